This is an optimization exercise on Yosys and OpenROAD, whose aim is small area, not a production implementation.
Where RTL was checked, it was by simulation tests only, not by an equivalence proof against the original.
Runs are listed by start time; runs that overlapped did not see each other's results, and the first one shown may already differ from the original design.
Some runs may be left out. An edit can pass the tests and still lose a function that they never use.
The RTL of runs 10 to 15, 21 to 24 and 32 was laid out without a check of its function.
Power figures rest on the tool's default switching activity, not on a simulated workload.

File: design.v
module cfg_count_stat  #(
    parameter DATA_WIDTH = 1 
)(
    input                     clk,
    input                     rstn,
    input                     rd_count_mode,      
    input                     sample_mode,        
    input                     rd,
    input    [DATA_WIDTH-1:0] data_in,
    input                     data_in_vld,
    input                     wr,                 
    input    [31:0]           wr_data,
    output  reg [31:0]        data_out 
);
reg [31:0] data_tmp;
reg  data_in_r;
always @ (posedge clk)
begin
    if (!rstn)
        data_in_r <= 0;
    else
        data_in_r <= data_in;
end
always @ (posedge clk)
begin
    if (!rstn)
        data_out <= 0;
    else if(rd)begin
        if (sample_mode)
            if (data_in_vld)
                data_out <= data_tmp + data_in;
            else
                data_out <= data_tmp;
        else
            data_out <= data_tmp ;
    end
end
always @ (posedge clk)
begin
    if (!rstn)
        data_tmp <= 0;
    else if (wr)
        data_tmp <= wr_data;
    else if(data_in_vld)begin
        case ({rd,rd_count_mode,sample_mode})
        3'b000: data_tmp <= data_tmp + (data_in && !data_in_r);
        3'b001: data_tmp <= data_tmp + data_in;
        3'b010: data_tmp <= data_tmp + (data_in && !data_in_r);
        3'b011: data_tmp <= data_tmp + data_in;
        3'b100: data_tmp <= 0; 
        3'b101: data_tmp <= 0;
        3'b110: data_tmp <= data_tmp + (data_in && !data_in_r);
        3'b111: data_tmp <= data_tmp + data_in;
        endcase
    end
    else if (rd && !rd_count_mode) begin
        data_tmp <= 0;
    end
end
endmodule
module cfg#(
    parameter ADDR_WIDTH = 32,
    parameter DATA_WIDTH = 32
)(
    input                             clk          ,
    input                             rstn         ,
    input        [ADDR_WIDTH - 1 : 0] addr         ,
    input        [DATA_WIDTH - 1 : 0] wdata        ,
    output  reg  [DATA_WIDTH - 1 : 0] rdata        ,
    output  reg                       rdata_vld    ,
    input                             wr           ,
    input                             rd           ,
    output  reg  [DATA_WIDTH - 1 : 0] addr_0_2     ,
    output  reg  [DATA_WIDTH - 1 : 0] addr_0_3     ,
    output  reg  [DATA_WIDTH - 1 : 0] addr_0_4     ,
    output  reg  [DATA_WIDTH - 1 : 0] addr_1_0     ,
    output  reg  [DATA_WIDTH - 1 : 0] addr_1_1     ,
    output  reg  [DATA_WIDTH - 1 : 0] addr_1_2     ,
    output  reg  [DATA_WIDTH - 1 : 0] addr_1_3     ,
    output  reg  [DATA_WIDTH - 1 : 0] addr_1_4     ,
    input        [DATA_WIDTH - 1 : 0] addr_2_0     ,
    input        [DATA_WIDTH - 1 : 0] addr_2_1     ,
    input        [DATA_WIDTH - 1 : 0] addr_2_2     ,
    input        [DATA_WIDTH - 1 : 0] addr_2_3      
);
localparam  RD_COUNT_MODE_0   = 6'h0  ;   
localparam  SAMPLE_MODE_0   = 6'h1  ;   
localparam  ADDR_0_2   = 6'h2  ;   
localparam  ADDR_0_3   = 6'h3  ;   
localparam  ADDR_0_4   = 6'h4  ;   
localparam  ADDR_1_0   = 6'h10  ;   
localparam  ADDR_1_1   = 6'h11  ;   
localparam  ADDR_1_2   = 6'h12  ;   
localparam  ADDR_1_3   = 6'h13  ;   
localparam  ADDR_1_4   = 6'h14  ;   
localparam  ADDR_2_0   = 6'h20  ;   
localparam  ADDR_2_1   = 6'h21  ;   
localparam  ADDR_2_2   = 6'h22  ;   
localparam  ADDR_2_3   = 6'h23  ;   
reg rd_count_mode;
reg sample_mode;
reg rdata_vld_r ;
reg rd_r;
reg [31:0]  addr_r;
reg [DATA_WIDTH - 1 : 0] addr_2_3_cnt;      
always @ (posedge clk)
begin
    rd_r <= rd ;
    addr_r   <= addr ;
end
always @ (posedge clk)
begin
    rdata_vld_r <= rd ;
    rdata_vld   <= rdata_vld_r ;
end
always @ (posedge clk)
begin
    if (!rstn)begin
        rd_count_mode  <= 1'h0 ;
        sample_mode  <= 1'h0 ;
        addr_0_2  <= 32'h0 ;
        addr_0_3  <= 32'h0 ;
        addr_0_4  <= 32'h0 ;
        addr_1_0  <= 32'h0 ;
        addr_1_1  <= 32'h0 ;
        addr_1_2  <= 32'h0 ;
        addr_1_3  <= 32'h0 ;
        addr_1_4  <= 32'h0 ;
    end
    else if (wr) begin
        case (addr[5:0])
            RD_COUNT_MODE_0 :
                rd_count_mode <= wdata[0] ;
            SAMPLE_MODE_0 :
                sample_mode <= wdata[0] ;
            ADDR_0_2 :
                addr_0_2 <= wdata ;
            ADDR_0_3 :
                addr_0_3 <= wdata ;
            ADDR_0_4 :
                addr_0_4 <= wdata ;
            ADDR_1_0 :
                addr_1_0 <= wdata ;
            ADDR_1_1 :
                addr_1_1 <= wdata ;
            ADDR_1_2 :
                addr_1_2 <= wdata ;
            ADDR_1_3 :
                addr_1_3 <= wdata ;
            ADDR_1_4 :
                addr_1_4 <= wdata ;
        endcase
    end
end
always @ (posedge clk)
begin
    if (!rstn) begin
        rdata <= 32'b0;
    end
    else if (rd_r) begin
        case (addr_r[5:0])
            RD_COUNT_MODE_0:
                rdata <= {31'b0,rd_count_mode};
            SAMPLE_MODE_0:
                rdata <= {31'b0,sample_mode};
            ADDR_0_2:
                rdata <= addr_0_2;
            ADDR_0_3:
                rdata <= addr_0_3;
            ADDR_0_4:
                rdata <= addr_0_4;
            ADDR_1_0:
                rdata <= addr_1_0;
            ADDR_1_1:
                rdata <= addr_1_1;
            ADDR_1_2:
                rdata <= addr_1_2;
            ADDR_1_3:
                rdata <= addr_1_3;
            ADDR_1_4:
                rdata <= addr_1_4;
            ADDR_2_0:
                rdata <= addr_2_0;
            ADDR_2_1:
                rdata <= addr_2_1;
            ADDR_2_2:
                rdata <= addr_2_2;
            ADDR_2_3:
                rdata <= addr_2_3_cnt;
            default :
                rdata <= 32'hf0f0f0f0;
        endcase
    end
end
wire addr_2_3_rd;
assign addr_2_3_rd = (addr[5:0] == ADDR_2_3 ) ? rd : 1'b0;
cfg_count_stat  addr_2_3_stat(
    .clk(clk),
    .rstn(rstn),
    .rd_count_mode(rd_count_mode),
    .sample_mode(sample_mode),
    .rd(addr_2_3_rd),
    .data_in(addr_2_3[0]),
    .data_in_vld(1'b1),
    .wr(wr && (addr[5:0] == ADDR_2_3)),
    .wr_data(wdata),
    .data_out(addr_2_3_cnt) 
);
endmodule
module cfg_test#(
    parameter DATA_WIDTH = 32
)(
    input clk,
    input rstn,
    input        [DATA_WIDTH - 1 : 0] in_0_2     ,
    input        [DATA_WIDTH - 1 : 0] in_0_3     ,
    input        [DATA_WIDTH - 1 : 0] in_0_4     ,
    input        [DATA_WIDTH - 1 : 0] in_1_0     ,
    input        [DATA_WIDTH - 1 : 0] in_1_1     ,
    input        [DATA_WIDTH - 1 : 0] in_1_2     ,
    input        [DATA_WIDTH - 1 : 0] in_1_3     ,
    input        [DATA_WIDTH - 1 : 0] in_1_4     ,
    output       [DATA_WIDTH - 1 : 0] out_2_0     ,
    output       [DATA_WIDTH - 1 : 0] out_2_1     ,
    output       [DATA_WIDTH - 1 : 0] out_2_2     ,
    output       [DATA_WIDTH - 1 : 0] out_2_3      
);
reg [18:0] cnt;
reg [31:0] reg_0_2;
reg [31:0] reg_2_0;
assign out_2_1 = 1'b1;
assign out_2_2 = 1'b0;
assign out_2_0 = reg_2_0;
always @ (posedge clk)
begin
    if (!rstn)
        reg_0_2 <= 0;
    else
        reg_0_2 <= in_0_2;
end
always @ (posedge clk)
begin
    if (!rstn)
        reg_2_0 <= 0;
    else
        reg_2_0 <= reg_0_2 + 1;
end
always @ (posedge clk)
begin
    if (!rstn)
        cnt <= 0;
    else 
        cnt <= cnt +1;
end
assign out_2_3 = (cnt <100) ? 1'b0 :1'b1;
endmodule
module cfg_test_top(
    input clk ,
    input rstn ,
    input        [32 - 1 : 0] addr         ,
    input        [32 - 1 : 0] wdata        ,
    output       [32 - 1 : 0] rdata        ,
    output                    rdata_vld    ,
    input                     wr           ,
    input                     rd            
);
wire [31:0] in_0_2   ;
wire [31:0] in_0_3   ;
wire [31:0] in_0_4   ;
wire [31:0] in_1_0   ;
wire [31:0] in_1_1   ;
wire [31:0] in_1_2   ;
wire [31:0] in_1_3   ;
wire [31:0] in_1_4   ;
wire [31:0] out_2_0  ;
wire [31:0] out_2_1  ;
wire [31:0] out_2_2  ;
wire [31:0] out_2_3  ;
cfg_test cfg_test_u0(
    .clk        ( clk       ),
    .rstn       ( rstn      ),
    .in_0_2     ( in_0_2    ),
    .in_0_3     ( in_0_3    ),
    .in_0_4     ( in_0_4    ),
    .in_1_0     ( in_1_0    ),
    .in_1_1     ( in_1_1    ),
    .in_1_2     ( in_1_2    ),
    .in_1_3     ( in_1_3    ),
    .in_1_4     ( in_1_4    ),
    .out_2_0    ( out_2_0   ),
    .out_2_1    ( out_2_1   ),
    .out_2_2    ( out_2_2   ),
    .out_2_3    ( out_2_3   )  
);
cfg cfg_u0(
    .clk          (clk         ),
    .rstn         (rstn        ),
    .addr         (addr        ),
    .wdata        (wdata       ),
    .rdata        (rdata       ),
    .rdata_vld    (rdata_vld   ),
    .wr           (wr          ),
    .rd           (rd          ),
    .addr_0_2     (in_0_2     ),
    .addr_0_3     (in_0_3     ),
    .addr_0_4     (in_0_4     ),
    .addr_1_0     (in_1_0     ),
    .addr_1_1     (in_1_1     ),
    .addr_1_2     (in_1_2     ),
    .addr_1_3     (in_1_3     ),
    .addr_1_4     (in_1_4     ),
    .addr_2_0     (out_2_0    ),
    .addr_2_1     (out_2_1    ),
    .addr_2_2     (out_2_2    ),
    .addr_2_3     (out_2_3    ) 
);
endmodule
File: run.sh
#!/bin/bash
# synth_recipe.tcl (not shown) runs the flow's synth.tcl, then flattens the netlist and writes it again
# the make line also repeats each setting of config.mk as NAME=value (left out here)
make -C /OpenROAD-flow-scripts/flow DESIGN_CONFIG=/design/flow/config.mk WORK_HOME=/design/flow/orfs CLKGATE_MAP_FILE= SYNTH_SCRIPT=/design/flow/synth_recipe.tcl finish
File: config.mk
export PLATFORM = sky130hd
export DESIGN_NAME = cfg_test_top
export DESIGN_NICKNAME = cfg_test_top
export VERILOG_FILES = /design/flow/design.v
export SDC_FILE = /design/flow/constraint.sdc
export NUM_CORES = 4
export LEC_CHECK = 0
export CAP_MARGIN = 20
export CORE_MARGIN = 2
export CORE_UTILIZATION = 40
export SLEW_MARGIN = 20
File: constraint.sdc
create_clock -name core_clock -period 5.0 [get_ports {clk}]
set_input_delay 1.0000 -clock core_clock [delete_from_list [all_inputs] [get_ports {clk}]]
set_output_delay 1.0000 -clock core_clock [all_outputs]
set_load 0.01 [all_outputs]
==> flow_summary.toml, run 1 <==
[clock_tree]
cts_max_path_buffers = 3
path_clk_slew_ns = 0.06
cts_hold_buf = 0
cts.sinks = 446
cts_resized = 0
cts_tree = "yes"
post-cts-setup-buffer-count = 0
cts-htree-levels = 2
clk_latency_ns = 0.58
cts_made_buffers = 47
cts-root-buf = "clkbuf_16"

[route]
top_layer = "met4"
wl_met3_um = 4510
wl_met1_um = 28100
vias = 17300
first_iter_violations = 1824
dr.pass1.iters = 5
dr_wl_met2_um = 30200
drcViolationCount = 0
drt_wl_total_um = 65200
wl_per_cell_um = 22.1
via_per_inst = 5.86
ant_nets = 0

[floorplan]
die_y_um = 222
initial_core_util = 0.406
rows = 79
die_area_mm2 = 0.0492
core_area_mm2 = 0.0468
io_pins = 101
fp.dieW_um = 222

[pwr]
pwr-share-seq = 0.479
power.internal_uw = 5860
p_leak_uw = 0.00705
switching_share = 0.223
vdd_drop_max_v = 0.000208
clock_power_share = 0.483
power_uw = 7540
p_per_area_mw_per_mm2 = 349
pwr-share-comb = 0.038
p_sw_uw = 1680

[cells_and_area]
layout-drive-gt1-share = 0.0586
final_cells = 2944
fin_nets = 2375
final_area_mm2 = 0.0216
area_growth_pct = 13.7

[sta]
hold_viol = 0
worst_slew_pin_slew_ns = 1.09
slew_headroom = 0.258
grt_setup_unrepaired = "false"
finalSetupTns_ns = 0
setup_viol = 0
fmax_ghz = 0.289
layout_setup_ws_ns = 1.54
drv_slew = 0
min_period_ns = 3.46
fin_crit_sh = 0.692
clock_skew_ns = 0.0190

[run_status]
status = "finished clean"

[synth]
synth_most_common_cell = "nand2_1"
syn_inst = 2352
synthFlopType = "dfxtp_1"
ys_seq_elements = 446
async_flop_share = 0
yosys.area.top_type_share = 0.470
synth_common_cells = "nand2_1, dfxtp_1, a21oi_1"
synth_top_cell_by_area = "dfxtp_1"
ys_seq_area_frac = 0.470
synth_edf_count = 0
avgSynthCellArea_um2 = 8.08
synth_cell_type_count = 65
yosys-top-cells-area = "dfxtp_1, nand2_1, a21oi_1, clkbuf_1, a22o_1"
syn_area_mm2 = 0.0190
yosys_warnings = 3
synth.net_count = 2426

[placement]
dp_cells = 2859
hpwl_um = 40600
io_buffer_count = 74
pre_cts_ws_ns = 1.07
dpl_cell_area_mm2 = 0.0200
gp_congestion = 0.843

[global_routing]
grt_start_max_net_pins = 178
antenna_found_initial = 1
track_usage = 0.261
grt.overflow.total = 0
first_global_vias = 16400
grt_pass1_wl_um = 99300

[worst_setup_path]
crit_fanout = 16
startpoint_type = "input pin"
r2r_cells = 9
worst-setup-path-type = "input pin to register"
critPathRequiredTime_ns = 5.49
critPathCaptureType = "register"
arrival_ns = 3.95

[min_path]
hp-class = "register to register"
hold_depth = 2

[run]
maxCapViolations = 0
sequential cells by signal, summed over array words and instances, names as in the netlist, 19 cells and up:
| register | flops |
|---|---|
| cfg_u0.addr_1_3 | 32 |
| cfg_u0.addr_2_3_stat.data_tmp | 32 |
| cfg_u0.addr_0_3 | 32 |
| cfg_test_u0.reg_0_2 | 32 |
| cfg_u0.addr_1_0 | 32 |
| cfg_u0.addr_1_2 | 32 |
| cfg_u0.addr_1_1 | 32 |
| cfg_u0.rdata | 32 |
| cfg_u0.addr_0_4 | 32 |
| cfg_u0.addr_1_4 | 32 |
| cfg_u0.addr_2_3_stat.data_out | 32 |
| cfg_test_u0.reg_2_0 | 32 |
| cfg_u0.addr_0_2 | 32 |
| cfg_test_u0.cnt | 19 |
final cells by class:
class / count / area (µm²)
clock buffer: 75 / 1450
tap: 607 / 759
sequential: 446 / 8930
inverter: 7 / 33.8
multi-input combinational: 1681 / 9190
fill: 4517 / 25100
timing repair buffer: 118 / 1080
antenna: 1 / 2.50
clock inverter: 9 / 163
stage by stage:
stage	hold slack, ns	utilization
floorplan	0.329	-
global placement	0.437	0.427
detailed placement	0.443	0.427
CTS	0.451	0.462
global route	0.466	0.462
finish	0.450	0.462
cell families after synthesis:
logic type	count (synthesis)	synth area share
xor gates and xnor gates	78	0.0360
adders and majority gates	6	0.00395
buffers and inverters	225	0.0477
AOI/OAI and AO/OA	589	0.194
and+or+nand+nor	999	0.243
DFF	446	0.470
muxes	9	0.00507
worst paths after layout:
check,endpoint,slack (ns),startpoint
worst min register to register,cfg_u0.addr_1_3[24]$_SDFFE_PN0P_,0.45,cfg_u0.addr_1_3[24]$_SDFFE_PN0P_
worst max-delay path,cfg_u0.addr_2_3_stat.data_tmp[22]$_SDFF_PN0_,1.54,addr[0]
worst min-delay path,cfg_u0.addr_1_3[24]$_SDFFE_PN0P_,0.45,cfg_u0.addr_1_3[24]$_SDFFE_PN0P_
worst max register to register,cfg_u0.addr_2_3_stat.data_out[26]$_SDFFE_PN0P_,1.89,cfg_test_u0.cnt[5]$_SDFF_PN0_
placed cells by master (no fill, tap or decap), types with 4 or more instances in the layout:
cell type	n
dfxtp_1	446
a21oi_1	284
nand2_1	587
bufinv_16	4
clkbuf_16	48
nand3_1	41
o31a_1	7
ha_1	6
a31oi_1	24
a2111oi_0	17
o21a_1	5
xnor2_1	45
or4_1	11
a22oi_1	54
mux2_2	5
o21ai_0	64
clkbuf_8	15
xor2_1	33
o211ai_1	7
clkbuf_1	12
nor4_1	25
a211oi_1	38
a222oi_1	16
nand4_1	41
inv_1	6
a221oi_1	16
mux2i_1	4
nor2b_1	4
a22o_1	48
buf_4	43
nor2_1	88
nor3_1	30
clkdlybuf4s50_1	73
nor4b_1	5
and3_1	58
and4_1	13
or3_1	15
and2_1	52
per-layer routing:
| metal | vias up | global-route usage |
|---|---|---|
| li1 | 8112 | - |
| met3 | 111 | 0.0297 |
| met4 | 0 | 0.102 |
| met2 | 649 | 0.429 |
| met1 | 8394 | 0.351 |
| met5 | - | 0 |
critical path, cell delays in order:
cell	delay (ns)
clkdlybuf4s50_1	0.55
nor4bb_2	0.31
buf_4	0.25
nand3_1	0.52
nor2_1	1.01
nand2_1	0.17
o21ai_0	0.12
power groups by stage:
stage          clock network (µW)  logic, µW  registers (µW)
2_1_floorplan                   0        143            3680
3_3_place_gp                    0        282            3690
3_5_place_dp                    0        286            3690
4_1_cts                      3700        287            3610
5_1_grt                      3840        304            3610
6_report                     3640        288            3610
==> run 2: changes to the inputs <==
==> design.v (replaced) <==
module cfg_test_top(
    input             clk ,
    input             rstn ,
    input      [31:0] addr ,
    input      [31:0] wdata ,
    output reg [31:0] rdata ,
    output            rdata_vld ,
    input             wr ,
    input             rd
);
wire [5:0] a = addr[5:0];
reg        rd_count_mode;
reg        sample_mode;
reg [31:0] r02, r03, r04, r10, r11, r12, r13, r14;
wire [31:0] wd = wdata & {32{rstn}};
wire        ld = wr | ~rstn;
always @(posedge clk) begin
    if (ld && (!rstn || a == 6'h00)) rd_count_mode <= wd[0];
    if (ld && (!rstn || a == 6'h01)) sample_mode   <= wd[0];
    if (ld && (!rstn || a == 6'h02)) r02 <= wd;
    if (ld && (!rstn || a == 6'h03)) r03 <= wd;
    if (ld && (!rstn || a == 6'h04)) r04 <= wd;
    if (ld && (!rstn || a == 6'h10)) r10 <= wd;
    if (ld && (!rstn || a == 6'h11)) r11 <= wd;
    if (ld && (!rstn || a == 6'h12)) r12 <= wd;
    if (ld && (!rstn || a == 6'h13)) r13 <= wd;
    if (ld && (!rstn || a == 6'h14)) r14 <= wd;
end
reg [31:0] p1;
reg        rst_d;
always @(posedge clk) begin
    p1    <= r02;
    rst_d <= ~rstn;
end
reg  [18:0] up;
reg         s_prev;
wire        s = |up[18:7] | (up[6:5] == 2'b11 & |up[4:2]);    
always @(posedge clk) begin
    up     <= rstn ? up + 19'd1 : 19'd0;
    s_prev <= s;
end
wire e = s & ~s_prev;
reg  [31:0] acc;
wire        is23 = (a == 6'h23);
wire [31:0] acc_inc = acc + {31'd0, sample_mode ? s : e};
always @(posedge clk) begin
    if (!rstn || (wr && is23))
        acc <= wd;
    else if (rd && is23 && !rd_count_mode)
        acc <= 32'd0;
    else
        acc <= acc_inc;
end
reg  [31:0] x;
always @(posedge clk)
    x <= (a[0] ? acc : p1) + {31'd0, a[0] ? (sample_mode & s) : 1'b1};
reg  [5:0] ar;
reg        v1, v2;
always @(posedge clk) begin
    ar <= {a[5:1], a[0] | (rst_d & a[5] & ~a[1])};
    v1 <= rd;
    v2 <= v1;
end
assign rdata_vld = v2;
always @(posedge clk) begin
    case (ar)
        6'h00: rdata <= {31'd0, rd_count_mode};
        6'h01: rdata <= {31'd0, sample_mode};
        6'h02: rdata <= r02;
        6'h03: rdata <= r03;
        6'h04: rdata <= r04;
        6'h10: rdata <= r10;
        6'h11: rdata <= r11;
        6'h12: rdata <= r12;
        6'h13: rdata <= r13;
        6'h14: rdata <= r14;
        6'h20: rdata <= x;
        6'h21: rdata <= 32'h1;
        6'h22: rdata <= 32'h0;
        6'h23: rdata <= x;
        default: rdata <= 32'hF0F0F0F0;
    endcase
end
endmodule
==> flow_summary.toml, run 2 <==
[run_status]
status = "finished clean"

[floorplan]
fp.dieW_um = 203
io_pins = 101
initial_core_util = 0.408
die_area_mm2 = 0.0413
rows = 72
die_y_um = 203
core_area_mm2 = 0.0389

[synth]
avgSynthCellArea_um2 = 13.4
synth_common_cells = "edfxtp_1, dfxtp_1, nand2_1"
synthFlopType = "edfxtp_1"
ys_seq_elements = 415
synth_edf_count = 258
yosys-top-cells-area = "edfxtp_1, dfxtp_1, mux2i_1, xor2_1, a22oi_1"
yosys.area.top_type_share = 0.488
synth.net_count = 1253
synth_top_cell_by_area = "edfxtp_1"
synth_cell_type_count = 67
syn_area_mm2 = 0.0159
syn_inst = 1180
yosys_warnings = 1
ys_seq_area_frac = 0.686
async_flop_share = 0
synth_most_common_cell = "edfxtp_1"

[clock_tree]
post-cts-setup-buffer-count = 0
cts_tree = "yes"
cts-root-buf = "clkbuf_16"
cts-htree-levels = 2
cts.sinks = 415
cts_made_buffers = 42
cts_resized = 0
path_clk_slew_ns = 0.06
cts_hold_buf = 0
clk_latency_ns = 0.54
cts_max_path_buffers = 3

[cells_and_area]
area_growth_pct = 17.5
layout-drive-gt1-share = 0.100
layout_common_cells = "edfxtp_1, dfxtp_1, nand2_1, clkdlybuf4s50_1, nor2_1"
n_antenna_cell = 0
final_area_mm2 = 0.0187
layout.cells.most_common = "edfxtp_1"
fillers = 3440
fin_nets = 1329

[worst_setup_path]
crit_fanout = 68
critPathCaptureType = "register"
worst-path-buf-inv = 2
critPathSlowestCell = "buf_4"
path_cells = "buf_2 -> buf_4 -> and3_1 -> a2bb2oi_4 -> and4_1 -> nand3_2 -> nor3b_2 -> xnor2_1"
critPathRequiredTime_ns = 5.47
cp_top_family = "simple AND/OR/NAND/NOR gates"
worst-setup-path-type = "input pin to register"
startpoint_type = "input pin"
critPathMaxStageDelay_ns = 0.69
arrival_ns = 3.65

[sta]
finalSetupTns_ns = 0
fmax_ghz = 0.314
fin_crit_sh = 0.637
hold_viol = 0
min_period_ns = 3.19
grt_setup_unrepaired = "false"
setup_viol = 0
slew_headroom = 0.338
drv_slew = 0
worst_slew_pin_slew_ns = 0.992
clock_skew_ns = 0.0130

[route]
wl_met3_um = 2100
ant_nets = 0
dr_wl_met2_um = 20000
top_layer = "met5"
dr.pass1.iters = 5
wl_per_cell_um = 22.8
wl_met1_um = 18000
via_per_inst = 5.52
vias = 9978
drcViolationCount = 0
first_iter_violations = 878
drt_wl_total_um = 41300

[placement]
dpl_cell_area_mm2 = 0.0172
io_buffer_count = 74
gp_congestion = 0.826
hpwl_um = 25500

[global_routing]
track_usage = 0.201
grt.overflow.total = 0
first_global_vias = 10000
grt_pass1_wl_um = 62300
antenna_found_initial = 1
grt_start_max_net_pins = 69

[min_path]
hp-class = "register to register"

[pwr]
p_per_area_mw_per_mm2 = 405
vdd_drop_max_v = 0.000276
p_leak_uw = 0.00656

[run]
maxCapViolations = 0
## run 2: metal layers
layer | global-route usage | vias up
li1 | - | 4601
met1 | 0.267 | 4981
met2 | 0.341 | 311
met3 | 0.0272 | 83
met4 | 0.0626 | 2
met5 | 0 | -
## run 2: final cells by class
type,instances,area (µm²),share of cell area
clock inverter,15,155,0.00832
clock buffer,63,1250,0.0672
inverter,39,146,0.00785
multi-input combinational,662,4640,0.249
sequential,415,10900,0.584
tap,518,648,0.0348
timing repair buffer,96,916,0.0491
## run 2: report_power, final
group | internal, µW | switching, µW | total [µW]
combinational | 143 | 254 | 397
sequential | 3900 | 89.0 | 3980
clock | 1890 | 1290 | 3180
total | 5930 | 1630 | 7560
## run 2: through the flow
step | setup slack (ns) | hold slack (ns) | instances | utilization | power [µW]
floorplan | 0.181 | 0.310 | 1180 | - | 4240
global route | 1.63 | 0.346 | 1808 | 0.479 | 7810
detailed placement | 1.28 | 0.314 | 1729 | 0.442 | 4460
CTS | 1.86 | 0.329 | 1807 | 0.479 | 7610
finish | 1.81 | 0.328 | 1808 | 0.479 | 7560
global placement | 1.32 | 0.312 | 1729 | 0.442 | 4440
## run 2: logic make-up (layout without fill, tap and decap cells)
group	count (synthesis)	count (layout)	synth area share
compound gates	206	206	0.0956
xor+xnor	82	82	0.0453
buf+inv	103	213	0.0290
fa+ha+maj	5	5	0.00394
mux	44	44	0.0280
simple gates	325	325	0.112
flops	415	415	0.686
## run 2: final timing paths
check              startpoint             to  slack [ns]  cells after the start
max                   addr[0]  x[28]$_DFF_P_        1.81                      8
max reg2reg  up[7]$_SDFF_PN0_  x[28]$_DFF_P_        2.09                     12
min reg2reg        v1$_DFF_P_     v2$_DFF_P_        0.33                      0
min                v1$_DFF_P_     v2$_DFF_P_        0.33                      0
==> run 3: changes to the inputs <==
--- a/config.mk
+++ b/config.mk
@@ -8,4 +8,7 @@
 export CAP_MARGIN = 20
 export CORE_MARGIN = 2
 export CORE_UTILIZATION = 40
+export CTS_BUF_LIST = sky130_fd_sc_hd__clkbuf_4
+export CTS_CLUSTER_DIAMETER = 50
+export CTS_CLUSTER_SIZE = 8
 export SLEW_MARGIN = 20
==> flow_summary.toml, run 3 <==
[clock_tree]
cts.sinks = 415
path_clk_slew_ns = 0.10
clk_latency_ns = 0.77
post-cts-setup-buffer-count = 0
cts_made_buffers = 59
cts-htree-levels = 2
cts_max_path_buffers = 3
cts_hold_buf = 0
cts_resized = 0
cts_tree = "yes"
cts-root-buf = "clkbuf_4"

[floorplan]
initial_core_util = 0.408
fp.dieW_um = 203
io_pins = 101
die_y_um = 203
rows = 72
core_area_mm2 = 0.0389
die_area_mm2 = 0.0413

[sta]
fin_crit_sh = 0.593
clock_skew_ns = 0.0391
setup_viol = 0
grt_setup_unrepaired = "false"
fmax_ghz = 0.337
finalSetupTns_ns = 0
worst_slew_pin_slew_ns = 0.987
layout_setup_ws_ns = 2.03
min_period_ns = 2.97
drv_slew = 0
slew_headroom = 0.341
hold-worst-slack_ns = 0.336
hold_viol = 0

[global_routing]
grt_start_max_net_pins = 69
track_usage = 0.201
grt_pass1_wl_um = 62500
grt.overflow.total = 0
antenna_found_initial = 2
first_global_vias = 10100

[run]
maxCapViolations = 0

[cells_and_area]
fin_nets = 1346
multiInputGateArea_mm2 = 0.00464
area_growth_pct = 13.8
final_cells = 1841
layout.cells.most_common = "edfxtp_1"
fillers = 3548
layout-drive-gt1-share = 0.133
layout_common_cells = "edfxtp_1, dfxtp_1, clkbuf_4, nand2_1, clkdlybuf4s50_1"
seq_area_mm2 = 0.0109

[route]
drcViolationCount = 0
dr.pass1.iters = 5
first_iter_violations = 921
ant_nets = 0
via_per_inst = 5.48
wl_per_cell_um = 22.4
vias = 10100
drt_wl_total_um = 41300

[synth]
syn_area_mm2 = 0.0159
yosys_warnings = 1
async_flop_share = 0
yosys-top-cells-area = "edfxtp_1, dfxtp_1, mux2i_1, xor2_1, a22oi_1"
synthFlopType = "edfxtp_1"
synth_top_cell_by_area = "edfxtp_1"
yosys.area.top_type_share = 0.488
syn_inst = 1180
synth_edf_count = 258
synth_common_cells = "edfxtp_1, dfxtp_1, nand2_1"
synth.net_count = 1253
synth_cell_type_count = 67
synth_most_common_cell = "edfxtp_1"
ys_seq_area_frac = 0.686
avgSynthCellArea_um2 = 13.4
ys_seq_elements = 415

[placement]
dp_cells = 1729
hpwl_um = 25500
pre_cts_ws_ns = 1.28
io_buffer_count = 74
gp_congestion = 0.826

[worst_setup_path]
worst-setup-path-type = "input pin to register"
critPathRequiredTime_ns = 5.68
arrival_ns = 3.65
startpoint_type = "input pin"
critPathCaptureType = "register"
crit_fanout = 68

[pwr]
p_per_area_mw_per_mm2 = 359
vdd_drop_max_v = 0.000189
p_leak_uw = 0.00637

[run_status]
status = "finished clean"

[min_path]
hp-class = "register to register"
==> run 3: report_power, final <==
part / switching (µW) / internal (µW) / total [µW]
clock: 1180 / 943 / 2120
sequential: 88.1 / 3890 / 3980
combinational: 253 / 143 / 396
total: 1520 / 4980 / 6490
==> run 3: area by class of cell <==
class / count / share of cell area
inverters: 39 / 0.00810
flip-flops and latches: 415 / 0.603
diodes: 1 / 0.000139
repair buffers: 96 / 0.0507
clock buffers: 106 / 0.0441
multi-input cells: 662 / 0.257
clock inverters: 4 / 0.00132
well taps: 518 / 0.0359
==> run 3: final timing paths <==
| check | cells past startpoint | startpoint | endpoint | slack [ns] |
|---|---|---|---|---|
| min reg2reg | 0 | v1$_DFF_P_ | v2$_DFF_P_ | 0.34 |
| min | 0 | v1$_DFF_P_ | v2$_DFF_P_ | 0.34 |
| max | 8 | addr[0] | x[28]$_DFF_P_ | 2.03 |
| max reg2reg | 11 | up[7]$_SDFF_PN0_ | x[25]$_DFF_P_ | 2.08 |
==> run 3: worst max-delay path, stage by stage <==
cell,delay [ns]
buf_2,0.23
buf_4,0.69
and3_1,0.36
a2bb2oi_4,0.26
and4_1,0.51
nand3_2,0.18
nor3b_2,0.25
xnor2_1,0.14
==> run 3: kinds of logic (layout without fill, tap and decap cells) <==
family | Yosys count | after routing | synth area share
compound gates | 206 | 206 | 0.0956
xor+xnor | 82 | 82 | 0.0453
fa+ha+maj | 5 | 5 | 0.00394
buf+inv | 103 | 245 | 0.0290
flops | 415 | 415 | 0.686
mux | 44 | 44 | 0.0280
other cells | 0 | 1 | 0
simple gates | 325 | 325 | 0.112
==> run 3: layer usage <==
layer	vias to the layer above	global-route usage	wire length, µm
met4	2	0.0691	1150
met5	-	0	16
met1	5025	0.268	18200
met2	336	0.337	19700
li1	4657	-	-
met3	76	0.0302	2220
==> run 3: through the flow <==
step	power [µW]	cell area (µm²)	utilization
2_1_floorplan	4240	15900	-
3_5_place_dp	4460	17200	0.442
5_1_grt	6750	18100	0.464
4_1_cts	6550	18000	0.463
3_3_place_gp	4440	17200	0.442
6_report	6490	18100	0.464
==> run 4: changes to the inputs <==
--- a/config.mk
+++ b/config.mk
@@ -8,7 +8,7 @@
 export CAP_MARGIN = 20
 export CORE_MARGIN = 2
 export CORE_UTILIZATION = 40
-export CTS_BUF_LIST = sky130_fd_sc_hd__clkbuf_4
-export CTS_CLUSTER_DIAMETER = 50
-export CTS_CLUSTER_SIZE = 8
+export CTS_BUF_LIST = sky130_fd_sc_hd__clkbuf_8
+export CTS_CLUSTER_DIAMETER = 60
+export CTS_CLUSTER_SIZE = 14
 export SLEW_MARGIN = 20
==> flow_summary.toml, run 4 <==
[clock_tree]
clk_latency_ns = 0.57
cts_max_path_buffers = 3
path_clk_slew_ns = 0.08
post-cts-setup-buffer-count = 0
cts.sinks = 415
cts_resized = 0
cts_tree = "yes"
cts_hold_buf = 0
cts-htree-levels = 2
cts-root-buf = "clkbuf_8"
cts_made_buffers = 37

[floorplan]
die_area_mm2 = 0.0413
fp.dieW_um = 203
die_y_um = 203
core_area_mm2 = 0.0389
rows = 72
initial_core_util = 0.408
io_pins = 101

[sta]
fin_crit_sh = 0.628
slew_headroom = 0.342
finalSetupTns_ns = 0
drv_slew = 0
grt_setup_unrepaired = "false"
min_period_ns = 3.14
clock_skew_ns = 0.0185
hold_viol = 0
worst_slew_pin_slew_ns = 0.986
fmax_ghz = 0.319
setup_viol = 0

[synth]
ys_seq_area_frac = 0.686
synth_cell_type_count = 67
yosys-top-cells-area = "edfxtp_1, dfxtp_1, mux2i_1, xor2_1, a22oi_1"
synthFlopType = "edfxtp_1"
ys_seq_elements = 415
synth_most_common_cell = "edfxtp_1"
syn_area_mm2 = 0.0159
synth_common_cells = "edfxtp_1, dfxtp_1, nand2_1"
synth_top_cell_by_area = "edfxtp_1"
async_flop_share = 0
yosys_warnings = 1
synth_edf_count = 258
yosys.area.top_type_share = 0.488
syn_inst = 1180
synth.net_count = 1253
avgSynthCellArea_um2 = 13.4

[worst_setup_path]
crit_fanout = 68
path_cells = "buf_2 -> buf_4 -> and3_1 -> a2bb2oi_4 -> and4_1 -> nand3_2 -> nor3b_2 -> xnor2_1"
r2r_slack_ns = 2.09
worst-setup-path-type = "input pin to register"
startpoint_type = "input pin"
critPathCaptureType = "register"
critPathRequiredTime_ns = 5.49
arrival_ns = 3.63
critPathSlowestCell = "buf_4"
critPathMaxStageDelay_ns = 0.69

[pwr]
pwr-share-comb = 0.063
power_uw = 6300
p_per_area_mw_per_mm2 = 351
p_leak_uw = 0.00629
p_sw_uw = 1480
vdd_drop_max_v = 0.000227
clock_power_share = 0.305
pwr-share-seq = 0.632
power.internal_uw = 4820
switching_share = 0.234

[route]
first_iter_violations = 860
wl_per_cell_um = 22.8
vias = 9838
drt_wl_total_um = 41000
via_per_inst = 5.47
dr.pass1.iters = 5
drcViolationCount = 0
ant_nets = 0

[global_routing]
antenna_found_initial = 1
first_global_vias = 9896
track_usage = 0.199
grt_start_max_net_pins = 69
grt.overflow.total = 0
grt_pass1_wl_um = 61900

[cells_and_area]
layout-drive-gt1-share = 0.0884
fin_nets = 1324
area_growth_pct = 13.0
layout.cells.most_common = "edfxtp_1"
n_antenna_cell = 0
layout_common_cells = "edfxtp_1, dfxtp_1, nand2_1, clkdlybuf4s50_1, nor2_1"

[run]
maxCapViolations = 0

[min_path]
hp-class = "register to register"

[placement]
io_buffer_count = 74
gp_congestion = 0.826
hpwl_um = 25500

[run_status]
status = "finished clean"
[run 4: power by group through the flow]
stage	registers, µW	clock network [µW]	logic [µW]
global placement	4050	0	396
floorplan	4040	0	201
finish	3980	1920	396
CTS	3980	1980	403
detailed placement	4060	0	401
global route	4000	2110	430
[run 4: final cells by class]
cell class,count,area (µm²)
sequential,415,10900
inverter,39,146
multi-input combinational,662,4640
clock inverter,28,148
timing repair buffer,96,916
tap,518,648
clock buffer,39,537
fill,3520,21000
[run 4: through the flow]
stage	setup WS (ns)	utilization	cells	hold slack [ns]	instance area, µm²
3_3_place_gp	1.32	0.442	1729	0.312	17200
2_1_floorplan	0.181	-	1180	0.310	15900
5_1_grt	1.69	0.461	1797	0.353	17900
3_5_place_dp	1.28	0.442	1729	0.314	17200
6_report	1.86	0.461	1797	0.334	17900
4_1_cts	1.90	0.460	1796	0.335	17900
[run 4: worst paths after layout]
| path | startpoint | cells after the start | endpoint |
|---|---|---|---|
| worst min-delay path | v1$_DFF_P_ | 0 | v2$_DFF_P_ |
| worst min register to register | v1$_DFF_P_ | 0 | v2$_DFF_P_ |
| worst max-delay path | addr[0] | 8 | x[28]$_DFF_P_ |
| worst max register to register | up[7]$_SDFF_PN0_ | 11 | x[25]$_DFF_P_ |
[run 4: metal layers]
| layer | share of wire | track usage |
|---|---|---|
| met1 | 0.44 | 0.269 |
| met2 | 0.48 | 0.336 |
| met3 | 0.051 | 0.0276 |
| met4 | 0.025 | 0.0566 |
| met5 | 0.00039 | 0 |
[run 4: cells by family after synthesis]
group,count (synthesis),share of synthesized area
AOI/OAI and AO/OA,206,0.0956
xor gates and xnor gates,82,0.0453
adders and majority gates,5,0.00394
buffers and inverters,103,0.0290
DFF,415,0.686
muxes,44,0.0280
and+or+nand+nor,325,0.112
[run 4: worst max-delay path: cells and delay by family]
family	cells	cell delay, ns
buffers and inverters	2	0.92
AOI/OAI and AO/OA	1	0.26
and+or+nand+nor	4	1.28
xor gates and xnor gates	1	0.14
==> run 5: changes to the inputs <==
--- a/config.mk
+++ b/config.mk
@@ -9,6 +9,6 @@
 export CORE_MARGIN = 2
 export CORE_UTILIZATION = 40
 export CTS_BUF_LIST = sky130_fd_sc_hd__clkbuf_8
-export CTS_CLUSTER_DIAMETER = 60
-export CTS_CLUSTER_SIZE = 14
+export CTS_CLUSTER_DIAMETER = 40
+export CTS_CLUSTER_SIZE = 18
 export SLEW_MARGIN = 20
==> flow_summary.toml, run 5 <==
[run_status]
status = "finished clean"

[floorplan]
rows = 72
io_pins = 101
die_area_mm2 = 0.0413
die_y_um = 203
initial_core_util = 0.408
core_area_mm2 = 0.0389
fp.dieW_um = 203

[global_routing]
grt_start_max_net_pins = 69
first_global_vias = 9975
antenna_found_initial = 1
grt_pass1_wl_um = 61700
track_usage = 0.199
grt.overflow.total = 0

[pwr]
clock_power_share = 0.370
vdd_drop_max_v = 0.000185
pwr-share-comb = 0.057
p_per_area_mw_per_mm2 = 379
p_sw_uw = 1680
power.internal_uw = 5260
p_leak_uw = 0.00645
switching_share = 0.242
pwr-share-seq = 0.573

[route]
drt_wl_total_um = 41000
via_per_inst = 5.47
ant_nets = 0
dr.pass1.iters = 5
wl_per_cell_um = 22.5
drcViolationCount = 0
first_iter_violations = 854
vias = 9949

[synth]
yosys.area.top_type_share = 0.488
synthFlopType = "edfxtp_1"
synth_xor_area_frac = 0.0453
synth_top_cell_by_area = "edfxtp_1"
yosys_warnings = 1
async_flop_share = 0
synth_fa_ha_area_frac = 0.00394
ys_seq_elements = 415
avgSynthCellArea_um2 = 13.4
syn_area_mm2 = 0.0159
synth.net_count = 1253
synth_compound_area_frac = 0.0956
synth_common_cells = "edfxtp_1, dfxtp_1, nand2_1"
synth_edf_count = 258
muxShareOfSynthArea = 0.0280
synth_most_common_cell = "edfxtp_1"
syn_inst = 1180
yosys-top-cells-area = "edfxtp_1, dfxtp_1, mux2i_1, xor2_1, a22oi_1"
ys_seq_area_frac = 0.686
synth_top_family_by_area = "simple AND/OR/NAND/NOR gates"
synth-simple-area-share = 0.112
synth_cell_type_count = 67

[clock_tree]
cts_max_path_buffers = 3
cts.sinks = 415
cts-root-buf = "clkbuf_8"
path_clk_slew_ns = 0.08
post-cts-setup-buffer-count = 0
clk_latency_ns = 0.60
cts_tree = "yes"
cts-htree-levels = 2
cts_made_buffers = 49
cts_resized = 0
cts_hold_buf = 0

[placement]
io_buffer_count = 74
gp_congestion = 0.826
pre_cts_ws_ns = 1.28
hpwl_um = 25500
dp_cells = 1729

[worst_setup_path]
worst-setup-path-type = "input pin to register"
startpoint_type = "input pin"
crit_fanout = 68
critPathRequiredTime_ns = 5.48
critPathCaptureType = "register"
arrival_ns = 3.59
r2r_slack_ns = 2.11

[cells_and_area]
area_growth_pct = 15.5
seq_area_mm2 = 0.0109
fin_util = 0.471
fillers = 3489
layout_common_cells = "edfxtp_1, dfxtp_1, nand2_1, clkdlybuf4s50_1, nor2_1"
multiInputGateArea_mm2 = 0.00464
final_cells = 1819
layout.cells.most_common = "edfxtp_1"
n_antenna_cell = 0
layout-drive-gt1-share = 0.114
fin_nets = 1336

[sta]
finalSetupTns_ns = 0
worst_slew_pin_slew_ns = 0.963
layout_setup_ws_ns = 1.89
slew_headroom = 0.358
fmax_ghz = 0.322
grt_setup_unrepaired = "false"
drv_slew = 0
fin_crit_sh = 0.622
hold_viol = 0
clock_skew_ns = 0.0265
min_period_ns = 3.11
setup_viol = 0

[min_path]
hp-class = "register to register"

[run]
maxCapViolations = 0
## run 5: kinds of logic after synthesis
group                    after synthesis
multiplexers                          44
AO/OA/AOI/OAI                        206
flip-flops                           415
buffers and inverters                103
XOR/XNOR                              82
AND/OR/NAND/NOR                      325
adder cells (fa/ha/maj)                5
## run 5: path summary, 6_finish.rpt
path,from,endpoint,cells past startpoint
max,addr[0],x[31]$_DFF_P_,7
min,v1$_DFF_P_,v2$_DFF_P_,0
max reg2reg,up[7]$_SDFF_PN0_,x[25]$_DFF_P_,11
min reg2reg,v1$_DFF_P_,v2$_DFF_P_,0
## run 5: area by class of cell
cell class	instances	share of cell area
inverter	39	0.00799
multi-input combinational	662	0.253
sequential	415	0.594
timing repair buffer	96	0.0500
clock buffer	51	0.0383
clock inverter	38	0.0209
tap	518	0.0354
## run 5: per-stage QoR
step	total power [µW]	hold WS, ns	area, µm²
2_1_floorplan	4240	0.310	15900
4_1_cts	7000	0.333	18300
3_3_place_gp	4440	0.312	17200
3_5_place_dp	4460	0.314	17200
5_1_grt	7190	0.351	18300
6_report	6940	0.332	18300
## run 5: per-layer routing
metal | track usage | up-vias | part of all wire
li1 | - | 4613 | -
met4 | 0.0631 | 2 | 0.026
met3 | 0.0286 | 75 | 0.047
met1 | 0.265 | 4987 | 0.44
met5 | 0 | - | 0.00039
met2 | 0.336 | 272 | 0.48
## run 5: worst max-delay path, cell delays in order
cell      delay [ns]
buf_2           0.23
buf_4           0.69
a41oi_1         0.48
nand4b_4        0.40
nor3_1          0.46
nand2_1         0.13
xor2_1          0.18
## run 5: power groups by stage
stage          clock network, µW  logic (µW)  registers [µW]
4_1_cts                     2620         403            3980
3_3_place_gp                   0         396            4050
2_1_floorplan                  0         201            4040
3_5_place_dp                   0         401            4060
6_report                    2560         397            3980
5_1_grt                     2750         430            4000
==> run 6: changes to the inputs <==
--- a/config.mk
+++ b/config.mk
@@ -7,7 +7,7 @@
 export LEC_CHECK = 0
 export CAP_MARGIN = 20
 export CORE_MARGIN = 2
-export CORE_UTILIZATION = 40
+export CORE_UTILIZATION = 65
 export CTS_BUF_LIST = sky130_fd_sc_hd__clkbuf_8
 export CTS_CLUSTER_DIAMETER = 40
 export CTS_CLUSTER_SIZE = 18
==> flow_summary.toml, run 6 <==
[global_routing]
grt_start_max_net_pins = 58
grtUsageMet1 = 0.406
antenna_found_initial = 1
track_usage = 0.288
grt.overflow.total = 0
grt_pass1_wl_um = 56000
grt.met2_usage = 0.464
grt.met3_usage = 0.0447
first_global_vias = 9708
busiest_layer = "met2"

[synth]
avgSynthCellArea_um2 = 13.4
ys_seq_elements = 415
synth_xor_area_frac = 0.0453
synth_edf_count = 258
syn_area_mm2 = 0.0159
yosys_warnings = 1
synth_cell_type_count = 67
synth.net_count = 1253
muxShareOfSynthArea = 0.0280
synthFlopType = "edfxtp_1"
yosys.area.top_type_share = 0.488
synth_common_cells = "edfxtp_1, dfxtp_1, nand2_1"
ys_seq_area_frac = 0.686
synth_top_cell_by_area = "edfxtp_1"
synth_top_family_by_area = "simple AND/OR/NAND/NOR gates"
syn_inst = 1180
synth_compound_area_frac = 0.0956
synth_most_common_cell = "edfxtp_1"
synth_fa_ha_area_frac = 0.00394
yosys-top-cells-area = "edfxtp_1, dfxtp_1, mux2i_1, xor2_1, a22oi_1"
async_flop_share = 0
synth-simple-area-share = 0.112

[floorplan]
io_pins = 101
rows = 57
fp.dieW_um = 160
die_y_um = 160
initial_core_util = 0.656
core_area_mm2 = 0.0242
die_area_mm2 = 0.0257

[sta]
fmax_ghz = 0.322
clock_skew_ns = 0.0295
drv_slew = 0
layout_setup_ws_ns = 1.89
worst_slew_pin_slew_ns = 1.07
grt_setup_unrepaired = "false"
finalSetupTns_ns = 0
slew_headroom = 0.286
fin_crit_sh = 0.622
hold-worst-slack_ns = 0.341
hold_viol = 0
min_period_ns = 3.11
setup_viol = 0

[cells_and_area]
seq_area_mm2 = 0.0109
layout_common_cells = "edfxtp_1, dfxtp_1, nand2_1, clkdlybuf4s50_1, nor2_1"
n_antenna_cell = 0
layout-drive-gt1-share = 0.114
area_growth_pct = 13.3
fillers = 1602
fin_util = 0.744
layout.cells.most_common = "edfxtp_1"
multiInputGateArea_mm2 = 0.00463
fin_nets = 1332

[route]
ant_nets = 0
drt_wl_total_um = 36500
dr.pass1.iters = 6
drcViolationCount = 0
vias = 9942
first_iter_violations = 959
wl_per_cell_um = 22.5
via_per_inst = 6.14

[placement]
io_buffer_count = 74
hpwl_um = 23600
pre_cts_ws_ns = 1.40
gp_congestion = 0.967

[clock_tree]
cts-root-buf = "clkbuf_8"
cts.sinks = 415
cts_resized = 0
cts_tree = "yes"
cts_made_buffers = 43
cts_max_path_buffers = 3
clk_latency_ns = 0.59
path_clk_slew_ns = 0.09
cts-htree-levels = 2
post-cts-setup-buffer-count = 0
cts_hold_buf = 0

[worst_setup_path]
worst-setup-path-type = "register to register"
startpoint_type = "register"
arrival_ns = 3.57
crit_fanout = 5
critPathCaptureType = "register"
r2r_cells = 11
critPathRequiredTime_ns = 5.46

[min_path]
hold_depth = 0
hp-class = "register to register"

[pwr]
vdd_drop_max_v = 0.000328
p_leak_uw = 0.00638
p_per_area_mw_per_mm2 = 376

[run_status]
status = "finished clean"

[run]
maxCapViolations = 0
run 6: cell counts after synthesis:
No cell type changed its count.
run 6: kinds of logic after synthesis:
kind of cell / Yosys count
muxes: 44
xor gates and xnor gates: 82
DFF: 415
buffers and inverters: 103
adders and majority gates: 5
AOI/OAI and AO/OA: 206
and+or+nand+nor: 325
run 6: area by class of cell:
class	count	area share
Sequential cell	415	0.606
Timing Repair Buffer	98	0.0506
Inverter	39	0.00814
Multi-Input combinational cell	662	0.258
Tap cell	324	0.0225
Clock inverter	35	0.0211
Clock buffer	45	0.0344
run 6: report_power, final:
part           switching [µW]  leakage [µW]  internal [µW]
combinational             242       0.00209            143
sequential               88.0       0.00379           3890
clock                    1310      0.000498           1090
run 6: stage by stage:
| stage | cell area (µm²) | total power, µW | instances |
|---|---|---|---|
| 2_1_floorplan | 15900 | 4240 | 1180 |
| 3_3_place_gp | 17000 | 4420 | 1538 |
| 3_5_place_dp | 17000 | 4440 | 1538 |
| 4_1_cts | 18000 | 6790 | 1618 |
| 5_1_grt | 18000 | 6990 | 1618 |
| 6_report | 18000 | 6760 | 1618 |
run 6: per-layer routing:
layer / part of all wire / vias up
met5: 0.00041 / -
met4: 0.032 / 2
met3: 0.067 / 86
met2: 0.47 / 411
met1: 0.43 / 4842
li1: - / 4601
run 6: critical path: stages (launching register included):
cell and delay (ns):
dfxtp_1 0.36, nor4_1 0.36, nand3_1 0.12, a21oi_1 0.29, o21ai_0 0.15, ha_1 0.28
and4b_1 0.21, a41oi_1 0.53, and4b_1 0.31, nand4_1 0.16, nor3_1 0.10, xnor2_1 0.13
run 6: worst paths after layout:
check                    startpoint             to  slack (ns)
setup / recovery  up[15]$_SDFF_PN0_  x[25]$_DFF_P_        1.89
hold / removal           v1$_DFF_P_     v2$_DFF_P_        0.34
setup reg to reg  up[15]$_SDFF_PN0_  x[25]$_DFF_P_        1.89
hold reg to reg          v1$_DFF_P_     v2$_DFF_P_        0.34
==> run 7: changes to the inputs <==
==> flow/run.sh (new file) <==
#!/bin/bash
set -euo pipefail
work=$(pwd)
rm -rf "$work/scripts"
mkdir -p "$work/scripts"
cp -r "$FLOW_HOME/scripts/." "$work/scripts/"
cp "$work/flow/abc.script" "$work/scripts/abc_speed.script"
export SCRIPTS_DIR="$work/scripts"
export BUFFER_PORTS_ARGS="-buffer_cell sky130_fd_sc_hd__buf_1"
bash standard.sh > "$work/orfs_make.log" 2>&1
==> flow/abc.script (new file) <==
&get -n
&st
&syn2
&dch
&nf -a -R 1000
&put
==> standard.sh (new file) <==
#!/bin/bash
# synth_recipe.tcl (not shown) runs the flow's synth.tcl, then flattens the netlist and writes it again
# the make line also repeats each setting of config.mk as NAME=value (left out here)
make -C /OpenROAD-flow-scripts/flow DESIGN_CONFIG=/design/flow/config.mk WORK_HOME=/design/flow/orfs CLKGATE_MAP_FILE= SYNTH_SCRIPT=/design/flow/synth_recipe.tcl "${@:-finish}"
--- a/config.mk
+++ b/config.mk
@@ -9,6 +9,7 @@
 export CORE_MARGIN = 2
 export CORE_UTILIZATION = 65
 export CTS_BUF_LIST = sky130_fd_sc_hd__clkbuf_8
-export CTS_CLUSTER_DIAMETER = 40
-export CTS_CLUSTER_SIZE = 18
+export CTS_CLUSTER_DIAMETER = 60
+export CTS_CLUSTER_SIZE = 14
+export GPL_TIMING_DRIVEN = 0
 export SLEW_MARGIN = 20
removed: run.sh
==> flow_summary.toml, run 7 <==
[worst_setup_path]
critPathRequiredTime_ns = 5.43
path_cells = "buf_2 -> buf_12 -> a32oi_1 -> nor2_1 -> and2_0 -> nor2b_1 -> nand2_1 -> or3_1 -> nor3_1 -> nor3b_2 -> nand2b_1 -> nand2b_1 -> or3b_1 -> nor2_1 -> nand4b_1 -> xor2_1"
crit_fanout = 27
critPathMaxStageDelay_ns = 0.40
arrival_ns = 5.09
critPathCaptureType = "register"
worst-setup-path-type = "input pin to register"
startpoint_type = "input pin"
critPathSlowestCell = "or3b_1"

[floorplan]
rows = 55
fp.dieW_um = 155
die_area_mm2 = 0.0239
initial_core_util = 0.656
io_pins = 101
core_area_mm2 = 0.0225
die_y_um = 155

[sta]
slew_headroom = 0.429
fmax_ghz = 0.215
fin_crit_sh = 0.932
layout_setup_ws_ns = 0.341
worst_slew_pin_slew_ns = 0.854
setup_viol = 0
grt_setup_unrepaired = "false"
hold_viol = 0
clock_skew_ns = 0.0270
drv_slew = 0
min_period_ns = 4.66

[synth]
syn_inst = 1049
syn_area_mm2 = 0.0148
synth_cell_type_count = 43
async_flop_share = 0
synthFlopType = "edfxtp_1"
avgSynthCellArea_um2 = 14.1
synth.net_count = 1122
synth_most_common_cell = "edfxtp_1"
synth_top_cell_by_area = "edfxtp_1"
ys_seq_area_frac = 0.738
ys_seq_elements = 415
synth_common_cells = "edfxtp_1, dfxtp_1, nand2_1"
yosys.area.top_type_share = 0.525
synth_edf_count = 258
yosys-top-cells-area = "edfxtp_1, dfxtp_1, a222oi_1, nand2_1, a22oi_1"
yosys_warnings = 1

[placement]
hpwl_um = 23900
dpl_cell_area_mm2 = 0.0163
gp_congestion = 0.808
pre_cts_ws_ns = -0.332
io_buffer_count = 74

[route]
ant_nets = 0
vias = 9466
drcViolationCount = 0
drt_wl_total_um = 36100
wl_met3_um = 2820
dr.pass1.iters = 6
top_layer = "met4"
first_iter_violations = 1194
via_per_inst = 6.29
wl_met1_um = 14800
dr_wl_met2_um = 17600
wl_per_cell_um = 24.0

[pwr]
vdd_drop_max_v = 0.000296
p_leak_uw = 0.00598
p_per_area_mw_per_mm2 = 368

[min_path]
hp-class = "register to register"

[clock_tree]
cts-root-buf = "clkbuf_8"
post-cts-setup-buffer-count = 0
cts_max_path_buffers = 3
cts_tree = "yes"
cts.sinks = 415
clk_latency_ns = 0.55
cts_hold_buf = 0
path_clk_slew_ns = 0.08
cts_resized = 0
cts-htree-levels = 2
cts_made_buffers = 36

[cells_and_area]
layout-drive-gt1-share = 0.0820
fin_nets = 1271
n_antenna_cell = 0
layout.cells.most_common = "edfxtp_1"
final_area_mm2 = 0.0169
area_growth_pct = 14.6
fillers = 1449
layout_common_cells = "edfxtp_1, dfxtp_1, nand2_1, buf_1, a21oi_1"

[global_routing]
track_usage = 0.308
grt_pass1_wl_um = 54700
first_global_vias = 9292
grt_start_max_net_pins = 30
grt.overflow.total = 0
antenna_found_initial = 0

[run_status]
status = "finished clean"

[run]
maxCapViolations = 0
-- run 7: cell types whose count changed after synthesis, moves of 13 or more --
cell / previous run / this run
a222oi_1: 16 / 49
a221oi_1: 30 / 1
clkbuf_1: 25 / 0
buf_2: 22 / 0
a22o_1: 13 / 0
nand4_1: 34 / 6
nor2_1: 70 / 54
inv_1: 38 / 0
o22ai_1: 32 / 19
xnor2_1: 36 / 22
a21oi_1: 29 / 61
mux2i_1: 41 / 21
nand2_1: 81 / 114
clkinv_1: 1 / 34
-- run 7: worst paths after layout --
| kind | startpoint | end | slack [ns] | cells past startpoint |
|---|---|---|---|---|
| hold / removal | v1$_DFF_P_ | v2$_DFF_P_ | 0.35 | 0 |
| hold reg to reg | v1$_DFF_P_ | v2$_DFF_P_ | 0.35 | 0 |
| setup reg to reg | p1[8]$_DFF_P_ | x[31]$_DFF_P_ | 1.01 | 15 |
| setup / recovery | addr[0] | x[31]$_DFF_P_ | 0.34 | 16 |
-- run 7: layout make-up --
type | instances | area, µm² | area share
clock buffer | 37 | 509 | 0.0301
clock inverter | 23 | 126 | 0.00747
inverter | 34 | 128 | 0.00754
multi-input combinational | 600 | 3920 | 0.232
sequential | 415 | 10900 | 0.644
tap | 285 | 357 | 0.0211
timing repair buffer | 111 | 988 | 0.0584
-- run 7: cells by family after synthesis --
group | share of synthesized area
XOR/XNOR | 0.0338
buffers and inverters | 0.00864
AO/OA/AOI/OAI | 0.104
adder cells (fa/ha/maj) | 0.00424
flip-flops | 0.738
AND/OR/NAND/NOR | 0.0918
multiplexers | 0.0203
-- run 7: metal layers --
metal,GRT usage,vias up
met5,0,-
met4,0.0979,0
met3,0.0429,76
met2,0.513,449
met1,0.429,4605
li1,-,4336
-- run 7: power breakdown --
part	internal (µW)	total, µW	switching, µW
Combinational	141	396	255
Clock	746	1810	1060
Sequential	3920	4020	104
Total	4810	6230	1420
-- run 7: critical path: cells and delay by family --
family	cells	cell delay, ns
AO/OA/AOI/OAI	1	0.17
AND/OR/NAND/NOR	12	2.99
buffers and inverters	2	0.67
XOR/XNOR	1	0.23
-- run 7: per-stage QoR --
stage	hold WS [ns]	instances	setup TNS (ns)	power (µW)	util
after floorplan	0.310	1049	0	4270	-
after global placement	0.310	1408	-1075.83	4430	0.684
after detailed placement	0.328	1445	-0.964	4490	0.723
after CTS	0.348	1505	0	6250	0.751
after global routing	0.355	1505	0	6420	0.752
final	0.351	1505	0	6230	0.752
==> run 8: changes to the inputs <==
--- a/config.mk
+++ b/config.mk
@@ -5,11 +5,11 @@
 export SDC_FILE = /design/flow/constraint.sdc
 export NUM_CORES = 4
 export LEC_CHECK = 0
-export CAP_MARGIN = 20
+export CAP_MARGIN = 5
 export CORE_MARGIN = 2
 export CORE_UTILIZATION = 65
 export CTS_BUF_LIST = sky130_fd_sc_hd__clkbuf_8
 export CTS_CLUSTER_DIAMETER = 60
 export CTS_CLUSTER_SIZE = 14
 export GPL_TIMING_DRIVEN = 0
-export SLEW_MARGIN = 20
+export SLEW_MARGIN = 5
==> flow_summary.toml, run 8 <==
[placement]
pre_cts_ws_ns = -0.183
dp_cells = 1435
io_buffer_count = 74
hpwl_um = 22700
gp_congestion = 0.808

[synth]
synth_compound_area_frac = 0.104
avgSynthCellArea_um2 = 14.1
yosys.area.top_type_share = 0.525
synth_xor_area_frac = 0.0338
synthFlopType = "edfxtp_1"
synth-simple-area-share = 0.0918
syn_inst = 1049
yosys-top-cells-area = "edfxtp_1, dfxtp_1, a222oi_1, nand2_1, a22oi_1"
muxShareOfSynthArea = 0.0203
synth_top_family_by_area = "compound AO/OA/AOI/OAI gates"
synth_most_common_cell = "edfxtp_1"
synth_fa_ha_area_frac = 0.00424
yosys_warnings = 1
async_flop_share = 0
ys_seq_area_frac = 0.738
ys_seq_elements = 415
synth_top_cell_by_area = "edfxtp_1"
syn_area_mm2 = 0.0148
synth_cell_type_count = 43
synth.net_count = 1122
synth_edf_count = 258
synth_common_cells = "edfxtp_1, dfxtp_1, nand2_1"

[sta]
worst_slew_pin_slew_ns = 1.37
setup_viol = 0
clock_skew_ns = 0.0262
slew_headroom = 0.0835
fmax_ghz = 0.215
layout_setup_ws_ns = 0.347
fin_crit_sh = 0.931
drv_slew = 0
min_period_ns = 4.65
grt_setup_unrepaired = "false"
hold_viol = 0

[cells_and_area]
final_cells = 1498
layout_common_cells = "edfxtp_1, dfxtp_1, nand2_1, buf_1, a21oi_1"
fin_util = 0.740
fin_nets = 1261
area_growth_pct = 12.8
n_antenna_cell = 0
layout.cells.most_common = "edfxtp_1"
layout-drive-gt1-share = 0.0725
fillers = 1533

[worst_setup_path]
startpoint_type = "input pin"
crit_fanout = 28
worst-setup-path-type = "input pin to register"
r2r_slack_ns = 0.98
r2r_cells = 15
rr_endpoint = "x[31]$_DFF_P_"
critPathRequiredTime_ns = 5.43
critPathCaptureType = "register"
arrival_ns = 5.08
rr_startpoint = "p1[8]$_DFF_P_"

[route]
via_per_inst = 6.28
first_iter_violations = 1199
dr.pass1.iters = 8
drcViolationCount = 0
ant_nets = 0
drt_wl_total_um = 35900
wl_per_cell_um = 24.0
vias = 9410

[min_path]
hold_depth = 0
hold_path_end = "v2$_DFF_P_"
min-delay-start = "v1$_DFF_P_"
hp-class = "register to register"

[clock_tree]
clk_latency_ns = 0.56
cts-root-buf = "clkbuf_8"
cts_max_path_buffers = 3
cts_resized = 0
cts_hold_buf = 0
post-cts-setup-buffer-count = 0
cts_made_buffers = 36
cts-htree-levels = 2
cts.sinks = 415
path_clk_slew_ns = 0.09
cts_tree = "yes"

[run]
maxCapViolations = 0

[run_status]
status = "finished clean"

[global_routing]
grt_start_max_net_pins = 30
grt.overflow.total = 0
grt_pass1_wl_um = 53700
first_global_vias = 9125
track_usage = 0.302
antenna_found_initial = 0

[floorplan]
io_pins = 101
core_area_mm2 = 0.0225
fp.dieW_um = 155
die_area_mm2 = 0.0239
initial_core_util = 0.656
die_y_um = 155
rows = 55

[pwr]
p_leak_uw = 0.00586
vdd_drop_max_v = 0.000284
p_per_area_mw_per_mm2 = 370
==> run 8: cell types whose count changed in the layout (fill, tap and decap cells not counted), sizes merged <==
cell,before,now
inv,20,24
bufinv,1,0
clkinvlp,0,1
buf,111,101
clkinv,36,35
==> run 8: worst max-delay path by stage <==
stage,end,slack (ns),start,cells past startpoint
4_1_cts,x[31]$_DFF_P_,0.37,addr[0],16
6_report,x[31]$_DFF_P_,0.35,addr[0],16
3_3_place_gp,acc[18]$_DFF_P_,-4.24,rstn,6
5_1_grt,x[31]$_DFF_P_,0.1,addr[0],16
2_1_floorplan,r02[0]$_DFFE_PP_,0.79,addr[5],2
3_5_place_dp,x[31]$_DFF_P_,-0.18,addr[0],16
==> run 8: logic make-up after synthesis <==
family          after synthesis
buf+inv                      34
fa+ha+maj                     5
simple gates                289
compound gates              220
xor+xnor                     57
mux                          29
flops                       415
==> run 8: power breakdown <==
part           internal [µW]  total [µW]  switching, µW
combinational            124         374            250
sequential              3920        4020            103
clock                    698        1770           1070
==> run 8: stage by stage <==
stage / TNS [ns] / hold slack, ns / power [µW] / instance area (µm²)
floorplan: 0 / 0.310 / 4270 / 14800
global placement: -1075.83 / 0.310 / 4430 / 15400
detailed placement: -0.239 / 0.313 / 4470 / 16000
CTS: 0 / 0.334 / 6170 / 16700
global route: 0 / 0.336 / 6350 / 16700
finish: 0 / 0.334 / 6160 / 16700
==> run 8: layout make-up <==
type / instances / area, µm² / share of cell area
flip-flops and latches: 415 / 10900 / 0.654
multi-input cells: 600 / 3910 / 0.235
repair buffers: 101 / 748 / 0.0449
clock buffers: 37 / 509 / 0.0306
well taps: 285 / 357 / 0.0214
inverters: 34 / 128 / 0.00766
clock inverters: 26 / 110 / 0.00661
==> run 8: metal layers <==
layer	track usage	wire, µm	share of wire
met1	0.424	14700	0.41
met2	0.503	17500	0.49
met3	0.0373	2860	0.080
met4	0.0948	860	0.024
met5	0	0	0
==> run 8: worst max-delay path: stages <==
cell and delay [ns]:
buf_2 0.36, buf_12 0.28, a32oi_1 0.17, nor2_1 0.16, and2_0 0.19, nor2b_1 0.18
nand2_1 0.11, or3_1 0.38, nor3_1 0.31, nor3b_2 0.32, nand2b_1 0.12, nand2b_1 0.25
or3b_1 0.40, nor2_1 0.30, nand4b_1 0.29, xor2_1 0.25
==> run 9: changes to the inputs <==
==> config.mk (replaced) <==
export PLATFORM = sky130hd
export DESIGN_NAME = cfg_test_top
export DESIGN_NICKNAME = cfg_test_top
export VERILOG_FILES = /design/flow/design.v
export SDC_FILE = /design/flow/constraint.sdc
export NUM_CORES = 4
export LEC_CHECK = 0
export CAP_MARGIN = 20
export CORE_MARGIN = 2
export CORE_UTILIZATION = 40
export CTS_BUF_LIST = sky130_fd_sc_hd__clkbuf_8
export CTS_CLUSTER_DIAMETER = 60
export CTS_CLUSTER_SIZE = 14
export SLEW_MARGIN = 20
==> flow_summary.toml, run 9 <==
[sta]
grt_setup_unrepaired = "false"
slew_headroom = 0.321
layout_setup_ws_ns = 0.925
setup_viol = 0
fmax_ghz = 0.245
clock_skew_ns = 0.0322
fin_crit_sh = 0.815
hold_viol = 0
drv_slew = 0
worst_slew_pin_slew_ns = 1.02
hold-worst-slack_ns = 0.329
finalSetupTns_ns = 0
min_period_ns = 4.08

[worst_setup_path]
critPathRequiredTime_ns = 5.47
crit_fanout = 6
critPathCaptureType = "register"
arrival_ns = 4.55
worst-setup-path-type = "input pin to register"
startpoint_type = "input pin"

[synth]
muxShareOfSynthArea = 0.0203
synth_top_family_by_area = "compound AO/OA/AOI/OAI gates"
synth_xor_area_frac = 0.0338
ys_seq_area_frac = 0.738
synth-simple-area-share = 0.0918
yosys.area.top_type_share = 0.525
ys_seq_elements = 415
yosys_warnings = 1
synth.net_count = 1122
synth_cell_type_count = 43
synth_most_common_cell = "edfxtp_1"
synth_compound_area_frac = 0.104
syn_area_mm2 = 0.0148
avgSynthCellArea_um2 = 14.1
yosys-top-cells-area = "edfxtp_1, dfxtp_1, a222oi_1, nand2_1, a22oi_1"
synth_fa_ha_area_frac = 0.00424
syn_inst = 1049
async_flop_share = 0
synth_common_cells = "edfxtp_1, dfxtp_1, nand2_1"
synth_top_cell_by_area = "edfxtp_1"
synth_edf_count = 258
synthFlopType = "edfxtp_1"

[pwr]
switching_share = 0.236
clock_power_share = 0.297
power.internal_uw = 4750
pwr-share-comb = 0.057
p_per_area_mw_per_mm2 = 374
pwr-share-seq = 0.646
vdd_drop_max_v = 0.000195
power_uw = 6220
p_sw_uw = 1470
p_leak_uw = 0.00578

[global_routing]
busiest_layer = "met2"
track_usage = 0.197
grtUsageMet1 = 0.263
first_global_vias = 9222
grt_start_max_net_pins = 45
grt.met3_usage = 0.0313
grt.met2_usage = 0.332
grt.overflow.total = 0
grt_pass1_wl_um = 56300
antenna_found_initial = 0

[floorplan]
rows = 70
fp.dieW_um = 196
die_y_um = 196
core_area_mm2 = 0.0365
initial_core_util = 0.404
die_area_mm2 = 0.0385
io_pins = 101

[clock_tree]
cts_hold_buf = 0
path_clk_slew_ns = 0.09
cts_tree = "yes"
cts.sinks = 415
cts_made_buffers = 37
cts-htree-levels = 2
cts_resized = 0
clk_latency_ns = 0.58
cts-root-buf = "clkbuf_8"
post-cts-setup-buffer-count = 0
cts_max_path_buffers = 3

[cells_and_area]
layout-drive-gt1-share = 0.0757
fillers = 3264
area_growth_pct = 12.8
n_antenna_cell = 0
layout_common_cells = "edfxtp_1, dfxtp_1, nand2_1, buf_1, a21oi_1"
layout.cells.most_common = "edfxtp_1"
fin_nets = 1262

[route]
drt_wl_total_um = 37900
ant_nets = 0
via_per_inst = 5.52
dr.pass1.iters = 6
wl_per_cell_um = 22.5
drcViolationCount = 0
vias = 9298
first_iter_violations = 937

[min_path]
hp-class = "register to register"

[placement]
hpwl_um = 22300
io_buffer_count = 74
pre_cts_ws_ns = 0.383
gp_congestion = 0.779

[run]
maxCapViolations = 0

[run_status]
status = "finished clean"
[run 9: changes by cell type in the layout (fill, tap and decap cells not counted), sizes merged]
cell | before | now
clkbuf | 37 | 40
inv | 24 | 23
clkinvlp | 1 | 2
buf | 101 | 99
clkinv | 35 | 37
[run 9: final cells by class]
type | count | area, µm² | share of cell area
Tap cell | 468 | 586 | 0.0352
Inverter | 34 | 128 | 0.00766
Clock inverter | 28 | 131 | 0.00789
Clock buffer | 38 | 523 | 0.0314
Multi-Input combinational cell | 600 | 3890 | 0.234
Timing Repair Buffer | 101 | 503 | 0.0302
Sequential cell | 415 | 10900 | 0.654
[run 9: critical path: stages]
cell      delay [ns]
clkbuf_2        0.16
nor2b_1         0.19
a32oi_1         0.10
nor2_1          0.15
and2_0          0.19
nor2b_1         0.18
nand2_1         0.11
or3_1           0.36
nor3_1          0.24
nor3b_1         0.32
nand2b_1        0.18
nand2b_1        0.25
or3b_1          0.40
nor2_1          0.35
nand4b_1        0.19
xor2_1          0.17
[run 9: kinds of logic after synthesis]
| kind of cell | Yosys count |
|---|---|
| adder cells (fa/ha/maj) | 5 |
| XOR/XNOR | 57 |
| multiplexers | 29 |
| AO/OA/AOI/OAI | 220 |
| buffers and inverters | 34 |
| AND/OR/NAND/NOR | 289 |
| flip-flops | 415 |
[run 9: worst paths after layout]
check / slack [ns] / to / startpoint / cells past startpoint
setup / recovery: 0.92 / x[31]$_DFF_P_ / addr[0] / 16
hold / removal: 0.33 / v2$_DFF_P_ / v1$_DFF_P_ / 0
setup reg to reg: 1.15 / x[31]$_DFF_P_ / p1[8]$_DFF_P_ / 15
hold reg to reg: 0.33 / v2$_DFF_P_ / v1$_DFF_P_ / 0
[run 9: metal layers]
| layer | wire length (µm) | vias up |
|---|---|---|
| met4 | 1020 | 0 |
| met2 | 18100 | 306 |
| met1 | 16400 | 4603 |
| met3 | 2420 | 66 |
| li1 | - | 4323 |
| met5 | 0 | - |
[run 9: through the flow]
step,utilization,cell area [µm²],cells
6_report,0.456,16700,1684
5_1_grt,0.456,16700,1684
3_5_place_dp,0.437,16000,1617
3_3_place_gp,0.437,16000,1617
4_1_cts,0.455,16600,1683
2_1_floorplan,-,14800,1049
[run 9: power groups by stage]
stage          registers (µW)  clock network [µW]  logic (µW)
5_1_grt                  4050                2010         394
3_3_place_gp             4090                   0         355
4_1_cts                  4020                1890         362
2_1_floorplan            4080                   0         192
3_5_place_dp             4100                   0         360
6_report                 4020                1850         357
==> run 10: changes to the inputs <==
--- a/design.v
+++ b/design.v
@@ -26,12 +26,9 @@
     if (ld && (!rstn || a == 6'h13)) r13 <= wd;
     if (ld && (!rstn || a == 6'h14)) r14 <= wd;
 end
-reg [31:0] p1;
 reg        rst_d;
-always @(posedge clk) begin
-    p1    <= r02;
+always @(posedge clk)
     rst_d <= ~rstn;
-end
 reg  [18:0] up;
 reg         s_prev;
 wire        s = |up[18:7] | (up[6:5] == 2'b11 & |up[4:2]);    
@@ -51,10 +48,11 @@
     else
         acc <= acc_inc;
 end
+reg  [5:0] ar;
 reg  [31:0] x;
+wire [31:0] p1 = (ar == 6'h02) ? x : r02;
 always @(posedge clk)
-    x <= (a[0] ? acc : p1) + {31'd0, a[0] ? (sample_mode & s) : 1'b1};
-reg  [5:0] ar;
+    x <= (a[0] ? acc : (a[5] ? p1 : r02)) + {31'd0, a[0] ? (sample_mode & s) : a[5]};
 reg        v1, v2;
 always @(posedge clk) begin
     ar <= {a[5:1], a[0] | (rst_d & a[5] & ~a[1])};
==> flow_summary.toml, run 10 <==
[pwr]
power.internal_uw = 4660
switching_share = 0.233
pwr-share-comb = 0.061
vdd_drop_max_v = 0.000205
clock_power_share = 0.322
p_per_area_mw_per_mm2 = 370
pwr-share-seq = 0.617
p_sw_uw = 1420
power_uw = 6070
p_leak_uw = 0.00572

[clock_tree]
cts_hold_buf = 0
cts_made_buffers = 35
cts.sinks = 383
cts_tree = "yes"
cts-root-buf = "clkbuf_8"
clk_latency_ns = 0.57
cts_max_path_buffers = 3
cts_resized = 0
path_clk_slew_ns = 0.09
cts-htree-levels = 2
post-cts-setup-buffer-count = 0

[worst_setup_path]
startpoint_type = "input pin"
path_cells = "buf_1 -> clkinv_1 -> nor4_4 -> buf_12 -> o21ai_0 -> o21ai_0 -> and3_1 -> nand2_1 -> nor2_1 -> and2_0 -> nand2_1 -> nor3b_1 -> nand2_1 -> nor3_1 -> and2_0 -> and4b_1 -> nand2_1 -> nor2_1 -> xnor2_1"
critPathSlowestCell = "nor4_4"
critPathRequiredTime_ns = 5.51
arrival_ns = 4.68
worst-setup-path-type = "input pin to register"
cp_top_family = "simple AND/OR/NAND/NOR gates"
cpMostUsedCell = "nand2_1"
critPathMaxStageDelay_ns = 0.36
worst-path-buf-inv = 3
crit_fanout = 32
critPathCaptureType = "register"

[global_routing]
grt_start_max_net_pins = 44
first_global_vias = 9323
grt.overflow.total = 0
track_usage = 0.198
antenna_found_initial = 1
grt_pass1_wl_um = 56900

[synth]
avgSynthCellArea_um2 = 13.3
syn_inst = 1079
async_flop_share = 0
yosys_warnings = 1
synth_cell_type_count = 34
syn_area_mm2 = 0.0144
ys_seq_area_frac = 0.713
synth_edf_count = 258
ys_seq_elements = 383
synthFlopType = "edfxtp_1"
synth_top_cell_by_area = "edfxtp_1"
yosys-top-cells-area = "edfxtp_1, dfxtp_1, a222oi_1, nand2_1, nor2_1"
yosys.area.top_type_share = 0.539
synth.net_count = 1152
synth_common_cells = "edfxtp_1, nand2_1, dfxtp_1"
synth_most_common_cell = "edfxtp_1"

[sta]
worst_slew_pin_slew_ns = 1.11
grt_setup_unrepaired = "false"
drv_slew = 0
clock_skew_ns = 0.0212
slew_headroom = 0.261
setup_viol = 0
hold_viol = 0
min_period_ns = 4.18
finalSetupTns_ns = 0
fmax_ghz = 0.240
fin_crit_sh = 0.835

[route]
drcViolationCount = 0
ant_nets = 0
wl_per_cell_um = 21.9
first_iter_violations = 1048
vias = 9520
dr.pass1.iters = 7
via_per_inst = 5.55
drt_wl_total_um = 37500

[cells_and_area]
final_area_mm2 = 0.0164
layout-drive-gt1-share = 0.0815
fin_util = 0.463
seq_area_mm2 = 0.0102
fin_nets = 1298
fillers = 3175
layout_common_cells = "edfxtp_1, nand2_1, dfxtp_1, nor2_1, buf_1"
area_growth_pct = 14.3
layout.cells.most_common = "edfxtp_1"
multiInputGateArea_mm2 = 0.00425

[placement]
io_buffer_count = 74
gp_congestion = 0.825
hpwl_um = 23000
dpl_cell_area_mm2 = 0.0157

[run]
maxCapViolations = 0

[min_path]
hp-class = "register to register"

[floorplan]
core_area_mm2 = 0.0355
die_y_um = 194
initial_core_util = 0.405
rows = 69
fp.dieW_um = 194
die_area_mm2 = 0.0375
io_pins = 101

[run_status]
status = "finished clean"
run 10: logic make-up (layout without fill, tap and decap cells):
| logic type | Yosys count | in the layout | share of synthesized area |
|---|---|---|---|
| AO/OA/AOI/OAI | 222 | 222 | 0.115 |
| buffers and inverters | 9 | 182 | 0.00235 |
| other | 0 | 1 | 0 |
| AND/OR/NAND/NOR | 398 | 398 | 0.127 |
| flip-flops | 383 | 383 | 0.713 |
| XOR/XNOR | 62 | 62 | 0.0378 |
| adder cells (fa/ha/maj) | 5 | 5 | 0.00435 |
run 10: worst paths after layout:
check / from / end / slack, ns / cells after the start
hold / removal: v1$_DFF_P_ / v2$_DFF_P_ / 0.33 / 0
hold reg to reg: v1$_DFF_P_ / v2$_DFF_P_ / 0.33 / 0
setup / recovery: addr[5] / x[31]$_DFF_P_ / 0.82 / 19
setup reg to reg: ar[2]$_DFF_P_ / x[31]$_DFF_P_ / 0.91 / 19
run 10: per-stage QoR:
step	setup slack (ns)	instances	hold WS, ns
floorplan	0.230	1079	0.310
global placement	0.408	1648	0.311
detailed placement	0.267	1648	0.313
CTS	0.846	1712	0.335
global route	0.272	1713	0.338
finish	0.825	1714	0.334
run 10: layout make-up:
type / count / share of cell area
diodes: 1 / 0.000152
clock buffers: 36 / 0.0302
clock inverters: 28 / 0.0142
inverters: 9 / 0.00206
multi-input cells: 687 / 0.259
flip-flops and latches: 383 / 0.624
well taps: 461 / 0.0351
repair buffers: 109 / 0.0358
run 10: power groups by stage:
stage / Clock (µW) / Combinational [µW] / Sequential [µW]
6_report: 1950 / 371 / 3750
3_5_place_dp: 0 / 372 / 3820
2_1_floorplan: 0 / 205 / 3800
5_1_grt: 2120 / 413 / 3770
3_3_place_gp: 0 / 366 / 3810
4_1_cts: 2000 / 374 / 3750
run 10: metal layers:
layer	global-route usage	vias to the layer above	wire [µm]
li1	-	4458	-
met1	0.284	4703	16900
met2	0.315	305	17300
met3	0.0300	54	2560
met4	0.0529	0	749
met5	0	-	0
==> run 11: changes to the inputs <==
--- a/config.mk
+++ b/config.mk
@@ -7,8 +7,8 @@
 export LEC_CHECK = 0
 export CAP_MARGIN = 20
 export CORE_MARGIN = 2
-export CORE_UTILIZATION = 40
+export CORE_UTILIZATION = 65
 export CTS_BUF_LIST = sky130_fd_sc_hd__clkbuf_8
-export CTS_CLUSTER_DIAMETER = 60
-export CTS_CLUSTER_SIZE = 14
+export CTS_CLUSTER_DIAMETER = 100
+export CTS_CLUSTER_SIZE = 17
 export SLEW_MARGIN = 20
==> flow_summary.toml, run 11 <==
[sta]
finalSetupTns_ns = 0
slew_headroom = 0.355
grt_setup_unrepaired = "false"
setup_viol = 0
drv_slew = 0
worst_slew_pin_slew_ns = 0.963
fin_crit_sh = 0.872
hold_viol = 0
clock_skew_ns = 0.0132
min_period_ns = 4.36
fmax_ghz = 0.229

[cells_and_area]
fin_nets = 1289
fin_util = 0.730
layout_common_cells = "edfxtp_1, nand2_1, dfxtp_1, nor2_1, buf_1"
area_growth_pct = 10.5
layout-drive-gt1-share = 0.0672
final_cells = 1517
layout.cells.most_common = "edfxtp_1"

[global_routing]
first_global_vias = 9151
antenna_found_initial = 0
grt.overflow.total = 0
track_usage = 0.297
grt_start_max_net_pins = 37
grt_pass1_wl_um = 53000

[min_path]
hp-class = "register to register"
min-delay-start = "v1$_DFF_P_"

[route]
ant_nets = 0
drt_wl_total_um = 35100
via_per_inst = 6.35
first_iter_violations = 1091
wl_per_cell_um = 23.1
dr.pass1.iters = 9
drcViolationCount = 0
vias = 9639

[floorplan]
die_area_mm2 = 0.0233
die_y_um = 153
rows = 54
core_area_mm2 = 0.0218
initial_core_util = 0.661
io_pins = 101
fp.dieW_um = 153

[synth]
synth_cell_type_count = 34
synth_edf_count = 258
synth_top_cell_by_area = "edfxtp_1"
synth_common_cells = "edfxtp_1, nand2_1, dfxtp_1"
ys_seq_area_frac = 0.713
yosys.area.top_type_share = 0.539
syn_inst = 1079
avgSynthCellArea_um2 = 13.3
synth_most_common_cell = "edfxtp_1"
yosys_warnings = 1
ys_seq_elements = 383
synth.net_count = 1152
synthFlopType = "edfxtp_1"
async_flop_share = 0
yosys-top-cells-area = "edfxtp_1, dfxtp_1, a222oi_1, nand2_1, nor2_1"
syn_area_mm2 = 0.0144

[clock_tree]
post-cts-setup-buffer-count = 0
cts_resized = 0
clk_latency_ns = 0.59
cts_max_path_buffers = 3
cts_made_buffers = 26
path_clk_slew_ns = 0.11
cts_tree = "yes"
cts_hold_buf = 0
cts-htree-levels = 1
cts.sinks = 383
cts-root-buf = "clkbuf_8"

[worst_setup_path]
rr_startpoint = "ar[2]$_DFF_P_"
crit_fanout = 5
startpoint_type = "input pin"
critPathRequiredTime_ns = 5.53
arrival_ns = 4.89
critPathCaptureType = "register"
crit_start = "addr[5]"
worst-setup-path-type = "input pin to register"

[placement]
io_buffer_count = 74
dp_cells = 1468
hpwl_um = 21600
gp_congestion = 0.861

[pwr]
p_leak_uw = 0.00560
vdd_drop_max_v = 0.000256
p_per_area_mw_per_mm2 = 350

[run_status]
status = "finished clean"

[run]
maxCapViolations = 0
-- run 11: cell counts after synthesis --
No cell type changed its count.
-- run 11: area by class of cell --
type                    count  area (µm²)
diodes                      1        2.50
well taps                 280         350
multi-input cells         687        4250
fillers                  1522        5870
repair buffers            109         543
clock buffers              27         372
flip-flops and latches    383       10200
inverters                   9        33.8
clock inverters            21        83.8
-- run 11: logic make-up after synthesis --
kind of cell / Yosys count / synth area share
AND/OR/NAND/NOR: 398 / 0.127
AO/OA/AOI/OAI: 222 / 0.115
flip-flops: 383 / 0.713
XOR/XNOR: 62 / 0.0378
adder cells (fa/ha/maj): 5 / 0.00435
buffers and inverters: 9 / 0.00235
-- run 11: critical path, stage by stage --
cell and delay [ns]:
buf_1 0.18, clkinv_1 0.24, nor4_4 0.53, o21ai_0 0.13, o21ai_0 0.30, and3_1 0.26
nand2_1 0.08, nor2_1 0.18, and2_0 0.24, nand2_1 0.10, nor3b_1 0.26, nand2_1 0.11
nor3_1 0.34, and2_0 0.22, and4b_1 0.31, nand2_1 0.12, nor2_1 0.15, xnor2_1 0.12
-- run 11: per-layer routing --
metal | wire length, µm | global-route usage
met2 | 15800 | 0.454
met1 | 15300 | 0.451
met4 | 780 | 0.0816
met5 | 0 | 0
met3 | 3210 | 0.0501
-- run 11: stage by stage --
stage	area (µm²)	power, µW	setup slack, ns	hold slack [ns]
global placement	15400	4170	0.309	0.318
finish	15900	5560	0.641	0.361
global route	15900	5750	0.303	0.348
CTS	15900	5570	0.708	0.367
detailed placement	15400	4190	0.111	0.339
floorplan	14400	4010	0.230	0.310
-- run 11: path summary, 6_finish.rpt --
path | endpoint | slack [ns] | depth (start not counted)
max | x[31]$_DFF_P_ | 0.64 | 18
min | v2$_DFF_P_ | 0.36 | 0
max reg2reg | x[31]$_DFF_P_ | 0.78 | 18
min reg2reg | v2$_DFF_P_ | 0.36 | 0
-- run 11: power by group --
part           internal (µW)  switching, µW
Clock                    508            938
Combinational            121            246
Sequential              3640            108
Total                   4270           1290
==> run 12: changes to the inputs <==
==> config.mk (replaced) <==
export PLATFORM = sky130hd
export DESIGN_NAME = cfg_test_top
export DESIGN_NICKNAME = cfg_test_top
export VERILOG_FILES = /design/flow/design.v
export SDC_FILE = /design/flow/constraint.sdc
export NUM_CORES = 4
export LEC_CHECK = 0
export CAP_MARGIN = 0
export CORE_MARGIN = 2
export CORE_UTILIZATION = 40
export CTS_BUF_LIST = sky130_fd_sc_hd__clkbuf_8
export CTS_CLUSTER_DIAMETER = 60
export CTS_CLUSTER_SIZE = 14
export SLEW_MARGIN = 0
==> flow_summary.toml, run 12 <==
[worst_setup_path]
critPathCaptureType = "register"
critPathSlowestCell = "nor4_4"
cpMostUsedCell = "nand2_1"
worst-setup-path-type = "input pin to register"
critPathRequiredTime_ns = 5.51
critPathMaxStageDelay_ns = 0.36
startpoint_type = "input pin"
arrival_ns = 4.69
crit_fanout = 32
cp_top_family = "simple AND/OR/NAND/NOR gates"
worst-path-buf-inv = 3
path_cells = "buf_1 -> clkinv_1 -> nor4_4 -> buf_12 -> o21ai_0 -> o21ai_0 -> and3_1 -> nand2_1 -> nor2_1 -> and2_0 -> nand2_1 -> nor3b_1 -> nand2_1 -> nor3_1 -> and2_0 -> and4b_1 -> nand2_1 -> nor2_1 -> xnor2_1"

[sta]
clock_skew_ns = 0.0228
fmax_ghz = 0.239
worst_slew_pin_slew_ns = 1.24
min_period_ns = 4.19
setup_viol = 0
slew_headroom = 0.168
hold_viol = 0
grt_setup_unrepaired = "false"
fin_crit_sh = 0.837
drv_slew = 0
finalSetupTns_ns = 0

[floorplan]
rows = 69
initial_core_util = 0.405
core_area_mm2 = 0.0355
fp.dieW_um = 194
die_y_um = 194
die_area_mm2 = 0.0375
io_pins = 101

[synth]
syn_area_mm2 = 0.0144
syn_inst = 1079
synthFlopType = "edfxtp_1"
avgSynthCellArea_um2 = 13.3
synth.net_count = 1152
async_flop_share = 0
yosys_warnings = 1
synth_most_common_cell = "edfxtp_1"
synth_top_cell_by_area = "edfxtp_1"
yosys.area.top_type_share = 0.539
yosys-top-cells-area = "edfxtp_1, dfxtp_1, a222oi_1, nand2_1, nor2_1"
synth_edf_count = 258
synth_common_cells = "edfxtp_1, nand2_1, dfxtp_1"
ys_seq_elements = 383
synth_cell_type_count = 34
ys_seq_area_frac = 0.713

[clock_tree]
post-cts-setup-buffer-count = 0
path_clk_slew_ns = 0.09
cts_made_buffers = 35
cts-root-buf = "clkbuf_8"
cts.sinks = 383
cts-htree-levels = 2
cts_resized = 0
clk_latency_ns = 0.57
cts_max_path_buffers = 3
cts_tree = "yes"
cts_hold_buf = 0

[pwr]
vdd_drop_max_v = 0.000205
p_leak_uw = 0.00571
p_per_area_mw_per_mm2 = 370
power_uw = 6070

[route]
dr.pass1.iters = 6
first_iter_violations = 1079
wl_per_cell_um = 21.9
ant_nets = 0
drt_wl_total_um = 37500
vias = 9555
drcViolationCount = 0
via_per_inst = 5.58

[min_path]
hp-class = "register to register"

[run]
maxCapViolations = 0

[global_routing]
track_usage = 0.198
antenna_found_initial = 1
grt.overflow.total = 0
grt_start_max_net_pins = 44
first_global_vias = 9323
grt_pass1_wl_um = 56900

[cells_and_area]
fin_nets = 1297
layout_common_cells = "edfxtp_1, nand2_1, dfxtp_1, nor2_1, buf_1"
layout.cells.most_common = "edfxtp_1"
layout-drive-gt1-share = 0.0807
area_growth_pct = 14.1

[placement]
io_buffer_count = 74
gp_congestion = 0.825
hpwl_um = 23000

[run_status]
status = "finished clean"
run 12: cell types whose count changed in the layout (fill, tap and decap cells not counted), sizes merged:
cell / before / now
buf: 107 / 106
bufinv: 0 / 4
clkinvlp: 0 / 4
inv: 21 / 16
clkinv: 9 / 13
clkbuf: 29 / 38
run 12: kinds of logic after synthesis:
logic type               share of synthesized area
flip-flops                                   0.713
AND/OR/NAND/NOR                              0.127
buffers and inverters                      0.00235
XOR/XNOR                                    0.0378
adder cells (fa/ha/maj)                    0.00435
AO/OA/AOI/OAI                                0.115
run 12: routing by layer:
| layer | share of wire | global-route usage | routed length [µm] |
|---|---|---|---|
| met4 | 0.019 | 0.0529 | 726 |
| met2 | 0.46 | 0.315 | 17200 |
| met5 | 0 | 0 | 0 |
| met3 | 0.065 | 0.0300 | 2440 |
| met1 | 0.46 | 0.284 | 17100 |
run 12: cell type report:
cell class | instances | area (µm²)
Antenna cell | 1 | 2.50
Clock buffer | 36 | 495
Clock inverter | 28 | 233
Fill cell | 3176 | 19100
Inverter | 9 | 33.8
Multi-Input combinational cell | 687 | 4250
Sequential cell | 383 | 10200
Tap cell | 461 | 577
Timing Repair Buffer | 108 | 561
run 12: per-stage QoR:
step	instance area, µm²	hold WS (ns)	util	setup slack (ns)	instances
floorplan	14400	0.310	-	0.230	1079
global placement	15700	0.311	0.442	0.408	1648
detailed placement	15700	0.313	0.442	0.267	1648
CTS	16400	0.335	0.462	0.846	1712
global route	16400	0.338	0.462	0.272	1712
finish	16400	0.334	0.462	0.814	1713
run 12: path summary, 6_finish.rpt:
path                      start       endpoint  slack (ns)  cells past startpoint
hold reg to reg      v1$_DFF_P_     v2$_DFF_P_        0.33                      0
setup reg to reg  ar[2]$_DFF_P_  x[31]$_DFF_P_        0.90                     19
hold / removal       v1$_DFF_P_     v2$_DFF_P_        0.33                      0
setup / recovery        addr[5]  x[31]$_DFF_P_        0.81                     19
run 12: where the power goes:
group / total [µW] / internal [µW] / leakage [µW] / switching, µW
Sequential: 3750 / 3640 / 0.00353 / 105
Clock: 1950 / 892 / 0.000415 / 1060
Combinational: 371 / 121 / 0.00177 / 250
==> run 13: changes to the inputs <==
--- a/config.mk
+++ b/config.mk
@@ -5,10 +5,10 @@
 export SDC_FILE = /design/flow/constraint.sdc
 export NUM_CORES = 4
 export LEC_CHECK = 0
-export CAP_MARGIN = 0
+export CAP_MARGIN = 5
 export CORE_MARGIN = 2
 export CORE_UTILIZATION = 40
 export CTS_BUF_LIST = sky130_fd_sc_hd__clkbuf_8
 export CTS_CLUSTER_DIAMETER = 60
 export CTS_CLUSTER_SIZE = 14
-export SLEW_MARGIN = 0
+export SLEW_MARGIN = 5
==> flow_summary.toml, run 13 <==
[run_status]
status = "finished clean"

[worst_setup_path]
worst-setup-path-type = "input pin to register"
critPathRequiredTime_ns = 5.51
critPathSlowestCell = "nor4_4"
crit_fanout = 32
arrival_ns = 4.69
critPathMaxStageDelay_ns = 0.36
path_cells = "buf_1 -> clkinv_1 -> nor4_4 -> buf_12 -> o21ai_0 -> o21ai_0 -> and3_1 -> nand2_1 -> nor2_1 -> and2_0 -> nand2_1 -> nor3b_1 -> nand2_1 -> nor3_1 -> and2_0 -> and4b_1 -> nand2_1 -> nor2_1 -> xnor2_1"
startpoint_type = "input pin"
critPathCaptureType = "register"
cpMostUsedCell = "nand2_1"
r2r_cells = 19

[placement]
io_buffer_count = 74
pre_cts_ws_ns = 0.267
hpwl_um = 23000
gp_congestion = 0.825

[route]
dr_wl_met2_um = 17200
dr.pass1.iters = 6
wl_met1_um = 17100
drcViolationCount = 0
via_per_inst = 5.58
ant_nets = 0
drt_wl_total_um = 37500
first_iter_violations = 1079
wl_met3_um = 2440
wl_per_cell_um = 21.9
vias = 9555
top_layer = "met4"

[cells_and_area]
layout-drive-gt1-share = 0.0807
fin_nets = 1297
layout_common_cells = "edfxtp_1, nand2_1, dfxtp_1, nor2_1, buf_1"
multiInputGateArea_mm2 = 0.00425
area_growth_pct = 14.1
layout.cells.most_common = "edfxtp_1"
fillers = 3176
seq_area_mm2 = 0.0102

[clock_tree]
clk_latency_ns = 0.57
cts_made_buffers = 35
cts-root-buf = "clkbuf_8"
cts_resized = 0
cts_max_path_buffers = 3
cts-htree-levels = 2
cts_hold_buf = 0
cts_tree = "yes"
post-cts-setup-buffer-count = 0
path_clk_slew_ns = 0.09
cts.sinks = 383

[sta]
clock_skew_ns = 0.0228
setup_viol = 0
worst_slew_pin_slew_ns = 1.24
finalSetupTns_ns = 0
min_period_ns = 4.19
hold_viol = 0
drv_slew = 0
fin_crit_sh = 0.837
grt_setup_unrepaired = "false"
fmax_ghz = 0.239
slew_headroom = 0.168
layout_setup_ws_ns = 0.814

[global_routing]
antenna_found_initial = 1
first_global_vias = 9323
grt_start_max_net_pins = 44
grt.overflow.total = 0
track_usage = 0.198
grt_pass1_wl_um = 56900

[synth]
synthFlopType = "edfxtp_1"
syn_inst = 1079
synth_most_common_cell = "edfxtp_1"
yosys-top-cells-area = "edfxtp_1, dfxtp_1, a222oi_1, nand2_1, nor2_1"
async_flop_share = 0
synth_top_cell_by_area = "edfxtp_1"
ys_seq_elements = 383
synth_edf_count = 258
ys_seq_area_frac = 0.713
syn_area_mm2 = 0.0144
yosys.area.top_type_share = 0.539
avgSynthCellArea_um2 = 13.3
synth.net_count = 1152
synth_common_cells = "edfxtp_1, nand2_1, dfxtp_1"
yosys_warnings = 1
synth_cell_type_count = 34

[floorplan]
io_pins = 101
initial_core_util = 0.405
core_area_mm2 = 0.0355
rows = 69
fp.dieW_um = 194
die_area_mm2 = 0.0375
die_y_um = 194

[pwr]
p_per_area_mw_per_mm2 = 370
p_leak_uw = 0.00571
vdd_drop_max_v = 0.000205
power_uw = 6070

[run]
maxCapViolations = 0

[min_path]
hp-class = "register to register"
hold_depth = 0
-- run 13: power by group --
part	internal [µW]	switching, µW
clock network	892	1060
registers	3640	105
logic	121	250
total	4660	1420
-- run 13: cells by family after synthesis --
kind of cell	share of synthesized area
AOI/OAI and AO/OA	0.115
DFF	0.713
xor gates and xnor gates	0.0378
buffers and inverters	0.00235
and+or+nand+nor	0.127
adders and majority gates	0.00435
-- run 13: worst paths after layout --
path | from | end | slack, ns
worst max-delay path | addr[5] | x[31]$_DFF_P_ | 0.81
worst min register to register | v1$_DFF_P_ | v2$_DFF_P_ | 0.33
worst min-delay path | v1$_DFF_P_ | v2$_DFF_P_ | 0.33
worst max register to register | ar[2]$_DFF_P_ | x[31]$_DFF_P_ | 0.90
-- run 13: metrics by stage --
step | hold slack, ns | instances | instance area, µm² | utilization
6_report | 0.334 | 1713 | 16400 | 0.462
3_3_place_gp | 0.311 | 1648 | 15700 | 0.442
2_1_floorplan | 0.310 | 1079 | 14400 | -
3_5_place_dp | 0.313 | 1648 | 15700 | 0.442
4_1_cts | 0.335 | 1712 | 16400 | 0.462
5_1_grt | 0.338 | 1712 | 16400 | 0.462
-- run 13: critical path, delay by kind of cell --
| family | cells | cell delay (ns) |
|---|---|---|
| AOI/OAI and AO/OA | 2 | 0.36 |
| xor gates and xnor gates | 1 | 0.12 |
| and+or+nand+nor | 13 | 2.61 |
| buffers and inverters | 3 | 0.60 |
-- run 13: area by class of cell --
| type | instances | share of cell area |
|---|---|---|
| antenna | 1 | 0.000153 |
| clock buffer | 36 | 0.0302 |
| clock inverter | 28 | 0.0142 |
| inverter | 9 | 0.00206 |
| multi-input combinational | 687 | 0.259 |
| sequential | 383 | 0.625 |
| tap | 461 | 0.0352 |
| timing repair buffer | 108 | 0.0342 |
-- run 13: metal layers --
metal	GRT usage	up-vias
li1	-	4453
met5	0	-
met3	0.0300	54
met2	0.315	300
met4	0.0529	0
met1	0.284	4748
==> run 14: changes to the inputs <==
==> config.mk (replaced) <==
export PLATFORM = sky130hd
export DESIGN_NAME = cfg_test_top
export DESIGN_NICKNAME = cfg_test_top
export VERILOG_FILES = /design/flow/design.v
export SDC_FILE = /design/flow/constraint.sdc
export NUM_CORES = 4
export LEC_CHECK = 0
export CAP_MARGIN = 0
export CORE_MARGIN = 2
export CORE_UTILIZATION = 85
export CTS_BUF_LIST = sky130_fd_sc_hd__clkbuf_8
export CTS_CLUSTER_DIAMETER = 100
export CTS_CLUSTER_SIZE = 17
export SLEW_MARGIN = 0
==> flow_summary.toml, run 14 <==
[run_status]
status = "complete, but fails checks"
failed_checks = "setup timing"

[worst_setup_path]
startpoint_type = "register"
arrival_ns = 5.66
critPathSlowestCell = "o21ai_0"
crit_fanout = 7
rr_startpoint = "ar[2]$_DFF_P_"
r2r_cells = 18
path_cells = "nor2_1 -> nand3b_1 -> nor4_4 -> buf_4 -> o21ai_0 -> o21ai_0 -> nand2_1 -> nor2_1 -> and2_0 -> nand2_1 -> nor3b_1 -> nand2_1 -> nor3_2 -> and2_0 -> and4b_1 -> nand2_1 -> nor2_1 -> xnor2_1"
worst-setup-path-type = "register to register"
critPathRequiredTime_ns = 5.54
rr_endpoint = "x[31]$_DFF_P_"
critPathCaptureType = "register"
cpMostUsedCell = "nand2_1"
r2r_slack_ns = -0.12
critPathMaxStageDelay_ns = 0.64

[synth]
syn_inst = 1079
synth_top_cell_by_area = "edfxtp_1"
avgSynthCellArea_um2 = 13.3
synth.net_count = 1152
synthFlopType = "edfxtp_1"
synth_cell_type_count = 34
yosys-top-cells-area = "edfxtp_1, dfxtp_1, a222oi_1, nand2_1, nor2_1"
yosys.area.top_type_share = 0.539
syn_area_mm2 = 0.0144
ys_seq_elements = 383
synth_edf_count = 258
yosys_warnings = 1
synth_common_cells = "edfxtp_1, nand2_1, dfxtp_1"
ys_seq_area_frac = 0.713
synth_most_common_cell = "edfxtp_1"
async_flop_share = 0

[placement]
io_buffer_count = 74
gp_congestion = 0.933
hpwl_um = 24600
pre_cts_ws_ns = 0.0646

[route]
drcViolationCount = 0
drt_wl_total_um = 48300
first_iter_violations = 3342
ant_nets = 0
via_per_inst = 8.31
dr.pass1.iters = 13
wl_per_cell_um = 33.2
vias = 12100

[sta]
fmax_ghz = 0.195
worst_slew_pin_slew_ns = 1.41
setup_viol = 2
clock_skew_ns = 0.0256
hold_viol = 0
layout_setup_ws_ns = -0.123
finalSetupTns_ns = -0.143
min_period_ns = 5.12
slew_headroom = 0.0589
fin_crit_sh = 1.02
drv_slew = 0
grt_setup_unrepaired = "false"

[clock_tree]
path_clk_slew_ns = 0.11
clk_latency_ns = 0.62
cts_max_path_buffers = 3
cts.sinks = 383
cts-root-buf = "clkbuf_8"
cts_tree = "yes"
cts_made_buffers = 26
cts-htree-levels = 1
cts_hold_buf = 0

[floorplan]
initial_core_util = 0.867
fp.dieW_um = 134
rows = 47
die_area_mm2 = 0.0180
core_area_mm2 = 0.0166
die_y_um = 134
io_pins = 101

[global_routing]
grt_pass1_wl_um = 71400
first_global_vias = 12000
antenna_found_initial = 2
grt_start_max_net_pins = 47
grt.overflow.total = 0
track_usage = 0.544

[cells_and_area]
layout.cells.most_common = "edfxtp_1"
layout_common_cells = "edfxtp_1, nand2_1, dfxtp_1, nor2_1, buf_1"
area_growth_pct = 9.75
seq_area_mm2 = 0.0102
fillers = 389
layout-drive-gt1-share = 0.0634
fin_nets = 1283
multiInputGateArea_mm2 = 0.00424

[min_path]
hold_depth = 0
hp-class = "register to register"
min-delay-start = "v1$_DFF_P_"
hold_path_end = "v2$_DFF_P_"

[run]
maxCapViolations = 0

[pwr]
p_per_area_mw_per_mm2 = 363
vdd_drop_max_v = 0.000327
p_leak_uw = 0.00557
==> run 14: stage by stage <==
step	hold WS (ns)	power (µW)	cell area [µm²]	cells	util
after floorplan	0.310	4010	14400	1079	-
after global placement	0.310	4150	15300	1401	0.922
after detailed placement	0.321	4200	15300	1401	0.922
after CTS	0.352	5620	15800	1449	0.950
after global routing	0.363	5780	15800	1450	0.951
final	0.357	5730	15800	1455	0.951
==> run 14: worst max-delay path: cells and delay by family, from the launching register on <==
family / cells / cell delay, ns
simple gates: 14 / 3.58
xor+xnor: 1 / 0.15
buf+inv: 1 / 0.21
flops: 1 / 0.36
compound gates: 2 / 0.75
==> run 14: how the worst max path moves through the flow <==
stage                              from  cells past startpoint       endpoint
final                     ar[2]$_DFF_P_                     18  x[31]$_DFF_P_
after global routing      ar[2]$_DFF_P_                     19  x[31]$_DFF_P_
after CTS                       addr[5]                     18  x[31]$_DFF_P_
after detailed placement        addr[5]                     18  x[31]$_DFF_P_
after global placement          addr[5]                     18  x[31]$_DFF_P_
after floorplan                 addr[5]                     17  x[31]$_DFF_P_
==> run 14: cell type report <==
| type | instances | share of cell area |
|---|---|---|
| antenna | 5 | 0.000793 |
| clock buffer | 27 | 0.0236 |
| clock inverter | 21 | 0.00531 |
| inverter | 9 | 0.00214 |
| multi-input combinational | 687 | 0.269 |
| sequential | 383 | 0.650 |
| tap | 220 | 0.0174 |
| timing repair buffer | 103 | 0.0324 |
==> run 14: what timing repair did <==
action / CTS / global route
resized for setup: 0 / 1
endpoints found under the setup margin: 0 / 3
setup buffers: 0 / 1
==> run 14: layer usage <==
| layer | vias to the layer above | global-route usage | share of wire |
|---|---|---|---|
| met2 | 1771 | 0.797 | 0.43 |
| met4 | 2 | 0.365 | 0.098 |
| li1 | 4429 | - | - |
| met3 | 573 | 0.223 | 0.20 |
| met1 | 5313 | 0.671 | 0.28 |
| met5 | - | 0.0111 | 0.0017 |
==> run 14: power by group <==
part / switching [µW] / internal, µW
Clock: 996 / 508
Sequential: 149 / 3650
Combinational: 309 / 119
Total: 1450 / 4270
==> run 14: logic make-up (layout without fill, tap and decap cells) <==
family,count (synthesis),after routing,share of synthesized area
AOI/OAI and AO/OA,222,222,0.115
xor gates and xnor gates,62,62,0.0378
adders and majority gates,5,5,0.00435
buffers and inverters,9,160,0.00235
DFF,383,383,0.713
other,0,5,0
and+or+nand+nor,398,398,0.127
==> run 15: changes to the inputs <==
--- a/config.mk
+++ b/config.mk
@@ -7,8 +7,8 @@
 export LEC_CHECK = 0
 export CAP_MARGIN = 0
 export CORE_MARGIN = 2
-export CORE_UTILIZATION = 85
+export CORE_UTILIZATION = 75
 export CTS_BUF_LIST = sky130_fd_sc_hd__clkbuf_8
 export CTS_CLUSTER_DIAMETER = 100
-export CTS_CLUSTER_SIZE = 17
+export CTS_CLUSTER_SIZE = 18
 export SLEW_MARGIN = 0
==> flow_summary.toml, run 15 <==
[run_status]
status = "finished clean"

[cells_and_area]
layout.cells.most_common = "edfxtp_1"
fillers = 997
fin_nets = 1288
layout_common_cells = "edfxtp_1, nand2_1, dfxtp_1, nor2_1, buf_1"
layout-drive-gt1-share = 0.0665
area_growth_pct = 9.93
fin_util = 0.842

[global_routing]
track_usage = 0.353
antenna_found_initial = 0
grt_start_max_net_pins = 33
grt.overflow.total = 0
grt_pass1_wl_um = 53800
first_global_vias = 9627

[synth]
avgSynthCellArea_um2 = 13.3
syn_inst = 1079
synth_most_common_cell = "edfxtp_1"
synth_edf_count = 258
synth_top_cell_by_area = "edfxtp_1"
yosys_warnings = 1
ys_seq_area_frac = 0.713
synth.net_count = 1152
synth_common_cells = "edfxtp_1, nand2_1, dfxtp_1"
synthFlopType = "edfxtp_1"
yosys-top-cells-area = "edfxtp_1, dfxtp_1, a222oi_1, nand2_1, nor2_1"
synth_cell_type_count = 34
ys_seq_elements = 383
syn_area_mm2 = 0.0144
async_flop_share = 0
yosys.area.top_type_share = 0.539

[pwr]
p_sw_uw = 1290
pwr-share-comb = 0.067
p_leak_uw = 0.00558
vdd_drop_max_v = 0.000275
pwr-share-seq = 0.679
switching_share = 0.233
power.internal_uw = 4240
clock_power_share = 0.254
p_per_area_mw_per_mm2 = 350

[sta]
hold_viol = 0
clock_skew_ns = 0.0319
min_period_ns = 4.42
fmax_ghz = 0.226
fin_crit_sh = 0.884
layout_setup_ws_ns = 0.579
finalSetupTns_ns = 0
setup_viol = 0
drv_slew = 0
grt_setup_unrepaired = "false"
worst_slew_pin_slew_ns = 1.25
slew_headroom = 0.164

[clock_tree]
clk_latency_ns = 0.59
path_clk_slew_ns = 0.11
cts_resized = 0
cts_tree = "yes"
cts_max_path_buffers = 3
cts.sinks = 383
cts-htree-levels = 1
cts_made_buffers = 25
post-cts-setup-buffer-count = 0
cts-root-buf = "clkbuf_8"
cts_hold_buf = 0

[route]
wl_per_cell_um = 24.0
vias = 10000
drt_wl_total_um = 35200
ant_nets = 0
drcViolationCount = 0
via_per_inst = 6.81
dr.pass1.iters = 9
first_iter_violations = 1427

[placement]
hpwl_um = 21700
pre_cts_ws_ns = 0.115
io_buffer_count = 74
gp_congestion = 0.942

[run]
maxCapViolations = 0

[worst_setup_path]
crit_fanout = 9
startpoint_type = "input pin"
critPathRequiredTime_ns = 5.51
worst-setup-path-type = "input pin to register"
arrival_ns = 4.93
critPathCaptureType = "register"

[floorplan]
core_area_mm2 = 0.0188
io_pins = 101
die_y_um = 142
fp.dieW_um = 142
initial_core_util = 0.766
rows = 50
die_area_mm2 = 0.0203

[min_path]
hp-class = "register to register"
run 15: cell counts after synthesis:
No cell type changed its count.
run 15: final timing paths:
kind,cells after the start,from,endpoint,slack [ns]
worst min register to register,0,v1$_DFF_P_,v2$_DFF_P_,0.35
worst max-delay path,19,addr[5],x[31]$_DFF_P_,0.58
worst min-delay path,0,v1$_DFF_P_,v2$_DFF_P_,0.35
worst max register to register,19,ar[2]$_DFF_P_,x[31]$_DFF_P_,0.69
run 15: worst max-delay path, cell delays in order:
cell and delay [ns]:
buf_1 0.19, clkinv_1 0.24, nor4_4 0.32, buf_4 0.22, o21ai_0 0.08, o21ai_0 0.33, and3_1 0.27, nand2_1 0.09
nor2_1 0.17, and2_0 0.24, nand2_1 0.10, nor3b_1 0.28, nand2_1 0.11, nor3_1 0.37, and2_0 0.24, and4b_1 0.29
nand2_1 0.11, nor2_1 0.14, xnor2_1 0.12
run 15: per-stage QoR:
step	std cells	cell area, µm²	power [µW]	hold WS, ns
final	1469	15800	5540	0.349
after global routing	1468	15800	5700	0.355
after CTS	1468	15800	5530	0.348
after detailed placement	1422	15400	4190	0.315
after global placement	1422	15400	4160	0.319
after floorplan	1079	14400	4010	0.310
run 15: kinds of logic after synthesis:
group                      Yosys count  share of synthesized area
buffers and inverters                9                    0.00235
xor gates and xnor gates            62                     0.0378
and+or+nand+nor                    398                      0.127
AOI/OAI and AO/OA                  222                      0.115
DFF                                383                      0.713
adders and majority gates            5                    0.00435
run 15: per-layer routing:
layer / up-vias / track usage / wire [µm]
met4: 0 / 0.127 / 1020
met2: 686 / 0.548 / 16000
met5: - / 0 / 0
met3: 81 / 0.0491 / 4260
met1: 4805 / 0.523 / 13900
li1: 4435 / - / -
run 15: power groups by stage:
stage,Combinational [µW],Clock [µW],Sequential (µW)
2_1_floorplan,205,0,3800
3_3_place_gp,350,0,3810
3_5_place_dp,365,0,3830
4_1_cts,367,1410,3750
5_1_grt,402,1520,3780
6_report,371,1410,3760
run 15: area by class of cell:
type / count / area (µm²) / share of cell area
Timing Repair Buffer: 109 / 543 / 0.0344
Sequential cell: 383 / 10200 / 0.649
Inverter: 9 / 33.8 / 0.00214
Clock buffer: 25 / 344 / 0.0218
Clock inverter: 21 / 95.1 / 0.00602
Antenna cell: 1 / 2.50 / 0.000158
Multi-Input combinational cell: 687 / 4240 / 0.268
Tap cell: 234 / 293 / 0.0185
==> run 16: changes to the inputs <==
--- a/design.v
+++ b/design.v
@@ -12,19 +12,33 @@
 reg        rd_count_mode;
 reg        sample_mode;
 reg [31:0] r02, r03, r04, r10, r11, r12, r13, r14;
-wire [31:0] wd = wdata & {32{rstn}};
-wire        ld = wr | ~rstn;
 always @(posedge clk) begin
-    if (ld && (!rstn || a == 6'h00)) rd_count_mode <= wd[0];
-    if (ld && (!rstn || a == 6'h01)) sample_mode   <= wd[0];
-    if (ld && (!rstn || a == 6'h02)) r02 <= wd;
-    if (ld && (!rstn || a == 6'h03)) r03 <= wd;
-    if (ld && (!rstn || a == 6'h04)) r04 <= wd;
-    if (ld && (!rstn || a == 6'h10)) r10 <= wd;
-    if (ld && (!rstn || a == 6'h11)) r11 <= wd;
-    if (ld && (!rstn || a == 6'h12)) r12 <= wd;
-    if (ld && (!rstn || a == 6'h13)) r13 <= wd;
-    if (ld && (!rstn || a == 6'h14)) r14 <= wd;
+    if (!rstn) begin
+        rd_count_mode <= 1'b0;
+        sample_mode   <= 1'b0;
+        r02 <= 32'd0;
+        r03 <= 32'd0;
+        r04 <= 32'd0;
+        r10 <= 32'd0;
+        r11 <= 32'd0;
+        r12 <= 32'd0;
+        r13 <= 32'd0;
+        r14 <= 32'd0;
+    end else if (wr) begin
+        case (a)
+            6'h00: rd_count_mode <= wdata[0];
+            6'h01: sample_mode   <= wdata[0];
+            6'h02: r02 <= wdata;
+            6'h03: r03 <= wdata;
+            6'h04: r04 <= wdata;
+            6'h10: r10 <= wdata;
+            6'h11: r11 <= wdata;
+            6'h12: r12 <= wdata;
+            6'h13: r13 <= wdata;
+            6'h14: r14 <= wdata;
+            default: ;
+        endcase
+    end
 end
 reg        rst_d;
 always @(posedge clk)
@@ -41,8 +55,10 @@
 wire        is23 = (a == 6'h23);
 wire [31:0] acc_inc = acc + {31'd0, sample_mode ? s : e};
 always @(posedge clk) begin
-    if (!rstn || (wr && is23))
-        acc <= wd;
+    if (!rstn)
+        acc <= 32'd0;
+    else if (wr && is23)
+        acc <= wdata;
     else if (rd && is23 && !rd_count_mode)
         acc <= 32'd0;
     else
==> flow/abc.script (replaced) <==
&get -n
&st
&syn4
&dch
&nf -a -R 1000
&put
==> config.mk (replaced) <==
export PLATFORM = sky130hd
export DESIGN_NAME = cfg_test_top
export DESIGN_NICKNAME = cfg_test_top
export VERILOG_FILES = /design/flow/design.v
export SDC_FILE = /design/flow/constraint.sdc
export NUM_CORES = 4
export LEC_CHECK = 0
export CAP_MARGIN = 20
export CORE_MARGIN = 2
export CORE_UTILIZATION = 70
export CTS_BUF_LIST = sky130_fd_sc_hd__clkbuf_8
export CTS_CLUSTER_DIAMETER = 100
export CTS_CLUSTER_SIZE = 17
export SLEW_MARGIN = 20
==> flow_summary.toml, run 16 <==
[sta]
fmax_ghz = 0.217
hold-worst-slack_ns = 0.342
min_period_ns = 4.61
clock_skew_ns = 0.0438
finalSetupTns_ns = 0
worst_slew_pin_slew_ns = 1.21
grt_setup_unrepaired = "false"
slew_headroom = 0.192
drv_slew = 0
fin_crit_sh = 0.921
setup_viol = 0
hold_viol = 0

[floorplan]
die_y_um = 144
core_area_mm2 = 0.0194
initial_core_util = 0.710
io_pins = 101
rows = 51
fp.dieW_um = 144
die_area_mm2 = 0.0208

[cells_and_area]
layout-drive-gt1-share = 0.0732
final_cells = 1686
area_growth_pct = 11.6
layout.cells.most_common = "dfxtp_1"
final_area_mm2 = 0.0154
fin_nets = 1494
layout_common_cells = "dfxtp_1, a22o_1, nand2_1, buf_1, a222oi_1"
n_antenna_cell = 0
fillers = 1336

[route]
drt_wl_total_um = 40900
ant_nets = 0
vias = 12200
wl_per_cell_um = 24.3
via_per_inst = 7.23
dr.pass1.iters = 7
first_iter_violations = 1802
drcViolationCount = 0

[synth]
avgSynthCellArea_um2 = 10.8
synth_cell_type_count = 38
ys_seq_elements = 383
async_flop_share = 0
synth_most_common_cell = "dfxtp_1"
synthFlopType = "dfxtp_1"
synth_top_cell_by_area = "dfxtp_1"
synth.net_count = 1348
yosys-top-cells-area = "dfxtp_1, a22o_1, a222oi_1, nand2_1, a21oi_1"
synth_common_cells = "dfxtp_1, a22o_1, nand2_1"
synth_edf_count = 0
yosys_warnings = 1
ys_seq_area_frac = 0.557
syn_inst = 1275
syn_area_mm2 = 0.0138
yosys.area.top_type_share = 0.557

[placement]
dpl_cell_area_mm2 = 0.0149
io_buffer_count = 74
dp_cells = 1656
hpwl_um = 25600
gp_congestion = 0.944

[min_path]
hp-class = "register to register"

[worst_setup_path]
startpoint_type = "register"
critPathRequiredTime_ns = 5.51
critPathCaptureType = "register"
worst-setup-path-type = "register to register"
arrival_ns = 5.12
crit_fanout = 4

[clock_tree]
cts-htree-levels = 1
cts-root-buf = "clkbuf_8"
path_clk_slew_ns = 0.11
cts_hold_buf = 0
cts.sinks = 383
cts_max_path_buffers = 3
cts_made_buffers = 26
cts_tree = "yes"
clk_latency_ns = 0.61

[global_routing]
first_global_vias = 11400
grt_pass1_wl_um = 63000
grt_start_max_net_pins = 33
track_usage = 0.388
antenna_found_initial = 2
grt.overflow.total = 0

[pwr]
vdd_drop_max_v = 0.000287
p_leak_uw = 0.00578
p_per_area_mw_per_mm2 = 309
power_uw = 4760

[run]
maxCapViolations = 0

[run_status]
status = "finished clean"
==> run 16: stage by stage <==
stage | utilization | worst slack, ns
2_1_floorplan | - | 0.126
3_3_place_gp | 0.766 | 0.134
3_5_place_dp | 0.769 | -0.00237
4_1_cts | 0.789 | 0.264
5_1_grt | 0.793 | 0.00293
6_report | 0.793 | 0.395
==> run 16: final cells by class <==
type / instances / area (µm²) / share of cell area
Sequential cell: 383 / 7670 / 0.499
Tap cell: 265 / 332 / 0.0216
Timing Repair Buffer: 118 / 702 / 0.0457
Clock inverter: 1 / 8.76 / 0.000570
Inverter: 9 / 33.8 / 0.00220
Multi-Input combinational cell: 883 / 6260 / 0.407
Clock buffer: 27 / 372 / 0.0242
==> run 16: repair_timing <==
| item | in CTS | in global routing |
|---|---|---|
| setup buffers | 0 | 0 |
| setup endpoints to repair | 0 | 3 |
| hold endpoints to repair | 0 | 0 |
| resized for setup | 0 | 4 |
==> run 16: path summary, 6_finish.rpt <==
check                start             to  slack [ns]  cells after the start
max          ar[3]$_DFF_P_  x[30]$_DFF_P_        0.39                     23
min             v1$_DFF_P_     v2$_DFF_P_        0.34                      0
max reg2reg  ar[3]$_DFF_P_  x[30]$_DFF_P_        0.39                     23
min reg2reg     v1$_DFF_P_     v2$_DFF_P_        0.34                      0
==> run 16: logic make-up (layout without fill, tap and decap cells) <==
kind of cell	after synthesis	after routing	share of synthesized area
DFF	383	383	0.557
and+or+nand+nor	314	314	0.103
AOI/OAI and AO/OA	521	521	0.306
adders and majority gates	5	5	0.00454
buffers and inverters	9	155	0.00245
xor gates and xnor gates	43	43	0.0273
==> run 16: routing by layer <==
metal,vias up,track usage,part of all wire
met1,5865,0.548,0.40
met2,816,0.596,0.44
met5,-,0,0.00032
met4,2,0.149,0.038
met3,125,0.0692,0.12
li1,5382,-,-
==> run 16: worst max-delay path: stages, from the launching register on <==
cell      delay, ns
dfxtp_1        0.36
nor2_2         0.20
nand3b_1       0.20
nor3_4         0.24
nand2_1        0.13
nor2_4         0.14
a22oi_1        0.08
nand2_1        0.13
nand2b_1       0.08
nand2b_1       0.19
nor3_2         0.17
nand2_1        0.15
nor2_2         0.15
nand2_1        0.09
nor3b_1        0.27
or3b_1         0.43
nor2_1         0.18
nand4_1        0.18
nor2_1         0.12
nand2_1        0.09
or3_1          0.42
nor3b_2        0.22
nor2b_1        0.18
xor2_1         0.15
==> run 16: where the power goes <==
part           leakage (µW)  total, µW  switching, µW  internal [µW]
Clock              0.000199       1430            940            488
Combinational       0.00249        237            177           59.8
Sequential          0.00309       3090           16.6           3070
==> run 17: changes to the inputs <==
--- a/flow/run.sh
+++ b/flow/run.sh
@@ -7,4 +7,5 @@
 cp "$work/flow/abc.script" "$work/scripts/abc_speed.script"
 export SCRIPTS_DIR="$work/scripts"
 export BUFFER_PORTS_ARGS="-buffer_cell sky130_fd_sc_hd__buf_1"
+export DONT_USE_CELLS="sky130_fd_sc_hd__buf_8 sky130_fd_sc_hd__buf_12 sky130_fd_sc_hd__buf_16"
 bash standard.sh > "$work/orfs_make.log" 2>&1
--- a/config.mk
+++ b/config.mk
@@ -10,5 +10,5 @@
 export CORE_UTILIZATION = 70
 export CTS_BUF_LIST = sky130_fd_sc_hd__clkbuf_8
 export CTS_CLUSTER_DIAMETER = 100
-export CTS_CLUSTER_SIZE = 17
+export CTS_CLUSTER_SIZE = 16
 export SLEW_MARGIN = 20
==> flow_summary.toml, run 17 <==
[sta]
hold_viol = 0
drv_slew = 0
fmax_ghz = 0.218
worst_slew_pin_slew_ns = 1.14
clock_skew_ns = 0.0264
fin_crit_sh = 0.917
setup_viol = 0
slew_headroom = 0.242
hold-worst-slack_ns = 0.343
min_period_ns = 4.58

[clock_tree]
cts_hold_buf = 0
cts_made_buffers = 27
path_clk_slew_ns = 0.10
cts_max_path_buffers = 3
cts-root-buf = "clkbuf_8"
post-cts-setup-buffer-count = 0
cts-htree-levels = 1
clk_latency_ns = 0.60
cts_tree = "yes"
cts_resized = 0
cts.sinks = 383

[synth]
synth_top_cell_by_area = "dfxtp_1"
ys_seq_elements = 383
synth_cell_type_count = 38
muxShareOfSynthArea = 0
yosys_warnings = 1
synth_compound_area_frac = 0.306
yosys.area.top_type_share = 0.557
synth_edf_count = 0
async_flop_share = 0
ys_seq_area_frac = 0.557
synth_common_cells = "dfxtp_1, a22o_1, nand2_1"
yosys-top-cells-area = "dfxtp_1, a22o_1, a222oi_1, nand2_1, a21oi_1"
synth_xor_area_frac = 0.0273
synth.net_count = 1348
avgSynthCellArea_um2 = 10.8
syn_area_mm2 = 0.0138
synthFlopType = "dfxtp_1"
synth_most_common_cell = "dfxtp_1"
synth_top_family_by_area = "compound AO/OA/AOI/OAI gates"
synth-simple-area-share = 0.103
synth_fa_ha_area_frac = 0.00454
syn_inst = 1275

[worst_setup_path]
crit_fanout = 7
startpoint_type = "register"
worst-setup-path-type = "register to register"
path_cells = "nor2_2 -> nand3b_1 -> nor3_4 -> buf_4 -> a21oi_2 -> a22o_1 -> a21oi_1 -> nand2b_1 -> nand2b_1 -> nor3_2 -> nand2_1 -> nor2_1 -> nand2_1 -> nor3b_1 -> or3b_1 -> nor2_1 -> nand4_1 -> nor2_1 -> nand2_1 -> or3_1 -> nor3b_2 -> nor2b_1 -> xor2_1"
arrival_ns = 5.12
critPathMaxStageDelay_ns = 0.43
cp_top_family = "simple AND/OR/NAND/NOR gates"
critPathCaptureType = "register"
critPathSlowestCell = "or3b_1"
worst-path-buf-inv = 1
critPathRequiredTime_ns = 5.53

[cells_and_area]
layout_common_cells = "dfxtp_1, a22o_1, nand2_1, buf_1, a222oi_1"
multiInputGateArea_mm2 = 0.00626
final_cells = 1687
final_area_mm2 = 0.0154
fin_nets = 1496
seq_area_mm2 = 0.00767
area_growth_pct = 11.8
n_antenna_cell = 0
layout.cells.most_common = "dfxtp_1"
layout-drive-gt1-share = 0.0724
fillers = 1327

[min_path]
hp-class = "register to register"

[floorplan]
die_y_um = 144
rows = 51
initial_core_util = 0.710
core_area_mm2 = 0.0194
fp.dieW_um = 144
die_area_mm2 = 0.0208
io_pins = 101

[pwr]
p_per_area_mw_per_mm2 = 308
vdd_drop_max_v = 0.000302
p_leak_uw = 0.00580

[global_routing]
track_usage = 0.387
antenna_found_initial = 2
first_global_vias = 11400
grt_start_max_net_pins = 33
grt.overflow.total = 0
grt_pass1_wl_um = 62800

[placement]
dpl_cell_area_mm2 = 0.0149
dp_cells = 1656
gp_congestion = 0.944
hpwl_um = 25600
io_buffer_count = 74

[route]
vias = 12100
dr.pass1.iters = 10
via_per_inst = 7.18
ant_nets = 0
drcViolationCount = 0
wl_per_cell_um = 24.3
first_iter_violations = 1773
drt_wl_total_um = 41000

[run_status]
status = "finished clean"

[run]
maxCapViolations = 0
-- run 17: cell types whose count changed in the layout (fill, tap and decap cells not counted), sizes merged --
cell  change
buf       +1
-- run 17: report_power, final --
| group | internal [µW] | switching [µW] | leakage [µW] | total (µW) |
|---|---|---|---|---|
| registers | 3070 | 16.3 | 0.00309 | 3090 |
| logic | 62.2 | 178 | 0.00250 | 240 |
| clock network | 485 | 925 | 0.000199 | 1410 |
-- run 17: metal layers --
metal,share of wire,track usage
met1,0.41,0.550
met2,0.44,0.597
met3,0.11,0.0632
met4,0.037,0.147
met5,0.00034,0
-- run 17: per-stage QoR --
| step | power [µW] | TNS, ns | utilization | worst slack (ns) |
|---|---|---|---|---|
| 2_1_floorplan | 3240 | 0 | - | 0.126 |
| 3_3_place_gp | 3370 | 0 | 0.766 | 0.134 |
| 3_5_place_dp | 3380 | -0.00241 | 0.769 | -0.00237 |
| 4_1_cts | 4720 | 0 | 0.789 | 0.282 |
| 5_1_grt | 4860 | -0.0112 | 0.794 | -0.00773 |
| 6_report | 4740 | 0 | 0.794 | 0.415 |
-- run 17: worst reg2reg max path, cell delays in order, from the launching register on --
cell	delay, ns
dfxtp_1	0.40
nor2_2	0.07
nand3b_1	0.18
nor3_4	0.07
buf_4	0.20
a21oi_2	0.21
a22o_1	0.15
a21oi_1	0.05
nand2b_1	0.15
nand2b_1	0.19
nor3_2	0.17
nand2_1	0.14
nor2_1	0.19
nand2_1	0.11
nor3b_1	0.28
or3b_1	0.43
nor2_1	0.19
nand4_1	0.18
nor2_1	0.12
nand2_1	0.09
or3_1	0.41
nor3b_2	0.22
nor2b_1	0.17
xor2_1	0.15
-- run 17: area by class of cell --
cell class,instances,area share
inverter,9,0.00219
clock inverter,1,0.000244
sequential,383,0.498
multi-input combinational,883,0.407
timing repair buffer,119,0.0474
clock buffer,27,0.0241
tap,265,0.0215
-- run 17: final timing paths --
kind	from	end	slack, ns	cells after the start
setup reg to reg	ar[2]$_DFF_P_	x[30]$_DFF_P_	0.42	23
setup / recovery	ar[2]$_DFF_P_	x[30]$_DFF_P_	0.42	23
hold reg to reg	v1$_DFF_P_	v2$_DFF_P_	0.34	0
hold / removal	v1$_DFF_P_	v2$_DFF_P_	0.34	0
-- run 17: cells by family after synthesis --
group                      after synthesis
AOI/OAI and AO/OA                      521
DFF                                    383
and+or+nand+nor                        314
xor gates and xnor gates                43
buffers and inverters                    9
adders and majority gates                5
==> run 18: changes to the inputs <==
==> flow/run.sh (replaced) <==
#!/bin/bash
set -euo pipefail
work=$(pwd)
rm -rf "$work/scripts"
mkdir -p "$work/scripts"
cp -r "$FLOW_HOME/scripts/." "$work/scripts/"
cp "$work/flow/abc.script" "$work/scripts/abc_speed.script"
export SCRIPTS_DIR="$work/scripts"
export BUFFER_PORTS_ARGS="-buffer_cell sky130_fd_sc_hd__buf_1"
bash standard.sh > "$work/orfs_make.log" 2>&1
==> flow_summary.toml, run 18 <==
[cells_and_area]
n_antenna_cell = 0
layout_common_cells = "dfxtp_1, a22o_1, nand2_1, buf_1, a222oi_1"
multiInputGateArea_mm2 = 0.00626
layout.cells.most_common = "dfxtp_1"
layout-drive-gt1-share = 0.0724
fin_nets = 1496
fillers = 1327
area_growth_pct = 11.8
seq_area_mm2 = 0.00767
fin_util = 0.794

[synth]
yosys_warnings = 1
avgSynthCellArea_um2 = 10.8
syn_area_mm2 = 0.0138
synth.net_count = 1348
ys_seq_elements = 383
synth_edf_count = 0
synth_top_cell_by_area = "dfxtp_1"
ys_seq_area_frac = 0.557
synthFlopType = "dfxtp_1"
syn_inst = 1275
synth_common_cells = "dfxtp_1, a22o_1, nand2_1"
yosys.area.top_type_share = 0.557
yosys-top-cells-area = "dfxtp_1, a22o_1, a222oi_1, nand2_1, a21oi_1"
async_flop_share = 0
synth_cell_type_count = 38
synth_most_common_cell = "dfxtp_1"

[pwr]
p_leak_uw = 0.00580
vdd_drop_max_v = 0.000302
p_per_area_mw_per_mm2 = 308
power_uw = 4740

[global_routing]
track_usage = 0.387
first_global_vias = 11400
grt_pass1_wl_um = 62800
grt_start_max_net_pins = 33
grt.overflow.total = 0
antenna_found_initial = 2

[worst_setup_path]
r2r_slack_ns = 0.42
critPathRequiredTime_ns = 5.53
crit_fanout = 7
cp_top_family = "simple AND/OR/NAND/NOR gates"
worst-setup-path-type = "register to register"
path_cells = "nor2_2 -> nand3b_1 -> nor3_4 -> buf_4 -> a21oi_2 -> a22o_1 -> a21oi_1 -> nand2b_1 -> nand2b_1 -> nor3_2 -> nand2_1 -> nor2_1 -> nand2_1 -> nor3b_1 -> or3b_1 -> nor2_1 -> nand4_1 -> nor2_1 -> nand2_1 -> or3_1 -> nor3b_2 -> nor2b_1 -> xor2_1"
worst-path-buf-inv = 1
critPathCaptureType = "register"
arrival_ns = 5.12
critPathMaxStageDelay_ns = 0.43
startpoint_type = "register"
critPathSlowestCell = "or3b_1"

[route]
dr.pass1.iters = 10
wl_per_cell_um = 24.3
vias = 12100
ant_nets = 0
drcViolationCount = 0
first_iter_violations = 1773
drt_wl_total_um = 41000
via_per_inst = 7.18

[placement]
gp_congestion = 0.944
io_buffer_count = 74
hpwl_um = 25600
pre_cts_ws_ns = -0.00237

[clock_tree]
cts-htree-levels = 1
cts_max_path_buffers = 3
cts-root-buf = "clkbuf_8"
cts_made_buffers = 27
path_clk_slew_ns = 0.10
cts_tree = "yes"
clk_latency_ns = 0.60
cts.sinks = 383

[run]
maxCapViolations = 0

[floorplan]
die_y_um = 144
initial_core_util = 0.710
fp.dieW_um = 144
rows = 51
io_pins = 101
core_area_mm2 = 0.0194
die_area_mm2 = 0.0208

[sta]
fin_crit_sh = 0.917
finalSetupTns_ns = 0
fmax_ghz = 0.218
hold_viol = 0
layout_setup_ws_ns = 0.415
drv_slew = 0
worst_slew_pin_slew_ns = 1.14
slew_headroom = 0.242
min_period_ns = 4.58
hold-worst-slack_ns = 0.343
clock_skew_ns = 0.0264
setup_viol = 0

[min_path]
hp-class = "register to register"

[run_status]
status = "finished clean"
[run 18: cell counts in the layout (fill, tap and decap cells not counted)]
Identical to the previous run, type by type.
[run 18: logic make-up after synthesis]
group           Yosys count  share of synthesized area
compound gates          521                      0.306
flops                   383                      0.557
simple gates            314                      0.103
xor+xnor                 43                     0.0273
buf+inv                   9                    0.00245
fa+ha+maj                 5                    0.00454
[run 18: path summary, 6_finish.rpt]
path	startpoint	end	depth (start not counted)
worst min-delay path	v1$_DFF_P_	v2$_DFF_P_	0
worst min register to register	v1$_DFF_P_	v2$_DFF_P_	0
worst max register to register	ar[2]$_DFF_P_	x[30]$_DFF_P_	23
worst max-delay path	ar[2]$_DFF_P_	x[30]$_DFF_P_	23
[run 18: through the flow]
step / instances / instance area (µm²)
floorplan: 1275 / 13800
global placement: 1654 / 14900
detailed placement: 1656 / 14900
finish: 1687 / 15400
global route: 1687 / 15400
CTS: 1684 / 15300
[run 18: worst register-to-register path, stage by stage, from the launching register on]
cell,delay [ns]
dfxtp_1,0.40
nor2_2,0.07
nand3b_1,0.18
nor3_4,0.07
buf_4,0.20
a21oi_2,0.21
a22o_1,0.15
a21oi_1,0.05
nand2b_1,0.15
nand2b_1,0.19
nor3_2,0.17
nand2_1,0.14
nor2_1,0.19
nand2_1,0.11
nor3b_1,0.28
or3b_1,0.43
nor2_1,0.19
nand4_1,0.18
nor2_1,0.12
nand2_1,0.09
or3_1,0.41
nor3b_2,0.22
nor2b_1,0.17
xor2_1,0.15
[run 18: repair_timing]
| action | CTS | global route |
|---|---|---|
| gates resized for setup | 0 | 3 |
| hold buffers | 0 | 0 |
| setup buffers | 0 | 0 |
| setup endpoints to repair | 0 | 3 |
[run 18: cell type report]
class | count | share of cell area
sequential | 383 | 0.498
multi-input combinational | 883 | 0.407
timing repair buffer | 119 | 0.0474
clock buffer | 27 | 0.0241
tap | 265 | 0.0215
inverter | 9 | 0.00219
clock inverter | 1 | 0.000244
[run 18: per-layer routing]
metal	track usage	vias to the layer above	routed length (µm)
met3	0.0632	128	4500
met4	0.147	2	1510
met5	0	-	14
met1	0.550	5834	16800
li1	-	5390	-
met2	0.597	764	18200
[run 18: where the power goes]
| group | switching, µW | leakage (µW) | internal, µW | total (µW) |
|---|---|---|---|---|
| Clock | 925 | 0.000199 | 485 | 1410 |
| Sequential | 16.3 | 0.00309 | 3070 | 3090 |
| Combinational | 178 | 0.00250 | 62.2 | 240 |
==> run 19: changes to the inputs <==
--- a/config.mk
+++ b/config.mk
@@ -5,10 +5,10 @@
 export SDC_FILE = /design/flow/constraint.sdc
 export NUM_CORES = 4
 export LEC_CHECK = 0
-export CAP_MARGIN = 20
+export CAP_MARGIN = 0
 export CORE_MARGIN = 2
 export CORE_UTILIZATION = 70
 export CTS_BUF_LIST = sky130_fd_sc_hd__clkbuf_8
 export CTS_CLUSTER_DIAMETER = 100
 export CTS_CLUSTER_SIZE = 16
-export SLEW_MARGIN = 20
+export SLEW_MARGIN = 0
==> flow_summary.toml, run 19 <==
[run_status]
status = "finished clean"

[sta]
finalSetupTns_ns = 0
slew_headroom = 0.146
drv_slew = 0
hold_viol = 0
grt_setup_unrepaired = "false"
fmax_ghz = 0.218
clock_skew_ns = 0.0159
setup_viol = 0
fin_crit_sh = 0.915
min_period_ns = 4.58
worst_slew_pin_slew_ns = 1.28

[synth]
syn_area_mm2 = 0.0138
synthFlopType = "dfxtp_1"
yosys.area.top_type_share = 0.557
synth.net_count = 1348
synth_most_common_cell = "dfxtp_1"
syn_inst = 1275
ys_seq_elements = 383
synth_top_cell_by_area = "dfxtp_1"
avgSynthCellArea_um2 = 10.8
yosys_warnings = 1
yosys-top-cells-area = "dfxtp_1, a22o_1, a222oi_1, nand2_1, a21oi_1"
synth_common_cells = "dfxtp_1, a22o_1, nand2_1"
async_flop_share = 0
synth_cell_type_count = 38
ys_seq_area_frac = 0.557
synth_edf_count = 0

[worst_setup_path]
critPathCaptureType = "register"
rr_startpoint = "ar[3]$_DFF_P_"
critPathMaxStageDelay_ns = 0.41
path_cells = "nor2_1 -> nand3b_1 -> nor3_4 -> nand2_1 -> nor2_4 -> a22oi_1 -> nand2_1 -> nand2b_1 -> nand2b_1 -> nor3_2 -> nand2_1 -> nor2_1 -> nand2_1 -> nor3b_2 -> or3b_1 -> nor2_1 -> nand4_1 -> nor2_1 -> nand2_1 -> or3_1 -> nor3b_1 -> nor2b_1 -> xor2_1"
crit_fanout = 4
rr_endpoint = "x[30]$_DFF_P_"
startpoint_type = "register"
critPathSlowestCell = "or3b_1"
cpMostUsedCell = "nand2_1"
cp.depth = 23
worst-setup-path-type = "register to register"
worst-path-buf-inv = 0
r2r_cells = 23
arrival_ns = 5.10
cp_top_family = "simple AND/OR/NAND/NOR gates"
r2r_slack_ns = 0.42
crit_end = "x[30]$_DFF_P_"
critPathRequiredTime_ns = 5.53
crit_start = "ar[3]$_DFF_P_"

[placement]
io_buffer_count = 74
hpwl_um = 25300
gp_congestion = 0.944

[global_routing]
grt_start_max_net_pins = 33
grt_pass1_wl_um = 62700
grt.overflow.total = 0
track_usage = 0.387
grt.met3_usage = 0.0765
first_global_vias = 11400
antenna_found_initial = 1
grt.met2_usage = 0.592
busiest_layer = "met2"
grtUsageMet1 = 0.540

[pwr]
power.internal_uw = 3610
p_sw_uw = 1120
pwr-share-comb = 0.048
p_leak_uw = 0.00573
p_per_area_mw_per_mm2 = 310
vdd_drop_max_v = 0.000276
pwr-share-seq = 0.654
switching_share = 0.236
clock_power_share = 0.298

[min_path]
hp-class = "register to register"

[floorplan]
io_pins = 101
die_area_mm2 = 0.0208
rows = 51
core_area_mm2 = 0.0194
die_y_um = 144
fp.dieW_um = 144
initial_core_util = 0.710

[clock_tree]
cts_max_path_buffers = 3
cts_tree = "yes"
cts_hold_buf = 0
cts-root-buf = "clkbuf_8"
cts_made_buffers = 27
path_clk_slew_ns = 0.10
cts.sinks = 383
clk_latency_ns = 0.60
cts-htree-levels = 1
cts_resized = 0
post-cts-setup-buffer-count = 0

[route]
drt_wl_total_um = 41000
first_iter_violations = 1650
dr.pass1.iters = 7
vias = 12200
wl_per_cell_um = 24.3
ant_nets = 0
drcViolationCount = 0
via_per_inst = 7.25

[cells_and_area]
area_growth_pct = 10.7
layout-drive-gt1-share = 0.0677
layout.cells.most_common = "dfxtp_1"
fin_nets = 1491
layout_common_cells = "dfxtp_1, a22o_1, nand2_1, buf_1, a222oi_1"
fillers = 1386
fin_util = 0.786

[run]
maxCapViolations = 0
-- run 19: logic make-up (layout without fill, tap and decap cells) --
logic type / Yosys count / after routing / share of synthesized area
buf+inv: 9 / 151 / 0.00245
fa+ha+maj: 5 / 5 / 0.00454
compound gates: 521 / 521 / 0.306
xor+xnor: 43 / 43 / 0.0273
simple gates: 314 / 314 / 0.103
flops: 383 / 383 / 0.557
other cells: 0 / 1 / 0
-- run 19: area by class of cell --
class                           count  area [µm²]  share of cell area
Sequential cell                   383        7670               0.503
Multi-Input combinational cell    883        6250               0.410
Clock buffer                       27         372              0.0244
Timing Repair Buffer              114         592              0.0388
Inverter                            9        33.8             0.00221
Tap cell                          265         332              0.0217
Antenna cell                        1        2.50            0.000164
Clock inverter                      1        3.75            0.000246
-- run 19: power by group through the flow --
| stage | Combinational [µW] | Sequential, µW | Clock (µW) |
|---|---|---|---|
| 2_1_floorplan | 80.2 | 3160 | 0 |
| 3_3_place_gp | 213 | 3160 | 0 |
| 3_5_place_dp | 218 | 3160 | 0 |
| 4_1_cts | 218 | 3090 | 1410 |
| 5_1_grt | 237 | 3090 | 1520 |
| 6_report | 226 | 3090 | 1410 |
-- run 19: metal layers --
metal / part of all wire / wire length [µm] / vias up
li1: - / - / 5368
met1: 0.41 / 16700 / 5913
met2: 0.44 / 18100 / 809
met3: 0.11 / 4660 / 113
met4: 0.036 / 1490 / 0
met5: 0 / 0 / -
-- run 19: through the flow --
stage	hold WS (ns)	cells	power [µW]	instance area, µm²	setup slack (ns)
after floorplan	0.310	1275	3240	13800	0.126
after global placement	0.310	1654	3370	14900	0.134
after detailed placement	0.326	1654	3380	14900	0.0203
after CTS	0.348	1682	4720	15200	0.330
after global routing	0.349	1682	4850	15200	0.0479
final	0.347	1683	4730	15300	0.423
-- run 19: worst min-delay path by stage --
stage / endpoint / startpoint / cells after the start / slack (ns)
global route: v2$_DFF_P_ / v1$_DFF_P_ / 0 / 0.35
CTS: v2$_DFF_P_ / v1$_DFF_P_ / 0 / 0.35
global placement: v2$_DFF_P_ / v1$_DFF_P_ / 0 / 0.31
finish: v2$_DFF_P_ / v1$_DFF_P_ / 0 / 0.35
detailed placement: v2$_DFF_P_ / v1$_DFF_P_ / 0 / 0.33
floorplan: v2$_DFF_P_ / v1$_DFF_P_ / 0 / 0.31
-- run 19: worst register-to-register path, cell delays in order (launching register included) --
cell and delay, ns:
dfxtp_1 0.33, nor2_1 0.21, nand3b_1 0.21, nor3_4 0.23, nand2_1 0.13, nor2_4 0.14, a22oi_1 0.08, nand2_1 0.12
nand2b_1 0.07, nand2b_1 0.18, nor3_2 0.17, nand2_1 0.14, nor2_1 0.19, nand2_1 0.12, nor3b_2 0.21, or3b_1 0.41
nor2_1 0.18, nand4_1 0.18, nor2_1 0.12, nand2_1 0.09, or3_1 0.41, nor3b_1 0.26, nor2b_1 0.19, xor2_1 0.15
==> run 20: changes to the inputs <==
--- a/config.mk
+++ b/config.mk
@@ -5,10 +5,11 @@
 export SDC_FILE = /design/flow/constraint.sdc
 export NUM_CORES = 4
 export LEC_CHECK = 0
-export CAP_MARGIN = 0
+export CAP_MARGIN = 20
 export CORE_MARGIN = 2
 export CORE_UTILIZATION = 70
 export CTS_BUF_LIST = sky130_fd_sc_hd__clkbuf_8
 export CTS_CLUSTER_DIAMETER = 100
 export CTS_CLUSTER_SIZE = 16
-export SLEW_MARGIN = 0
+export GPL_TIMING_DRIVEN = 0
+export SLEW_MARGIN = 20
==> flow_summary.toml, run 20 <==
[run_status]
status = "finished clean"

[global_routing]
grt_pass1_wl_um = 66700
grt.overflow.total = 0
track_usage = 0.413
grt_start_max_net_pins = 32
antenna_found_initial = 0
first_global_vias = 11900

[cells_and_area]
area_growth_pct = 15.1
layout.cells.most_common = "dfxtp_1"
final_cells = 1689
fin_nets = 1498
layout_common_cells = "dfxtp_1, a22o_1, nand2_1, buf_1, a222oi_1"
fillers = 1186
final_area_mm2 = 0.0159
n_antenna_cell = 0
layout-drive-gt1-share = 0.0822
fin_util = 0.817

[sta]
worst_slew_pin_slew_ns = 0.911
hold_viol = 0
setup_viol = 0
fmax_ghz = 0.210
grt_setup_unrepaired = "false"
clock_skew_ns = 0.0157
fin_crit_sh = 0.954
min_period_ns = 4.77
slew_headroom = 0.390
drv_slew = 0

[min_path]
hold_path_end = "v2$_DFF_P_"
min-delay-start = "v1$_DFF_P_"
hp-class = "register to register"
hold_depth = 0

[floorplan]
die_y_um = 144
fp.dieW_um = 144
initial_core_util = 0.710
core_area_mm2 = 0.0194
rows = 51
die_area_mm2 = 0.0208
io_pins = 101

[route]
drcViolationCount = 0
ant_nets = 0
wl_per_cell_um = 25.7
dr.pass1.iters = 10
first_iter_violations = 2084
vias = 12600
via_per_inst = 7.46
drt_wl_total_um = 43500

[clock_tree]
cts-htree-levels = 1
cts_made_buffers = 27
clk_latency_ns = 0.61
cts-root-buf = "clkbuf_8"
path_clk_slew_ns = 0.10
cts_tree = "yes"
cts.sinks = 383
cts_max_path_buffers = 3
cts_hold_buf = 0

[worst_setup_path]
critPathCaptureType = "register"
crit_fanout = 16
startpoint_type = "register"
critPathRequiredTime_ns = 5.53
arrival_ns = 5.30
worst-setup-path-type = "register to register"
rr_startpoint = "ar[2]$_DFF_P_"
r2r_slack_ns = 0.23
rr_endpoint = "x[30]$_DFF_P_"
r2r_cells = 24

[synth]
synthFlopType = "dfxtp_1"
async_flop_share = 0
yosys_warnings = 1
yosys.area.top_type_share = 0.557
synth_most_common_cell = "dfxtp_1"
synth_edf_count = 0
avgSynthCellArea_um2 = 10.8
syn_area_mm2 = 0.0138
syn_inst = 1275
ys_seq_area_frac = 0.557
synth_common_cells = "dfxtp_1, a22o_1, nand2_1"
synth_cell_type_count = 38
synth.net_count = 1348
synth_top_cell_by_area = "dfxtp_1"
ys_seq_elements = 383
yosys-top-cells-area = "dfxtp_1, a22o_1, a222oi_1, nand2_1, a21oi_1"

[placement]
io_buffer_count = 74
dpl_cell_area_mm2 = 0.0154
hpwl_um = 28000
dp_cells = 1653
gp_congestion = 0.832

[pwr]
pwr-share-seq = 0.648
p_per_area_mw_per_mm2 = 301
switching_share = 0.239
vdd_drop_max_v = 0.000273
p_sw_uw = 1140
clock_power_share = 0.297
pwr-share-comb = 0.055
p_leak_uw = 0.00592
power.internal_uw = 3630

[run]
maxCapViolations = 0
run 20: area by class of cell:
type | count | area (µm²) | area share
clock buffer | 27 | 372 | 0.0234
clock inverter | 1 | 3.75 | 0.000237
inverter | 9 | 33.8 | 0.00213
multi-input combinational | 884 | 6360 | 0.401
sequential | 383 | 7670 | 0.484
tap | 265 | 332 | 0.0209
timing repair buffer | 120 | 1080 | 0.0684
run 20: through the flow:
step / setup WS [ns] / hold slack, ns / setup TNS [ns] / total power [µW]
after CTS: 0.0241 / 0.347 / 0 / 4750
after detailed placement: -1.03 / 0.323 / -4.65 / 3410
after floorplan: 0.126 / 0.310 / 0 / 3240
after global routing: 0.0209 / 0.357 / 0 / 4880
final: 0.228 / 0.348 / 0 / 4770
after global placement: -2.32 / 0.310 / -356.91 / 3360
run 20: repair_timing:
item / 4_1_cts / 5_1_grt
setup endpoints to repair: 9 / 6
setup buffers: 6 / 1
gates resized for setup: 2 / 10
gates cloned: 1 / 0
pin swaps: 4 / 1
run 20: worst max path at each step:
stage                     start                 end  cells past startpoint
2_1_floorplan     ar[3]$_DFF_P_       x[31]$_DFF_P_                     22
3_3_place_gp            addr[0]       x[31]$_DFF_P_                     20
5_1_grt        up[6]$_SDFF_PN0_  acc[31]$_SDFF_PN0_                     20
6_report          ar[2]$_DFF_P_       x[30]$_DFF_P_                     24
3_5_place_dp      ar[3]$_DFF_P_       x[30]$_DFF_P_                     22
4_1_cts           ar[3]$_DFF_P_       x[30]$_DFF_P_                     22
run 20: critical path: stages, from the launching register on:
cell and delay (ns):
dfxtp_1 0.45, nor2_4 0.07, nand3b_1 0.19, nor3_4 0.08, buf_4 0.21, a21oi_4 0.18, buf_8 0.19, a22o_1 0.14
a21oi_1 0.06, nand2b_1 0.17, nand2b_1 0.18, nor3_2 0.17, nand2_1 0.14, nor2_2 0.18, nand2_1 0.11, nor3b_2 0.20
or3b_1 0.44, nor2_2 0.15, nand4_1 0.20, nor2_1 0.13, nand2_1 0.09, or3_1 0.42, nor3b_2 0.22, nor2b_1 0.18
xor2_1 0.15
run 20: cells by family (layout without fill, tap and decap cells):
logic type               count (synthesis)  count (layout)  share of synthesized area
buffers and inverters                    9             157                    0.00245
AND/OR/NAND/NOR                        314             315                      0.103
XOR/XNOR                                43              43                     0.0273
AO/OA/AOI/OAI                          521             521                      0.306
adder cells (fa/ha/maj)                  5               5                    0.00454
flip-flops                             383             383                      0.557
run 20: per-layer routing:
layer / track usage / vias to the layer above / wire length [µm]
met5: 0 / - / 0
li1: - / 5388 / -
met1: 0.579 / 6022 / 16800
met3: 0.0675 / 172 / 5540
met2: 0.636 / 1022 / 19100
met4: 0.180 / 0 / 2070
run 20: power groups by stage:
stage          clock [µW]  sequential, µW  combinational (µW)
6_report             1420            3090                 263
5_1_grt              1510            3100                 271
3_5_place_dp            0            3160                 249
3_3_place_gp            0            3160                 198
4_1_cts              1410            3090                 251
2_1_floorplan           0            3160                80.2
==> run 21: changes to the inputs <==
--- a/design.v
+++ b/design.v
@@ -9,6 +9,17 @@
     input             rd
 );
 wire [5:0] a = addr[5:0];
+function [31:0] inc32(input [31:0] q, input ci);
+    integer i;
+    reg     c;
+    begin
+        c = ci;
+        for (i = 0; i < 32; i = i + 1) begin
+            inc32[i] = q[i] ^ c;
+            c        = c & q[i];
+        end
+    end
+endfunction
 reg        rd_count_mode;
 reg        sample_mode;
 reg [31:0] r02, r03, r04, r10, r11, r12, r13, r14;
@@ -47,13 +58,13 @@
 reg         s_prev;
 wire        s = |up[18:7] | (up[6:5] == 2'b11 & |up[4:2]);    
 always @(posedge clk) begin
-    up     <= rstn ? up + 19'd1 : 19'd0;
+    up     <= rstn ? inc32({13'd0, up}, 1'b1) : 19'd0;
     s_prev <= s;
 end
 wire e = s & ~s_prev;
 reg  [31:0] acc;
 wire        is23 = (a == 6'h23);
-wire [31:0] acc_inc = acc + {31'd0, sample_mode ? s : e};
+wire [31:0] acc_inc = inc32(acc, sample_mode ? s : e);
 always @(posedge clk) begin
     if (!rstn)
         acc <= 32'd0;
@@ -68,7 +79,7 @@
 reg  [31:0] x;
 wire [31:0] p1 = (ar == 6'h02) ? x : r02;
 always @(posedge clk)
-    x <= (a[0] ? acc : (a[5] ? p1 : r02)) + {31'd0, a[0] ? (sample_mode & s) : a[5]};
+    x <= inc32(a[0] ? acc : (a[5] ? p1 : r02), a[0] ? (sample_mode & s) : a[5]);
 reg        v1, v2;
 always @(posedge clk) begin
     ar <= {a[5:1], a[0] | (rst_d & a[5] & ~a[1])};
--- a/config.mk
+++ b/config.mk
@@ -11,5 +11,4 @@
 export CTS_BUF_LIST = sky130_fd_sc_hd__clkbuf_8
 export CTS_CLUSTER_DIAMETER = 100
 export CTS_CLUSTER_SIZE = 16
-export GPL_TIMING_DRIVEN = 0
 export SLEW_MARGIN = 20
==> flow_summary.toml, run 21 <==
[run_status]
status = "complete, but fails checks"
failed_checks = "setup timing"

[route]
drt_wl_total_um = 45300
top_layer = "met4"
vias = 12100
dr_wl_met2_um = 20400
wl_met1_um = 16600
ant_nets = 0
via_per_inst = 7.66
first_iter_violations = 2029
wl_met3_um = 5350
drcViolationCount = 0
wl_per_cell_um = 28.6
dr.pass1.iters = 9

[floorplan]
io_pins = 101
fp.dieW_um = 143
core_area_mm2 = 0.0188
die_y_um = 143
die_area_mm2 = 0.0204
initial_core_util = 0.717
rows = 50

[global_routing]
grt_start_max_net_pins = 33
grt_pass1_wl_um = 67300
antenna_found_initial = 1
first_global_vias = 12100
grt.overflow.total = 0
track_usage = 0.428

[clock_tree]
cts-htree-levels = 1
path_clk_slew_ns = 0.12
cts.sinks = 383
cts_tree = "yes"
clk_latency_ns = 0.60
cts_max_path_buffers = 3
cts_made_buffers = 27
cts_hold_buf = 0
cts-root-buf = "clkbuf_8"

[synth]
ys_seq_elements = 383
synth_common_cells = "dfxtp_1, a22o_1, a222oi_1, ha_1, nand2_1"
synth_most_common_cell = "dfxtp_1"
synth_cell_type_count = 32
avgSynthCellArea_um2 = 12.2
synth.net_count = 1256
ys_seq_area_frac = 0.568
syn_inst = 1109
yosys.area.top_type_share = 0.568
syn_area_mm2 = 0.0135
synth_top_cell_by_area = "dfxtp_1"
yosys_warnings = 1
async_flop_share = 0
synth_edf_count = 0
synthFlopType = "dfxtp_1"
yosys-top-cells-area = "dfxtp_1, a22o_1, ha_1, a222oi_1, a22oi_1"

[worst_setup_path]
rr_endpoint = "x[31]$_DFF_P_"
r2r_slack_ns = -1.79
crit_end = "x[31]$_DFF_P_"
r2r_cells = 39
critPathCaptureType = "register"
crit_start = "ar[2]$_DFF_P_"
worst-setup-path-type = "register to register"
rr_startpoint = "ar[2]$_DFF_P_"
cpMostUsedCell = "ha_4"
critPathMaxStageDelay_ns = 0.35
critPathRequiredTime_ns = 5.49
crit_fanout = 4
critPathSlowestCell = "dfxtp_2"
arrival_ns = 7.28
startpoint_type = "register"

[sta]
setup_viol = 22
hold_viol = 0
clock_skew_ns = 0.0252
slew_headroom = 0.199
drv_slew = 0
fin_crit_sh = 1.36
min_period_ns = 6.79
worst_slew_pin_slew_ns = 1.20
finalSetupTns_ns = -18.11
layout_setup_ws_ns = -1.79
grt_setup_unrepaired = "true"
fmax_ghz = 0.147

[cells_and_area]
layout-drive-gt1-share = 0.183
layout_common_cells = "dfxtp_1, a22o_1, buf_4, a222oi_1, buf_1"
fin_nets = 1471
layout.cells.most_common = "dfxtp_1"
area_growth_pct = 21.9
final_cells = 1584
final_area_mm2 = 0.0165

[min_path]
hp-class = "register to register"

[pwr]
p_per_area_mw_per_mm2 = 289
vdd_drop_max_v = 0.000242
p_leak_uw = 0.00645
power_uw = 4760

[placement]
dpl_cell_area_mm2 = 0.0156
gp_congestion = 0.864
io_buffer_count = 74
hpwl_um = 24100
pre_cts_ws_ns = -2.01
dp_cells = 1520

[run]
maxCapViolations = 0
==> run 21: changes by cell type after synthesis, sizes merged, moves of 15 or more <==
| cell | delta |
|---|---|
| nand2 | -75 |
| nor2 | -39 |
| nand3 | -15 |
| a221o | -16 |
| o21ai | -31 |
| a22o | +21 |
| xnor2 | -19 |
| a21oi | -30 |
| a31oi | -19 |
| xor2 | -20 |
| ha | +74 |
==> run 21: through the flow <==
step / hold WS, ns / utilization
floorplan: 0.310 / -
global placement: 0.310 / 0.830
detailed placement: 0.317 / 0.830
CTS: 0.342 / 0.869
global route: 0.363 / 0.874
finish: 0.362 / 0.874
==> run 21: worst min-delay path by stage <==
stage                     startpoint          to  slack, ns  cells past startpoint
final                     v1$_DFF_P_  v2$_DFF_P_       0.36                      0
after global routing      v1$_DFF_P_  v2$_DFF_P_       0.36                      0
after CTS                 v1$_DFF_P_  v2$_DFF_P_       0.34                      0
after detailed placement  v1$_DFF_P_  v2$_DFF_P_       0.32                      0
after global placement    v1$_DFF_P_  v2$_DFF_P_       0.31                      0
after floorplan           v1$_DFF_P_  v2$_DFF_P_       0.31                      0
==> run 21: cells by family (layout without fill, tap and decap cells) <==
logic type               Yosys count  after routing  synth area share
buffers and inverters             16            230           0.00445
AO/OA/AOI/OAI                    466            466             0.296
XOR/XNOR                           4              4           0.00260
AND/OR/NAND/NOR                  160            160            0.0551
multiplexers                       1              1          0.000741
other                              0              1                 0
flip-flops                       383            383             0.568
adder cells (fa/ha/maj)           79             79            0.0732
==> run 21: layout make-up <==
type	instances	area (µm²)
clock buffer	27	372
timing repair buffer	186	1240
sequential	383	7670
antenna	1	2.50
clock inverter	1	3.75
tap	260	325
fill	899	2370
inverter	16	60.1
multi-input combinational	710	6790
==> run 21: power breakdown <==
part / leakage (µW) / switching (µW) / internal, µW / total (µW)
Clock: 0.000199 / 931 / 485 / 1420
Combinational: 0.00315 / 187 / 64.2 / 252
Sequential: 0.00309 / 15.5 / 3070 / 3090
Total: 0.00645 / 1130 / 3620 / 4760
==> run 21: metal layers <==
layer  GRT usage  vias up
met5           0        -
met4       0.286        0
met3      0.0966      287
met2       0.683     1068
met1       0.520     5818
li1            -     4964
==> run 21: worst max-delay path: cells and delay by family (launching register included) <==
kind / cells / cell delay, ns
xor+xnor: 1 / 0.14
flops: 1 / 0.35
simple gates: 4 / 0.64
fa+ha+maj: 31 / 4.85
compound gates: 3 / 0.65
==> run 21: timing repair <==
item / CTS / global route
gates cloned: 0 / 3
pin swaps: 21 / 4
resized for setup: 13 / 6
setup buffers: 42 / 4
setup endpoints to repair: 20 / 54
==> run 22: changes to the inputs <==
--- a/design.v
+++ b/design.v
@@ -79,7 +79,7 @@
 reg  [31:0] x;
 wire [31:0] p1 = (ar == 6'h02) ? x : r02;
 always @(posedge clk)
-    x <= inc32(a[0] ? acc : (a[5] ? p1 : r02), a[0] ? (sample_mode & s) : a[5]);
+    x <= (a[0] ? acc : (a[5] ? p1 : r02)) + {31'd0, a[0] ? (sample_mode & s) : a[5]};
 reg        v1, v2;
 always @(posedge clk) begin
     ar <= {a[5:1], a[0] | (rst_d & a[5] & ~a[1])};
--- a/config.mk
+++ b/config.mk
@@ -5,10 +5,10 @@
 export SDC_FILE = /design/flow/constraint.sdc
 export NUM_CORES = 4
 export LEC_CHECK = 0
-export CAP_MARGIN = 20
+export CAP_MARGIN = 0
 export CORE_MARGIN = 2
 export CORE_UTILIZATION = 70
 export CTS_BUF_LIST = sky130_fd_sc_hd__clkbuf_8
 export CTS_CLUSTER_DIAMETER = 100
 export CTS_CLUSTER_SIZE = 16
-export SLEW_MARGIN = 20
+export SLEW_MARGIN = 0
==> flow_summary.toml, run 22 <==
[run_status]
status = "complete, but fails checks"
failed_checks = "setup timing"

[clock_tree]
clk_latency_ns = 0.62
cts_tree = "yes"
cts_max_path_buffers = 3
cts-root-buf = "clkbuf_8"
path_clk_slew_ns = 0.10
cts_made_buffers = 27
cts-htree-levels = 1
cts.sinks = 383

[run]
maxCapViolations = 0

[placement]
hpwl_um = 23800
pre_cts_ws_ns = -1.24
io_buffer_count = 74
gp_congestion = 0.877

[sta]
hold_viol = 0
fmax_ghz = 0.161
fin_crit_sh = 1.24
grt_setup_unrepaired = "true"
clock_skew_ns = 0.0347
worst_slew_pin_slew_ns = 1.27
setup_viol = 9
finalSetupTns_ns = -5.88
drv_slew = 0
slew_headroom = 0.150
layout_setup_ws_ns = -1.20
min_period_ns = 6.20

[synth]
synth_top_cell_by_area = "dfxtp_1"
synth_cell_type_count = 31
yosys_warnings = 1
yosys-top-cells-area = "dfxtp_1, a22o_1, a222oi_1, ha_1, nand2_1"
synth.net_count = 1288
synth_common_cells = "dfxtp_1, a22o_1, nand2_1"
avgSynthCellArea_um2 = 11.7
syn_inst = 1170
synthFlopType = "dfxtp_1"
syn_area_mm2 = 0.0137
synth_most_common_cell = "dfxtp_1"
ys_seq_area_frac = 0.561
ys_seq_elements = 383
synth_edf_count = 0
async_flop_share = 0
yosys.area.top_type_share = 0.561

[worst_setup_path]
critPathMaxStageDelay_ns = 0.33
critPathCaptureType = "register"
r2r_cells = 36
critPathRequiredTime_ns = 5.53
rr_startpoint = "up[4]$_SDFF_PN0_"
startpoint_type = "register"
crit_fanout = 2
worst-setup-path-type = "register to register"
critPathSlowestCell = "dfxtp_2"
arrival_ns = 6.73
rr_endpoint = "acc[31]$_SDFF_PN0_"
cpMostUsedCell = "ha_4"
r2r_slack_ns = -1.20

[cells_and_area]
layout_common_cells = "dfxtp_1, a22o_1, nand2_1, buf_1, a222oi_1"
n_antenna_cell = 0
layout.cells.most_common = "dfxtp_1"
area_growth_pct = 14.6
fin_nets = 1438
seq_area_mm2 = 0.00767
multiInputGateArea_mm2 = 0.00663
fillers = 1267
fin_util = 0.810
layout-drive-gt1-share = 0.111

[pwr]
p_per_area_mw_per_mm2 = 302
p_leak_uw = 0.00598
vdd_drop_max_v = 0.000323

[floorplan]
die_y_um = 144
io_pins = 101
initial_core_util = 0.707
core_area_mm2 = 0.0193
rows = 51
die_area_mm2 = 0.0207
fp.dieW_um = 144

[min_path]
min-delay-start = "v1$_DFF_P_"
hp-class = "register to register"
hold_depth = 0
hold_path_end = "v2$_DFF_P_"

[route]
wl_met1_um = 15900
dr_wl_met2_um = 18500
vias = 11500
via_per_inst = 7.25
first_iter_violations = 1535
wl_met3_um = 4430
drcViolationCount = 0
dr.pass1.iters = 8
drt_wl_total_um = 40300
ant_nets = 0
top_layer = "met4"
wl_per_cell_um = 25.4

[global_routing]
grt_pass1_wl_um = 62200
grt_start_max_net_pins = 33
track_usage = 0.387
antenna_found_initial = 0
grt.overflow.total = 0
first_global_vias = 11400
-- run 22: where the power goes --
part	total, µW	switching, µW	internal, µW	leakage (µW)
clock network	1420	935	486	0.000200
logic	221	175	46.3	0.00269
registers	3090	15.5	3070	0.00309
-- run 22: per-layer routing --
layer / global-route usage / vias to the layer above
met3: 0.0716 / 117
met2: 0.621 / 776
met1: 0.522 / 5578
met5: 0 / -
li1: - / 5027
met4: 0.149 / 0
-- run 22: timing repair --
item,CTS,global route
buffers inserted,1,0
setup endpoints to repair,9,12
resized for setup,4,7
pin swaps,2,3
hold buffers,0,0
-- run 22: through the flow --
stage | instances | hold slack [ns] | instance area, µm² | power, µW
final | 1585 | 0.335 | 15700 | 4730
after global routing | 1585 | 0.350 | 15700 | 4850
after CTS | 1585 | 0.343 | 15600 | 4720
after detailed placement | 1555 | 0.318 | 15200 | 3370
after global placement | 1555 | 0.311 | 15200 | 3370
after floorplan | 1170 | 0.310 | 14100 | 3230
-- run 22: area by class of cell --
class	count	area share
sequential	383	0.490
multi-input combinational	782	0.423
timing repair buffer	121	0.0403
clock buffer	27	0.0237
tap	265	0.0212
inverter	5	0.00120
clock inverter	2	0.000719
-- run 22: cell families (layout without fill, tap and decap cells) --
kind of cell | after synthesis | after routing | synth area share
compound gates | 483 | 483 | 0.297
xor+xnor | 31 | 31 | 0.0199
fa+ha+maj | 50 | 50 | 0.0458
buf+inv | 5 | 155 | 0.00137
flops | 383 | 383 | 0.561
simple gates | 218 | 218 | 0.0745
-- run 22: worst max-delay path: cells and delay by family (launching register included) --
family | cells | cell delay, ns
adders and majority gates | 31 | 4.76
DFF | 1 | 0.33
AOI/OAI and AO/OA | 3 | 0.66
xor gates and xnor gates | 1 | 0.14
and+or+nand+nor | 1 | 0.19
-- run 22: worst max path at each step --
| stage | slack (ns) | to | from |
|---|---|---|---|
| 6_report | -1.20 | acc[31]$_SDFF_PN0_ | up[4]$_SDFF_PN0_ |
| 5_1_grt | -1.38 | acc[31]$_SDFF_PN0_ | up[13]$_SDFF_PN0_ |
| 4_1_cts | -1.19 | acc[31]$_SDFF_PN0_ | up[4]$_SDFF_PN0_ |
| 3_5_place_dp | -1.24 | acc[31]$_SDFF_PN0_ | up[2]$_SDFF_PN0_ |
| 3_3_place_gp | -1.18 | acc[31]$_SDFF_PN0_ | up[2]$_SDFF_PN0_ |
| 2_1_floorplan | -0.97 | acc[31]$_SDFF_PN0_ | up[2]$_SDFF_PN0_ |
==> run 23: changes to the inputs <==
--- a/design.v
+++ b/design.v
@@ -17,6 +17,21 @@
         for (i = 0; i < 32; i = i + 1) begin
             inc32[i] = q[i] ^ c;
             c        = c & q[i];
+        end
+    end
+endfunction
+function [31:0] inc32b(input [31:0] q, input ci);
+    integer i, k;
+    reg     c, bc;
+    begin
+        bc = ci;
+        for (k = 0; k < 8; k = k + 1) begin
+            c = bc;
+            for (i = 4 * k; i < 4 * k + 4; i = i + 1) begin
+                inc32b[i] = q[i] ^ c;
+                c         = c & q[i];
+            end
+            bc = bc & (&q[4 * k +: 4]);
         end
     end
 endfunction
@@ -79,7 +94,7 @@
 reg  [31:0] x;
 wire [31:0] p1 = (ar == 6'h02) ? x : r02;
 always @(posedge clk)
-    x <= (a[0] ? acc : (a[5] ? p1 : r02)) + {31'd0, a[0] ? (sample_mode & s) : a[5]};
+    x <= inc32b(a[0] ? acc : (a[5] ? p1 : r02), a[0] ? (sample_mode & s) : a[5]);
 reg        v1, v2;
 always @(posedge clk) begin
     ar <= {a[5:1], a[0] | (rst_d & a[5] & ~a[1])};
==> flow_summary.toml, run 23 <==
[cells_and_area]
layout-drive-gt1-share = 0.112
layout_common_cells = "dfxtp_1, a22o_1, nand2_1, buf_1, a222oi_1"
layout.cells.most_common = "dfxtp_1"
area_growth_pct = 15.0
final_area_mm2 = 0.0156
fin_nets = 1430

[worst_setup_path]
r2r_slack_ns = -1.27
startpoint_type = "register"
worst-setup-path-type = "register to register"
critPathMaxStageDelay_ns = 0.34
rr_startpoint = "up[11]$_SDFF_PN0_"
critPathCaptureType = "register"
worst-path-buf-inv = 0
r2r_cells = 36
critPathSlowestCell = "dfxtp_2"
rr_endpoint = "acc[31]$_SDFF_PN0_"
cpMostUsedCell = "ha_4"
cp_top_family = "adder cells"
critPathRequiredTime_ns = 5.52
crit_fanout = 2
arrival_ns = 6.79

[pwr]
vdd_drop_max_v = 0.000279
power.internal_uw = 3610
power_uw = 4720
p_per_area_mw_per_mm2 = 302
switching_share = 0.236
pwr-share-seq = 0.655
p_sw_uw = 1110
pwr-share-comb = 0.046
p_leak_uw = 0.00630
clock_power_share = 0.299

[run]
maxCapViolations = 0

[min_path]
hp-class = "register to register"
min-delay-start = "v1$_DFF_P_"
hold_depth = 0
hold_path_end = "v2$_DFF_P_"

[route]
vias = 11400
ant_nets = 0
first_iter_violations = 1518
via_per_inst = 7.34
wl_per_cell_um = 26.0
dr.pass1.iters = 8
drt_wl_total_um = 40300
drcViolationCount = 0

[sta]
fmax_ghz = 0.159
finalSetupTns_ns = -6.60
slew_headroom = 0.150
hold_viol = 0
worst_slew_pin_slew_ns = 1.27
setup_viol = 9
min_period_ns = 6.27
layout_setup_ws_ns = -1.27
clock_skew_ns = 0.0191
drv_slew = 0
grt_setup_unrepaired = "true"
fin_crit_sh = 1.25

[placement]
hpwl_um = 23500
dpl_cell_area_mm2 = 0.0151
io_buffer_count = 74
gp_congestion = 0.854

[synth]
synth_cell_type_count = 32
yosys-top-cells-area = "dfxtp_1, a22o_1, ha_1, a222oi_1, a22oi_1"
synth_top_cell_by_area = "dfxtp_1"
ys_seq_area_frac = 0.565
synth_edf_count = 0
synthFlopType = "dfxtp_1"
async_flop_share = 0
syn_inst = 1135
yosys_warnings = 1
ys_seq_elements = 383
yosys.area.top_type_share = 0.565
synth.net_count = 1275
syn_area_mm2 = 0.0136
synth_common_cells = "dfxtp_1, a22o_1, nand2_1"
synth_most_common_cell = "dfxtp_1"
avgSynthCellArea_um2 = 12.0

[clock_tree]
cts_tree = "yes"
cts.sinks = 383
cts_hold_buf = 0
cts-root-buf = "clkbuf_8"
cts_max_path_buffers = 3
cts-htree-levels = 1
clk_latency_ns = 0.62
cts_made_buffers = 27
path_clk_slew_ns = 0.10

[floorplan]
initial_core_util = 0.718
fp.dieW_um = 143
core_area_mm2 = 0.0189
rows = 50
die_area_mm2 = 0.0205
die_y_um = 143
io_pins = 101

[global_routing]
antenna_found_initial = 1
track_usage = 0.388
grt_start_max_net_pins = 33
grt.overflow.total = 0
first_global_vias = 11200
grt_pass1_wl_um = 61600

[run_status]
failed_checks = "setup timing"
status = "complete, but fails checks"
run 23: logic make-up (layout without fill, tap and decap cells):
logic type / count (synthesis) / in the layout / synth area share
adders and majority gates: 72 / 72 / 0.0664
xor gates and xnor gates: 11 / 11 / 0.00710
other: 0 / 1 / 0
AOI/OAI and AO/OA: 471 / 471 / 0.293
DFF: 383 / 383 / 0.565
and+or+nand+nor: 193 / 193 / 0.0669
buffers and inverters: 5 / 160 / 0.00138
run 23: power by group through the flow:
| stage | clock network (µW) | logic, µW | registers, µW |
|---|---|---|---|
| 4_1_cts | 1410 | 209 | 3090 |
| 2_1_floorplan | 0 | 67.1 | 3160 |
| 3_3_place_gp | 0 | 204 | 3160 |
| 5_1_grt | 1510 | 226 | 3090 |
| 3_5_place_dp | 0 | 207 | 3160 |
| 6_report | 1410 | 218 | 3090 |
run 23: how the worst max path moves through the flow:
stage                            from                  to  cells past startpoint  slack, ns
floorplan            up[2]$_SDFF_PN0_  acc[31]$_SDFF_PN0_                     36      -0.98
global placement    up[14]$_SDFF_PN0_  acc[31]$_SDFF_PN0_                     36      -1.28
detailed placement  up[10]$_SDFF_PN0_  acc[31]$_SDFF_PN0_                     36      -1.31
CTS                 up[11]$_SDFF_PN0_  acc[31]$_SDFF_PN0_                     36      -1.26
global route         up[4]$_SDFF_PN0_  acc[31]$_SDFF_PN0_                     36      -1.40
finish              up[11]$_SDFF_PN0_  acc[31]$_SDFF_PN0_                     36      -1.27
run 23: worst reg2reg max path, delay by kind of cell (launching register included):
| family | cells | cell delay [ns] |
|---|---|---|
| fa+ha+maj | 31 | 4.79 |
| simple gates | 2 | 0.49 |
| compound gates | 2 | 0.39 |
| flops | 1 | 0.34 |
| xor+xnor | 1 | 0.15 |
run 23: layout make-up:
class	count	area, µm²
Timing Repair Buffer	126	719
Antenna cell	1	2.50
Fill cell	1196	3290
Sequential cell	383	7670
Clock inverter	2	11.3
Inverter	5	18.8
Multi-Input combinational cell	747	6480
Tap cell	260	325
Clock buffer	27	372
run 23: stage by stage:
step	hold WS, ns	setup slack (ns)	cells	util
after floorplan	0.310	-0.985	1135	-
after global placement	0.311	-1.28	1518	0.802
after detailed placement	0.316	-1.31	1518	0.802
after CTS	0.343	-1.26	1549	0.824
after global routing	0.347	-1.40	1550	0.826
final	0.338	-1.27	1551	0.826
run 23: metal layers:
layer | global-route usage | vias up | routed length, µm
met2 | 0.626 | 768 | 18400
met4 | 0.152 | 0 | 1600
met1 | 0.524 | 5557 | 15600
li1 | - | 4935 | -
met5 | 0 | - | 0
met3 | 0.0661 | 130 | 4640
run 23: timing repair:
action / CTS / global route
pin swaps: 4 / 1
cloned: 0 / 0
endpoints found under the setup margin: 10 / 11
buffers inserted: 2 / 1
gates resized for setup: 5 / 3
==> run 24: changes to the inputs <==
--- a/design.v
+++ b/design.v
@@ -73,13 +73,13 @@
 reg         s_prev;
 wire        s = |up[18:7] | (up[6:5] == 2'b11 & |up[4:2]);    
 always @(posedge clk) begin
-    up     <= rstn ? inc32({13'd0, up}, 1'b1) : 19'd0;
+    up     <= rstn ? inc32b({13'd0, up}, 1'b1) : 19'd0;
     s_prev <= s;
 end
 wire e = s & ~s_prev;
 reg  [31:0] acc;
 wire        is23 = (a == 6'h23);
-wire [31:0] acc_inc = inc32(acc, sample_mode ? s : e);
+wire [31:0] acc_inc = inc32b(acc, sample_mode ? s : e);
 always @(posedge clk) begin
     if (!rstn)
         acc <= 32'd0;
==> flow_summary.toml, run 24 <==
[synth]
ys_seq_area_frac = 0.561
synth_top_cell_by_area = "dfxtp_1"
synth_xor_area_frac = 0.0141
yosys-top-cells-area = "dfxtp_1, a22o_1, ha_1, a222oi_1, a22oi_1"
synth_most_common_cell = "dfxtp_1"
syn_inst = 1158
synth_edf_count = 0
ys_seq_elements = 383
synth_top_family_by_area = "compound AO/OA/AOI/OAI gates"
synth_common_cells = "dfxtp_1, a22o_1, nand2_1"
synth_fa_ha_area_frac = 0.0559
avgSynthCellArea_um2 = 11.8
synth_compound_area_frac = 0.290
syn_area_mm2 = 0.0137
yosys_warnings = 1
yosys.area.top_type_share = 0.561
synth-simple-area-share = 0.0765
muxShareOfSynthArea = 0
async_flop_share = 0
synth_cell_type_count = 31
synth.net_count = 1287
synthFlopType = "dfxtp_1"

[pwr]
p_leak_uw = 0.00627
vdd_drop_max_v = 0.000301
p_per_area_mw_per_mm2 = 313
power_uw = 4720

[global_routing]
grt_pass1_wl_um = 60000
antenna_found_initial = 1
first_global_vias = 10900
grt.overflow.total = 0
track_usage = 0.373
grt_start_max_net_pins = 33

[worst_setup_path]
critPathMaxStageDelay_ns = 0.46
critPathSlowestCell = "nor4_1"
startpoint_type = "register"
crit_fanout = 11
critPathCaptureType = "register"
arrival_ns = 5.10
r2r_slack_ns = 0.40
critPathRequiredTime_ns = 5.50
path_cells = "nor2_1 -> nand3b_1 -> nor3_4 -> buf_4 -> nand2_1 -> nor2_4 -> a22oi_1 -> nand2_1 -> nand2_1 -> nor4_1 -> and4_1 -> and4_1 -> and3_1 -> and4_1 -> and4_1 -> ha_1 -> ha_1 -> ha_1 -> xor2_1 -> a221o_1"
worst-setup-path-type = "register to register"
cpMostUsedCell = "and4_1"
cp_top_family = "simple AND/OR/NAND/NOR gates"
worst-path-buf-inv = 1

[route]
first_iter_violations = 1657
dr.pass1.iters = 6
vias = 11300
wl_per_cell_um = 25.0
drcViolationCount = 0
ant_nets = 0
via_per_inst = 7.25
drt_wl_total_um = 39100

[sta]
finalSetupTns_ns = 0
setup_viol = 0
slew_headroom = 0.142
fin_crit_sh = 0.921
hold_viol = 0
fmax_ghz = 0.217
grt_setup_unrepaired = "false"
min_period_ns = 4.60
drv_slew = 0
clock_skew_ns = 0.0131
layout_setup_ws_ns = 0.395
worst_slew_pin_slew_ns = 1.29

[cells_and_area]
layout.cells.most_common = "dfxtp_1"
fin_util = 0.781
layout-drive-gt1-share = 0.0694
fillers = 1334
fin_nets = 1425
final_cells = 1561
multiInputGateArea_mm2 = 0.00614
seq_area_mm2 = 0.00767
area_growth_pct = 10.5
n_antenna_cell = 0
layout_common_cells = "dfxtp_1, a22o_1, nand2_1, buf_1, a222oi_1"

[clock_tree]
clk_latency_ns = 0.61
path_clk_slew_ns = 0.10
cts_tree = "yes"
cts_hold_buf = 0
cts-root-buf = "clkbuf_8"
cts_max_path_buffers = 3
cts.sinks = 383
cts_made_buffers = 27
cts-htree-levels = 1

[min_path]
hp-class = "register to register"

[floorplan]
io_pins = 101
die_area_mm2 = 0.0206
rows = 51
core_area_mm2 = 0.0193
die_y_um = 144
initial_core_util = 0.707
fp.dieW_um = 144

[placement]
pre_cts_ws_ns = 0.116
io_buffer_count = 74
hpwl_um = 23000
gp_congestion = 0.907
dp_cells = 1532

[run_status]
status = "finished clean"

[run]
maxCapViolations = 0
==> run 24: metrics by stage <==
| step | area (µm²) | hold slack, ns |
|---|---|---|
| after global routing | 15100 | 0.367 |
| after detailed placement | 14700 | 0.342 |
| after global placement | 14700 | 0.339 |
| final | 15100 | 0.360 |
| after CTS | 15100 | 0.361 |
| after floorplan | 13700 | 0.310 |
==> run 24: per-layer routing <==
layer  up-vias  wire length [µm]  global-route usage
li1       4977                 -                   -
met1      5515             15900               0.522
met2       701             17500               0.575
met3       116              4310              0.0780
met4         2              1350               0.135
met5         -                10                   0
==> run 24: timing repair <==
item | 4_1_cts | 5_1_grt
endpoints found under the setup margin | 0 | 1
buffers inserted | 0 | 0
gates resized for setup | 0 | 1
==> run 24: worst register-to-register path, delay by kind of cell, from the launching register on <==
family / cells / cell delay, ns
compound gates: 2 / 0.45
flops: 1 / 0.34
buf+inv: 1 / 0.22
xor+xnor: 1 / 0.09
fa+ha+maj: 3 / 0.53
simple gates: 13 / 2.86
==> run 24: final cells by class <==
class / count / area share
Timing Repair Buffer: 109 / 0.0359
Sequential cell: 383 / 0.508
Multi-Input combinational cell: 768 / 0.407
Clock buffer: 27 / 0.0246
Tap cell: 265 / 0.0220
Clock inverter: 2 / 0.000746
Inverter: 7 / 0.00174
==> run 24: logic make-up after synthesis <==
logic type / after synthesis
buffers and inverters: 7
AO/OA/AOI/OAI: 466
AND/OR/NAND/NOR: 219
XOR/XNOR: 22
adder cells (fa/ha/maj): 61
flip-flops: 383
==> run 24: final timing paths <==
kind                 startpoint            end  cells past startpoint
hold reg to reg      v1$_DFF_P_     v2$_DFF_P_                      0
hold / removal       v1$_DFF_P_     v2$_DFF_P_                      0
setup / recovery  ar[3]$_DFF_P_  x[31]$_DFF_P_                     20
setup reg to reg  ar[3]$_DFF_P_  x[31]$_DFF_P_                     20
==> run 24: report_power, final <==
group | internal (µW) | leakage [µW] | switching [µW]
Clock | 487 | 0.000200 | 931
Sequential | 3070 | 0.00309 | 15.0
Combinational | 43.3 | 0.00298 | 168
Total | 3600 | 0.00627 | 1110
==> run 25: changes to the inputs <==
--- a/design.v
+++ b/design.v
@@ -9,17 +9,6 @@
     input             rd
 );
 wire [5:0] a = addr[5:0];
-function [31:0] inc32(input [31:0] q, input ci);
-    integer i;
-    reg     c;
-    begin
-        c = ci;
-        for (i = 0; i < 32; i = i + 1) begin
-            inc32[i] = q[i] ^ c;
-            c        = c & q[i];
-        end
-    end
-endfunction
 function [31:0] inc32b(input [31:0] q, input ci);
     integer i, k;
     reg     c, bc;
==> flow_summary.toml, run 25 <==
[worst_setup_path]
rr_startpoint = "ar[3]$_DFF_P_"
critPathCaptureType = "register"
crit_start = "ar[3]$_DFF_P_"
worst-setup-path-type = "register to register"
crit_fanout = 11
r2r_slack_ns = 0.40
critPathSlowestCell = "nor4_1"
arrival_ns = 5.10
startpoint_type = "register"
r2r_cells = 20
critPathRequiredTime_ns = 5.50
cpMostUsedCell = "and4_1"
rr_endpoint = "x[31]$_DFF_P_"
critPathMaxStageDelay_ns = 0.46
path_cells = "nor2_1 -> nand3b_1 -> nor3_4 -> buf_4 -> nand2_1 -> nor2_4 -> a22oi_1 -> nand2_1 -> nand2_1 -> nor4_1 -> and4_1 -> and4_1 -> and3_1 -> and4_1 -> and4_1 -> ha_1 -> ha_1 -> ha_1 -> xor2_1 -> a221o_1"

[clock_tree]
clk_latency_ns = 0.61
cts_max_path_buffers = 3
cts_tree = "yes"
cts_made_buffers = 27
cts_hold_buf = 0
cts-root-buf = "clkbuf_8"
path_clk_slew_ns = 0.10
cts-htree-levels = 1
cts.sinks = 383

[global_routing]
first_global_vias = 10900
grt.overflow.total = 0
track_usage = 0.373
grt_start_max_net_pins = 33
antenna_found_initial = 1
grt_pass1_wl_um = 60000

[route]
wl_per_cell_um = 25.0
vias = 11300
drcViolationCount = 0
first_iter_violations = 1657
ant_nets = 0
via_per_inst = 7.25
drt_wl_total_um = 39100
dr.pass1.iters = 6

[synth]
yosys_warnings = 1
synth_top_cell_by_area = "dfxtp_1"
yosys.area.top_type_share = 0.561
ys_seq_elements = 383
synthFlopType = "dfxtp_1"
synth_edf_count = 0
synth_most_common_cell = "dfxtp_1"
syn_inst = 1158
synth_common_cells = "dfxtp_1, a22o_1, nand2_1"
yosys-top-cells-area = "dfxtp_1, a22o_1, ha_1, a222oi_1, a22oi_1"
async_flop_share = 0
avgSynthCellArea_um2 = 11.8
synth_cell_type_count = 31
synth.net_count = 1287
syn_area_mm2 = 0.0137
ys_seq_area_frac = 0.561

[sta]
fin_crit_sh = 0.921
slew_headroom = 0.142
layout_setup_ws_ns = 0.395
fmax_ghz = 0.217
clock_skew_ns = 0.0131
hold_viol = 0
worst_slew_pin_slew_ns = 1.29
drv_slew = 0
grt_setup_unrepaired = "false"
finalSetupTns_ns = 0
min_period_ns = 4.60
setup_viol = 0
hold-worst-slack_ns = 0.360

[placement]
pre_cts_ws_ns = 0.116
hpwl_um = 23000
dpl_cell_area_mm2 = 0.0147
io_buffer_count = 74
gp_congestion = 0.907
dp_cells = 1532

[cells_and_area]
fillers = 1334
layout-drive-gt1-share = 0.0694
fin_nets = 1425
n_antenna_cell = 0
final_cells = 1561
layout_common_cells = "dfxtp_1, a22o_1, nand2_1, buf_1, a222oi_1"
layout.cells.most_common = "dfxtp_1"
final_area_mm2 = 0.0151
area_growth_pct = 10.5

[min_path]
min-delay-start = "v1$_DFF_P_"
hold_path_end = "v2$_DFF_P_"
hp-class = "register to register"
hold_depth = 0

[floorplan]
rows = 51
core_area_mm2 = 0.0193
io_pins = 101
die_area_mm2 = 0.0206
die_y_um = 144
initial_core_util = 0.707
fp.dieW_um = 144

[pwr]
p_leak_uw = 0.00627
p_per_area_mw_per_mm2 = 313
vdd_drop_max_v = 0.000301

[run]
maxCapViolations = 0

[run_status]
status = "finished clean"
-- run 25: worst max path at each step --
stage	cells past startpoint	slack (ns)	to
6_report	20	0.40	x[31]$_DFF_P_
5_1_grt	20	0.09	x[31]$_DFF_P_
4_1_cts	20	0.28	x[31]$_DFF_P_
3_5_place_dp	17	0.12	x[31]$_DFF_P_
3_3_place_gp	17	0.32	x[31]$_DFF_P_
2_1_floorplan	14	0.17	x[31]$_DFF_P_
-- run 25: area by class of cell --
class | instances | area (µm²) | area share
sequential | 383 | 7670 | 0.508
multi-input combinational | 768 | 6140 | 0.407
timing repair buffer | 109 | 542 | 0.0359
clock buffer | 27 | 372 | 0.0246
tap | 265 | 332 | 0.0220
inverter | 7 | 26.3 | 0.00174
clock inverter | 2 | 11.3 | 0.000746
-- run 25: timing repair --
item | 4_1_cts | 5_1_grt
endpoints found under the setup margin | 0 | 1
gates resized for setup | 0 | 1
buffers inserted | 0 | 0
-- run 25: metal layers --
metal / part of all wire / vias up / track usage
li1: - / 4977 / -
met1: 0.41 / 5515 / 0.522
met2: 0.45 / 701 / 0.575
met3: 0.11 / 116 / 0.0780
met4: 0.034 / 2 / 0.135
met5: 0.00026 / - / 0
-- run 25: cells by family after synthesis --
| group | Yosys count | share of synthesized area |
|---|---|---|
| AO/OA/AOI/OAI | 466 | 0.290 |
| flip-flops | 383 | 0.561 |
| AND/OR/NAND/NOR | 219 | 0.0765 |
| adder cells (fa/ha/maj) | 61 | 0.0559 |
| XOR/XNOR | 22 | 0.0141 |
| buffers and inverters | 7 | 0.00192 |
-- run 25: report_power, final --
group,internal [µW],leakage (µW),switching (µW)
clock,487,0.000200,931
sequential,3070,0.00309,15.0
combinational,43.3,0.00298,168
-- run 25: critical path: cells and delay by family (launching register included) --
family | cells | cell delay [ns]
xor gates and xnor gates | 1 | 0.09
buffers and inverters | 1 | 0.22
AOI/OAI and AO/OA | 2 | 0.45
and+or+nand+nor | 13 | 2.85
DFF | 1 | 0.34
adders and majority gates | 3 | 0.53
-- run 25: through the flow --
stage | util | power, µW
4_1_cts | 0.780 | 4700
3_5_place_dp | 0.761 | 3360
2_1_floorplan | - | 3230
5_1_grt | 0.781 | 4840
3_3_place_gp | 0.761 | 3360
6_report | 0.781 | 4720
==> run 26: changes to the inputs <==
--- a/config.mk
+++ b/config.mk
@@ -7,7 +7,7 @@
 export LEC_CHECK = 0
 export CAP_MARGIN = 0
 export CORE_MARGIN = 2
-export CORE_UTILIZATION = 70
+export CORE_UTILIZATION = 75
 export CTS_BUF_LIST = sky130_fd_sc_hd__clkbuf_8
 export CTS_CLUSTER_DIAMETER = 100
 export CTS_CLUSTER_SIZE = 16
==> flow_summary.toml, run 26 <==
[synth]
yosys_warnings = 1
syn_area_mm2 = 0.0137
yosys.area.top_type_share = 0.561
synthFlopType = "dfxtp_1"
async_flop_share = 0
synth_edf_count = 0
synth_top_cell_by_area = "dfxtp_1"
syn_inst = 1158
synth_cell_type_count = 31
yosys-top-cells-area = "dfxtp_1, a22o_1, ha_1, a222oi_1, a22oi_1"
ys_seq_area_frac = 0.561
avgSynthCellArea_um2 = 11.8
synth.net_count = 1287
synth_most_common_cell = "dfxtp_1"
ys_seq_elements = 383
synth_common_cells = "dfxtp_1, a22o_1, nand2_1"

[clock_tree]
cts-htree-levels = 1
cts_resized = 0
cts-root-buf = "clkbuf_8"
cts_made_buffers = 27
path_clk_slew_ns = 0.10
cts_hold_buf = 0
cts.sinks = 383
cts_max_path_buffers = 3
post-cts-setup-buffer-count = 0
clk_latency_ns = 0.61
cts_tree = "yes"

[worst_setup_path]
crit_fanout = 10
worst-setup-path-type = "register to register"
critPathMaxStageDelay_ns = 0.48
critPathSlowestCell = "nor4_1"
path_cells = "nor2_1 -> nand3b_1 -> nor3_4 -> nand2_1 -> nor2_2 -> a22oi_1 -> nand2_1 -> nand2_1 -> nor4_1 -> and4_1 -> and4_1 -> and3_1 -> and4_1 -> and4_1 -> ha_1 -> ha_1 -> ha_1 -> xor2_1 -> a221o_1"
startpoint_type = "register"
cpMostUsedCell = "and4_1"
arrival_ns = 5.08
critPathCaptureType = "register"
critPathRequiredTime_ns = 5.47

[sta]
layout_setup_ws_ns = 0.394
min_period_ns = 4.61
hold_viol = 0
fmax_ghz = 0.217
grt_setup_unrepaired = "false"
drv_slew = 0
setup_viol = 0
worst_slew_pin_slew_ns = 1.26
slew_headroom = 0.157
finalSetupTns_ns = 0
fin_crit_sh = 0.921
clock_skew_ns = 0.0369

[route]
first_iter_violations = 1698
wl_per_cell_um = 25.6
vias = 11600
dr.pass1.iters = 9
drcViolationCount = 0
drt_wl_total_um = 39200
ant_nets = 0
via_per_inst = 7.56

[cells_and_area]
n_antenna_cell = 0
layout_common_cells = "dfxtp_1, a22o_1, nand2_1, buf_1, a222oi_1"
layout.cells.most_common = "dfxtp_1"
layout-drive-gt1-share = 0.0716
area_growth_pct = 10.3
fin_nets = 1429
fin_util = 0.842

[global_routing]
grt_pass1_wl_um = 61100
grt.overflow.total = 0
grt_start_max_net_pins = 33
antenna_found_initial = 0
track_usage = 0.393
first_global_vias = 11700

[floorplan]
initial_core_util = 0.763
io_pins = 101
fp.dieW_um = 139
die_area_mm2 = 0.0193
core_area_mm2 = 0.0179
rows = 49
die_y_um = 139

[placement]
pre_cts_ws_ns = 0.149
io_buffer_count = 74
gp_congestion = 0.922
hpwl_um = 24200

[pwr]
switching_share = 0.233
power.internal_uw = 3600
vdd_drop_max_v = 0.000312
p_leak_uw = 0.00629
p_sw_uw = 1090
pwr-share-seq = 0.658
p_per_area_mw_per_mm2 = 312
clock_power_share = 0.297
pwr-share-comb = 0.045

[run]
maxCapViolations = 0

[min_path]
hp-class = "register to register"

[run_status]
status = "finished clean"
-- run 26: cell counts after synthesis --
No cell type changed its count.
-- run 26: layout make-up --
type                            count  area (µm²)
Inverter                            7        26.3
Multi-Input combinational cell    768        6130
Tap cell                          229         287
Sequential cell                   383        7670
Clock inverter                      1        3.75
Fill cell                        1045        2830
Clock buffer                       27         372
Timing Repair Buffer              113         584
-- run 26: through the flow --
stage          hold slack [ns]  power [µW]  instance area [µm²]  instances
6_report                 0.335        4700                15100       1528
5_1_grt                  0.353        4800                15100       1528
4_1_cts                  0.336        4680                15100       1528
3_5_place_dp             0.314        3360                14700       1500
3_3_place_gp             0.310        3360                14700       1500
2_1_floorplan            0.310        3230                13700       1158
-- run 26: worst paths after layout --
path	startpoint	end	slack [ns]	depth (start not counted)
setup / recovery	ar[3]$_DFF_P_	x[31]$_DFF_P_	0.39	19
hold / removal	v1$_DFF_P_	v2$_DFF_P_	0.33	0
setup reg to reg	ar[3]$_DFF_P_	x[31]$_DFF_P_	0.39	19
hold reg to reg	v1$_DFF_P_	v2$_DFF_P_	0.33	0
-- run 26: kinds of logic after synthesis --
| kind of cell | synth area share |
|---|---|
| AO/OA/AOI/OAI | 0.290 |
| XOR/XNOR | 0.0141 |
| adder cells (fa/ha/maj) | 0.0559 |
| buffers and inverters | 0.00192 |
| flip-flops | 0.561 |
| AND/OR/NAND/NOR | 0.0765 |
-- run 26: per-layer routing --
layer	GRT usage	wire length, µm
met3	0.0753	4640
met4	0.183	1810
met5	0	0
met1	0.524	15000
met2	0.623	17700
-- run 26: power groups by stage --
stage / registers, µW / logic (µW) / clock network [µW]
finish: 3090 / 213 / 1390
global route: 3090 / 222 / 1480
CTS: 3090 / 205 / 1390
detailed placement: 3160 / 203 / 0
global placement: 3160 / 198 / 0
floorplan: 3160 / 67.1 / 0
-- run 26: critical path: cells and delay by family, from the launching register on --
kind	cells	cell delay [ns]
adder cells (fa/ha/maj)	3	0.56
flip-flops	1	0.34
AO/OA/AOI/OAI	2	0.50
AND/OR/NAND/NOR	13	2.99
XOR/XNOR	1	0.09
==> run 27: changes to the inputs <==
--- a/config.mk
+++ b/config.mk
@@ -7,7 +7,7 @@
 export LEC_CHECK = 0
 export CAP_MARGIN = 0
 export CORE_MARGIN = 2
-export CORE_UTILIZATION = 75
+export CORE_UTILIZATION = 62
 export CTS_BUF_LIST = sky130_fd_sc_hd__clkbuf_8
 export CTS_CLUSTER_DIAMETER = 100
 export CTS_CLUSTER_SIZE = 16
==> flow_summary.toml, run 27 <==
[placement]
hpwl_um = 22900
io_buffer_count = 74
dp_cells = 1545
gp_congestion = 0.854

[worst_setup_path]
critPathRequiredTime_ns = 5.50
r2r_slack_ns = 0.38
path_cells = "nor2_1 -> nand3b_1 -> nor3_4 -> nand2_1 -> nor2_2 -> a22oi_1 -> nand2_1 -> nand2_1 -> nor4_1 -> and4_1 -> and4_1 -> and3_1 -> and4_1 -> and4_1 -> ha_1 -> ha_1 -> ha_1 -> xor2_1 -> a221o_1"
startpoint_type = "register"
worst-setup-path-type = "register to register"
cpMostUsedCell = "and4_1"
crit_fanout = 10
arrival_ns = 5.11
rr_startpoint = "ar[3]$_DFF_P_"
critPathMaxStageDelay_ns = 0.47
critPathSlowestCell = "nor4_1"
crit_start = "ar[3]$_DFF_P_"
rr_endpoint = "x[31]$_DFF_P_"
critPathCaptureType = "register"
r2r_cells = 19

[synth]
yosys_warnings = 1
synthFlopType = "dfxtp_1"
synth.net_count = 1287
synth_edf_count = 0
yosys-top-cells-area = "dfxtp_1, a22o_1, ha_1, a222oi_1, a22oi_1"
ys_seq_area_frac = 0.561
synth_common_cells = "dfxtp_1, a22o_1, nand2_1"
yosys.area.top_type_share = 0.561
synth_cell_type_count = 31
syn_inst = 1158
ys_seq_elements = 383
synth_top_cell_by_area = "dfxtp_1"
avgSynthCellArea_um2 = 11.8
synth_most_common_cell = "dfxtp_1"
syn_area_mm2 = 0.0137
async_flop_share = 0

[clock_tree]
cts-root-buf = "clkbuf_8"
cts-htree-levels = 1
cts_resized = 0
path_clk_slew_ns = 0.11
clk_latency_ns = 0.60
cts.sinks = 383
cts_max_path_buffers = 3
cts_made_buffers = 27
cts_tree = "yes"
cts_hold_buf = 0
post-cts-setup-buffer-count = 0

[pwr]
p_leak_uw = 0.00626
pwr-share-comb = 0.046
vdd_drop_max_v = 0.000254
power.internal_uw = 3600
p_per_area_mw_per_mm2 = 312
pwr-share-seq = 0.654
switching_share = 0.236
clock_power_share = 0.300
p_sw_uw = 1120
power_uw = 4720

[run]
maxCapViolations = 0

[route]
wl_per_cell_um = 25.3
ant_nets = 0
via_per_inst = 7.10
first_iter_violations = 1371
drcViolationCount = 0
drt_wl_total_um = 39900
dr.pass1.iters = 9
vias = 11200

[cells_and_area]
final_cells = 1573
seq_area_mm2 = 0.00767
area_growth_pct = 10.7
n_antenna_cell = 0
layout_common_cells = "dfxtp_1, a22o_1, nand2_1, buf_1, a222oi_1"
multiInputGateArea_mm2 = 0.00617
fillers = 1695
layout.cells.most_common = "dfxtp_1"
fin_nets = 1423
layout-drive-gt1-share = 0.0673
fin_util = 0.695

[min_path]
min-delay-start = "v1$_DFF_P_"
hold_depth = 0
hp-class = "register to register"
hold_path_end = "v2$_DFF_P_"

[run_status]
status = "finished clean"

[sta]
clock_skew_ns = 0.0149
fin_crit_sh = 0.923
finalSetupTns_ns = 0
slew_headroom = 0.145
grt_setup_unrepaired = "false"
hold_viol = 0
min_period_ns = 4.62
drv_slew = 0
fmax_ghz = 0.217
worst_slew_pin_slew_ns = 1.28
setup_viol = 0

[global_routing]
grt_pass1_wl_um = 61600
track_usage = 0.329
antenna_found_initial = 1
grt.overflow.total = 0
grt_start_max_net_pins = 33
first_global_vias = 10900

[floorplan]
die_area_mm2 = 0.0232
core_area_mm2 = 0.0218
die_y_um = 152
io_pins = 101
fp.dieW_um = 152
rows = 54
initial_core_util = 0.628
-- run 27: area by class of cell --
cell class	instances	share of cell area
tap	280	0.0232
multi-input combinational	768	0.408
inverter	7	0.00174
clock buffer	27	0.0246
clock inverter	1	0.000248
timing repair buffer	107	0.0357
sequential	383	0.507
-- run 27: cell families after synthesis --
logic type                 count (synthesis)  synth area share
AOI/OAI and AO/OA                        466             0.290
DFF                                      383             0.561
and+or+nand+nor                          219            0.0765
adders and majority gates                 61            0.0559
xor gates and xnor gates                  22            0.0141
buffers and inverters                      7           0.00192
-- run 27: worst max-delay path by stage --
stage	endpoint	slack, ns	cells after the start
6_report	x[31]$_DFF_P_	0.38	19
5_1_grt	x[31]$_DFF_P_	0.005	19
4_1_cts	x[31]$_DFF_P_	0.38	19
3_5_place_dp	x[31]$_DFF_P_	0.05	17
3_3_place_gp	x[31]$_DFF_P_	0.12	17
2_1_floorplan	x[31]$_DFF_P_	0.17	14
-- run 27: critical path: cells and delay by family, from the launching register on --
family                     cells  cell delay [ns]
and+or+nand+nor               13             3.05
DFF                            1             0.34
adders and majority gates      3             0.55
AOI/OAI and AO/OA              2             0.47
xor gates and xnor gates       1             0.09
-- run 27: layer usage --
metal  global-route usage  part of all wire  routed length (µm)  up-vias
met4                0.104             0.027                1080        2
met5                    0           0.00028                  11        -
met3               0.0432             0.091                3630       87
met1                0.486              0.44               17600     5556
met2                0.506              0.44               17500      562
li1                     -                 -                   -     4969
-- run 27: per-stage QoR --
step | setup WS, ns | hold WS [ns] | area [µm²]
after floorplan | 0.173 | 0.310 | 13700
after global placement | 0.123 | 0.311 | 14700
after detailed placement | 0.0513 | 0.318 | 14700
after CTS | 0.382 | 0.347 | 15100
after global routing | 0.00545 | 0.346 | 15100
final | 0.384 | 0.343 | 15100
-- run 27: power by group through the flow --
stage	combinational, µW	clock [µW]	sequential [µW]
floorplan	67.1	0	3160
global placement	208	0	3160
detailed placement	210	0	3160
CTS	210	1430	3090
global route	225	1530	3090
finish	216	1410	3090
==> run 28: changes to the inputs <==
--- a/design.v
+++ b/design.v
@@ -58,11 +58,20 @@
 reg        rst_d;
 always @(posedge clk)
     rst_d <= ~rstn;
-reg  [18:0] up;
+reg  [6:0]  ul;
+reg  [11:0] uh;
 reg         s_prev;
-wire        s = |up[18:7] | (up[6:5] == 2'b11 & |up[4:2]);    
+wire        uh_fb = uh[11] ^ uh[5] ^ uh[3] ^ uh[0] ^ (uh[10:0] == 11'd0);
+wire        s = |uh | (ul[6:5] == 2'b11 & |ul[4:2]);
 always @(posedge clk) begin
-    up     <= rstn ? inc32b({13'd0, up}, 1'b1) : 19'd0;
+    if (!rstn) begin
+        ul <= 7'd0;
+        uh <= 12'd0;
+    end else begin
+        ul <= ul + 7'd1;
+        if (&ul)
+            uh <= {uh[10:0], uh_fb};
+    end
     s_prev <= s;
 end
 wire e = s & ~s_prev;
--- a/config.mk
+++ b/config.mk
@@ -7,7 +7,7 @@
 export LEC_CHECK = 0
 export CAP_MARGIN = 0
 export CORE_MARGIN = 2
-export CORE_UTILIZATION = 62
+export CORE_UTILIZATION = 70
 export CTS_BUF_LIST = sky130_fd_sc_hd__clkbuf_8
 export CTS_CLUSTER_DIAMETER = 100
 export CTS_CLUSTER_SIZE = 16
==> flow_summary.toml, run 28 <==
[clock_tree]
clk_latency_ns = 0.59
path_clk_slew_ns = 0.10
post-cts-setup-buffer-count = 0
cts-root-buf = "clkbuf_8"
cts_hold_buf = 0
cts_tree = "yes"
cts_resized = 0
cts.sinks = 383
cts_max_path_buffers = 3
cts-htree-levels = 1
cts_made_buffers = 27

[synth]
synth_edf_count = 0
yosys.area.top_type_share = 0.565
yosys-top-cells-area = "dfxtp_1, a22o_1, a222oi_1, ha_1, a22oi_1"
synth_cell_type_count = 32
synth_top_cell_by_area = "dfxtp_1"
synth_common_cells = "dfxtp_1, a22o_1, nand2_1"
syn_inst = 1156
avgSynthCellArea_um2 = 11.7
syn_area_mm2 = 0.0136
synth_most_common_cell = "dfxtp_1"
async_flop_share = 0
yosys_warnings = 1
synth.net_count = 1273
ys_seq_elements = 383
synthFlopType = "dfxtp_1"
ys_seq_area_frac = 0.565

[pwr]
p_leak_uw = 0.00618
vdd_drop_max_v = 0.000292
p_per_area_mw_per_mm2 = 313

[global_routing]
grt_start_max_net_pins = 35
grt_pass1_wl_um = 61400
busiest_layer = "met2"
first_global_vias = 11200
grtUsageMet1 = 0.502
track_usage = 0.383
grt.met2_usage = 0.638
grt.met3_usage = 0.0614
antenna_found_initial = 0
grt.overflow.total = 0

[floorplan]
initial_core_util = 0.719
io_pins = 101
rows = 50
fp.dieW_um = 143
die_y_um = 143
core_area_mm2 = 0.0189
die_area_mm2 = 0.0205

[worst_setup_path]
critPathRequiredTime_ns = 5.48
startpoint_type = "register"
cpMostUsedCell = "and4_1"
path_cells = "nor2_1 -> nand3b_1 -> nor3_4 -> nand2_1 -> nor2_2 -> a22oi_1 -> nand2_1 -> nand2_1 -> nor3_1 -> and4_1 -> and4_1 -> and4_1 -> and4_1 -> and4_1 -> ha_1 -> ha_1 -> ha_1 -> xor2_1 -> a221o_1"
arrival_ns = 4.99
rr_endpoint = "x[31]$_DFF_P_"
rr_startpoint = "ar[3]$_DFF_P_"
crit_end = "x[31]$_DFF_P_"
crit_start = "ar[3]$_DFF_P_"
critPathCaptureType = "register"
critPathSlowestCell = "nor2_2"
worst-setup-path-type = "register to register"
r2r_cells = 19
r2r_slack_ns = 0.49
critPathMaxStageDelay_ns = 0.48
crit_fanout = 13

[cells_and_area]
layout_common_cells = "dfxtp_1, a22o_1, nand2_1, buf_1, a222oi_1"
fin_nets = 1407
layout-drive-gt1-share = 0.0652
final_area_mm2 = 0.0150
n_antenna_cell = 0
area_growth_pct = 10.5
layout.cells.most_common = "dfxtp_1"

[route]
ant_nets = 0
drt_wl_total_um = 39100
drcViolationCount = 0
first_iter_violations = 1393
via_per_inst = 7.30
vias = 11300
wl_per_cell_um = 25.2
dr.pass1.iters = 9

[sta]
slew_headroom = 0.129
drv_slew = 0
clock_skew_ns = 0.0194
fmax_ghz = 0.222
fin_crit_sh = 0.902
worst_slew_pin_slew_ns = 1.30
hold_viol = 0
setup_viol = 0
min_period_ns = 4.51
grt_setup_unrepaired = "false"
finalSetupTns_ns = 0

[min_path]
hp-class = "register to register"

[placement]
gp_congestion = 0.886
io_buffer_count = 74
hpwl_um = 22600
dpl_cell_area_mm2 = 0.0146

[run_status]
status = "finished clean"

[run]
maxCapViolations = 0
-- run 28: kinds of logic (layout without fill, tap and decap cells) --
family          Yosys count  in the layout  synth area share
compound gates          485            485             0.302
flops                   383            383             0.565
buf+inv                   6            139           0.00166
simple gates            209            209            0.0710
xor+xnor                 24             24            0.0155
fa+ha+maj                49             49            0.0452
-- run 28: worst min path at each step --
stage / depth (start not counted) / to / start / slack (ns)
after floorplan: 0 / v2$_DFF_P_ / v1$_DFF_P_ / 0.31
after global routing: 0 / v2$_DFF_P_ / v1$_DFF_P_ / 0.36
after detailed placement: 0 / v2$_DFF_P_ / v1$_DFF_P_ / 0.31
final: 0 / v2$_DFF_P_ / v1$_DFF_P_ / 0.34
after CTS: 0 / v2$_DFF_P_ / v1$_DFF_P_ / 0.34
after global placement: 0 / v2$_DFF_P_ / v1$_DFF_P_ / 0.31
-- run 28: metal layers --
metal | up-vias | share of wire | wire [µm]
li1 | 4971 | - | -
met1 | 5531 | 0.39 | 15300
met2 | 701 | 0.48 | 18600
met3 | 104 | 0.099 | 3870
met4 | 0 | 0.034 | 1330
met5 | - | 0 | 0
-- run 28: report_power, final --
part | total [µW] | switching, µW | internal (µW)
registers | 3090 | 14.9 | 3070
logic | 218 | 171 | 46.2
clock network | 1400 | 911 | 485
total | 4700 | 1100 | 3600
-- run 28: critical path: cells and delay by family, from the launching register on --
kind / cells / cell delay (ns)
AOI/OAI and AO/OA: 2 / 0.48
xor gates and xnor gates: 1 / 0.09
adders and majority gates: 3 / 0.56
DFF: 1 / 0.34
and+or+nand+nor: 13 / 2.91
-- run 28: cell type report --
type | count | area, µm²
well taps | 260 | 325
clock buffers | 27 | 372
clock inverters | 1 | 3.75
fillers | 1263 | 3890
repair buffers | 105 | 524
flip-flops and latches | 383 | 7670
inverters | 6 | 22.5
multi-input cells | 767 | 6090
-- run 28: stage by stage --
step / utilization / instances / hold WS (ns) / setup WS [ns] / total power [µW]
6_report: 0.794 / 1549 / 0.336 / 0.489 / 4700
5_1_grt: 0.794 / 1549 / 0.356 / 0.250 / 4820
4_1_cts: 0.794 / 1549 / 0.335 / 0.507 / 4690
3_5_place_dp: 0.774 / 1521 / 0.312 / 0.328 / 3370
3_3_place_gp: 0.774 / 1521 / 0.310 / 0.346 / 3360
2_1_floorplan: - / 1156 / 0.310 / 0.0776 / 3230
==> run 29: changes to the inputs <==
--- a/config.mk
+++ b/config.mk
@@ -8,7 +8,7 @@
 export CAP_MARGIN = 0
 export CORE_MARGIN = 2
 export CORE_UTILIZATION = 70
-export CTS_BUF_LIST = sky130_fd_sc_hd__clkbuf_8
+export CTS_BUF_LIST = sky130_fd_sc_hd__clkbuf_4
 export CTS_CLUSTER_DIAMETER = 100
-export CTS_CLUSTER_SIZE = 16
+export CTS_CLUSTER_SIZE = 9
 export SLEW_MARGIN = 0
==> flow_summary.toml, run 29 <==
[synth]
syn_inst = 1156
ys_seq_area_frac = 0.565
yosys-top-cells-area = "dfxtp_1, a22o_1, a222oi_1, ha_1, a22oi_1"
synthFlopType = "dfxtp_1"
avgSynthCellArea_um2 = 11.7
synth_top_cell_by_area = "dfxtp_1"
ys_seq_elements = 383
synth_common_cells = "dfxtp_1, a22o_1, nand2_1"
synth_most_common_cell = "dfxtp_1"
async_flop_share = 0
yosys_warnings = 1
synth.net_count = 1273
synth_edf_count = 0
yosys.area.top_type_share = 0.565
synth_cell_type_count = 32
syn_area_mm2 = 0.0136

[min_path]
hold_depth = 0
hp-class = "register to register"

[placement]
gp_congestion = 0.886
io_buffer_count = 74
hpwl_um = 22600
pre_cts_ws_ns = 0.328
dpl_cell_area_mm2 = 0.0146

[pwr]
clock_power_share = 0.307
pwr-share-comb = 0.046
power.internal_uw = 3620
p_sw_uw = 1150
pwr-share-seq = 0.647
switching_share = 0.241
p_per_area_mw_per_mm2 = 318
p_leak_uw = 0.00622
power_uw = 4770
vdd_drop_max_v = 0.000273

[worst_setup_path]
critPathMaxStageDelay_ns = 0.48
worst-setup-path-type = "register to register"
critPathRequiredTime_ns = 5.60
path_cells = "nor2_1 -> nand3b_1 -> nor3_4 -> nand2_1 -> nor2_2 -> a22oi_1 -> nand2_1 -> nand3_1 -> nor3_1 -> and4_1 -> and4_1 -> and4_1 -> and4_1 -> and4_1 -> ha_1 -> ha_1 -> ha_1 -> xor2_1 -> a221o_1"
r2r_cells = 19
cpMostUsedCell = "and4_1"
crit_start = "ar[3]$_DFF_P_"
cp.depth = 19
cp_top_family = "simple AND/OR/NAND/NOR gates"
crit_fanout = 13
critPathCaptureType = "register"
worst-path-buf-inv = 0
r2r_slack_ns = 0.50
crit_end = "x[31]$_DFF_P_"
critPathSlowestCell = "nor2_2"
startpoint_type = "register"
arrival_ns = 5.10
rr_startpoint = "ar[3]$_DFF_P_"
rr_endpoint = "x[31]$_DFF_P_"

[clock_tree]
path_clk_slew_ns = 0.10
cts-root-buf = "clkbuf_4"
cts_max_path_buffers = 3
clk_latency_ns = 0.70
cts_hold_buf = 0
cts.sinks = 383
cts_tree = "yes"
cts_made_buffers = 48
post-cts-setup-buffer-count = 0
cts_resized = 0
cts-htree-levels = 2

[route]
via_per_inst = 7.31
drcViolationCount = 0
ant_nets = 0
dr.pass1.iters = 9
drt_wl_total_um = 39400
vias = 11500
wl_per_cell_um = 25.1
first_iter_violations = 1640

[global_routing]
grt_pass1_wl_um = 62100
antenna_found_initial = 1
first_global_vias = 11600
track_usage = 0.388
grt_start_max_net_pins = 35
grt.overflow.total = 0

[sta]
worst_slew_pin_slew_ns = 1.34
clock_skew_ns = 0.0308
fin_crit_sh = 0.900
min_period_ns = 4.50
setup_viol = 0
fmax_ghz = 0.222
grt_setup_unrepaired = "false"
hold_viol = 0
slew_headroom = 0.100
drv_slew = 0
layout_setup_ws_ns = 0.502
finalSetupTns_ns = 0

[floorplan]
initial_core_util = 0.719
rows = 50
die_y_um = 143
io_pins = 101
core_area_mm2 = 0.0189
fp.dieW_um = 143
die_area_mm2 = 0.0205

[cells_and_area]
layout-drive-gt1-share = 0.0816
final_area_mm2 = 0.0150
layout_common_cells = "dfxtp_1, a22o_1, nand2_1, buf_1, a222oi_1"
layout.cells.most_common = "dfxtp_1"
fin_nets = 1428
area_growth_pct = 10.7

[run_status]
status = "finished clean"

[run]
maxCapViolations = 0
==> run 29: routing by layer <==
metal  wire length (µm)  part of all wire  track usage
met5                  0                 0            0
met4               1750             0.045        0.195
met3               4200              0.11       0.0701
met2              18100              0.46        0.626
met1              15400              0.39        0.504
==> run 29: area by class of cell <==
class,instances,area (µm²)
tap,260,325
fill,1267,3860
clock buffer,49,368
sequential,383,7670
timing repair buffer,105,524
clock inverter,1,30.0
inverter,6,22.5
multi-input combinational,767,6090
antenna,1,2.50
==> run 29: worst min path at each step <==
stage | start | endpoint | slack [ns]
4_1_cts | v1$_DFF_P_ | v2$_DFF_P_ | 0.33
6_report | v1$_DFF_P_ | v2$_DFF_P_ | 0.34
5_1_grt | v1$_DFF_P_ | v2$_DFF_P_ | 0.36
2_1_floorplan | v1$_DFF_P_ | v2$_DFF_P_ | 0.31
3_3_place_gp | v1$_DFF_P_ | v2$_DFF_P_ | 0.31
3_5_place_dp | v1$_DFF_P_ | v2$_DFF_P_ | 0.31
==> run 29: per-stage QoR <==
stage                     instances  utilization  hold slack (ns)
after floorplan                1156            -            0.310
after global placement         1521        0.774            0.310
after detailed placement       1521        0.774            0.312
after CTS                      1571        0.795            0.335
after global routing           1572        0.795            0.356
final                          1572        0.795            0.336
==> run 29: cells by family (layout without fill, tap and decap cells) <==
logic type                 Yosys count  count (layout)  share of synthesized area
buffers and inverters                6             161                    0.00166
adders and majority gates           49              49                     0.0452
AOI/OAI and AO/OA                  485             485                      0.302
and+or+nand+nor                    209             209                     0.0710
xor gates and xnor gates            24              24                     0.0155
other                                0               1                          0
DFF                                383             383                      0.565
==> run 29: power by group through the flow <==
stage | combinational (µW) | sequential (µW) | clock, µW
floorplan | 68.8 | 3160 | 0
global placement | 206 | 3160 | 0
detailed placement | 209 | 3160 | 0
CTS | 210 | 3090 | 1460
global route | 228 | 3090 | 1590
finish | 218 | 3090 | 1470
==> run 30: changes to the inputs <==
--- a/config.mk
+++ b/config.mk
@@ -8,7 +8,7 @@
 export CAP_MARGIN = 0
 export CORE_MARGIN = 2
 export CORE_UTILIZATION = 70
-export CTS_BUF_LIST = sky130_fd_sc_hd__clkbuf_4
+export CTS_BUF_LIST = sky130_fd_sc_hd__clkbuf_16
 export CTS_CLUSTER_DIAMETER = 100
-export CTS_CLUSTER_SIZE = 9
+export CTS_CLUSTER_SIZE = 30
 export SLEW_MARGIN = 0
==> flow_summary.toml, run 30 <==
[run_status]
status = "finished clean"

[clock_tree]
cts.sinks = 383
cts_resized = 0
cts_made_buffers = 16
path_clk_slew_ns = 0.11
post-cts-setup-buffer-count = 0
cts_tree = "yes"
cts_hold_buf = 0
clk_latency_ns = 0.52
cts-htree-levels = 1
cts-root-buf = "clkbuf_16"
cts_max_path_buffers = 3

[cells_and_area]
area_growth_pct = 10.9
fillers = 1248
seq_area_mm2 = 0.00767
n_antenna_cell = 0
layout-drive-gt1-share = 0.0586
multiInputGateArea_mm2 = 0.00609
fin_nets = 1396
layout_common_cells = "dfxtp_1, a22o_1, nand2_1, buf_1, a222oi_1"
layout.cells.most_common = "dfxtp_1"

[sta]
grt_setup_unrepaired = "false"
hold_viol = 0
clock_skew_ns = 0.0182
fmax_ghz = 0.220
worst_slew_pin_slew_ns = 1.37
min_period_ns = 4.55
slew_headroom = 0.0829
layout_setup_ws_ns = 0.454
finalSetupTns_ns = 0
setup_viol = 0
drv_slew = 0
fin_crit_sh = 0.909

[floorplan]
rows = 50
core_area_mm2 = 0.0189
die_area_mm2 = 0.0205
die_y_um = 143
fp.dieW_um = 143
initial_core_util = 0.719
io_pins = 101

[synth]
synthFlopType = "dfxtp_1"
synth_common_cells = "dfxtp_1, a22o_1, nand2_1"
avgSynthCellArea_um2 = 11.7
synth_cell_type_count = 32
synth_xor_area_frac = 0.0155
ys_seq_elements = 383
async_flop_share = 0
synth_top_cell_by_area = "dfxtp_1"
ys_seq_area_frac = 0.565
synth_top_family_by_area = "compound AO/OA/AOI/OAI gates"
syn_area_mm2 = 0.0136
muxShareOfSynthArea = 0
syn_inst = 1156
yosys_warnings = 1
yosys-top-cells-area = "dfxtp_1, a22o_1, a222oi_1, ha_1, a22oi_1"
synth_most_common_cell = "dfxtp_1"
synth_edf_count = 0
yosys.area.top_type_share = 0.565
synth.net_count = 1273
synth_fa_ha_area_frac = 0.0452
synth_compound_area_frac = 0.302
synth-simple-area-share = 0.0710

[global_routing]
grt.overflow.total = 0
grt_pass1_wl_um = 61200
first_global_vias = 11300
busiest_layer = "met2"
track_usage = 0.380
grt_start_max_net_pins = 35
grt.met2_usage = 0.636
grtUsageMet1 = 0.496
antenna_found_initial = 0
grt.met3_usage = 0.0553

[worst_setup_path]
arrival_ns = 4.96
worst-setup-path-type = "register to register"
critPathCaptureType = "register"
startpoint_type = "register"
r2r_slack_ns = 0.45
critPathRequiredTime_ns = 5.41
crit_fanout = 13

[pwr]
p_per_area_mw_per_mm2 = 321
power_uw = 4830
p_leak_uw = 0.00620
vdd_drop_max_v = 0.000354

[route]
drt_wl_total_um = 38900
first_iter_violations = 1582
drcViolationCount = 0
wl_per_cell_um = 25.3
ant_nets = 0
via_per_inst = 7.27
vias = 11200
dr.pass1.iters = 9

[min_path]
hp-class = "register to register"

[placement]
io_buffer_count = 74
hpwl_um = 22600
gp_congestion = 0.886
pre_cts_ws_ns = 0.328

[run]
maxCapViolations = 0
==> run 30: power breakdown <==
group	leakage (µW)	internal (µW)	switching [µW]
logic	0.00289	46.2	171
clock network	0.000214	620	904
registers	0.00309	3080	14.9
==> run 30: path summary, 6_finish.rpt <==
path,to,cells after the start,from
setup / recovery,x[31]$_DFF_P_,19,ar[3]$_DFF_P_
hold / removal,v2$_DFF_P_,0,v1$_DFF_P_
setup reg to reg,x[31]$_DFF_P_,19,ar[3]$_DFF_P_
hold reg to reg,v2$_DFF_P_,0,v1$_DFF_P_
==> run 30: kinds of logic (layout without fill, tap and decap cells) <==
kind of cell | after synthesis | in the layout
and+or+nand+nor | 209 | 209
adders and majority gates | 49 | 49
buffers and inverters | 6 | 129
DFF | 383 | 383
xor gates and xnor gates | 24 | 24
AOI/OAI and AO/OA | 485 | 485
==> run 30: area by class of cell <==
class | count | area share
clock buffers | 17 | 0.0282
clock inverters | 1 | 0.000581
inverters | 6 | 0.00150
multi-input cells | 767 | 0.404
flip-flops and latches | 383 | 0.509
well taps | 260 | 0.0216
repair buffers | 105 | 0.0348
==> run 30: critical path, stage by stage (launching register included) <==
cell and delay (ns):
dfxtp_1 0.34, nor2_1 0.22, nand3b_1 0.19, nor3_4 0.19
nand2_1 0.11, nor2_2 0.49, a22oi_1 0.14, nand2_1 0.14
nand3_1 0.12, nor3_1 0.26, and4_1 0.33, and4_1 0.25
and4_1 0.23, and4_1 0.22, and4_1 0.21, ha_1 0.17
ha_1 0.16, ha_1 0.23, xor2_1 0.08, a221o_1 0.34
==> run 30: layer usage <==
metal  vias to the layer above  wire length (µm)
li1                       4957                 -
met1                      5442             15200
met2                       674             18300
met3                       115              3780
met4                         0              1670
met5                         -                 0
==> run 30: through the flow <==
step | instances | util | instance area [µm²] | hold slack [ns]
final | 1539 | 0.797 | 15100 | 0.337
after global routing | 1539 | 0.797 | 15100 | 0.357
after CTS | 1539 | 0.797 | 15100 | 0.336
after detailed placement | 1521 | 0.774 | 14600 | 0.312
after global placement | 1521 | 0.774 | 14600 | 0.310
after floorplan | 1156 | - | 13600 | 0.310
==> run 31: changes to the inputs <==
--- a/design.v
+++ b/design.v
@@ -90,9 +90,13 @@
 end
 reg  [5:0] ar;
 reg  [31:0] x;
-wire [31:0] p1 = (ar == 6'h02) ? x : r02;
+wire        xs_acc = a[0];
+wire        xs_x   = ~a[0] & a[5] & (ar == 6'h02);
+wire        xs_r02 = ~a[0] & ~xs_x;
+wire [31:0] nx;
+cfg_ao222n u_xm [31:0] (.s({32{xs_acc, xs_x, xs_r02}}), .d0(acc), .d1(x), .d2(r02), .y(nx));
 always @(posedge clk)
-    x <= inc32b(a[0] ? acc : (a[5] ? p1 : r02), a[0] ? (sample_mode & s) : a[5]);
+    x <= inc32b(~nx, a[0] ? (sample_mode & s) : a[5]);
 reg        v1, v2;
 always @(posedge clk) begin
     ar <= {a[5:1], a[0] | (rst_d & a[5] & ~a[1])};
@@ -100,23 +104,38 @@
     v2 <= v1;
 end
 assign rdata_vld = v2;
-always @(posedge clk) begin
-    case (ar)
-        6'h00: rdata <= {31'd0, rd_count_mode};
-        6'h01: rdata <= {31'd0, sample_mode};
-        6'h02: rdata <= r02;
-        6'h03: rdata <= r03;
-        6'h04: rdata <= r04;
-        6'h10: rdata <= r10;
-        6'h11: rdata <= r11;
-        6'h12: rdata <= r12;
-        6'h13: rdata <= r13;
-        6'h14: rdata <= r14;
-        6'h20: rdata <= x;
-        6'h21: rdata <= 32'h1;
-        6'h22: rdata <= 32'h0;
-        6'h23: rdata <= x;
-        default: rdata <= 32'hF0F0F0F0;
-    endcase
-end
+wire       g0  = ar[5:3] == 3'b000;
+wire       g2  = ar[5:3] == 3'b010;
+wire       g4  = ar[5:3] == 3'b100;
+wire [2:0] lo  = ar[2:0];
+wire       s00 = g0 & lo == 3'd0;
+wire       s01 = g0 & lo == 3'd1;
+wire       s02 = g0 & lo == 3'd2;
+wire       s03 = g0 & lo == 3'd3;
+wire       s04 = g0 & lo == 3'd4;
+wire       s10 = g2 & lo == 3'd0;
+wire       s11 = g2 & lo == 3'd1;
+wire       s12 = g2 & lo == 3'd2;
+wire       s13 = g2 & lo == 3'd3;
+wire       s14 = g2 & lo == 3'd4;
+wire       sx  = g4 & (lo == 3'd0 | lo == 3'd3);
+wire       s21 = g4 & lo == 3'd1;
+wire       sdf = ~((g0 | g2) & lo <= 3'd4) & ~(g4 & lo <= 3'd3);
+wire [31:0] n0, n1, n2;
+cfg_ao222n u_m0 [31:0] (.s({32{s02, s03, s04}}), .d0(r02), .d1(r03), .d2(r04), .y(n0));
+cfg_ao222n u_m1 [31:0] (.s({32{s10, s11, s12}}), .d0(r10), .d1(r11), .d2(r12), .y(n1));
+cfg_ao222n u_m2 [31:0] (.s({32{s13, s14, sx}}),  .d0(r13), .d1(r14), .d2(x),   .y(n2));
+always @(posedge clk)
+    rdata <= ~(n0 & n1 & n2)
+           | ({32{sdf}} & 32'hF0F0F0F0)
+           | {31'd0, s00 & rd_count_mode | s01 & sample_mode | s21};
 endmodule
+module cfg_ao222n (
+    input  [2:0] s,
+    input        d0,
+    input        d1,
+    input        d2,
+    output       y
+);
+assign y = ~(s[2] & d0 | s[1] & d1 | s[0] & d2);
+endmodule
--- a/config.mk
+++ b/config.mk
@@ -8,7 +8,8 @@
 export CAP_MARGIN = 0
 export CORE_MARGIN = 2
 export CORE_UTILIZATION = 70
-export CTS_BUF_LIST = sky130_fd_sc_hd__clkbuf_16
+export CTS_BUF_LIST = sky130_fd_sc_hd__clkbuf_8
 export CTS_CLUSTER_DIAMETER = 100
-export CTS_CLUSTER_SIZE = 30
+export CTS_CLUSTER_SIZE = 16
 export SLEW_MARGIN = 0
+export SYNTH_HIERARCHICAL = 1
==> flow_summary.toml, run 31 <==
[run_status]
status = "finished clean"

[route]
via_per_inst = 7.62
vias = 10900
wl_per_cell_um = 26.4
top_layer = "met4"
wl_met3_um = 3910
ant_nets = 0
wl_met1_um = 14900
first_iter_violations = 1846
dr.pass1.iters = 9
drt_wl_total_um = 37900
dr_wl_met2_um = 17700
drcViolationCount = 0

[clock_tree]
cts_max_path_buffers = 3
cts_resized = 0
cts-root-buf = "clkbuf_8"
path_clk_slew_ns = 0.10
clk_latency_ns = 0.59
post-cts-setup-buffer-count = 0
cts_made_buffers = 27
cts.sinks = 383
cts_tree = "yes"
cts-htree-levels = 1
cts_hold_buf = 0

[synth]
syn_area_mm2 = 0.0133
synth.net_count = 1183
synth_common_cells = "dfxtp_1, a22o_1, a222oi_1"
synth_most_common_cell = "dfxtp_1"
yosys-top-cells-area = "dfxtp_1, a22o_1, a222oi_1, ha_1, and3_1"
synth-simple-area-share = 0.0527
synthFlopType = "dfxtp_1"
yosys_warnings = 7
synth_top_cell_by_area = "dfxtp_1"
avgSynthCellArea_um2 = 12.5
yosys.area.top_type_share = 0.575
synth_compound_area_frac = 0.304
muxShareOfSynthArea = 0
syn_inst = 1066
synth_top_family_by_area = "compound AO/OA/AOI/OAI gates"
async_flop_share = 0
synth_edf_count = 0
ys_seq_area_frac = 0.575
synth_xor_area_frac = 0.0138
synth_cell_type_count = 35
synth_fa_ha_area_frac = 0.0459
ys_seq_elements = 383

[cells_and_area]
final_cells = 1435
layout_common_cells = "dfxtp_1, a22o_1, a222oi_1, buf_1, ha_1"
fillers = 1240
layout.cells.most_common = "dfxtp_1"
fin_util = 0.788
n_antenna_cell = 0
area_growth_pct = 10.4
layout-drive-gt1-share = 0.0666
fin_nets = 1319

[worst_setup_path]
rr_startpoint = "ar[2]$_DFF_P_"
worst-setup-path-type = "register to register"
arrival_ns = 4.51
rr_endpoint = "x[31]$_DFF_P_"
critPathCaptureType = "register"
r2r_cells = 17
crit_fanout = 28
startpoint_type = "register"
critPathRequiredTime_ns = 5.47
r2r_slack_ns = 0.96

[floorplan]
die_y_um = 142
die_area_mm2 = 0.0202
initial_core_util = 0.713
rows = 50
core_area_mm2 = 0.0187
fp.dieW_um = 142
io_pins = 101

[sta]
slew_headroom = 0.208
setup_viol = 0
drv_slew = 0
fin_crit_sh = 0.808
fmax_ghz = 0.248
hold_viol = 0
grt_setup_unrepaired = "false"
min_period_ns = 4.04
clock_skew_ns = 0.0101
worst_slew_pin_slew_ns = 1.19
finalSetupTns_ns = 0
layout_setup_ws_ns = 0.960

[global_routing]
track_usage = 0.372
first_global_vias = 10700
antenna_found_initial = 0
grt_start_max_net_pins = 37
grt.overflow.total = 0
grt_pass1_wl_um = 59200

[run]
maxCapViolations = 0

[placement]
io_buffer_count = 74
hpwl_um = 22000
dp_cells = 1407
gp_congestion = 0.898
pre_cts_ws_ns = 0.649

[min_path]
hold_path_end = "v2$_DFF_P_"
hold_depth = 0
hp-class = "register to register"
min-delay-start = "v1$_DFF_P_"

[pwr]
power.internal_uw = 3600
p_leak_uw = 0.00579
p_sw_uw = 1090
pwr-share-seq = 0.658
vdd_drop_max_v = 0.000286
power_uw = 4700
p_per_area_mw_per_mm2 = 319
switching_share = 0.233
clock_power_share = 0.297
pwr-share-comb = 0.045
[run 31: metal layers]
metal  up-vias  track usage
met3       107       0.0690
li1       4787            -
met2       686        0.610
met5         -            0
met1      5356        0.492
met4         0        0.143
[run 31: cell families (layout without fill, tap and decap cells)]
| kind of cell | count (synthesis) | after routing |
|---|---|---|
| adders and majority gates | 49 | 49 |
| DFF | 383 | 383 |
| AOI/OAI and AO/OA | 454 | 454 |
| buffers and inverters | 31 | 166 |
| xor gates and xnor gates | 21 | 21 |
| and+or+nand+nor | 128 | 128 |
[run 31: through the flow]
step / instance area [µm²] / hold slack (ns)
floorplan: 13400 / 0.310
global placement: 14400 / 0.311
detailed placement: 14400 / 0.315
CTS: 14700 / 0.334
global route: 14700 / 0.336
finish: 14700 / 0.331
[run 31: worst max path at each step]
| stage | startpoint | end | slack, ns | cells after the start |
|---|---|---|---|---|
| floorplan | ar[1]$_DFF_P_ | x[23]$_DFF_P_ | 0.08 | 17 |
| global placement | addr[5] | x[31]$_DFF_P_ | 0.73 | 17 |
| detailed placement | addr[5] | x[31]$_DFF_P_ | 0.65 | 17 |
| CTS | ar[2]$_DFF_P_ | x[31]$_DFF_P_ | 0.99 | 17 |
| global route | ar[2]$_DFF_P_ | x[31]$_DFF_P_ | 0.76 | 17 |
| finish | ar[2]$_DFF_P_ | x[31]$_DFF_P_ | 0.96 | 17 |
[run 31: critical path, cell delays in order, from the launching register on]
cell	delay (ns)
dfxtp_1	0.37
or3b_1	0.49
nor4_4	0.20
and2_1	0.36
nor2_2	0.11
buf_4	0.27
a222oi_1	0.46
nor3_1	0.12
and3_1	0.25
and3_1	0.22
nand3_1	0.11
clkinv_1	0.08
nand2_1	0.11
nor3_1	0.07
ha_1	0.20
ha_1	0.19
ha_1	0.19
xnor2_1	0.12
[run 31: cell type report]
cell class / instances / area [µm²] / share of cell area
flip-flops and latches: 383 / 7670 / 0.520
multi-input cells: 652 / 5720 / 0.388
repair buffers: 107 / 564 / 0.0383
clock buffers: 27 / 372 / 0.0252
well taps: 234 / 293 / 0.0199
inverters: 31 / 116 / 0.00790
clock inverters: 1 / 3.75 / 0.000255
[run 31: power by group through the flow]
stage | clock network, µW | registers (µW) | logic [µW]
4_1_cts | 1400 | 3090 | 205
2_1_floorplan | 0 | 3160 | 67.0
3_5_place_dp | 0 | 3160 | 204
3_3_place_gp | 0 | 3160 | 200
6_report | 1400 | 3090 | 211
5_1_grt | 1520 | 3090 | 221
[run 31: Yosys stat by module, one instance, submodules excluded]
module,copies in the design,flops+latches
cfg_test_top,1,383
cfg_ao222n,128,0
==> run 32: changes to the inputs <==
--- a/design.v
+++ b/design.v
@@ -27,33 +27,28 @@
 reg        rd_count_mode;
 reg        sample_mode;
 reg [31:0] r02, r03, r04, r10, r11, r12, r13, r14;
+wire [9:0] ld = {10{wr}} & {a == 6'h14, a == 6'h13, a == 6'h12, a == 6'h11,
+                            a == 6'h10, a == 6'h04, a == 6'h03, a == 6'h02,
+                            a == 6'h01, a == 6'h00};
+wire [9:0] wl, hl, wh, hh;
+cfg_wh u_ctl_lo [9:0] (.ld(ld), .rstn(rstn), .w(wl), .h(hl));
+cfg_wh u_ctl_hi [9:0] (.ld(ld), .rstn(rstn), .w(wh), .h(hh));
+function [31:0] upd(input [31:0] q, input wlo, input hlo, input whi, input hhi,
+                    input [31:0] d);
+    upd = {{16{whi}} & d[31:16] | {16{hhi}} & q[31:16],
+           {16{wlo}} & d[15:0]  | {16{hlo}} & q[15:0]};
+endfunction
 always @(posedge clk) begin
-    if (!rstn) begin
-        rd_count_mode <= 1'b0;
-        sample_mode   <= 1'b0;
-        r02 <= 32'd0;
-        r03 <= 32'd0;
-        r04 <= 32'd0;
-        r10 <= 32'd0;
-        r11 <= 32'd0;
-        r12 <= 32'd0;
-        r13 <= 32'd0;
-        r14 <= 32'd0;
-    end else if (wr) begin
-        case (a)
-            6'h00: rd_count_mode <= wdata[0];
-            6'h01: sample_mode   <= wdata[0];
-            6'h02: r02 <= wdata;
-            6'h03: r03 <= wdata;
-            6'h04: r04 <= wdata;
-            6'h10: r10 <= wdata;
-            6'h11: r11 <= wdata;
-            6'h12: r12 <= wdata;
-            6'h13: r13 <= wdata;
-            6'h14: r14 <= wdata;
-            default: ;
-        endcase
-    end
+    rd_count_mode <= wl[0] & wdata[0] | hl[0] & rd_count_mode;
+    sample_mode   <= wl[1] & wdata[0] | hl[1] & sample_mode;
+    r02 <= upd(r02, wl[2], hl[2], wh[2], hh[2], wdata);
+    r03 <= upd(r03, wl[3], hl[3], wh[3], hh[3], wdata);
+    r04 <= upd(r04, wl[4], hl[4], wh[4], hh[4], wdata);
+    r10 <= upd(r10, wl[5], hl[5], wh[5], hh[5], wdata);
+    r11 <= upd(r11, wl[6], hl[6], wh[6], hh[6], wdata);
+    r12 <= upd(r12, wl[7], hl[7], wh[7], hh[7], wdata);
+    r13 <= upd(r13, wl[8], hl[8], wh[8], hh[8], wdata);
+    r14 <= upd(r14, wl[9], hl[9], wh[9], hh[9], wdata);
 end
 reg        rst_d;
 always @(posedge clk)
@@ -139,3 +134,12 @@
 );
 assign y = ~(s[2] & d0 | s[1] & d1 | s[0] & d2);
 endmodule
+module cfg_wh (
+    input  ld,
+    input  rstn,
+    output w,
+    output h
+);
+assign w = ld & rstn;
+assign h = ~ld & rstn;
+endmodule
==> flow_summary.toml, run 32 <==
[pwr]
p_leak_uw = 0.00576
vdd_drop_max_v = 0.000248
p_per_area_mw_per_mm2 = 319
power_uw = 4700

[sta]
slew_headroom = 0.0293
worst_slew_pin_slew_ns = 1.46
min_period_ns = 4.01
finalSetupTns_ns = 0
drv_slew = 0
layout_setup_ws_ns = 0.989
grt_setup_unrepaired = "false"
clock_skew_ns = 0.0153
hold-worst-slack_ns = 0.345
fin_crit_sh = 0.802
hold_viol = 0
setup_viol = 0
fmax_ghz = 0.249

[cells_and_area]
area_growth_pct = 9.19
layout.cells.most_common = "dfxtp_1"
layout_common_cells = "dfxtp_1, a22o_1, a222oi_1, buf_1, ha_1"
layout-drive-gt1-share = 0.0604
fin_nets = 1343
final_cells = 1485
n_antenna_cell = 0
fillers = 1275

[placement]
io_buffer_count = 74
hpwl_um = 22600
pre_cts_ws_ns = 0.537
dp_cells = 1457
gp_congestion = 0.881

[synth]
syn_inst = 1096
yosys.area.top_type_share = 0.568
syn_area_mm2 = 0.0135
ys_seq_elements = 383
async_flop_share = 0
synth_common_cells = "dfxtp_1, a22o_1, a222oi_1"
synth_top_cell_by_area = "dfxtp_1"
synthFlopType = "dfxtp_1"
synth.net_count = 1213
yosys-top-cells-area = "dfxtp_1, a22o_1, a222oi_1, ha_1, nor2_1"
ys_seq_area_frac = 0.568
synth_cell_type_count = 31
avgSynthCellArea_um2 = 12.3
synth_edf_count = 0
yosys_warnings = 7
synth_most_common_cell = "dfxtp_1"

[route]
via_per_inst = 7.39
vias = 11000
dr.pass1.iters = 10
ant_nets = 0
wl_per_cell_um = 25.5
drcViolationCount = 0
first_iter_violations = 1778
drt_wl_total_um = 37900

[clock_tree]
cts_resized = 0
cts_hold_buf = 0
cts_max_path_buffers = 3
cts_tree = "yes"
cts-root-buf = "clkbuf_8"
post-cts-setup-buffer-count = 0
cts_made_buffers = 27
clk_latency_ns = 0.60
path_clk_slew_ns = 0.10
cts.sinks = 383
cts-htree-levels = 1

[worst_setup_path]
arrival_ns = 4.49
r2r_slack_ns = 0.99
worst-setup-path-type = "register to register"
critPathRequiredTime_ns = 5.48
crit_fanout = 28
critPathCaptureType = "register"
startpoint_type = "register"

[floorplan]
rows = 50
die_area_mm2 = 0.0204
io_pins = 101
initial_core_util = 0.717
die_y_um = 143
fp.dieW_um = 143
core_area_mm2 = 0.0188

[global_routing]
grt.overflow.total = 0
grt_pass1_wl_um = 58200
track_usage = 0.367
antenna_found_initial = 0
first_global_vias = 10500
grt_start_max_net_pins = 40

[min_path]
hp-class = "register to register"

[run_status]
status = "finished clean"

[run]
maxCapViolations = 0
[run 32: cell type report]
class                           instances  area, µm²  area share
Sequential cell                       383       7670       0.520
Multi-Input combinational cell        682       5780       0.392
Timing Repair Buffer                  101        482      0.0327
Clock buffer                           27        372      0.0252
Tap cell                              260        325      0.0221
Inverter                               31        116     0.00789
Clock inverter                          1       3.75    0.000255
[run 32: worst paths after layout]
path / startpoint / end / cells past startpoint
max: ar[4]$_DFF_P_ / x[23]$_DFF_P_ / 18
min: v1$_DFF_P_ / v2$_DFF_P_ / 0
max reg2reg: ar[4]$_DFF_P_ / x[23]$_DFF_P_ / 18
min reg2reg: v1$_DFF_P_ / v2$_DFF_P_ / 0
[run 32: critical path, cell delays in order (launching register included)]
cell,delay (ns)
dfxtp_1,0.36
or3_1,0.46
nor2_2,0.16
and2_1,0.13
buf_4,0.24
nor2_2,0.11
buf_4,0.26
a222oi_1,0.47
nor3_1,0.12
and3_1,0.24
and3_1,0.20
nand3_1,0.10
clkinv_1,0.11
nand2_1,0.14
clkinv_1,0.11
ha_1,0.20
ha_1,0.19
ha_1,0.19
xnor2_1,0.12
[run 32: metrics by stage]
stage	area, µm²	util
floorplan	13500	-
global placement	14400	0.763
detailed placement	14400	0.763
CTS	14700	0.783
global route	14700	0.783
finish	14700	0.783
[run 32: where the power goes]
part,internal (µW),switching [µW]
logic,50.3,163
clock network,485,910
registers,3080,14.7
[run 32: kinds of logic (layout without fill, tap and decap cells)]
| group | after synthesis | in the layout | share of synthesized area |
|---|---|---|---|
| DFF | 383 | 383 | 0.568 |
| buffers and inverters | 31 | 160 | 0.00862 |
| adders and majority gates | 49 | 49 | 0.0454 |
| xor gates and xnor gates | 23 | 23 | 0.0149 |
| and+or+nand+nor | 166 | 166 | 0.0660 |
| AOI/OAI and AO/OA | 444 | 444 | 0.297 |
[run 32: routing by layer]
layer | vias to the layer above | track usage | share of wire
li1 | 4842 | - | -
met4 | 0 | 0.128 | 0.029
met3 | 95 | 0.0899 | 0.13
met2 | 721 | 0.545 | 0.43
met5 | - | 0 | 0
met1 | 5323 | 0.526 | 0.41
[run 32: Yosys stat by module (local to each module, per instance)]
module	times used	cells	cell area, µm²	flip-flops and latches
cfg_test_top	1	932	12000	383
cfg_wh	18	2	12.5	0
cfg_ao222n	128	1	10.0	0
==> run 33: changes to the inputs <==
--- a/design.v
+++ b/design.v
@@ -27,28 +27,33 @@
 reg        rd_count_mode;
 reg        sample_mode;
 reg [31:0] r02, r03, r04, r10, r11, r12, r13, r14;
-wire [9:0] ld = {10{wr}} & {a == 6'h14, a == 6'h13, a == 6'h12, a == 6'h11,
-                            a == 6'h10, a == 6'h04, a == 6'h03, a == 6'h02,
-                            a == 6'h01, a == 6'h00};
-wire [9:0] wl, hl, wh, hh;
-cfg_wh u_ctl_lo [9:0] (.ld(ld), .rstn(rstn), .w(wl), .h(hl));
-cfg_wh u_ctl_hi [9:0] (.ld(ld), .rstn(rstn), .w(wh), .h(hh));
-function [31:0] upd(input [31:0] q, input wlo, input hlo, input whi, input hhi,
-                    input [31:0] d);
-    upd = {{16{whi}} & d[31:16] | {16{hhi}} & q[31:16],
-           {16{wlo}} & d[15:0]  | {16{hlo}} & q[15:0]};
-endfunction
 always @(posedge clk) begin
-    rd_count_mode <= wl[0] & wdata[0] | hl[0] & rd_count_mode;
-    sample_mode   <= wl[1] & wdata[0] | hl[1] & sample_mode;
-    r02 <= upd(r02, wl[2], hl[2], wh[2], hh[2], wdata);
-    r03 <= upd(r03, wl[3], hl[3], wh[3], hh[3], wdata);
-    r04 <= upd(r04, wl[4], hl[4], wh[4], hh[4], wdata);
-    r10 <= upd(r10, wl[5], hl[5], wh[5], hh[5], wdata);
-    r11 <= upd(r11, wl[6], hl[6], wh[6], hh[6], wdata);
-    r12 <= upd(r12, wl[7], hl[7], wh[7], hh[7], wdata);
-    r13 <= upd(r13, wl[8], hl[8], wh[8], hh[8], wdata);
-    r14 <= upd(r14, wl[9], hl[9], wh[9], hh[9], wdata);
+    if (!rstn) begin
+        rd_count_mode <= 1'b0;
+        sample_mode   <= 1'b0;
+        r02 <= 32'd0;
+        r03 <= 32'd0;
+        r04 <= 32'd0;
+        r10 <= 32'd0;
+        r11 <= 32'd0;
+        r12 <= 32'd0;
+        r13 <= 32'd0;
+        r14 <= 32'd0;
+    end else if (wr) begin
+        case (a)
+            6'h00: rd_count_mode <= wdata[0];
+            6'h01: sample_mode   <= wdata[0];
+            6'h02: r02 <= wdata;
+            6'h03: r03 <= wdata;
+            6'h04: r04 <= wdata;
+            6'h10: r10 <= wdata;
+            6'h11: r11 <= wdata;
+            6'h12: r12 <= wdata;
+            6'h13: r13 <= wdata;
+            6'h14: r14 <= wdata;
+            default: ;
+        endcase
+    end
 end
 reg        rst_d;
 always @(posedge clk)
@@ -134,12 +139,3 @@
 );
 assign y = ~(s[2] & d0 | s[1] & d1 | s[0] & d2);
 endmodule
-module cfg_wh (
-    input  ld,
-    input  rstn,
-    output w,
-    output h
-);
-assign w = ld & rstn;
-assign h = ~ld & rstn;
-endmodule
--- a/config.mk
+++ b/config.mk
@@ -10,6 +10,6 @@
 export CORE_UTILIZATION = 70
 export CTS_BUF_LIST = sky130_fd_sc_hd__clkbuf_8
 export CTS_CLUSTER_DIAMETER = 100
-export CTS_CLUSTER_SIZE = 16
+export CTS_CLUSTER_SIZE = 18
 export SLEW_MARGIN = 0
 export SYNTH_HIERARCHICAL = 1
==> flow_summary.toml, run 33 <==
[synth]
ys_seq_elements = 383
synth_top_cell_by_area = "dfxtp_1"
syn_area_mm2 = 0.0133
synth.net_count = 1183
synth_cell_type_count = 35
synth_common_cells = "dfxtp_1, a22o_1, a222oi_1"
synth_most_common_cell = "dfxtp_1"
yosys_warnings = 7
synth_edf_count = 0
synthFlopType = "dfxtp_1"
async_flop_share = 0
avgSynthCellArea_um2 = 12.5
yosys-top-cells-area = "dfxtp_1, a22o_1, a222oi_1, ha_1, and3_1"
yosys.area.top_type_share = 0.575
syn_inst = 1066
ys_seq_area_frac = 0.575

[worst_setup_path]
r2r_cells = 17
arrival_ns = 4.54
path_cells = "or3b_1 -> nor4_4 -> and2_1 -> nor2_2 -> buf_4 -> a222oi_1 -> nor3_1 -> and3_1 -> and3_1 -> nand3_1 -> clkinv_1 -> nand2_1 -> nor3_1 -> ha_1 -> ha_1 -> ha_1 -> xnor2_1"
r2r_slack_ns = 0.91
startpoint_type = "register"
cp_top_family = "simple AND/OR/NAND/NOR gates"
rr_startpoint = "ar[2]$_DFF_P_"
critPathMaxStageDelay_ns = 0.48
rr_endpoint = "x[31]$_DFF_P_"
worst-path-buf-inv = 2
crit_fanout = 28
critPathSlowestCell = "or3b_1"
critPathCaptureType = "register"
cpMostUsedCell = "ha_1"
critPathRequiredTime_ns = 5.45
worst-setup-path-type = "register to register"

[sta]
clock_skew_ns = 0.0339
fin_crit_sh = 0.818
drv_slew = 0
setup_viol = 0
slew_headroom = 0.231
finalSetupTns_ns = 0
min_period_ns = 4.09
worst_slew_pin_slew_ns = 1.15
grt_setup_unrepaired = "false"
hold_viol = 0
fmax_ghz = 0.245

[route]
vias = 11000
dr.pass1.iters = 10
via_per_inst = 7.67
first_iter_violations = 1799
drt_wl_total_um = 37700
wl_per_cell_um = 26.3
ant_nets = 0
drcViolationCount = 0

[pwr]
p_per_area_mw_per_mm2 = 317
power_uw = 4670
vdd_drop_max_v = 0.000295
p_leak_uw = 0.00578

[global_routing]
grt.overflow.total = 0
grt_start_max_net_pins = 37
antenna_found_initial = 0
grt_pass1_wl_um = 58500
first_global_vias = 10600
track_usage = 0.368

[placement]
hpwl_um = 22000
dpl_cell_area_mm2 = 0.0144
io_buffer_count = 74
gp_congestion = 0.898
dp_cells = 1407

[cells_and_area]
fin_nets = 1317
layout-drive-gt1-share = 0.0659
area_growth_pct = 10.3
fillers = 1234
layout.cells.most_common = "dfxtp_1"
final_area_mm2 = 0.0147
final_cells = 1434
layout_common_cells = "dfxtp_1, a22o_1, a222oi_1, buf_1, ha_1"

[floorplan]
io_pins = 101
rows = 50
fp.dieW_um = 142
die_area_mm2 = 0.0202
initial_core_util = 0.713
core_area_mm2 = 0.0187
die_y_um = 142

[min_path]
hp-class = "register to register"
min-delay-start = "v1$_DFF_P_"
hold_depth = 0
hold_path_end = "v2$_DFF_P_"

[clock_tree]
path_clk_slew_ns = 0.11
cts.sinks = 383
cts_resized = 0
cts_made_buffers = 25
cts_max_path_buffers = 3
post-cts-setup-buffer-count = 0
cts-root-buf = "clkbuf_8"
cts_hold_buf = 0
cts_tree = "yes"
cts-htree-levels = 1
clk_latency_ns = 0.59

[run]
maxCapViolations = 0

[run_status]
status = "finished clean"
[run 33: cell types whose count changed in the layout (fill, tap and decap cells not counted), sizes merged, moves of 3 or more]
cell / previous run / this run
and2: 21 / 3
nor2b: 19 / 1
nor2: 36 / 22
and3: 13 / 23
a21oi: 4 / 12
buf: 100 / 106
nor4: 3 / 6
[run 33: per-stage QoR]
step / hold WS (ns) / util / setup WS (ns)
global placement: 0.311 / 0.768 / 0.726
detailed placement: 0.315 / 0.768 / 0.649
global route: 0.347 / 0.787 / 0.741
CTS: 0.340 / 0.787 / 0.957
finish: 0.340 / 0.787 / 0.911
floorplan: 0.310 / - / 0.0786
[run 33: how the worst max path moves through the flow]
stage / start / to / slack [ns] / cells after the start
floorplan: ar[1]$_DFF_P_ / x[23]$_DFF_P_ / 0.08 / 17
global placement: addr[5] / x[31]$_DFF_P_ / 0.73 / 17
CTS: ar[1]$_DFF_P_ / x[31]$_DFF_P_ / 0.96 / 17
finish: ar[2]$_DFF_P_ / x[31]$_DFF_P_ / 0.91 / 17
global route: ar[2]$_DFF_P_ / x[23]$_DFF_P_ / 0.74 / 17
detailed placement: addr[5] / x[31]$_DFF_P_ / 0.65 / 17
[run 33: cell families (layout without fill, tap and decap cells)]
logic type                 Yosys count  after routing  synth area share
and+or+nand+nor                    128            128            0.0527
DFF                                383            383             0.575
other                                0              1                 0
xor gates and xnor gates            21             21            0.0138
AOI/OAI and AO/OA                  454            454             0.304
buffers and inverters               31            164           0.00872
adders and majority gates           49             49            0.0459
[run 33: Yosys stat by module (local to each module, per instance)]
module	cell area, µm²	flip-flops and latches
cfg_test_top	12100	383
cfg_ao222n	10.0	0
[run 33: report_power, final]
| group | switching, µW | leakage, µW | internal (µW) |
|---|---|---|---|
| sequential | 15.5 | 0.00309 | 3080 |
| combinational | 167 | 0.00249 | 45.1 |
| clock | 905 | 0.000187 | 457 |
| total | 1090 | 0.00578 | 3580 |
[run 33: layer usage]
layer | share of wire | track usage | vias up
li1 | - | - | 4775
met1 | 0.39 | 0.498 | 5374
met2 | 0.46 | 0.594 | 753
met3 | 0.11 | 0.0683 | 98
met4 | 0.034 | 0.132 | 0
met5 | 0 | 0 | -
[run 33: cell type report]
cell class / count / area, µm² / area share
diodes: 1 / 2.50 / 0.000170
clock buffers: 25 / 344 / 0.0234
clock inverters: 1 / 16.3 / 0.00110
inverters: 31 / 116 / 0.00790
multi-input cells: 652 / 5720 / 0.388
flip-flops and latches: 383 / 7670 / 0.521
well taps: 234 / 293 / 0.0199
repair buffers: 107 / 564 / 0.0383
==> run 34: changes to the inputs <==
--- a/config.mk
+++ b/config.mk
@@ -10,6 +10,7 @@
 export CORE_UTILIZATION = 70
 export CTS_BUF_LIST = sky130_fd_sc_hd__clkbuf_8
 export CTS_CLUSTER_DIAMETER = 100
-export CTS_CLUSTER_SIZE = 18
+export CTS_CLUSTER_SIZE = 16
+export PLACE_DENSITY = 0.75
 export SLEW_MARGIN = 0
 export SYNTH_HIERARCHICAL = 1
==> flow_summary.toml, run 34 <==
[run_status]
status = "finished clean"

[run]
maxCapViolations = 0

[synth]
synth_edf_count = 0
yosys_warnings = 7
synth_top_cell_by_area = "dfxtp_1"
async_flop_share = 0
synth_common_cells = "dfxtp_1, a22o_1, a222oi_1"
synthFlopType = "dfxtp_1"
syn_area_mm2 = 0.0133
synth_cell_type_count = 35
synth.net_count = 1183
yosys-top-cells-area = "dfxtp_1, a22o_1, a222oi_1, ha_1, and3_1"
yosys.area.top_type_share = 0.575
avgSynthCellArea_um2 = 12.5
synth_most_common_cell = "dfxtp_1"
ys_seq_elements = 383
ys_seq_area_frac = 0.575
syn_inst = 1066

[route]
first_iter_violations = 1846
drt_wl_total_um = 37900
via_per_inst = 7.62
vias = 10900
wl_per_cell_um = 26.4
ant_nets = 0
drcViolationCount = 0
dr.pass1.iters = 9

[placement]
io_buffer_count = 74
hpwl_um = 22000
pre_cts_ws_ns = 0.649
dpl_cell_area_mm2 = 0.0144
dp_cells = 1407
gp_congestion = 0.898

[global_routing]
grt.overflow.total = 0
first_global_vias = 10700
antenna_found_initial = 0
grt_start_max_net_pins = 37
track_usage = 0.372
grt_pass1_wl_um = 59200

[clock_tree]
cts_max_path_buffers = 3
post-cts-setup-buffer-count = 0
cts_resized = 0
cts-htree-levels = 1
cts_tree = "yes"
clk_latency_ns = 0.59
path_clk_slew_ns = 0.10
cts.sinks = 383
cts_made_buffers = 27
cts_hold_buf = 0
cts-root-buf = "clkbuf_8"

[floorplan]
fp.dieW_um = 142
die_area_mm2 = 0.0202
rows = 50
initial_core_util = 0.713
core_area_mm2 = 0.0187
io_pins = 101
die_y_um = 142

[min_path]
hp-class = "register to register"

[sta]
drv_slew = 0
finalSetupTns_ns = 0
min_period_ns = 4.04
clock_skew_ns = 0.0101
fin_crit_sh = 0.808
worst_slew_pin_slew_ns = 1.19
grt_setup_unrepaired = "false"
fmax_ghz = 0.248
setup_viol = 0
hold_viol = 0
slew_headroom = 0.208
layout_setup_ws_ns = 0.960

[worst_setup_path]
arrival_ns = 4.51
critPathCaptureType = "register"
crit_fanout = 28
critPathMaxStageDelay_ns = 0.49
cpMostUsedCell = "ha_1"
startpoint_type = "register"
critPathSlowestCell = "or3b_1"
path_cells = "or3b_1 -> nor4_4 -> and2_1 -> nor2_2 -> buf_4 -> a222oi_1 -> nor3_1 -> and3_1 -> and3_1 -> nand3_1 -> clkinv_1 -> nand2_1 -> nor3_1 -> ha_1 -> ha_1 -> ha_1 -> xnor2_1"
worst-path-buf-inv = 2
worst-setup-path-type = "register to register"
cp_top_family = "simple AND/OR/NAND/NOR gates"
critPathRequiredTime_ns = 5.47

[cells_and_area]
final_cells = 1435
n_antenna_cell = 0
layout-drive-gt1-share = 0.0666
layout.cells.most_common = "dfxtp_1"
fillers = 1240
final_area_mm2 = 0.0147
fin_nets = 1319
area_growth_pct = 10.4
multiInputGateArea_mm2 = 0.00572
seq_area_mm2 = 0.00767
layout_common_cells = "dfxtp_1, a22o_1, a222oi_1, buf_1, ha_1"

[pwr]
p_leak_uw = 0.00579
power_uw = 4700
p_per_area_mw_per_mm2 = 319
vdd_drop_max_v = 0.000286
[run 34: worst paths after layout]
| kind | startpoint | end | slack [ns] | cells after the start |
|---|---|---|---|---|
| setup / recovery | ar[2]$_DFF_P_ | x[31]$_DFF_P_ | 0.96 | 17 |
| hold / removal | v1$_DFF_P_ | v2$_DFF_P_ | 0.33 | 0 |
| setup reg to reg | ar[2]$_DFF_P_ | x[31]$_DFF_P_ | 0.96 | 17 |
| hold reg to reg | v1$_DFF_P_ | v2$_DFF_P_ | 0.33 | 0 |
[run 34: per-layer routing]
| layer | up-vias | wire, µm | track usage |
|---|---|---|---|
| met5 | - | 0 | 0 |
| met4 | 0 | 1340 | 0.143 |
| met3 | 107 | 3910 | 0.0690 |
| met2 | 686 | 17700 | 0.610 |
| met1 | 5356 | 14900 | 0.492 |
| li1 | 4787 | - | - |
[run 34: through the flow]
stage	util	hold WS, ns
floorplan	-	0.310
global placement	0.768	0.311
detailed placement	0.768	0.315
CTS	0.788	0.334
global route	0.788	0.336
finish	0.788	0.331
[run 34: layout make-up]
class | count | share of cell area
Clock buffer | 27 | 0.0252
Sequential cell | 383 | 0.520
Tap cell | 234 | 0.0199
Timing Repair Buffer | 107 | 0.0383
Clock inverter | 1 | 0.000255
Multi-Input combinational cell | 652 | 0.388
Inverter | 31 | 0.00790
[run 34: where the power goes]
part	internal (µW)	switching [µW]
clock network	485	911
registers	3070	15.5
logic	45.1	166
total	3600	1090
[run 34: cells by family (layout without fill, tap and decap cells)]
group                      Yosys count  in the layout  synth area share
and+or+nand+nor                    128            128            0.0527
AOI/OAI and AO/OA                  454            454             0.304
adders and majority gates           49             49            0.0459
buffers and inverters               31            166           0.00872
DFF                                383            383             0.575
xor gates and xnor gates            21             21            0.0138
[run 34: worst reg2reg max path: cells and delay by family (launching register included)]
kind | cells | cell delay [ns]
AO/OA/AOI/OAI | 1 | 0.47
XOR/XNOR | 1 | 0.12
adder cells (fa/ha/maj) | 3 | 0.58
buffers and inverters | 2 | 0.35
flip-flops | 1 | 0.37
AND/OR/NAND/NOR | 10 | 2.04
[run 34: per-module statistics from Yosys, one instance, submodules excluded]
module / flops+latches / cells inside
cfg_test_top: 383 / 938
cfg_ao222n: 0 / 1
==> run 35: changes to the inputs <==
--- a/design.v
+++ b/design.v
@@ -55,9 +55,6 @@
         endcase
     end
 end
-reg        rst_d;
-always @(posedge clk)
-    rst_d <= ~rstn;
 reg  [6:0]  ul;
 reg  [11:0] uh;
 reg         s_prev;
@@ -99,7 +96,7 @@
     x <= inc32b(~nx, a[0] ? (sample_mode & s) : a[5]);
 reg        v1, v2;
 always @(posedge clk) begin
-    ar <= {a[5:1], a[0] | (rst_d & a[5] & ~a[1])};
+    ar <= {a[5:2], a[1] & rstn, a[0]};
     v1 <= rd;
     v2 <= v1;
 end
--- a/config.mk
+++ b/config.mk
@@ -11,6 +11,5 @@
 export CTS_BUF_LIST = sky130_fd_sc_hd__clkbuf_8
 export CTS_CLUSTER_DIAMETER = 100
 export CTS_CLUSTER_SIZE = 16
-export PLACE_DENSITY = 0.75
 export SLEW_MARGIN = 0
 export SYNTH_HIERARCHICAL = 1
==> flow_summary.toml, run 35 <==
[pwr]
p_leak_uw = 0.00577
vdd_drop_max_v = 0.000283
p_per_area_mw_per_mm2 = 320
power_uw = 4700

[placement]
pre_cts_ws_ns = 0.514
hpwl_um = 21200
gp_congestion = 0.862
io_buffer_count = 74

[cells_and_area]
area_growth_pct = 9.96
fin_nets = 1317
layout-drive-gt1-share = 0.0676
fin_util = 0.785
layout.cells.most_common = "dfxtp_1"
layout_common_cells = "dfxtp_1, a22o_1, a222oi_1, buf_1, ha_1"
fillers = 1282

[floorplan]
fp.dieW_um = 142
rows = 50
core_area_mm2 = 0.0187
io_pins = 101
die_y_um = 142
die_area_mm2 = 0.0202
initial_core_util = 0.714

[worst_setup_path]
critPathSlowestCell = "or4_1"
rr_startpoint = "ar[1]$_DFF_P_"
startpoint_type = "register"
r2r_slack_ns = 0.83
cpMostUsedCell = "ha_1"
crit_fanout = 20
cp_top_family = "simple AND/OR/NAND/NOR gates"
arrival_ns = 4.65
critPathRequiredTime_ns = 5.48
critPathMaxStageDelay_ns = 0.55
worst-path-buf-inv = 2
path_cells = "or3b_1 -> nor4_4 -> and2_1 -> buf_4 -> a222oi_1 -> or4_1 -> nor2_1 -> and3_1 -> and3_1 -> nand3_1 -> clkinv_1 -> nand2_1 -> nor3_1 -> ha_1 -> ha_1 -> ha_1 -> xnor2_1"
crit_start = "ar[1]$_DFF_P_"
worst-setup-path-type = "register to register"
critPathCaptureType = "register"

[route]
drt_wl_total_um = 37300
first_iter_violations = 1654
via_per_inst = 7.59
dr.pass1.iters = 9
drcViolationCount = 0
wl_per_cell_um = 26.0
vias = 10900
ant_nets = 0

[synth]
ys_seq_elements = 382
synth_top_cell_by_area = "dfxtp_1"
synth_cell_type_count = 34
synth.net_count = 1187
avgSynthCellArea_um2 = 12.5
syn_inst = 1070
synthFlopType = "dfxtp_1"
yosys_warnings = 7
synth_common_cells = "dfxtp_1, a22o_1, a222oi_1"
syn_area_mm2 = 0.0134
yosys-top-cells-area = "dfxtp_1, a22o_1, a222oi_1, ha_1, nand4_1"
ys_seq_area_frac = 0.573
yosys.area.top_type_share = 0.573
async_flop_share = 0
synth_most_common_cell = "dfxtp_1"
synth_edf_count = 0

[clock_tree]
cts_hold_buf = 0
post-cts-setup-buffer-count = 0
cts_resized = 0
cts-htree-levels = 1
cts_made_buffers = 27
clk_latency_ns = 0.59
path_clk_slew_ns = 0.10
cts-root-buf = "clkbuf_8"
cts.sinks = 382
cts_tree = "yes"
cts_max_path_buffers = 3

[sta]
slew_headroom = 0.0744
fmax_ghz = 0.240
hold_viol = 0
finalSetupTns_ns = 0
worst_slew_pin_slew_ns = 1.38
drv_slew = 0
grt_setup_unrepaired = "false"
fin_crit_sh = 0.833
clock_skew_ns = 0.0125
min_period_ns = 4.17
layout_setup_ws_ns = 0.833
setup_viol = 0

[run_status]
status = "finished clean"

[run]
maxCapViolations = 0

[min_path]
min-delay-start = "v1$_DFF_P_"
hp-class = "register to register"

[global_routing]
grt.overflow.total = 0
antenna_found_initial = 0
grt_pass1_wl_um = 58000
grt_start_max_net_pins = 44
track_usage = 0.363
first_global_vias = 10700
-- run 35: changes by cell type in the layout (fill, tap and decap cells not counted), moves of 2 or more --
cell,delta
xnor2_1,-2
nor3_2,+3
and3_1,-6
buf_12,-3
nand2_1,+5
nor3_1,-2
a21oi_4,-7
nor2_4,-2
a21boi_4,+8
and2_0,+4
nor2_2,+5
buf_4,-3
-- run 35: through the flow --
step / area, µm² / hold slack [ns] / std cells
2_1_floorplan: 13400 / 0.310 / 1070
3_3_place_gp: 14300 / 0.348 / 1405
3_5_place_dp: 14300 / 0.349 / 1405
4_1_cts: 14700 / 0.365 / 1433
5_1_grt: 14700 / 0.374 / 1433
6_report: 14700 / 0.363 / 1434
-- run 35: cell families after synthesis --
group	synth area share
compound gates	0.306
xor+xnor	0.0131
fa+ha+maj	0.0459
buf+inv	0.00843
flops	0.573
simple gates	0.0536
-- run 35: modules after synthesis, one instance, submodules excluded --
module	times used	cells
cfg_ao222n	128	1
cfg_test_top	1	942
-- run 35: area by class of cell --
class	count	area, µm²	share of cell area
sequential	382	7650	0.521
inverter	30	113	0.00767
clock buffer	28	385	0.0262
tap	234	293	0.0199
multi-input combinational	658	5760	0.392
antenna	1	2.50	0.000170
timing repair buffer	101	482	0.0328
-- run 35: routing by layer --
| metal | up-vias | GRT usage | wire, µm | share of wire |
|---|---|---|---|---|
| met4 | 0 | 0.146 | 1280 | 0.034 |
| met2 | 720 | 0.565 | 16800 | 0.45 |
| met1 | 5266 | 0.509 | 15100 | 0.40 |
| li1 | 4800 | - | - | - |
| met3 | 95 | 0.0585 | 4200 | 0.11 |
| met5 | - | 0 | 0 | 0 |
-- run 35: final timing paths --
| kind | to | depth (start not counted) |
|---|---|---|
| setup / recovery | x[31]$_DFF_P_ | 17 |
| setup reg to reg | x[31]$_DFF_P_ | 17 |
| hold reg to reg | v2$_DFF_P_ | 0 |
| hold / removal | v2$_DFF_P_ | 0 |
-- run 35: where the power goes --
group / switching, µW / internal [µW]
Sequential: 15.5 / 3070
Combinational: 162 / 42.4
Clock: 913 / 500
Total: 1090 / 3610
==> run 36: changes to the inputs <==
--- a/config.mk
+++ b/config.mk
@@ -11,5 +11,6 @@
 export CTS_BUF_LIST = sky130_fd_sc_hd__clkbuf_8
 export CTS_CLUSTER_DIAMETER = 100
 export CTS_CLUSTER_SIZE = 16
+export GPL_TIMING_DRIVEN = 0
 export SLEW_MARGIN = 0
 export SYNTH_HIERARCHICAL = 1
==> flow_summary.toml, run 36 <==
[global_routing]
grt.met3_usage = 0.0831
first_global_vias = 11100
busiest_layer = "met2"
track_usage = 0.398
antenna_found_initial = 0
grt_pass1_wl_um = 62500
grtUsageMet1 = 0.536
grt.met2_usage = 0.619
grt_start_max_net_pins = 45
grt.overflow.total = 0

[floorplan]
initial_core_util = 0.714
io_pins = 101
fp.dieW_um = 142
core_area_mm2 = 0.0187
rows = 50
die_area_mm2 = 0.0202
die_y_um = 142

[synth]
synth_common_cells = "dfxtp_1, a22o_1, a222oi_1"
yosys.area.top_type_share = 0.573
ys_seq_elements = 382
synth_cell_type_count = 34
syn_inst = 1070
synth_edf_count = 0
synth.net_count = 1187
avgSynthCellArea_um2 = 12.5
ys_seq_area_frac = 0.573
yosys_warnings = 7
synth_top_cell_by_area = "dfxtp_1"
yosys-top-cells-area = "dfxtp_1, a22o_1, a222oi_1, ha_1, nand4_1"
syn_area_mm2 = 0.0134
synth_most_common_cell = "dfxtp_1"
synthFlopType = "dfxtp_1"
async_flop_share = 0

[clock_tree]
cts-root-buf = "clkbuf_8"
cts.sinks = 382
path_clk_slew_ns = 0.11
clk_latency_ns = 0.61
cts_made_buffers = 27
cts_max_path_buffers = 3
cts-htree-levels = 1
cts_tree = "yes"
cts_hold_buf = 0

[worst_setup_path]
path_cells = "or3b_1 -> nor4_4 -> and2_4 -> a222oi_1 -> or4_1 -> nor2_1 -> and3_1 -> and3_1 -> nand3_1 -> clkinv_1 -> nand2_1 -> nor3_1 -> ha_1 -> ha_1 -> ha_1 -> xnor2_1"
worst-setup-path-type = "register to register"
r2r_slack_ns = 0.25
cpMostUsedCell = "ha_1"
startpoint_type = "register"
crit_start = "ar[2]$_DFF_P_"
r2r_cells = 16
critPathSlowestCell = "and2_4"
crit_end = "x[31]$_DFF_P_"
crit_fanout = 34
critPathCaptureType = "register"
critPathMaxStageDelay_ns = 0.57
rr_endpoint = "x[31]$_DFF_P_"
rr_startpoint = "ar[2]$_DFF_P_"
critPathRequiredTime_ns = 5.47
arrival_ns = 5.21

[pwr]
power_uw = 4750
p_per_area_mw_per_mm2 = 312
vdd_drop_max_v = 0.000309
p_leak_uw = 0.00597

[placement]
io_buffer_count = 74
gp_congestion = 0.875
hpwl_um = 25600
pre_cts_ws_ns = -0.588

[sta]
grt_setup_unrepaired = "false"
setup_viol = 0
worst_slew_pin_slew_ns = 1.42
slew_headroom = 0.0540
hold-worst-slack_ns = 0.358
layout_setup_ws_ns = 0.252
hold_viol = 0
clock_skew_ns = 0.0390
min_period_ns = 4.75
fin_crit_sh = 0.950
finalSetupTns_ns = 0
fmax_ghz = 0.211
drv_slew = 0

[route]
drt_wl_total_um = 40900
first_iter_violations = 1773
drcViolationCount = 0
ant_nets = 0
via_per_inst = 7.85
wl_per_cell_um = 28.3
dr.pass1.iters = 8
vias = 11400

[cells_and_area]
layout-drive-gt1-share = 0.0816
fin_nets = 1331
layout_common_cells = "dfxtp_1, a22o_1, a222oi_1, buf_1, ha_1"
area_growth_pct = 14.1
layout.cells.most_common = "dfxtp_1"
n_antenna_cell = 0

[run]
maxCapViolations = 0

[run_status]
status = "finished clean"

[min_path]
hp-class = "register to register"
-- run 36: cell types whose count changed in the layout (fill, tap and decap cells not counted), moves of 2 or more --
| cell | before | now |
|---|---|---|
| buf_16 | 0 | 13 |
| and3_1 | 17 | 15 |
| nor2_2 | 10 | 1 |
| nor2_4 | 0 | 10 |
| and3_2 | 0 | 2 |
| buf_4 | 27 | 6 |
| buf_12 | 0 | 6 |
| buf_6 | 0 | 14 |
-- run 36: worst max-delay path: cells and delay by family, from the launching register on --
family          cells  cell delay [ns]
compound gates      1             0.20
xor+xnor            1             0.07
fa+ha+maj           3             0.50
buf+inv             1             0.07
flops               1             0.39
simple gates       10             3.35
-- run 36: per-stage QoR --
stage	cell area (µm²)	util	instances
6_report	15200	0.815	1447
5_1_grt	15200	0.815	1447
4_1_cts	15200	0.813	1443
3_5_place_dp	14800	0.792	1415
3_3_place_gp	13900	0.745	1378
2_1_floorplan	13400	-	1070
-- run 36: final cells by class --
| type | instances | area, µm² |
|---|---|---|
| timing repair buffer | 114 | 975 |
| inverter | 30 | 113 |
| multi-input combinational | 659 | 5820 |
| sequential | 382 | 7650 |
| clock buffer | 28 | 385 |
| fill | 1136 | 3470 |
| tap | 234 | 293 |
-- run 36: repair_timing --
item / 4_1_cts / 5_1_grt
gates cloned: 0 / 1
setup buffers: 0 / 3
resized for setup: 1 / 0
setup endpoints to repair: 6 / 6
pin swaps: 0 / 2
-- run 36: worst min path at each step --
stage,cells after the start,start,slack (ns),to
2_1_floorplan,0,v1$_DFF_P_,0.31,v2$_DFF_P_
3_3_place_gp,0,v1$_DFF_P_,0.31,v2$_DFF_P_
3_5_place_dp,0,v1$_DFF_P_,0.33,v2$_DFF_P_
4_1_cts,0,v1$_DFF_P_,0.35,v2$_DFF_P_
5_1_grt,0,v1$_DFF_P_,0.36,v2$_DFF_P_
6_report,0,v1$_DFF_P_,0.36,v2$_DFF_P_
-- run 36: metal layers --
metal  share of wire  vias to the layer above
met1            0.38                     5483
met2            0.45                      892
li1                -                     4820
met5               0                        -
met4           0.046                        0
met3            0.12                      159
-- run 36: report_power, final --
part,switching [µW],leakage (µW),internal (µW),total [µW]
registers,16.5,0.00309,3070,3080
logic,178,0.00268,62.7,241
clock network,924,0.000201,500,1420
total,1120,0.00597,3630,4750
-- run 36: logic make-up after synthesis --
| logic type | count (synthesis) | synth area share |
|---|---|---|
| xor+xnor | 20 | 0.0131 |
| flops | 382 | 0.573 |
| simple gates | 134 | 0.0536 |
| fa+ha+maj | 49 | 0.0459 |
| compound gates | 455 | 0.306 |
| buf+inv | 30 | 0.00843 |
-- run 36: per-module statistics from Yosys (local to each module, per instance) --
module	cells	area, µm²	flops+latches	copies in the design
cfg_test_top	942	12100	382	1
cfg_ao222n	1	10.0	0	128
==> run 37: changes to the inputs <==
--- a/config.mk
+++ b/config.mk
@@ -7,10 +7,9 @@
 export LEC_CHECK = 0
 export CAP_MARGIN = 0
 export CORE_MARGIN = 2
-export CORE_UTILIZATION = 70
+export CORE_UTILIZATION = 78
 export CTS_BUF_LIST = sky130_fd_sc_hd__clkbuf_8
 export CTS_CLUSTER_DIAMETER = 100
 export CTS_CLUSTER_SIZE = 16
-export GPL_TIMING_DRIVEN = 0
 export SLEW_MARGIN = 0
 export SYNTH_HIERARCHICAL = 1
==> flow_summary.toml, run 37 <==
[route]
drcViolationCount = 0
vias = 11600
ant_nets = 0
dr.pass1.iters = 13
drt_wl_total_um = 40200
first_iter_violations = 2341
via_per_inst = 8.13
wl_per_cell_um = 28.3

[floorplan]
die_area_mm2 = 0.0182
io_pins = 101
rows = 47
core_area_mm2 = 0.0166
fp.dieW_um = 135
die_y_um = 135
initial_core_util = 0.802

[worst_setup_path]
critPathRequiredTime_ns = 5.52
critPathSlowestCell = "or4_1"
startpoint_type = "register"
worst-setup-path-type = "register to register"
arrival_ns = 4.68
worst-path-buf-inv = 2
cpMostUsedCell = "ha_1"
crit_fanout = 19
critPathCaptureType = "register"
rr_startpoint = "ar[2]$_DFF_P_"
rr_endpoint = "x[31]$_DFF_P_"
path_cells = "or3b_1 -> nor4_4 -> and2_1 -> buf_4 -> a222oi_1 -> or4_1 -> nor2_1 -> and3_1 -> and3_1 -> nand3_1 -> clkinv_1 -> nand2_1 -> nor3_1 -> ha_1 -> ha_1 -> ha_1 -> xnor2_1"
r2r_slack_ns = 0.84
critPathMaxStageDelay_ns = 0.54
r2r_cells = 17
cp_top_family = "simple AND/OR/NAND/NOR gates"

[pwr]
p_leak_uw = 0.00579
p_per_area_mw_per_mm2 = 321
vdd_drop_max_v = 0.000290

[synth]
synthFlopType = "dfxtp_1"
yosys.area.top_type_share = 0.573
synth_most_common_cell = "dfxtp_1"
async_flop_share = 0
synth.net_count = 1187
synth_edf_count = 0
ys_seq_area_frac = 0.573
ys_seq_elements = 382
synth_cell_type_count = 34
yosys-top-cells-area = "dfxtp_1, a22o_1, a222oi_1, ha_1, nand4_1"
avgSynthCellArea_um2 = 12.5
synth_top_cell_by_area = "dfxtp_1"
yosys_warnings = 7
synth_common_cells = "dfxtp_1, a22o_1, a222oi_1"
syn_area_mm2 = 0.0134
syn_inst = 1070

[placement]
io_buffer_count = 74
gp_congestion = 0.923
hpwl_um = 23200

[min_path]
hold_depth = 0
hp-class = "register to register"
min-delay-start = "v1$_DFF_P_"
hold_path_end = "v2$_DFF_P_"

[clock_tree]
cts-root-buf = "clkbuf_8"
cts.sinks = 382
cts_made_buffers = 27
cts_max_path_buffers = 3
cts_resized = 0
clk_latency_ns = 0.60
post-cts-setup-buffer-count = 0
cts-htree-levels = 1
path_clk_slew_ns = 0.10
cts_hold_buf = 0
cts_tree = "yes"

[cells_and_area]
layout.cells.most_common = "dfxtp_1"
n_antenna_cell = 0
area_growth_pct = 10.0
layout_common_cells = "dfxtp_1, a22o_1, a222oi_1, buf_1, ha_1"
fin_nets = 1321
layout-drive-gt1-share = 0.0707

[sta]
fmax_ghz = 0.241
grt_setup_unrepaired = "false"
clock_skew_ns = 0.0122
min_period_ns = 4.16
slew_headroom = 0.104
drv_slew = 0
setup_viol = 0
hold_viol = 0
hold-worst-slack_ns = 0.356
finalSetupTns_ns = 0
fin_crit_sh = 0.831
worst_slew_pin_slew_ns = 1.34

[global_routing]
grt.overflow.total = 0
grt_pass1_wl_um = 62200
first_global_vias = 11600
grt_start_max_net_pins = 44
antenna_found_initial = 0
track_usage = 0.437

[run_status]
status = "finished clean"

[run]
maxCapViolations = 0
run 37: changes by cell type in the layout (fill, tap and decap cells not counted), sizes merged:
| cell | delta |
|---|---|
| clkbuf | +1 |
| buf | -10 |
| nor2 | -1 |
run 37: logic make-up (layout without fill, tap and decap cells):
group                      count (synthesis)  count (layout)  share of synthesized area
and+or+nand+nor                          134             134                     0.0536
buffers and inverters                     30             163                    0.00843
adders and majority gates                 49              49                     0.0459
AOI/OAI and AO/OA                        455             455                      0.306
xor gates and xnor gates                  20              20                     0.0131
DFF                                      382             382                      0.573
run 37: layout make-up:
class                           count  area, µm²
Inverter                           30        113
Clock buffer                       28        385
Sequential cell                   382       7650
Timing Repair Buffer              105        512
Fill cell                         789       1950
Multi-Input combinational cell    658       5760
Tap cell                          220        275
run 37: Yosys stat by module (local to each module, per instance):
module,copies in the design,flip-flops and latches
cfg_test_top,1,382
cfg_ao222n,128,0
run 37: worst register-to-register path, cell delays in order, from the launching register on:
cell and delay (ns):
dfxtp_1 0.37, or3b_1 0.46, nor4_4 0.17, and2_1 0.23, buf_4 0.28, a222oi_1 0.14
or4_1 0.54, nor2_1 0.17, and3_1 0.26, and3_1 0.27, nand3_1 0.12, clkinv_1 0.08
nand2_1 0.17, nor3_1 0.24, ha_1 0.18, ha_1 0.14, ha_1 0.16, xnor2_1 0.12
run 37: layer usage:
metal,global-route usage,vias to the layer above,wire length (µm)
li1,-,4795,-
met1,0.550,5585,14200
met2,0.691,979,18100
met3,0.127,216,5880
met4,0.216,0,2030
met5,0,-,0
run 37: worst max-delay path by stage:
stage	from	end	slack (ns)	cells after the start
5_1_grt	ar[2]$_DFF_P_	x[31]$_DFF_P_	0.71	17
2_1_floorplan	ar[1]$_DFF_P_	x[23]$_DFF_P_	0.08	17
3_3_place_gp	addr[5]	x[31]$_DFF_P_	0.71	17
3_5_place_dp	addr[5]	x[31]$_DFF_P_	0.61	17
6_report	ar[2]$_DFF_P_	x[31]$_DFF_P_	0.84	17
4_1_cts	ar[2]$_DFF_P_	x[31]$_DFF_P_	0.91	17
run 37: through the flow:
| stage | util | worst slack [ns] | std cells | power, µW | instance area [µm²] |
|---|---|---|---|---|---|
| 6_report | 0.883 | 0.844 | 1423 | 4710 | 14700 |
| 5_1_grt | 0.883 | 0.707 | 1423 | 4810 | 14700 |
| 4_1_cts | 0.883 | 0.906 | 1423 | 4690 | 14700 |
| 3_5_place_dp | 0.860 | 0.612 | 1395 | 3350 | 14300 |
| 3_3_place_gp | 0.860 | 0.710 | 1395 | 3350 | 14300 |
| 2_1_floorplan | - | 0.0786 | 1070 | 3220 | 13400 |
run 37: report_power, final:
part,internal (µW),total [µW],switching (µW)
registers,3070,3080,16.6
clock network,500,1420,915
logic,44.2,214,170
==> run 38: changes to the inputs <==
--- a/config.mk
+++ b/config.mk
@@ -7,9 +7,9 @@
 export LEC_CHECK = 0
 export CAP_MARGIN = 0
 export CORE_MARGIN = 2
-export CORE_UTILIZATION = 78
+export CORE_UTILIZATION = 70
 export CTS_BUF_LIST = sky130_fd_sc_hd__clkbuf_8
 export CTS_CLUSTER_DIAMETER = 100
-export CTS_CLUSTER_SIZE = 16
+export CTS_CLUSTER_SIZE = 18
 export SLEW_MARGIN = 0
 export SYNTH_HIERARCHICAL = 1
==> flow_summary.toml, run 38 <==
[synth]
avgSynthCellArea_um2 = 12.5
synthFlopType = "dfxtp_1"
synth_cell_type_count = 34
synth_edf_count = 0
syn_area_mm2 = 0.0134
async_flop_share = 0
synth_most_common_cell = "dfxtp_1"
synth_top_cell_by_area = "dfxtp_1"
ys_seq_area_frac = 0.573
yosys_warnings = 7
yosys.area.top_type_share = 0.573
synth_common_cells = "dfxtp_1, a22o_1, a222oi_1"
ys_seq_elements = 382
yosys-top-cells-area = "dfxtp_1, a22o_1, a222oi_1, ha_1, nand4_1"
synth.net_count = 1187
syn_inst = 1070

[global_routing]
track_usage = 0.361
busiest_layer = "met2"
grt_start_max_net_pins = 44
first_global_vias = 10600
antenna_found_initial = 0
grt.overflow.total = 0
grt.met2_usage = 0.565
grt.met3_usage = 0.0511
grtUsageMet1 = 0.510
grt_pass1_wl_um = 57700

[sta]
fmax_ghz = 0.241
clock_skew_ns = 0.0202
finalSetupTns_ns = 0
drv_slew = 0
layout_setup_ws_ns = 0.859
fin_crit_sh = 0.828
hold_viol = 0
min_period_ns = 4.14
grt_setup_unrepaired = "false"
worst_slew_pin_slew_ns = 1.36
setup_viol = 0
slew_headroom = 0.0901

[route]
ant_nets = 0
via_per_inst = 7.62
vias = 10900
wl_per_cell_um = 25.9
first_iter_violations = 1754
dr.pass1.iters = 8
drcViolationCount = 0
drt_wl_total_um = 37100

[cells_and_area]
layout.cells.most_common = "dfxtp_1"
area_growth_pct = 9.77
multiInputGateArea_mm2 = 0.00576
fin_nets = 1315
seq_area_mm2 = 0.00765
layout_common_cells = "dfxtp_1, a22o_1, a222oi_1, buf_1, ha_1"
layout-drive-gt1-share = 0.0660
fillers = 1269
fin_util = 0.784

[min_path]
min-delay-start = "v1$_DFF_P_"
hold_depth = 0
hp-class = "register to register"

[clock_tree]
clk_latency_ns = 0.58
cts_hold_buf = 0
cts.sinks = 382
path_clk_slew_ns = 0.11
cts-root-buf = "clkbuf_8"
cts_resized = 0
cts_tree = "yes"
post-cts-setup-buffer-count = 0
cts_made_buffers = 25
cts-htree-levels = 1
cts_max_path_buffers = 3

[floorplan]
core_area_mm2 = 0.0187
io_pins = 101
initial_core_util = 0.714
die_y_um = 142
rows = 50
die_area_mm2 = 0.0202
fp.dieW_um = 142

[run]
maxCapViolations = 0

[worst_setup_path]
r2r_cells = 17
r2r_slack_ns = 0.86
critPathCaptureType = "register"
cp.depth = 17
worst-path-buf-inv = 2
critPathSlowestCell = "or4_1"
critPathRequiredTime_ns = 5.47
cp_top_family = "simple AND/OR/NAND/NOR gates"
crit_start = "ar[1]$_DFF_P_"
rr_startpoint = "ar[1]$_DFF_P_"
startpoint_type = "register"
crit_fanout = 20
path_cells = "or3b_1 -> nor4_4 -> and2_1 -> buf_4 -> a222oi_1 -> or4_1 -> nor2_1 -> and3_1 -> and3_1 -> nand3_1 -> clkinv_1 -> nand2_1 -> nor3_1 -> ha_1 -> ha_1 -> ha_1 -> xnor2_1"
critPathMaxStageDelay_ns = 0.55
arrival_ns = 4.61
cpMostUsedCell = "ha_1"
worst-setup-path-type = "register to register"

[pwr]
vdd_drop_max_v = 0.000262
p_per_area_mw_per_mm2 = 318
p_leak_uw = 0.00575

[placement]
pre_cts_ws_ns = 0.514
io_buffer_count = 74
gp_congestion = 0.862
hpwl_um = 21200

[run_status]
status = "finished clean"
==> run 38: cell types whose count changed in the layout (fill, tap and decap cells not counted), sizes merged <==
cell    change
buf         -4
clkbuf      -3
diode       +1
inv         +1
==> run 38: cells by family (layout without fill, tap and decap cells) <==
| kind of cell | after synthesis | after routing | share of synthesized area |
|---|---|---|---|
| compound gates | 455 | 455 | 0.306 |
| flops | 382 | 382 | 0.573 |
| simple gates | 134 | 134 | 0.0536 |
| fa+ha+maj | 49 | 49 | 0.0459 |
| buf+inv | 30 | 157 | 0.00843 |
| xor+xnor | 20 | 20 | 0.0131 |
| other cells | 0 | 1 | 0 |
==> run 38: worst paths after layout <==
check | end
setup / recovery | x[31]$_DFF_P_
hold / removal | v2$_DFF_P_
setup reg to reg | x[31]$_DFF_P_
hold reg to reg | v2$_DFF_P_
==> run 38: cell type report <==
cell class,instances,share of cell area
diodes,1,0.000171
clock buffers,25,0.0235
clock inverters,1,0.00111
inverters,30,0.00768
multi-input cells,658,0.393
flip-flops and latches,382,0.522
well taps,234,0.0200
repair buffers,101,0.0329
==> run 38: report_power, final <==
part	internal (µW)	switching (µW)
combinational	42.4	162
sequential	3070	15.5
clock	460	916
total	3570	1090
==> run 38: metrics by stage <==
stage / hold slack, ns / area [µm²] / power (µW) / instances
after detailed placement: 0.349 / 14300 / 3350 / 1405
after global routing: 0.365 / 14700 / 4790 / 1431
final: 0.366 / 14700 / 4660 / 1432
after floorplan: 0.310 / 13400 / 3220 / 1070
after CTS: 0.370 / 14700 / 4650 / 1431
after global placement: 0.348 / 14300 / 3350 / 1405
==> run 38: Yosys stat by module (local to each module, per instance) <==
| module | flops+latches | cells inside | cell area (µm²) | copies in the design |
|---|---|---|---|---|
| cfg_test_top | 382 | 942 | 12100 | 1 |
| cfg_ao222n | 0 | 1 | 10.0 | 128 |
==> run 38: metal layers <==
layer / vias to the layer above / wire [µm]
met5: - / 0
met4: 0 / 1210
met1: 5377 / 15400
met2: 670 / 16800
met3: 89 / 3760
li1: 4779 / -

re-timing with driven ports:
Ports are ideal in the flow. The routed layouts listed here were re-timed in OpenROAD. Step 1 sets driving cells, clkbuf_16 on the clock port and buf_2 on the other inputs (assumed; they add their load-dependent delay and slew). Step 2 adds t to the input delays and takes it off the output delays; t is the mean of the earliest and latest rising clock arrival at the registers after step 1. Input paths then give back, and output paths get back, about the clock's delay inside the block. Slacks: ideal ports / drivers / drivers and shift; pairs: ideal ports / drivers.
| run | t, ns | setup WS [ns] | hold WS [ns] | worst register clock-pin slew, ns |
|---|---|---|---|---|
| run 1 | 0.624 | 1.542 / 1.552 / 0.928 | 0.450 / 0.450 / 0.450 | 0.06 / 0.06 |
| run 2 | 0.587 | 1.814 / 1.786 / 1.200 | 0.328 / 0.328 / 0.328 | 0.06 / 0.06 |
| run 3 | 0.794 | 2.035 / 1.997 / 1.203 | 0.336 / 0.336 / 0.336 | 0.11 / 0.11 |
| run 4 | 0.608 | 1.861 / 1.832 / 1.224 | 0.334 / 0.334 / 0.334 | 0.10 / 0.10 |
| run 5 | 0.637 | 1.891 / 1.864 / 1.227 | 0.332 / 0.332 / 0.332 | 0.09 / 0.09 |
| run 6 | 0.616 | 1.891 / 1.890 / 1.300 | 0.341 / 0.341 / 0.341 | 0.11 / 0.11 |
| run 7 | 0.583 | 0.341 / 0.362 / -0.221 | 0.351 / 0.351 / 0.351 | 0.10 / 0.10 |
| run 8 | 0.587 | 0.347 / 0.365 / -0.223 | 0.334 / 0.334 / 0.334 | 0.10 / 0.10 |
| run 9 | 0.616 | 0.925 / 0.926 / 0.310 | 0.329 / 0.329 / 0.329 | 0.10 / 0.10 |
| run 10 | 0.605 | 0.825 / 0.815 / 0.211 | 0.334 / 0.334 / 0.334 | 0.10 / 0.10 |
| run 11 | 0.625 | 0.641 / 0.662 / 0.037 | 0.361 / 0.361 / 0.361 | 0.11 / 0.11 |
| run 12 | 0.605 | 0.814 / 0.803 / 0.198 | 0.334 / 0.334 / 0.334 | 0.10 / 0.10 |
| run 13 | 0.605 | 0.814 / 0.803 / 0.198 | 0.334 / 0.334 / 0.334 | 0.10 / 0.10 |
| run 14 | 0.651 | -0.123 / -0.123 / -0.550 | 0.357 / 0.357 / 0.357 | 0.12 / 0.12 |
| run 15 | 0.615 | 0.579 / 0.601 / -0.014 | 0.349 / 0.349 / 0.349 | 0.12 / 0.12 |
| run 16 | 0.635 | 0.395 / 0.395 / 0.086 | 0.342 / 0.342 / 0.342 | 0.12 / 0.12 |
| run 17 | 0.632 | 0.415 / 0.415 / 0.043 | 0.343 / 0.343 / 0.343 | 0.11 / 0.11 |
| run 18 | 0.632 | 0.415 / 0.415 / 0.043 | 0.343 / 0.343 / 0.343 | 0.11 / 0.11 |
| run 19 | 0.633 | 0.423 / 0.423 / 0.072 | 0.347 / 0.347 / 0.347 | 0.11 / 0.11 |
| run 20 | 0.645 | 0.228 / 0.228 / -0.252 | 0.348 / 0.348 / 0.348 | 0.11 / 0.11 |
| run 21 | 0.639 | -1.788 / -1.788 / -2.202 | 0.362 / 0.362 / 0.362 | 0.12 / 0.12 |
| run 22 | 0.654 | -1.198 / -1.198 / -1.198 | 0.335 / 0.335 / 0.335 | 0.11 / 0.11 |
| run 23 | 0.657 | -1.272 / -1.272 / -1.272 | 0.338 / 0.338 / 0.338 | 0.10 / 0.10 |
| run 24 | 0.647 | 0.395 / 0.395 / 0.207 | 0.360 / 0.360 / 0.360 | 0.11 / 0.11 |
| run 25 | 0.647 | 0.395 / 0.395 / 0.207 | 0.360 / 0.360 / 0.360 | 0.11 / 0.11 |
| run 26 | 0.628 | 0.394 / 0.394 / 0.089 | 0.335 / 0.335 / 0.335 | 0.11 / 0.11 |
| run 27 | 0.640 | 0.384 / 0.384 / 0.042 | 0.343 / 0.343 / 0.343 | 0.11 / 0.11 |
| run 28 | 0.632 | 0.489 / 0.489 / 0.290 | 0.336 / 0.336 / 0.336 | 0.10 / 0.10 |
| run 29 | 0.733 | 0.502 / 0.502 / 0.320 | 0.336 / 0.336 / 0.336 | 0.11 / 0.11 |
| run 30 | 0.562 | 0.454 / 0.454 / 0.242 | 0.337 / 0.337 / 0.337 | 0.11 / 0.11 |
| run 31 | 0.625 | 0.960 / 0.960 / 0.615 | 0.331 / 0.331 / 0.331 | 0.10 / 0.10 |
| run 32 | 0.635 | 0.989 / 0.989 / 0.441 | 0.345 / 0.345 / 0.345 | 0.10 / 0.10 |
| run 33 | 0.615 | 0.911 / 0.911 / 0.581 | 0.340 / 0.340 / 0.340 | 0.11 / 0.11 |
| run 34 | 0.625 | 0.960 / 0.960 / 0.615 | 0.331 / 0.331 / 0.331 | 0.10 / 0.10 |
| run 35 | 0.626 | 0.833 / 0.833 / 0.407 | 0.363 / 0.363 / 0.363 | 0.10 / 0.10 |
| run 36 | 0.637 | 0.252 / 0.252 / -0.250 | 0.358 / 0.358 / 0.358 | 0.11 / 0.11 |
| run 37 | 0.631 | 0.844 / 0.844 / 0.428 | 0.356 / 0.356 / 0.356 | 0.10 / 0.10 |
| run 38 | 0.608 | 0.859 / 0.859 / 0.448 | 0.366 / 0.366 / 0.366 | 0.11 / 0.11 |
Met with ideal ports but missed after step 2: setup timing in 5 of these runs. The setup slack of run 3, which loses most, moves by -0.038 ns with the drivers and by -0.832 ns with both steps.
